From an optimization exercise on the open Yosys and OpenROAD flow, aimed at a short achievable clock period and few clock cycles per item; shortcuts taken in it are not production practice.
In this exercise RTL edits were held to simulation tests only and were not proved equivalent to the original.
The runs stand in the order in which they began. Some may have run side by side, so a run need not build on the results above it, and the first need not be the original design.
The series may have gaps, and a smaller design here may also do less where the tests do not look.

`design/flow/run.sh`:
```
#!/bin/bash
# synth_recipe.tcl (not shown) runs the flow's synth.tcl, then flattens the netlist and writes it again
# the make line also repeats each setting of config.mk as NAME=value (left out here)
make -C /OpenROAD-flow-scripts/flow DESIGN_CONFIG=/design/flow/config.mk WORK_HOME=/design/flow/orfs CLKGATE_MAP_FILE= SYNTH_SCRIPT=/design/flow/synth_recipe.tcl finish
```
`design/flow/config.mk`:
```
export PLATFORM = sky130hd
export DESIGN_NAME = APRSC
export DESIGN_NICKNAME = APRSC
export VERILOG_FILES = /design/flow/design.v
export SDC_FILE = /design/flow/constraint.sdc
export NUM_CORES = 4
export LEC_CHECK = 0
export CAP_MARGIN = 20
export CORE_MARGIN = 2
export CORE_UTILIZATION = 40
export SLEW_MARGIN = 20
```
`design/flow/constraint.sdc`:
```
create_clock -name core_clock -period 11.5 [get_ports {clk}]
set_input_delay 2.3000 -clock core_clock [delete_from_list [all_inputs] [get_ports {clk}]]
set_output_delay 2.3000 -clock core_clock [all_outputs]
set_load 0.01 [all_outputs]
```
`design/flow/design.v`:
```
module ACCUM (
  input             reset,        
  input             clk,          
  input             clear,        
  input             scan_in0,     
  input             scan_in1,     
  input             scan_in2,     
  input             scan_in3,     
  input             scan_in4,     
  input             scan_enable,  
  input             test_mode,    
  input      [15:0] W,
  output reg [15:0] S,
  output            scan_out0,    
  output            scan_out1,    
  output            scan_out2,    
  output            scan_out3,    
  output            scan_out4     
);
  always@(posedge clk, posedge reset)begin
    if(reset)
      S <= 0;
    else if(clear)
      S <= 0;
    else
      S <= W + S;
  end
endmodule  
module FMULT (
input		reset,
input		clk,
input		scan_in0,
input		scan_in1,
input		scan_in2,
input		scan_in3,
input		scan_in4,
input		scan_enable,
input		test_mode,
output		scan_out0,
output		scan_out1,
output		scan_out2,
output		scan_out3,
output		scan_out4,
input  [15:0]	AnBn,
input  [10:0]	SRnDQn,
output [15:0]	WAnWBn
);
wire		AnBnS;
wire [12:0]	AnBnMAG;			 
wire [5:0]	AnBnMANT;			 
reg  [3:0]	AnBnEXP;			 
wire 		SRnDQnS;
wire [3:0]	SRnDQnEXP;
wire [5:0]	SRnDQnMANT;
wire 		WAnWBnS;
wire [4:0] 	WAnWBnEXP;
wire [11:0] WAnWBnMANT;
wire [14:0]	WAnWBnMAG;
assign AnBnS = AnBn[15];		 
assign SRnDQnS = SRnDQn[10];
assign WAnWBnS = AnBnS ^ SRnDQnS;	 
assign SRnDQnEXP = SRnDQn[9:6];	 
assign SRnDQnMANT = SRnDQn[5:0];	 
assign AnBnMAG = (AnBnS) ? (15'h4000 - {2'b00, AnBn[15:2]}) : (AnBn[15:2]);  
always@ (AnBnMAG) begin
	casez (AnBnMAG)
		13'b1????????????:
			begin
				AnBnEXP <= 4'hD;
			end
		13'b01???????????:
			begin
				AnBnEXP <= 4'hC;
			end
		13'b001??????????:
			begin
				AnBnEXP <= 4'hB;
			end
		13'b0001?????????:
			begin
				AnBnEXP <= 4'hA;
			end
		13'b00001????????:
			begin
				AnBnEXP <= 4'h9;
			end
		13'b000001???????:
			begin
				AnBnEXP <= 4'h8;
			end
		13'b0000001??????:
			begin
				AnBnEXP <= 4'h7;
			end
		13'b00000001?????:
			begin
				AnBnEXP <= 4'h6;
			end
		13'b000000001????:
			begin
				AnBnEXP <= 4'h5;
			end
		13'b0000000001???:
			begin
				AnBnEXP <= 4'h4;
			end
		13'b00000000001??:
			begin
				AnBnEXP <= 4'h3;
			end
		13'b000000000001?:
			begin
				AnBnEXP <= 4'h2;
			end
		13'b0000000000001:
			begin
				AnBnEXP <= 4'h1;
			end
		default:
			begin
				AnBnEXP <= 4'h0;
			end
	endcase
end
assign WAnWBnEXP = AnBnEXP + SRnDQnEXP;
assign WAnWBnMANT = (AnBnMAG)	? ((({AnBnMAG, 6'b000000} >> AnBnEXP) * SRnDQnMANT) + 12'h030) : (((6'h20) * SRnDQnMANT) + 12'h030);
assign WAnWBnMAG = (WAnWBnEXP < 27) ? ({WAnWBnMANT[11:4], 7'b0000000} >> (26 - WAnWBnEXP)) : ({WAnWBnMANT[11:4], 7'b0000000} << (WAnWBnEXP - 26));
assign WAnWBn = (WAnWBnS) ? (17'h10000 - {2'b00, WAnWBnMAG}) : (WAnWBnMAG);
endmodule  
module FMULT_ACCUM (
           reset,
           clk,
           start,
           scan_in0,
           scan_in1,
           scan_in2,
           scan_in3,
           scan_in4,
           scan_enable,
           test_mode,
           scan_out0,
           scan_out1,
           scan_out2,
           scan_out3,
           scan_out4,
           b1,b2,b3,b4,b5,b6,a1,a2,
           dq1,dq2,dq3,dq4,dq5,dq6,sr1,sr2,
           se,sez,
           done
           );
input
    reset,                       
    start,
    clk;
input[15:0] b1,b2,b3,b4,b5,b6,a1,a2;              
input[10:0] dq1,dq2,dq3,dq4,dq5,dq6,sr1,sr2;      
input
    scan_in0,                    
    scan_in1,                    
    scan_in2,                    
    scan_in3,                    
    scan_in4,                    
    scan_enable,                 
    test_mode;                   
output
    scan_out0,                   
    scan_out1,                   
    scan_out2,                   
    scan_out3,                   
    scan_out4;                   
output
    done;
reg [15:0] f1;                 
reg [10:0] f2;
reg [3:0]  in_sel;
wire[15:0] S;
wire[15:0] W;
output reg[14:0] sez,se;
reg clear,done;
FMULT FMULT_INST0(
	   .reset(reset),
           .clk(clk),
           .scan_in0(),
           .scan_in1(),
           .scan_in2(),
           .scan_in3(),
           .scan_in4(),
           .scan_out0(),
           .scan_out1(),
           .scan_out2(),
           .scan_out3(),
           .scan_out4(),
           .scan_enable(scan_enable),
           .test_mode(test_mode),
           .AnBn(f1),
           .SRnDQn(f2),
           .WAnWBn(W) 
);
ACCUM ACCUM_INST0(
	   .reset(reset),
           .clk(clk),
           .clear(clear),
           .scan_in0(),
           .scan_in1(),
           .scan_in2(),
           .scan_in3(),
           .scan_in4(),
           .scan_enable(scan_enable),
           .test_mode(test_mode),
           .W(W),
           .S(S),
           .scan_out0(),
           .scan_out1(),
           .scan_out2(),
           .scan_out3(),
           .scan_out4()
);
always @(posedge reset, posedge clk)
begin
	if(reset)
	begin
		f1<=16'h0000;
		f2<=11'h000;
		in_sel <= 4'h0;
		clear<=1'b1;
		done<=1'b0;
		sez<=15'h0000;
		se <=15'h0000;
	end
	else begin
		if (start) begin
			case (in_sel)
				4'h0: begin
					f1<=16'h0000;
					f2<=11'h000;
					in_sel<= in_sel + 1'b1;
					clear<=1'b0;
					done<=1'b0;
					sez<=15'h0000;
					se <=15'h0000;
				end
				4'h1: begin
					f1 <= b1;
					f2 <= dq1;
					in_sel<= in_sel + 1'b1;
					clear<=1'b0;
					done<=1'b0;
					sez<=15'h0000;
					se <=15'h0000;
				end 
				4'h2: begin
					f1 <= b2;
					f2 <= dq2;
					in_sel<= in_sel + 1'b1;
					clear<=1'b0;
					done<=1'b0;
					sez<=15'h0000;
					se <=15'h0000;
				end
				4'h3: begin
					f1 <= b3;
					f2 <= dq3;
					in_sel<= in_sel + 1'b1;
					clear<=1'b0;
					done<=1'b0;
					sez<=15'h0000;
					se <=15'h0000;
				end
				4'h4: begin
					f1 <= b4;
					f2 <= dq4;
					in_sel<= in_sel + 1'b1;
					clear<=1'b0;
					done<=1'b0;
					sez<=15'h0000;
					se <=15'h0000;
				end
				4'h5: begin
					f1 <= b5;
					f2 <= dq5;
					in_sel<= in_sel + 1'b1;
					clear<=1'b0;
					done<=1'b0;
					sez<=15'h0000;
					se <=15'h0000;
				end
				4'h6: begin
					f1 <= b6;
					f2 <= dq6;
					in_sel<= in_sel + 1'b1;
					clear<=1'b0;
					done<=1'b0;
					sez<=15'h0000;
					se <=15'h0000;
				end
				4'h7: begin
					f1 <= a1;
					f2 <= sr1;
					sez <= 15'h0000;
					se <=15'h0000;
					in_sel<= in_sel + 1'b1;
					clear<=1'b0;
					done<=1'b0;
				end
				4'h8: begin
					f1 <= a2;
					f2 <= sr2;
					in_sel<= in_sel + 1'b1;
					clear<=1'b0;
					done<=1'b0;
					sez[14:0]<=S[15:1];
					se <=15'h0000;
				end
				4'h9: begin
					f1 <= 16'h0000;
					f2 <= 11'h000;
					in_sel<= in_sel + 1'b1;
					clear<=1'b0;
					done<=1'b0;
					sez<=sez;
					se <=15'h0000;
				end
				default: begin
					f1<=16'h0000;
					f2<=11'h000;
					se[14:0]<=S[15:1];
					sez<=sez;
					in_sel<=1'b0;
					clear<=1'b1;
					done<=1'b1;
				end
			endcase  
		end  
	end  
end  
endmodule
module ADDB (
           reset,
           clk,
           scan_in0,
           scan_in1,
           scan_in2,
           scan_in3,
           scan_in4,
           scan_enable,
           test_mode,
           scan_out0,
           scan_out1,
           scan_out2,
           scan_out3,
           scan_out4,
	   DQ,
	   SE,
	   SR
	   );
input
    reset,                       
    clk;                         
input
    scan_in0,                    
    scan_in1,                    
    scan_in2,                    
    scan_in3,                    
    scan_in4,                    
    scan_enable,                 
    test_mode;                   
output
    scan_out0,                   
    scan_out1,                   
    scan_out2,                   
    scan_out3,                   
    scan_out4;                   
input [15:0]
	DQ;
input [14:0]	
	SE;
output wire [15:0]
	SR;
wire
	DQS,
	SES;
wire [15:0] 
	DQI,
	SEI;
assign DQS	= DQ[15];									 
assign DQI	= (DQS == 1'b0)	?	DQ	:	(65536 - ({1'b0,DQ[14:0]}))	;	 
assign SES	= SE[14];									 
assign SEI	= (SES == 1'b0)	?	SE	:	(32768 + SE)	;			 
assign SR	= (DQI + SEI);									 
endmodule  
module ADDC (
           reset,
           clk,
           scan_in0,
           scan_in1,
           scan_in2,
           scan_in3,
           scan_in4,
           scan_enable,
           test_mode,
           scan_out0,
           scan_out1,
           scan_out2,
           scan_out3,
           scan_out4,
           DQ,
           SEZ,
           PK0,
           SIGPK           
       );
input
    reset,                       
    clk;                         
input
    scan_in0,                    
    scan_in1,                    
    scan_in2,                    
    scan_in3,                    
    scan_in4,                    
    scan_enable,                 
    test_mode;                   
output
    scan_out0,                   
    scan_out1,                   
    scan_out2,                   
    scan_out3,                   
    scan_out4;                   
input [15:0]
	DQ;
input [14:0]
	SEZ;
output wire
	PK0,
	SIGPK;
wire
	DQS,
	SEZS;
wire [15:0] 
	DQI,
	DQSEZ,
	SEZI;
assign	DQS	=	DQ[15];							 
assign	DQI	=	(DQS == 0)?	DQ	:	(65536 - (DQ & 32767));	 
assign	SEZS	=	SEZ[14];						 
assign	SEZI	=	(SEZS == 0)?	SEZ	:	((32768) + SEZ);	 
assign	DQSEZ	=	(DQI + SEZI);						 
assign	PK0	=	DQSEZ[15]; 						 
assign	SIGPK	=	(DQSEZ == 0);						 
endmodule  
module FLOATA (
           reset,
           clk,
           scan_in0,
           scan_in1,
           scan_in2,
           scan_in3,
           scan_in4,
           scan_enable,
           test_mode,
           scan_out0,
           scan_out1,
           scan_out2,
           scan_out3,
           scan_out4,
	   DQ,
	   DQ0
       );
input
    reset,                       
    clk;                         
input
    scan_in0,                    
    scan_in1,                    
    scan_in2,                    
    scan_in3,                    
    scan_in4,                    
    scan_enable,                 
    test_mode;                   
output
    scan_out0,                   
    scan_out1,                   
    scan_out2,                   
    scan_out3,                   
    scan_out4;                   
input [15:0] 
	DQ;
output wire [10:0] 
	DQ0;
wire
	DQS;
wire [14:0]
	MAG;
reg [3:0]
	EXP;
wire [5:0]
	MANT;
assign	DQS = DQ[15];
assign	MAG = (DQ & 32767);
always@ (MAG) begin
	casez (MAG)	
		15'b1??????????????:
			begin
				EXP <= 15;
			end
		15'b01?????????????:
			begin
				EXP <= 14;
			end
		15'b001????????????:
			begin
				EXP <= 13;
			end
		15'b0001???????????:
			begin
				EXP <= 12;
			end
		15'b00001??????????:
			begin
				EXP <= 11;
			end
		15'b000001?????????:
			begin
				EXP <= 10;
			end
		15'b0000001????????:
			begin
				EXP <= 9;
			end
		15'b00000001???????:
			begin
				EXP <= 8;
			end
		15'b000000001??????:
			begin
				EXP <= 7;
			end
		15'b0000000001?????:
			begin
				EXP <= 6;
			end
		15'b00000000001????:
			begin
				EXP <= 5;
			end
		15'b000000000001???:
			begin
				EXP <= 4;
			end
		15'b0000000000001??:
			begin
				EXP <= 3;
			end
		15'b00000000000001?:
			begin
				EXP <= 2;
			end
		15'b000000000000001:
			begin
				EXP <= 1;
			end
		default:
			begin
				EXP <= 0;
			end
	endcase
end
assign MANT = (MAG == 0)?32:(({MAG,6'b000000})>>EXP);
assign	DQ0 = ({DQS,EXP,MANT});
endmodule  
module FLOATB (
           reset,
           clk,
           scan_in0,
           scan_in1,
           scan_in2,
           scan_in3,
           scan_in4,
           scan_enable,
           test_mode,
           scan_out0,
           scan_out1,
           scan_out2,
           scan_out3,
           scan_out4,
	   SR,
	   SR0
       );
input
    reset,                       
    clk;                         
input
    scan_in0,                    
    scan_in1,                    
    scan_in2,                    
    scan_in3,                    
    scan_in4,                    
    scan_enable,                 
    test_mode;                   
output
    scan_out0,                   
    scan_out1,                   
    scan_out2,                   
    scan_out3,                   
    scan_out4;                   
input [15:0] 
	SR;
output wire [10:0] 
	SR0;
wire 
	SRS;
wire [14:0]
	MAG;
reg [3:0]
	EXP;
wire [5:0]
	MANT;
assign SRS = SR[15];
assign MAG = (SRS == 0)?SR:((65536-SR) & 32767);
always@ (MAG) begin
	casez (MAG)	
		15'b1??????????????:
			begin
				EXP <= 15;
			end
		15'b01?????????????:
			begin
				EXP <= 14;
			end
		15'b001????????????:
			begin
				EXP <= 13;
			end
		15'b0001???????????:
			begin
				EXP <= 12;
			end
		15'b00001??????????:
			begin
				EXP <= 11;
			end
		15'b000001?????????:
			begin
				EXP <= 10;
			end
		15'b0000001????????:
			begin
				EXP <= 9;
			end
		15'b00000001???????:
			begin
				EXP <= 8;
			end
		15'b000000001??????:
			begin
				EXP <= 7;
			end
		15'b0000000001?????:
			begin
				EXP <= 6;
			end
		15'b00000000001????:
			begin
				EXP <= 5;
			end
		15'b000000000001???:
			begin
				EXP <= 4;
			end
		15'b0000000000001??:
			begin
				EXP <= 3;
			end
		15'b00000000000001?:
			begin
				EXP <= 2;
			end
		15'b000000000000001:
			begin
				EXP <= 1;
			end
		default:
			begin
				EXP <= 0;
			end
	endcase
end
assign MANT = (MAG == 0)?32:({MAG,6'b000000}>>EXP);
assign SR0 = ({SRS,EXP,MANT});
endmodule  
module UPA1 (
	input     reset,
	input     clk,
	input     scan_in0,
	input     scan_in1,
	input     scan_in2,
	input     scan_in3,
	input     scan_in4,
	input     scan_enable,
	input     test_mode,
	output    scan_out0,
	output    scan_out1,
	output    scan_out2,
	output    scan_out3,
	output    scan_out4,
	input     PK0,
	input     PK1,
	input     [15:0]A1,
	input     SIGPK,
	output    [15:0]A1T
);
   reg           [15:0] UGA1;
   wire          PKS,A1S;
   wire          [15:0] ULA1;
   wire          [15:0] UA1;
assign PKS = PK0^PK1;
always @ (SIGPK or PK0 or PK1) begin
	if ( (!PKS) && (!SIGPK))
		UGA1<= 192;
	else if ( (PKS) && (!SIGPK))
		UGA1<= 65344;
	else 
		UGA1<=0;
end
assign A1S=A1[15];
assign ULA1= A1S ? (65536-({8'h00, A1[15:8]} + 65280)) : (65536-{8'h00, A1[15:8]});
assign UA1=(UGA1+ULA1);
assign A1T=(A1+UA1);
endmodule  
module UPA2 (
input               reset,          
input               clk,            
input               test_mode,      
input               scan_enable,    
input               scan_in0,      
input               scan_in1,       
input               scan_in2,      
input               scan_in3,      
input               scan_in4,       
output              scan_out0,      
output              scan_out1,      
output              scan_out2,      
output              scan_out3,      
output              scan_out4,      
input          PK0,            
input          PK1,            
input          PK2,           
input [15:0]   A1,                
input [15:0]   A2,                
input          SIGPK,            
output [15:0]  A2T                
       );
wire        PKS1;
wire        PKS2;
wire [16:0] UGA2A;
wire        A1S;
reg  [16:0] FA1;
wire [16:0] FA;
wire [16:0] UGA2B;
wire        UGA2S;
wire [15:0] UGA2;
wire        A2S;
wire [15:0] ULA2;
wire [15:0] UA2;
wire [15:0] a;
assign PKS1 = PK0 ^ PK1;
assign PKS2 = PK0 ^ PK2; 
assign UGA2A = PKS2 ? 114688 : 16384;
assign A1S = A1[15];  
always @(A1,A1S) begin
	if (!A1S)
		FA1 <= (A1<=8191)?{A1[14:0], 2'b00}:(32764);
	else
		FA1 <= (A1>=57345)? {A1[14:0], 2'b00}: (98308);
end 
assign FA= PKS1 ? FA1 : (131072-FA1);
assign UGA2B =(UGA2A+FA);
assign UGA2S =UGA2B[16];
assign a = UGA2S ? {6'b000000, UGA2B[16:7]}+64512 : {6'b000000, UGA2B[16:7]} ;
assign UGA2 = SIGPK ? 0 : a ;         
assign A2S=A2[15]; 
assign ULA2= A2S ? (65536-({7'b0000000,A2[15:7]}+65024)) : (65536-{7'b0000000,A2[15:7]});
assign UA2 =(UGA2+ULA2);
assign A2T = (A2 + UA2);
endmodule  
module UPB (
input			reset,
input			clk,
input	[1:0]		rate_in,
input			Un,
input [15:0]	DQn,
input [15:0]	Bn,
input			scan_in0,
input			scan_in1,
input			scan_in2,
input			scan_in3,
input			scan_in4,
input			scan_enable,
input			test_mode,
output		scan_out0,
output		scan_out1,
output		scan_out2,
output		scan_out3,
output		scan_out4,
output reg [15:0] BnP
	);
wire [15:0] DQnMAG;	 
wire 		BnS;		 
wire [15:0] UBn;
reg [15:0] UGBn;		 
reg [15:0] ULBn;		 
assign DQnMAG = {1'b0, DQn[14:0]};	 
assign BnS = Bn[15];	 
always@ (DQnMAG, Un) begin
	if (DQnMAG == 16'h0000) begin
		UGBn <= 16'h0000;		 
	end else if (Un) begin
		UGBn <= 16'hFF80;		 
	end else begin
		UGBn <= 16'h0080;		 
	end
end
always@ (Bn, BnS, rate_in) begin
	if (rate_in == 2'b00) begin
		if (BnS) begin
			ULBn <= 17'h10000 - ({9'h1FF, Bn[15:9]});
		end else begin
			ULBn <= 17'h10000 - ({9'h000, Bn[15:9]});
		end
	end else begin
		if (BnS) begin
			ULBn <= 17'h10000 - ({8'hFF, Bn[15:8]});
		end else begin
			ULBn <= 17'h10000 - ({8'h00, Bn[15:8]});
		end
	end
end
assign UBn = UGBn + ULBn;
always@ (UBn, Bn) begin
	BnP <= Bn + UBn;
end
endmodule  
module LIMC (
           reset,
           clk,
           scan_in0,
           scan_in1,
           scan_in2,
           scan_in3,
           scan_in4,
           scan_enable,
           test_mode,
           scan_out0,
           scan_out1,
           scan_out2,
           scan_out3,
           scan_out4,
           A2T,
           A2P
       );
input
    reset,                       
    clk;                         
input
    scan_in0,                    
    scan_in1,                    
    scan_in2,                    
    scan_in3,                    
    scan_in4,                    
    scan_enable,                 
    test_mode;                   
output
    scan_out0,                   
    scan_out1,                   
    scan_out2,                   
    scan_out3,                   
    scan_out4;                   
input [15:0] A2T;
output reg [15:0] A2P;
 reg [15:0] A2UL;
 reg [15:0] A2LL;
always@(A2T)begin
                A2UL  = 16'h3000;                     
                A2LL  = 16'hD000;                     
		if ((16'h8000 <= A2T) && (A2T <= A2LL)) begin        
                A2P = A2LL;
                end
                else if ((A2UL <= A2T) && (A2T <= 16'h7FFF)) begin        
                A2P = A2UL;
                end 
                else begin
                A2P = A2T;
                end
end
endmodule                
module LIMD (
           reset,
           clk,
           scan_in0,
           scan_in1,
           scan_in2,
           scan_in3,
           scan_in4,
           scan_enable,
           test_mode,
           scan_out0,
           scan_out1,
           scan_out2,
           scan_out3,
           scan_out4,
           A1T,
           A2P,
           A1P
       );
input
    reset,                       
    clk;                         
input
    scan_in0,                    
    scan_in1,                    
    scan_in2,                    
    scan_in3,                    
    scan_in4,                    
    scan_enable,                 
    test_mode;                   
output
    scan_out0,                   
    scan_out1,                   
    scan_out2,                   
    scan_out3,                   
    scan_out4;                   
input [15:0]
	A1T;
input [15:0]
	A2P;
output reg [15:0]
       A1P;
 reg [15:0] A1UL;
 reg [15:0] A1LL;
 reg [15:0] OME;
always @(A1T,A2P)begin
                OME   = 16'd15360;
                A1UL  = (OME + 65536 - A2P);                     
                A1LL  = (A2P + 65536 - OME); 
                if ( 32768 <= A1T && A1T <= A1LL) begin        
                A1P = A1LL;
                end 
                else if ( A1UL <= A1T && A1T <= 32767) begin        
                A1P = A1UL;
                end 
                else begin
                A1P = A1T;
                end
end 
endmodule  
module TRIGB (
           reset,
           clk,
           scan_in0,
           scan_in1,
           scan_in2,
           scan_in3,
           scan_in4,
           scan_enable,
           test_mode,
           scan_out0,
           scan_out1,
           scan_out2,
           scan_out3,
           scan_out4,
           TR,
           AnP,
           AnR
       );
input
    reset,                       
    clk;                         
input
    scan_in0,                    
    scan_in1,                    
    scan_in2,                    
    scan_in3,                    
    scan_in4,                    
    scan_enable,                 
    test_mode,                   
    TR;
input [15:0] AnP;
output
    scan_out0,                   
    scan_out1,                   
    scan_out2,                   
    scan_out3,                   
    scan_out4;                   
output [15:0] AnR;
reg [15:0] AnR;
always @ (AnP, TR) begin
	if ( TR == 0) begin
		AnR = AnP;                    
	end else begin
		AnR = 0;                      
	end
end
endmodule  
module XOR (
           reset,
           clk,
           scan_in0,
           scan_in1,
           scan_in2,
           scan_in3,
           scan_in4,
           scan_enable,
           test_mode,
           scan_out0,
           scan_out1,
           scan_out2,
           scan_out3,
           scan_out4,
           DQn,
           DQ,
           Un
       );
input
    reset,                       
    clk;                         
input
    scan_in0,                    
    scan_in1,                    
    scan_in2,                    
    scan_in3,                    
    scan_in4,                    
    scan_enable,                 
    test_mode;                   
input [15:0] DQ;
input [10:0] DQn;
output
    scan_out0,                   
    scan_out1,                   
    scan_out2,                   
    scan_out3,                   
    scan_out4,                   
    Un;
reg DQS;
reg DQnS;
reg Un;
always @ (DQn, DQ) begin
	DQS = DQ [15];        
	DQnS = DQn [10];      
	Un = DQS ^ DQnS;      
end
endmodule  
module DELAY #(
  parameter SIZE   = 16,   
  parameter RSTVAL = 0     
)(
  input                 reset,        
  input                 clk,          
  input                 en,           
  input  [SIZE-1:0]     X,            
  output reg [SIZE-1:0] Y             
);
  localparam [SIZE-1:0] RV = RSTVAL;
  reg [31*SIZE-1:0] R;  
  always@(posedge clk, posedge reset) begin
    if(reset) begin  
      Y <= RV;
      R <= {31{RV}};
    end
    else if(en) begin  
      Y <= R[30*SIZE +: SIZE];
      R <= {R[0 +: 30*SIZE], X};
    end
  end
endmodule
module APRSC (
	input             reset,       
	input             clk,         
	input      [31:0] i_wb_adr,    
	input      [3:0]  i_wb_sel,    
	input             i_wb_we,     
	output reg [31:0] o_wb_dat,    
	input      [31:0] i_wb_dat,    
	input             i_wb_cyc,    
	input             i_wb_stb,    
	output            o_wb_ack,    
	output            o_wb_err     
);
localparam APRSC_TR   = 16'h0000;
localparam APRSC_DQ   = 16'h0004;
localparam APRSC_REQ  = 16'h0008;
localparam APRSC_RATE = 16'h000C;
localparam APRSC_A2P  = 16'h0010;
localparam APRSC_SE   = 16'h0014;
localparam APRSC_ACK  = 16'h0018;
localparam APRSC_SR   = 16'h001C;
wire sigpk, pk0, pk1, pk2;
wire u1, u2, u3, u4, u5, u6;
wire [15:0] sr_int;
wire [10:0] sr0, sr1, sr2;
wire [15:0] a1t, a2t, a1p, a1r, a2r, a1, a2;
wire [15:0] b1, b2, b3, b4, b5, b6;
wire [15:0] b1p, b2p, b3p, b4p, b5p, b6p;
wire [15:0] b1r, b2r, b3r, b4r, b5r, b6r;
wire [10:0] dq0, dq1, dq2, dq3, dq4, dq5, dq6;
wire [14:0] se_int, sez_int;
wire [15:0] a2p_int;
reg [14:0] se;         
reg        req;        
reg [15:0] dq;
reg        tr;
reg [1:0]  rate_in;
reg        ack;        
reg [1:0] state;
wire      MACdone;     
wire      MACstart;    
reg       rd_ack;      
wire wb_req   = i_wb_stb & i_wb_cyc;
wire wb_write = wb_req & i_wb_we;
wire wb_read  = wb_req & (~i_wb_we) & (~rd_ack);   
wire delayEn  = wb_read & (i_wb_adr[15:0] == APRSC_A2P);
assign o_wb_err = 1'b0;
assign o_wb_ack = i_wb_we ? wb_req : (wb_req & rd_ack);
ADDC ADDC_INST0 (           
	   .reset(reset),
           .clk(clk),
           .test_mode(1'b0),
           .DQ(dq),
           .SEZ(sez_int),
           .PK0(pk0),
           .SIGPK(sigpk)    	
	);
DELAY #(.SIZE(1), .RSTVAL(0)) DELAY_PK0(
	   .reset(reset),
           .clk(clk),
           .en(delayEn),
           .X(pk0),
           .Y(pk1)  	
	);
DELAY #(.SIZE(1), .RSTVAL(0)) DELAY_PK1(
	   .reset(reset),
           .clk(clk),
           .en(delayEn),
           .X(pk1),
           .Y(pk2)  	
	);
ADDB ADDB_INST0 (           
	   .reset(reset),
           .clk(clk),
           .test_mode(1'b0),
           .DQ(dq),
           .SE(se_int),
           .SR(sr_int)    	
	);
FLOATB FLOATB_INST0(
	   .reset(reset),
           .clk(clk),
           .test_mode(1'b0),
           .SR(sr_int),
           .SR0(sr0) 	
	);
DELAY #(.SIZE(11), .RSTVAL(32))DELAY_SR0(
	   .reset(reset),
           .clk(clk),
           .en(delayEn),
           .X(sr0),
           .Y(sr1)  	
	);
DELAY #(.SIZE(11), .RSTVAL(32)) DELAY_SR1(
	   .reset(reset),
           .clk(clk),
           .en(delayEn),
           .X(sr1),
           .Y(sr2)  	
	);
FLOATA FLOATA_INST0(
	   .reset(reset),
           .clk(clk),
           .test_mode(1'b0),
           .DQ(dq),
           .DQ0(dq0) 	
	);
DELAY #(.SIZE(11), .RSTVAL(32)) DELAY_DQ0(
	   .reset(reset),
           .clk(clk),
           .en(delayEn),
           .X(dq0),
           .Y(dq1)  	
	);
DELAY #(.SIZE(11), .RSTVAL(32)) DELAY_DQ1(
	   .reset(reset),
           .clk(clk),
           .en(delayEn),
           .X(dq1),
           .Y(dq2)  	
	);
DELAY #(.SIZE(11), .RSTVAL(32)) DELAY_DQ2(
	   .reset(reset),
           .clk(clk),
           .en(delayEn),
           .X(dq2),
           .Y(dq3)  	
	);
DELAY #(.SIZE(11), .RSTVAL(32)) DELAY_DQ3(
	   .reset(reset),
           .clk(clk),
           .en(delayEn),
           .X(dq3),
           .Y(dq4)  	
	);
DELAY #(.SIZE(11), .RSTVAL(32)) DELAY_DQ4(
	   .reset(reset),
           .clk(clk),
           .en(delayEn),
           .X(dq4),
           .Y(dq5)  	
	);
DELAY #(.SIZE(11), .RSTVAL(32)) DELAY_DQ5(
	   .reset(reset),
           .clk(clk),
           .en(delayEn),
           .X(dq5),
           .Y(dq6)  	
	);
UPA1 UPA1_INST0(
	   .reset(reset),
           .clk(clk),
           .test_mode(1'b0),
           .SIGPK(sigpk),
           .PK0(pk0),
           .PK1(pk1),
           .A1(a1),
           .A1T(a1t)
	);
LIMD LIMD_INST0(
	   .reset(reset),
           .clk(clk),
           .test_mode(1'b0),
           .A1T(a1t),
           .A2P(a2p_int),
           .A1P(a1p)
	);
TRIGB TRIGB_A1P(
	   .reset(reset),
           .clk(clk),
           .test_mode(1'b0),
           .AnP(a1p),
           .TR(tr),
           .AnR(a1r)
	);
DELAY #(.SIZE(16), .RSTVAL(0)) DELAY_A1R(
	   .reset(reset),
           .clk(clk),
           .en(delayEn),
           .X(a1r),
           .Y(a1)  	
	);
UPA2 UPA2_INST0(
	   .reset(reset),
           .clk(clk),
           .test_mode(1'b0),
           .SIGPK(sigpk),
           .PK0(pk0),
           .PK1(pk1),
           .PK2(pk2),
           .A1(a1),
           .A2(a2),
           .A2T(a2t)
	);
LIMC LIMC_INST0(
	   .reset(reset),
           .clk(clk),
           .test_mode(1'b0),
           .A2T(a2t),
           .A2P(a2p_int) 
	);
TRIGB TRIGB_A2P(
	   .reset(reset),
           .clk(clk),
           .test_mode(1'b0),
           .AnP(a2p_int), 
           .TR(tr),
           .AnR(a2r)
	);
DELAY #(.SIZE(16), .RSTVAL(0)) DELAY_A2R(
	   .reset(reset),
           .clk(clk),
           .en(delayEn),
           .X(a2r),
           .Y(a2)  	
	);
XOR XOR_INST0(
	   .reset(reset),
           .clk(clk),
           .test_mode(1'b0),
           .DQn(dq1),
           .DQ(dq),
           .Un(u1)
	);
UPB UPB_INST0(
	   .reset(reset),
           .clk(clk),
           .test_mode(1'b0),
           .DQn(dq),
           .Un(u1),
	   .rate_in(rate_in),
           .Bn(b1),
           .BnP(b1p)
	);
TRIGB TRIGB_B1P(
	   .reset(reset),
           .clk(clk),
           .test_mode(1'b0),
           .AnP(b1p),
           .TR(tr),
           .AnR(b1r)
	);
DELAY #(.SIZE(16), .RSTVAL(0)) DELAY_B1R(
	   .reset(reset),
           .clk(clk),
           .en(delayEn),
           .X(b1r),
           .Y(b1)  	
	);
XOR XOR_INST1(
	   .reset(reset),
           .clk(clk),
           .test_mode(1'b0),
           .DQn(dq2),
           .DQ(dq),
           .Un(u2)
	);
UPB UPB_INST1(
	   .reset(reset),
           .clk(clk),
           .test_mode(1'b0),
           .DQn(dq),
           .Un(u2),
	   .rate_in(rate_in),
           .Bn(b2),
           .BnP(b2p)
	);
TRIGB TRIGB_B2P(
	   .reset(reset),
           .clk(clk),
           .test_mode(1'b0),
           .AnP(b2p),
           .TR(tr),
           .AnR(b2r)
	);
DELAY #(.SIZE(16), .RSTVAL(0)) DELAY_B2R(
	   .reset(reset),
           .clk(clk),
           .en(delayEn),
           .X(b2r),
           .Y(b2)  	
	);
XOR XOR_INST2(
	   .reset(reset),
           .clk(clk),
           .test_mode(1'b0),
           .DQn(dq3),
           .DQ(dq),
           .Un(u3)
	);
UPB UPB_INST2(
	   .reset(reset),
           .clk(clk),
           .test_mode(1'b0),
           .DQn(dq),
           .Un(u3),
	   .rate_in(rate_in),
           .Bn(b3),
           .BnP(b3p)
	);
TRIGB TRIGB_B3P(
	   .reset(reset),
           .clk(clk),
           .test_mode(1'b0),
           .AnP(b3p),
           .TR(tr),
           .AnR(b3r)
	);
DELAY #(.SIZE(16), .RSTVAL(0)) DELAY_B3R(
	   .reset(reset),
           .clk(clk),
           .en(delayEn),
           .X(b3r),
           .Y(b3)  	
	);
XOR XOR_INST3(
	   .reset(reset),
           .clk(clk),
           .test_mode(1'b0),
           .DQn(dq4),
           .DQ(dq),
           .Un(u4)
	);
UPB UPB_INST3(
	   .reset(reset),
           .clk(clk),
           .test_mode(1'b0),
           .DQn(dq),
           .Un(u4),
	   .rate_in(rate_in),
           .Bn(b4),
           .BnP(b4p)
	);
TRIGB TRIGB_B4P(
	   .reset(reset),
           .clk(clk),
           .test_mode(1'b0),
           .AnP(b4p),
           .TR(tr),
           .AnR(b4r)
	);
DELAY #(.SIZE(16), .RSTVAL(0)) DELAY_B4R(
	   .reset(reset),
           .clk(clk),
           .en(delayEn),
           .X(b4r),
           .Y(b4)  	
	);
XOR XOR_INST4(
	   .reset(reset),
           .clk(clk),
           .test_mode(1'b0),
           .DQn(dq5),
           .DQ(dq),
           .Un(u5)
	);
UPB UPB_INST4(
	   .reset(reset),
           .clk(clk),
           .test_mode(1'b0),
           .DQn(dq),
           .Un(u5),
	   .rate_in(rate_in),
           .Bn(b5),
           .BnP(b5p)
	);
TRIGB TRIGB_B5P(
	   .reset(reset),
           .clk(clk),
           .test_mode(1'b0),
           .AnP(b5p),
           .TR(tr),
           .AnR(b5r)
	);
DELAY #(.SIZE(16), .RSTVAL(0)) DELAY_B5R(
	   .reset(reset),
           .clk(clk),
           .en(delayEn),
           .X(b5r),
           .Y(b5)  	
	);
XOR XOR_INST5(
	   .reset(reset),
           .clk(clk),
           .test_mode(1'b0),
           .DQn(dq6),
           .DQ(dq),
           .Un(u6)
	);
UPB UPB_INST5(
	   .reset(reset),
           .clk(clk),
           .test_mode(1'b0),
           .DQn(dq),
           .Un(u6),
	   .rate_in(rate_in),
           .Bn(b6),
           .BnP(b6p)
	);
TRIGB TRIGB_B6P(
	   .reset(reset),
           .clk(clk),
           .test_mode(1'b0),
           .AnP(b6p),
           .TR(tr),
           .AnR(b6r)
	);
DELAY #(.SIZE(16), .RSTVAL(0)) DELAY_B6R(
	   .reset(reset),
           .clk(clk),
           .en(delayEn),
           .X(b6r),
           .Y(b6)  	
	);
FMULT_ACCUM FMULT_ACCUM_INST0 (
           .reset(reset),
           .clk(clk),
           .start(MACstart),
           .test_mode(1'b0),
           .b1(b1),
           .b2(b2),
           .b3(b3),
           .b4(b4),
           .b5(b5),
           .b6(b6),
           .a1(a1),
           .a2(a2),
           .dq1(dq1),
           .dq2(dq2),
           .dq3(dq3),
           .dq4(dq4),
           .dq5(dq5),
           .dq6(dq6),
           .sr1(sr1),
           .sr2(sr2),
           .se(se_int),
           .sez(sez_int),
           .done(MACdone)
           );
assign MACstart = (state == 2'b01) | ((state == 2'b11) & ~MACdone);
always @(posedge clk or posedge reset) begin
	if(reset) begin
		se    <= 15'h0000;
		state <= 2'b00;
	end
	else begin
		case(state)
			2'b00: if(req) state <= 2'b01;
			2'b01: state <= 2'b11;
			2'b11: if(MACdone) begin
				state <= 2'b10;
				se    <= se_int;
			end
			default: if(!req) state <= 2'b00;
		endcase
	end
end
always @(posedge clk or posedge reset) begin
	if (reset) begin
		o_wb_dat <= 32'h0000_0000;
		rd_ack   <= 1'b0;
		req      <= 1'b0;
		tr       <= 1'b0;
		dq       <= 16'h0000;
		rate_in  <= 2'b00;
		ack      <= 1'b0;
	end else begin
		if ((state == 2'b11) & MACdone)
			ack <= 1'b1;
		if (wb_write) begin
			case (i_wb_adr[15:0])
				APRSC_REQ:	begin
					req <= i_wb_dat[0];
					if (i_wb_dat[0]) ack <= 1'b0;
				end
				APRSC_TR:	tr      <= i_wb_dat[0];
				APRSC_DQ:	dq      <= i_wb_dat[15:0];
				APRSC_RATE:	rate_in <= i_wb_dat[1:0];
				default:	req     <= req;
			endcase
		end
		rd_ack <= wb_read;
		if (wb_read) begin
			case (i_wb_adr[15:0])
				APRSC_ACK:	o_wb_dat <= {31'h0000_0000, ack};
				APRSC_A2P:	o_wb_dat <= {16'h0000, a2p_int};
				APRSC_SE:	o_wb_dat <= {17'h00000, se};
				APRSC_SR:	o_wb_dat <= {16'h0000, sr_int};
				default:	o_wb_dat <= 32'hdead_beef;
			endcase
		end
	end
end
endmodule  
```
==> flow_metrics.tcl, run 1 <==
set metrics [dict create \
    first_global_vias 204000 \
    dr.pass1.iters 6 \
    worstPathBufferInverterCount 11 \
    core_area_mm2 0.712 \
    finClkSkew_ns 0.128 \
    fillCellCount 69000 \
    cts_max_path_buffers 4 \
    synth_top_cell_area_share_pct 60.1 \
    fin_area_mm2 0.325 \
    finalWorstSetupSlack_ns 0.582 \
    rr_startpoint "FMULT_ACCUM_INST0.f1[3]" \
    clock-root-buffer "clkbuf_16" \
    hpwl_mm 426 \
    start_kind "flop" \
    ys_seq_area_share_pct 62.4 \
    max_stage_delay_ns 0.54 \
    critical_path.max_fanout 7 \
    die_x_um 849 \
    fin_util_pct 45.6 \
    crit_required_ns 12.47 \
    synth-edff-count 0 \
    io_pins 107 \
    period_needed_ns 10.92 \
    portBuffers 64 \
    synth_top_area_cell "dfrtp_1" \
    cp-startpoint "FMULT_ACCUM_INST0.f1[3]" \
    grt_pass1_wl_mm 1140 \
    antenna_found_initial 25 \
    ys_top_cells_by_area "dfrtp_1, nand2_1, dfstp_2, clkbuf_1, ha_1" \
    outcome "finished clean" \
    path_class "reg -> reg" \
    endpoint "FMULT_ACCUM_INST0.ACCUM_INST0.S[15]" \
    r2r_cells 54 \
    drive_gt1_share_pct 7.34 \
    vias 203000 \
    wl_per_cell_um 16.1 \
    timing.fmax_mhz 91.6 \
    die_y_um 849 \
    dieArea_mm2 0.720 \
    clock_sinks 7109 \
    grt_use_total_pct 18.9 \
    yosysMostFrequentCell "nand2_1" \
    tritoncts "done" \
    gp_congestion 0.839 \
    slew_viol_final 0 \
    grt_start_max_net_pins 238 \
    hold_viol 0 \
    synth_cell_types 119 \
    cpLargestDelayFamily "compound AO/OA/AOI/OAI gates" \
    slowest_stage "fa_1" \
    final_net_count 33000 \
    ys_async_sr_fraction_pct 100 \
    r2r-end "FMULT_ACCUM_INST0.ACCUM_INST0.S[15]" \
    holdWs_ns 0.356 \
    hold_path.class "reg -> reg" \
    finalSetupViolations 0 \
    worstSkewPairLatency_ns 1.17 \
    finalCritPeriodShare_pct 94.9 \
    synth_common_cells "nand2_1, dfrtp_1, clkbuf_1, inv_1, o21ai_0" \
    dpl_cell_area_mm2 0.298 \
    route.detailed.drc 0 \
    path_depth 54 \
    antenna_left 0 \
    critPathMostFrequentCell "buf_4" \
    crit_arrival_ns 11.89 \
    relSlewSlack_pct 15.2 \
    cts_max_level 6 \
    endpoint_kind "flop" \
    areaGrowthSynthToFinish_pct 13.8 \
    clk_pin_slew_ns 0.06 \
    worst_pin_slew_ns 1.27 \
    numCtsBuffers 743 \
    rows 310 \
    r2r_slack_ns 0.58 \
    routed_wl_mm 687 \
    synthFlopType "dfrtp_1" \
    syn-cell-area_mm2 0.285 \
    synthCells 32600 \
    drt_iter0_markers 17000 \
    synth_seq_cells 7109 \
    synth_area_per_cell_um2 8.75 \
    synth_warnings 16 \
    viasPerCell 4.75 \
    start_util_pct 40.1 \
    place_ws_ns -0.607 \
    grt-ovfl-total 0 \
    maxCapViolCount 0 \
]
worst min path at each step:
stage                          start               end  slack, ns  cells after the start
floorplan             DELAY_SR0.R[5]   DELAY_SR0.R[16]       0.43                      2
global placement    DELAY_DQ1.R[170]  DELAY_DQ1.R[181]       0.44                      2
detailed placement  DELAY_DQ1.R[335]    DELAY_DQ1.Y[5]       0.44                      2
CTS                   DELAY_B2R.R[8]   DELAY_B2R.R[24]       0.38                      2
global route        DELAY_B6R.R[467]  DELAY_B6R.R[483]       0.38                      2
finish                DELAY_B2R.R[8]   DELAY_B2R.R[24]       0.36                      2
worst min-delay path: stages, from the launching register on:
cell and delay (ns):
dfrtp_1 0.34, nand2_1 0.05, nand2_1 0.05
repair_timing:
action	CTS	global route
hold buffers	0	0
buffers inserted	7	17
endpoints found under the setup margin	22	23
pin swaps	12	69
resized for setup	41	100
per-stage QoR:
step                      std cells  setup TNS, ns
final                         42700              0
after CTS                     42600              0
after detailed placement      41300          -7.39
after floorplan               32600              -
after global routing          42700         -0.101
after global placement        41300         -14.25
logic make-up after synthesis:
kind of cell / share of synthesized area [%]
muxes: 0.439
other: 0.00263
xor gates and xnor gates: 0.813
adders and majority gates: 2.20
buffers and inverters: 2.82
AOI/OAI and AO/OA: 2.74
DFF: 62.4
and+or+nand+nor: 28.6
cell type report:
type	count	area, um^2	area share [%]
multi-input combinational	23400	100000	30.8
clock buffer	1164	22200	6.84
timing repair buffer	842	7820	2.41
inverter	375	1410	0.435
antenna	10	25.0	0.00771
sequential	7109	178000	54.9
clock inverter	218	3150	0.970
tap	9516	11900	3.67
registers in the layout, summed over array words and instances (netlist names), 496 cells and up:
register / cells
DELAY_A1R.R: 496
DELAY_B5R.R: 496
DELAY_B1R.R: 496
DELAY_B2R.R: 496
DELAY_B6R.R: 496
DELAY_A2R.R: 496
DELAY_B4R.R: 496
DELAY_B3R.R: 496
layer usage:
metal | share of wire [%] | track usage, % | routed length [um] | vias up
li1 | - | - | - | 99800
met1 | 49 | 28.7 | 339000 | 99800
met2 | 45 | 29.5 | 309000 | 2458
met3 | 3.6 | 2.37 | 25000 | 832
met4 | 2.0 | 3.69 | 13500 | 4
met5 | 0.0038 | 0 | 26 | -
placed cells by master, fill, tap and decap left out, types with 23 or more instances in the layout:
| master | Yosys | final |
|---|---|---|
| mux2i_1 | 57 | 51 |
| nand2b_1 | 32 | 30 |
| nand3_1 | 68 | 64 |
| and3_1 | 37 | 36 |
| o21a_1 | 38 | 38 |
| buf_12 | 0 | 99 |
| a21o_1 | 50 | 50 |
| nor4_1 | 27 | 24 |
| nand2_1 | 20800 | 20800 |
| clkbuf_8 | 4 | 193 |
| xnor2_1 | 186 | 182 |
| clkinv_2 | 0 | 98 |
| nor2_1 | 235 | 228 |
| clkinv_16 | 0 | 30 |
| clkbuf_16 | 0 | 748 |
| ha_1 | 318 | 310 |
| and2_1 | 29 | 25 |
| o22ai_1 | 32 | 31 |
| conb_1 | 2 | 23 |
| bufinv_16 | 0 | 38 |
| clkbuf_1 | 1661 | 223 |
| a21oi_1 | 212 | 197 |
| clkdlybuf4s50_1 | 0 | 64 |
| buf_4 | 18 | 664 |
| inv_1 | 371 | 368 |
| nor3_1 | 68 | 65 |
| a22o_1 | 69 | 69 |
| mux2_2 | 51 | 50 |
| nor2b_1 | 42 | 41 |
| xor2_1 | 79 | 77 |
| o21ai_0 | 347 | 328 |
| dfstp_2 | 257 | 257 |
| a221oi_1 | 69 | 63 |
| a31oi_1 | 47 | 45 |
| o211ai_1 | 25 | 25 |
| fa_1 | 115 | 114 |
| o31ai_1 | 51 | 47 |
| dfrtp_1 | 6852 | 6851 |
Testbench counts, summed over its fixed seeds: cycles 110,592, samples 4,096.
Power of run 1 is not shown: the default activity estimate is doubtful for this run.
==> inputs of run 2 (changes only) <==
--- a/design/flow/design.v
+++ b/design/flow/design.v
@@ -26,106 +26,62 @@
       S <= W + S;
   end
 endmodule  
-module FMULT (
-input		reset,
-input		clk,
-input		scan_in0,
-input		scan_in1,
-input		scan_in2,
-input		scan_in3,
-input		scan_in4,
-input		scan_enable,
-input		test_mode,
-output		scan_out0,
-output		scan_out1,
-output		scan_out2,
-output		scan_out3,
-output		scan_out4,
+module FMULT_PRE (
 input  [15:0]	AnBn,
 input  [10:0]	SRnDQn,
-output [15:0]	WAnWBn
+output		S,		 
+output [4:0]	EXP,		 
+output [5:0]	AMANT,		 
+output [5:0]	BMANT		 
 );
-wire		AnBnS;
-wire [12:0]	AnBnMAG;			 
-wire [5:0]	AnBnMANT;			 
-reg  [3:0]	AnBnEXP;			 
-wire 		SRnDQnS;
-wire [3:0]	SRnDQnEXP;
-wire [5:0]	SRnDQnMANT;
-wire 		WAnWBnS;
-wire [4:0] 	WAnWBnEXP;
-wire [11:0] WAnWBnMANT;
-wire [14:0]	WAnWBnMAG;
-assign AnBnS = AnBn[15];		 
-assign SRnDQnS = SRnDQn[10];
-assign WAnWBnS = AnBnS ^ SRnDQnS;	 
-assign SRnDQnEXP = SRnDQn[9:6];	 
-assign SRnDQnMANT = SRnDQn[5:0];	 
-assign AnBnMAG = (AnBnS) ? (15'h4000 - {2'b00, AnBn[15:2]}) : (AnBn[15:2]);  
-always@ (AnBnMAG) begin
+wire [12:0]	AnBnMAG;
+reg  [3:0]	AnBnEXP;
+assign S = AnBn[15] ^ SRnDQn[10];
+assign AnBnMAG = (AnBn[15]) ? (15'h4000 - {2'b00, AnBn[15:2]}) : (AnBn[15:2]);
+always @(*) begin
 	casez (AnBnMAG)
-		13'b1????????????:
-			begin
-				AnBnEXP <= 4'hD;
-			end
-		13'b01???????????:
-			begin
-				AnBnEXP <= 4'hC;
-			end
-		13'b001??????????:
-			begin
-				AnBnEXP <= 4'hB;
-			end
-		13'b0001?????????:
-			begin
-				AnBnEXP <= 4'hA;
-			end
-		13'b00001????????:
-			begin
-				AnBnEXP <= 4'h9;
-			end
-		13'b000001???????:
-			begin
-				AnBnEXP <= 4'h8;
-			end
-		13'b0000001??????:
-			begin
-				AnBnEXP <= 4'h7;
-			end
-		13'b00000001?????:
-			begin
-				AnBnEXP <= 4'h6;
-			end
-		13'b000000001????:
-			begin
-				AnBnEXP <= 4'h5;
-			end
-		13'b0000000001???:
-			begin
-				AnBnEXP <= 4'h4;
-			end
-		13'b00000000001??:
-			begin
-				AnBnEXP <= 4'h3;
-			end
-		13'b000000000001?:
-			begin
-				AnBnEXP <= 4'h2;
-			end
-		13'b0000000000001:
-			begin
-				AnBnEXP <= 4'h1;
-			end
-		default:
-			begin
-				AnBnEXP <= 4'h0;
-			end
+		13'b1????????????: AnBnEXP = 4'hD;
+		13'b01???????????: AnBnEXP = 4'hC;
+		13'b001??????????: AnBnEXP = 4'hB;
+		13'b0001?????????: AnBnEXP = 4'hA;
+		13'b00001????????: AnBnEXP = 4'h9;
+		13'b000001???????: AnBnEXP = 4'h8;
+		13'b0000001??????: AnBnEXP = 4'h7;
+		13'b00000001?????: AnBnEXP = 4'h6;
+		13'b000000001????: AnBnEXP = 4'h5;
+		13'b0000000001???: AnBnEXP = 4'h4;
+		13'b00000000001??: AnBnEXP = 4'h3;
+		13'b000000000001?: AnBnEXP = 4'h2;
+		13'b0000000000001: AnBnEXP = 4'h1;
+		default:           AnBnEXP = 4'h0;
 	endcase
 end
-assign WAnWBnEXP = AnBnEXP + SRnDQnEXP;
-assign WAnWBnMANT = (AnBnMAG)	? ((({AnBnMAG, 6'b000000} >> AnBnEXP) * SRnDQnMANT) + 12'h030) : (((6'h20) * SRnDQnMANT) + 12'h030);
-assign WAnWBnMAG = (WAnWBnEXP < 27) ? ({WAnWBnMANT[11:4], 7'b0000000} >> (26 - WAnWBnEXP)) : ({WAnWBnMANT[11:4], 7'b0000000} << (WAnWBnEXP - 26));
-assign WAnWBn = (WAnWBnS) ? (17'h10000 - {2'b00, WAnWBnMAG}) : (WAnWBnMAG);
+wire [18:0] norm = {AnBnMAG, 6'b000000} >> AnBnEXP;
+assign EXP   = AnBnEXP + SRnDQn[9:6];
+assign AMANT = (AnBnMAG != 13'd0) ? norm[5:0] : 6'h20;
+assign BMANT = SRnDQn[5:0];
+endmodule  
+module FMULT_POST (
+input		S,
+input  [4:0]	EXP,
+input  [5:0]	AMANT,
+input  [5:0]	BMANT,
+output [15:0]	WAnWBn
+);
+wire [11:0] MANT = AMANT * BMANT + 12'h030;
+wire [14:0] MAG  = (EXP < 27) ? ({MANT[11:4], 7'b0000000} >> (26 - EXP)) : ({MANT[11:4], 7'b0000000} << (EXP - 26));
+assign WAnWBn = (S) ? (17'h10000 - {2'b00, MAG}) : (MAG);
+endmodule  
+module FMULT (
+input  [15:0]	AnBn,
+input  [10:0]	SRnDQn,
+output [15:0]	WAnWBn
+);
+wire		S;
+wire [4:0]	EXP;
+wire [5:0]	AMANT, BMANT;
+FMULT_PRE  PRE  (.AnBn(AnBn), .SRnDQn(SRnDQn), .S(S), .EXP(EXP), .AMANT(AMANT), .BMANT(BMANT));
+FMULT_POST POST (.S(S), .EXP(EXP), .AMANT(AMANT), .BMANT(BMANT), .WAnWBn(WAnWBn));
 endmodule  
 module FMULT_ACCUM (
            reset,
@@ -178,23 +134,9 @@
 output reg[14:0] sez,se;
 reg clear,done;
 FMULT FMULT_INST0(
-	   .reset(reset),
-           .clk(clk),
-           .scan_in0(),
-           .scan_in1(),
-           .scan_in2(),
-           .scan_in3(),
-           .scan_in4(),
-           .scan_out0(),
-           .scan_out1(),
-           .scan_out2(),
-           .scan_out3(),
-           .scan_out4(),
-           .scan_enable(scan_enable),
-           .test_mode(test_mode),
            .AnBn(f1),
            .SRnDQn(f2),
-           .WAnWBn(W) 
+           .WAnWBn(W)
 );
 ACCUM ACCUM_INST0(
 	   .reset(reset),
@@ -713,7 +655,7 @@
    wire          [15:0] ULA1;
    wire          [15:0] UA1;
 assign PKS = PK0^PK1;
-always @ (SIGPK or PK0 or PK1) begin
+always @(*) begin
 	if ( (!PKS) && (!SIGPK))
 		UGA1<= 192;
 	else if ( (PKS) && (!SIGPK))
@@ -766,7 +708,7 @@
 assign PKS2 = PK0 ^ PK2; 
 assign UGA2A = PKS2 ? 114688 : 16384;
 assign A1S = A1[15];  
-always @(A1,A1S) begin
+always @(*) begin
 	if (!A1S)
 		FA1 <= (A1<=8191)?{A1[14:0], 2'b00}:(32764);
 	else
@@ -810,7 +752,7 @@
 reg [15:0] ULBn;		 
 assign DQnMAG = {1'b0, DQn[14:0]};	 
 assign BnS = Bn[15];	 
-always@ (DQnMAG, Un) begin
+always @(*) begin
 	if (DQnMAG == 16'h0000) begin
 		UGBn <= 16'h0000;		 
 	end else if (Un) begin
@@ -819,7 +761,7 @@
 		UGBn <= 16'h0080;		 
 	end
 end
-always@ (Bn, BnS, rate_in) begin
+always @(*) begin
 	if (rate_in == 2'b00) begin
 		if (BnS) begin
 			ULBn <= 17'h10000 - ({9'h1FF, Bn[15:9]});
@@ -835,7 +777,7 @@
 	end
 end
 assign UBn = UGBn + ULBn;
-always@ (UBn, Bn) begin
+always @(*) begin
 	BnP <= Bn + UBn;
 end
 endmodule  
@@ -1056,10 +998,12 @@
   input                 clk,          
   input                 en,           
   input  [SIZE-1:0]     X,            
-  output reg [SIZE-1:0] Y             
+  output reg [SIZE-1:0] Y,            
+  output [SIZE-1:0]     T             
 );
   localparam [SIZE-1:0] RV = RSTVAL;
   reg [31*SIZE-1:0] R;  
+  assign T = R[30*SIZE +: SIZE];
   always@(posedge clk, posedge reset) begin
     if(reset) begin  
       Y <= RV;
@@ -1092,476 +1036,257 @@
 localparam APRSC_SE   = 16'h0014;
 localparam APRSC_ACK  = 16'h0018;
 localparam APRSC_SR   = 16'h001C;
-wire sigpk, pk0, pk1, pk2;
-wire u1, u2, u3, u4, u5, u6;
-wire [15:0] sr_int;
-wire [10:0] sr0, sr1, sr2;
-wire [15:0] a1t, a2t, a1p, a1r, a2r, a1, a2;
-wire [15:0] b1, b2, b3, b4, b5, b6;
-wire [15:0] b1p, b2p, b3p, b4p, b5p, b6p;
-wire [15:0] b1r, b2r, b3r, b4r, b5r, b6r;
-wire [10:0] dq0, dq1, dq2, dq3, dq4, dq5, dq6;
-wire [14:0] se_int, sez_int;
-wire [15:0] a2p_int;
-reg [14:0] se;         
-reg        req;        
-reg [15:0] dq;
-reg        tr;
-reg [1:0]  rate_in;
-reg        ack;        
-reg [1:0] state;
-wire      MACdone;     
-wire      MACstart;    
-reg       rd_ack;      
 wire wb_req   = i_wb_stb & i_wb_cyc;
 wire wb_write = wb_req & i_wb_we;
-wire wb_read  = wb_req & (~i_wb_we) & (~rd_ack);   
-wire delayEn  = wb_read & (i_wb_adr[15:0] == APRSC_A2P);
+wire wb_read  = wb_req & ~i_wb_we;
 assign o_wb_err = 1'b0;
-assign o_wb_ack = i_wb_we ? wb_req : (wb_req & rd_ack);
-ADDC ADDC_INST0 (           
-	   .reset(reset),
-           .clk(clk),
-           .test_mode(1'b0),
-           .DQ(dq),
-           .SEZ(sez_int),
-           .PK0(pk0),
-           .SIGPK(sigpk)    	
-	);
-DELAY #(.SIZE(1), .RSTVAL(0)) DELAY_PK0(
-	   .reset(reset),
-           .clk(clk),
-           .en(delayEn),
-           .X(pk0),
-           .Y(pk1)  	
-	);
-DELAY #(.SIZE(1), .RSTVAL(0)) DELAY_PK1(
-	   .reset(reset),
-           .clk(clk),
-           .en(delayEn),
-           .X(pk1),
-           .Y(pk2)  	
-	);
-ADDB ADDB_INST0 (           
-	   .reset(reset),
-           .clk(clk),
-           .test_mode(1'b0),
-           .DQ(dq),
-           .SE(se_int),
-           .SR(sr_int)    	
-	);
-FLOATB FLOATB_INST0(
-	   .reset(reset),
-           .clk(clk),
-           .test_mode(1'b0),
-           .SR(sr_int),
-           .SR0(sr0) 	
-	);
-DELAY #(.SIZE(11), .RSTVAL(32))DELAY_SR0(
-	   .reset(reset),
-           .clk(clk),
-           .en(delayEn),
-           .X(sr0),
-           .Y(sr1)  	
-	);
-DELAY #(.SIZE(11), .RSTVAL(32)) DELAY_SR1(
-	   .reset(reset),
-           .clk(clk),
-           .en(delayEn),
-           .X(sr1),
-           .Y(sr2)  	
-	);
-FLOATA FLOATA_INST0(
-	   .reset(reset),
-           .clk(clk),
-           .test_mode(1'b0),
-           .DQ(dq),
-           .DQ0(dq0) 	
-	);
-DELAY #(.SIZE(11), .RSTVAL(32)) DELAY_DQ0(
-	   .reset(reset),
-           .clk(clk),
-           .en(delayEn),
-           .X(dq0),
-           .Y(dq1)  	
-	);
-DELAY #(.SIZE(11), .RSTVAL(32)) DELAY_DQ1(
-	   .reset(reset),
-           .clk(clk),
-           .en(delayEn),
-           .X(dq1),
-           .Y(dq2)  	
-	);
-DELAY #(.SIZE(11), .RSTVAL(32)) DELAY_DQ2(
-	   .reset(reset),
-           .clk(clk),
-           .en(delayEn),
-           .X(dq2),
-           .Y(dq3)  	
-	);
-DELAY #(.SIZE(11), .RSTVAL(32)) DELAY_DQ3(
-	   .reset(reset),
-           .clk(clk),
-           .en(delayEn),
-           .X(dq3),
-           .Y(dq4)  	
-	);
-DELAY #(.SIZE(11), .RSTVAL(32)) DELAY_DQ4(
-	   .reset(reset),
-           .clk(clk),
-           .en(delayEn),
-           .X(dq4),
-           .Y(dq5)  	
-	);
-DELAY #(.SIZE(11), .RSTVAL(32)) DELAY_DQ5(
-	   .reset(reset),
-           .clk(clk),
-           .en(delayEn),
-           .X(dq5),
-           .Y(dq6)  	
-	);
-UPA1 UPA1_INST0(
-	   .reset(reset),
-           .clk(clk),
-           .test_mode(1'b0),
-           .SIGPK(sigpk),
-           .PK0(pk0),
-           .PK1(pk1),
-           .A1(a1),
-           .A1T(a1t)
-	);
-LIMD LIMD_INST0(
-	   .reset(reset),
-           .clk(clk),
-           .test_mode(1'b0),
-           .A1T(a1t),
-           .A2P(a2p_int),
-           .A1P(a1p)
-	);
-TRIGB TRIGB_A1P(
-	   .reset(reset),
-           .clk(clk),
-           .test_mode(1'b0),
-           .AnP(a1p),
-           .TR(tr),
-           .AnR(a1r)
-	);
-DELAY #(.SIZE(16), .RSTVAL(0)) DELAY_A1R(
-	   .reset(reset),
-           .clk(clk),
-           .en(delayEn),
-           .X(a1r),
-           .Y(a1)  	
-	);
-UPA2 UPA2_INST0(
-	   .reset(reset),
-           .clk(clk),
-           .test_mode(1'b0),
-           .SIGPK(sigpk),
-           .PK0(pk0),
-           .PK1(pk1),
-           .PK2(pk2),
-           .A1(a1),
-           .A2(a2),
-           .A2T(a2t)
-	);
-LIMC LIMC_INST0(
-	   .reset(reset),
-           .clk(clk),
-           .test_mode(1'b0),
-           .A2T(a2t),
-           .A2P(a2p_int) 
-	);
-TRIGB TRIGB_A2P(
-	   .reset(reset),
-           .clk(clk),
-           .test_mode(1'b0),
-           .AnP(a2p_int), 
-           .TR(tr),
-           .AnR(a2r)
-	);
-DELAY #(.SIZE(16), .RSTVAL(0)) DELAY_A2R(
-	   .reset(reset),
-           .clk(clk),
-           .en(delayEn),
-           .X(a2r),
-           .Y(a2)  	
-	);
-XOR XOR_INST0(
-	   .reset(reset),
-           .clk(clk),
-           .test_mode(1'b0),
-           .DQn(dq1),
-           .DQ(dq),
-           .Un(u1)
-	);
-UPB UPB_INST0(
-	   .reset(reset),
-           .clk(clk),
-           .test_mode(1'b0),
-           .DQn(dq),
-           .Un(u1),
-	   .rate_in(rate_in),
-           .Bn(b1),
-           .BnP(b1p)
-	);
-TRIGB TRIGB_B1P(
-	   .reset(reset),
-           .clk(clk),
-           .test_mode(1'b0),
-           .AnP(b1p),
-           .TR(tr),
-           .AnR(b1r)
-	);
-DELAY #(.SIZE(16), .RSTVAL(0)) DELAY_B1R(
-	   .reset(reset),
-           .clk(clk),
-           .en(delayEn),
-           .X(b1r),
-           .Y(b1)  	
-	);
-XOR XOR_INST1(
-	   .reset(reset),
-           .clk(clk),
-           .test_mode(1'b0),
-           .DQn(dq2),
-           .DQ(dq),
-           .Un(u2)
-	);
-UPB UPB_INST1(
-	   .reset(reset),
-           .clk(clk),
-           .test_mode(1'b0),
-           .DQn(dq),
-           .Un(u2),
-	   .rate_in(rate_in),
-           .Bn(b2),
-           .BnP(b2p)
-	);
-TRIGB TRIGB_B2P(
-	   .reset(reset),
-           .clk(clk),
-           .test_mode(1'b0),
-           .AnP(b2p),
-           .TR(tr),
-           .AnR(b2r)
-	);
-DELAY #(.SIZE(16), .RSTVAL(0)) DELAY_B2R(
-	   .reset(reset),
-           .clk(clk),
-           .en(delayEn),
-           .X(b2r),
-           .Y(b2)  	
-	);
-XOR XOR_INST2(
-	   .reset(reset),
-           .clk(clk),
-           .test_mode(1'b0),
-           .DQn(dq3),
-           .DQ(dq),
-           .Un(u3)
-	);
-UPB UPB_INST2(
-	   .reset(reset),
-           .clk(clk),
-           .test_mode(1'b0),
-           .DQn(dq),
-           .Un(u3),
-	   .rate_in(rate_in),
-           .Bn(b3),
-           .BnP(b3p)
-	);
-TRIGB TRIGB_B3P(
-	   .reset(reset),
-           .clk(clk),
-           .test_mode(1'b0),
-           .AnP(b3p),
-           .TR(tr),
-           .AnR(b3r)
-	);
-DELAY #(.SIZE(16), .RSTVAL(0)) DELAY_B3R(
-	   .reset(reset),
-           .clk(clk),
-           .en(delayEn),
-           .X(b3r),
-           .Y(b3)  	
-	);
-XOR XOR_INST3(
-	   .reset(reset),
-           .clk(clk),
-           .test_mode(1'b0),
-           .DQn(dq4),
-           .DQ(dq),
-           .Un(u4)
-	);
-UPB UPB_INST3(
-	   .reset(reset),
-           .clk(clk),
-           .test_mode(1'b0),
-           .DQn(dq),
-           .Un(u4),
-	   .rate_in(rate_in),
-           .Bn(b4),
-           .BnP(b4p)
-	);
-TRIGB TRIGB_B4P(
-	   .reset(reset),
-           .clk(clk),
-           .test_mode(1'b0),
-           .AnP(b4p),
-           .TR(tr),
-           .AnR(b4r)
-	);
-DELAY #(.SIZE(16), .RSTVAL(0)) DELAY_B4R(
-	   .reset(reset),
-           .clk(clk),
-           .en(delayEn),
-           .X(b4r),
-           .Y(b4)  	
-	);
-XOR XOR_INST4(
-	   .reset(reset),
-           .clk(clk),
-           .test_mode(1'b0),
-           .DQn(dq5),
-           .DQ(dq),
-           .Un(u5)
-	);
-UPB UPB_INST4(
-	   .reset(reset),
-           .clk(clk),
-           .test_mode(1'b0),
-           .DQn(dq),
-           .Un(u5),
-	   .rate_in(rate_in),
-           .Bn(b5),
-           .BnP(b5p)
-	);
-TRIGB TRIGB_B5P(
-	   .reset(reset),
-           .clk(clk),
-           .test_mode(1'b0),
-           .AnP(b5p),
-           .TR(tr),
-           .AnR(b5r)
-	);
-DELAY #(.SIZE(16), .RSTVAL(0)) DELAY_B5R(
-	   .reset(reset),
-           .clk(clk),
-           .en(delayEn),
-           .X(b5r),
-           .Y(b5)  	
-	);
-XOR XOR_INST5(
-	   .reset(reset),
-           .clk(clk),
-           .test_mode(1'b0),
-           .DQn(dq6),
-           .DQ(dq),
-           .Un(u6)
-	);
-UPB UPB_INST5(
-	   .reset(reset),
-           .clk(clk),
-           .test_mode(1'b0),
-           .DQn(dq),
-           .Un(u6),
-	   .rate_in(rate_in),
-           .Bn(b6),
-           .BnP(b6p)
-	);
-TRIGB TRIGB_B6P(
-	   .reset(reset),
-           .clk(clk),
-           .test_mode(1'b0),
-           .AnP(b6p),
-           .TR(tr),
-           .AnR(b6r)
-	);
-DELAY #(.SIZE(16), .RSTVAL(0)) DELAY_B6R(
-	   .reset(reset),
-           .clk(clk),
-           .en(delayEn),
-           .X(b6r),
-           .Y(b6)  	
-	);
-FMULT_ACCUM FMULT_ACCUM_INST0 (
-           .reset(reset),
-           .clk(clk),
-           .start(MACstart),
-           .test_mode(1'b0),
-           .b1(b1),
-           .b2(b2),
-           .b3(b3),
-           .b4(b4),
-           .b5(b5),
-           .b6(b6),
-           .a1(a1),
-           .a2(a2),
-           .dq1(dq1),
-           .dq2(dq2),
-           .dq3(dq3),
-           .dq4(dq4),
-           .dq5(dq5),
-           .dq6(dq6),
-           .sr1(sr1),
-           .sr2(sr2),
-           .se(se_int),
-           .sez(sez_int),
-           .done(MACdone)
-           );
-assign MACstart = (state == 2'b01) | ((state == 2'b11) & ~MACdone);
+assign o_wb_ack = wb_req;
+reg         shift;                        
+wire        pk1, pk2, pk1n, pk2n;
+wire [10:0] sr1, sr2, sr1n, sr2n;
+wire [10:0] dq1, dq2, dq3, dq4, dq5, dq6;
+wire [10:0] dq1n, dq2n, dq3n, dq4n, dq5n, dq6n;
+wire [15:0] a1, a2, a1n, a2n;
+wire [15:0] b1, b2, b3, b4, b5, b6;
+wire [15:0] b1n, b2n, b3n, b4n, b5n, b6n;
+reg         u_pk0;
+reg  [10:0] u_sr0, u_dq0;
+reg  [15:0] u_a1r, u_a2r;
+reg  [15:0] u_b1r, u_b2r, u_b3r, u_b4r, u_b5r, u_b6r;
+DELAY #(.SIZE(1),  .RSTVAL(0))  DELAY_PK0 (.reset(reset), .clk(clk), .en(shift), .X(u_pk0), .Y(pk1), .T(pk1n));
+DELAY #(.SIZE(1),  .RSTVAL(0))  DELAY_PK1 (.reset(reset), .clk(clk), .en(shift), .X(pk1),   .Y(pk2), .T(pk2n));
+DELAY #(.SIZE(11), .RSTVAL(32)) DELAY_SR0 (.reset(reset), .clk(clk), .en(shift), .X(u_sr0), .Y(sr1), .T(sr1n));
+DELAY #(.SIZE(11), .RSTVAL(32)) DELAY_SR1 (.reset(reset), .clk(clk), .en(shift), .X(sr1),   .Y(sr2), .T(sr2n));
+DELAY #(.SIZE(11), .RSTVAL(32)) DELAY_DQ0 (.reset(reset), .clk(clk), .en(shift), .X(u_dq0), .Y(dq1), .T(dq1n));
+DELAY #(.SIZE(11), .RSTVAL(32)) DELAY_DQ1 (.reset(reset), .clk(clk), .en(shift), .X(dq1),   .Y(dq2), .T(dq2n));
+DELAY #(.SIZE(11), .RSTVAL(32)) DELAY_DQ2 (.reset(reset), .clk(clk), .en(shift), .X(dq2),   .Y(dq3), .T(dq3n));
+DELAY #(.SIZE(11), .RSTVAL(32)) DELAY_DQ3 (.reset(reset), .clk(clk), .en(shift), .X(dq3),   .Y(dq4), .T(dq4n));
+DELAY #(.SIZE(11), .RSTVAL(32)) DELAY_DQ4 (.reset(reset), .clk(clk), .en(shift), .X(dq4),   .Y(dq5), .T(dq5n));
+DELAY #(.SIZE(11), .RSTVAL(32)) DELAY_DQ5 (.reset(reset), .clk(clk), .en(shift), .X(dq5),   .Y(dq6), .T(dq6n));
+DELAY #(.SIZE(16), .RSTVAL(0))  DELAY_A1R (.reset(reset), .clk(clk), .en(shift), .X(u_a1r), .Y(a1),  .T(a1n));
+DELAY #(.SIZE(16), .RSTVAL(0))  DELAY_A2R (.reset(reset), .clk(clk), .en(shift), .X(u_a2r), .Y(a2),  .T(a2n));
+DELAY #(.SIZE(16), .RSTVAL(0))  DELAY_B1R (.reset(reset), .clk(clk), .en(shift), .X(u_b1r), .Y(b1),  .T(b1n));
+DELAY #(.SIZE(16), .RSTVAL(0))  DELAY_B2R (.reset(reset), .clk(clk), .en(shift), .X(u_b2r), .Y(b2),  .T(b2n));
+DELAY #(.SIZE(16), .RSTVAL(0))  DELAY_B3R (.reset(reset), .clk(clk), .en(shift), .X(u_b3r), .Y(b3),  .T(b3n));
+DELAY #(.SIZE(16), .RSTVAL(0))  DELAY_B4R (.reset(reset), .clk(clk), .en(shift), .X(u_b4r), .Y(b4),  .T(b4n));
+DELAY #(.SIZE(16), .RSTVAL(0))  DELAY_B5R (.reset(reset), .clk(clk), .en(shift), .X(u_b5r), .Y(b5),  .T(b5n));
+DELAY #(.SIZE(16), .RSTVAL(0))  DELAY_B6R (.reset(reset), .clk(clk), .en(shift), .X(u_b6r), .Y(b6),  .T(b6n));
+wire [7:0]  m_s;
+wire [39:0] m_exp;
+wire [47:0] m_am, m_bm;
+reg  [7:0]  p1_s;
+reg  [39:0] p1_exp;
+reg  [47:0] p1_am, p1_bm;
+FMULT_PRE PRE1 (.AnBn(b1n), .SRnDQn(dq1n), .S(m_s[0]), .EXP(m_exp[ 0 +: 5]), .AMANT(m_am[ 0 +: 6]), .BMANT(m_bm[ 0 +: 6]));
+FMULT_PRE PRE2 (.AnBn(b2n), .SRnDQn(dq2n), .S(m_s[1]), .EXP(m_exp[ 5 +: 5]), .AMANT(m_am[ 6 +: 6]), .BMANT(m_bm[ 6 +: 6]));
+FMULT_PRE PRE3 (.AnBn(b3n), .SRnDQn(dq3n), .S(m_s[2]), .EXP(m_exp[10 +: 5]), .AMANT(m_am[12 +: 6]), .BMANT(m_bm[12 +: 6]));
+FMULT_PRE PRE4 (.AnBn(b4n), .SRnDQn(dq4n), .S(m_s[3]), .EXP(m_exp[15 +: 5]), .AMANT(m_am[18 +: 6]), .BMANT(m_bm[18 +: 6]));
+FMULT_PRE PRE5 (.AnBn(b5n), .SRnDQn(dq5n), .S(m_s[4]), .EXP(m_exp[20 +: 5]), .AMANT(m_am[24 +: 6]), .BMANT(m_bm[24 +: 6]));
+FMULT_PRE PRE6 (.AnBn(b6n), .SRnDQn(dq6n), .S(m_s[5]), .EXP(m_exp[25 +: 5]), .AMANT(m_am[30 +: 6]), .BMANT(m_bm[30 +: 6]));
+FMULT_PRE PRE7 (.AnBn(a1n), .SRnDQn(sr1n), .S(m_s[6]), .EXP(m_exp[30 +: 5]), .AMANT(m_am[36 +: 6]), .BMANT(m_bm[36 +: 6]));
+FMULT_PRE PRE8 (.AnBn(a2n), .SRnDQn(sr2n), .S(m_s[7]), .EXP(m_exp[35 +: 5]), .AMANT(m_am[42 +: 6]), .BMANT(m_bm[42 +: 6]));
+wire [15:0] a2t_c0, a2t_c1, a2t_cz, a2p_c0, a2p_c1, a2p_cz;
+wire [15:0] a1t_c0, a1t_c1, a1t_cz;
+reg  [15:0] p1_a2p_c0, p1_a2p_c1, p1_a2p_cz;
+reg  [15:0] p1_a1t_c0, p1_a1t_c1, p1_a1t_cz;
+UPA2 UPA2_C0 (.reset(reset), .clk(clk), .test_mode(1'b0), .SIGPK(1'b0), .PK0(1'b0), .PK1(pk1n), .PK2(pk2n), .A1(a1n), .A2(a2n), .A2T(a2t_c0));
+UPA2 UPA2_C1 (.reset(reset), .clk(clk), .test_mode(1'b0), .SIGPK(1'b0), .PK0(1'b1), .PK1(pk1n), .PK2(pk2n), .A1(a1n), .A2(a2n), .A2T(a2t_c1));
+UPA2 UPA2_CZ (.reset(reset), .clk(clk), .test_mode(1'b0), .SIGPK(1'b1), .PK0(1'b0), .PK1(pk1n), .PK2(pk2n), .A1(a1n), .A2(a2n), .A2T(a2t_cz));
+LIMC LIMC_C0 (.reset(reset), .clk(clk), .test_mode(1'b0), .A2T(a2t_c0), .A2P(a2p_c0));
+LIMC LIMC_C1 (.reset(reset), .clk(clk), .test_mode(1'b0), .A2T(a2t_c1), .A2P(a2p_c1));
+LIMC LIMC_CZ (.reset(reset), .clk(clk), .test_mode(1'b0), .A2T(a2t_cz), .A2P(a2p_cz));
+UPA1 UPA1_C0 (.reset(reset), .clk(clk), .test_mode(1'b0), .SIGPK(1'b0), .PK0(1'b0), .PK1(pk1n), .A1(a1n), .A1T(a1t_c0));
+UPA1 UPA1_C1 (.reset(reset), .clk(clk), .test_mode(1'b0), .SIGPK(1'b0), .PK0(1'b1), .PK1(pk1n), .A1(a1n), .A1T(a1t_c1));
+UPA1 UPA1_CZ (.reset(reset), .clk(clk), .test_mode(1'b0), .SIGPK(1'b1), .PK0(1'b0), .PK1(pk1n), .A1(a1n), .A1T(a1t_cz));
 always @(posedge clk or posedge reset) begin
-	if(reset) begin
-		se    <= 15'h0000;
-		state <= 2'b00;
+	if (reset) begin
+		p1_s      <= 8'h00;
+		p1_exp    <= 40'h0;
+		p1_am     <= 48'h0;
+		p1_bm     <= 48'h0;
+		p1_a2p_c0 <= 16'h0000;
+		p1_a2p_c1 <= 16'h0000;
+		p1_a2p_cz <= 16'h0000;
+		p1_a1t_c0 <= 16'h0000;
+		p1_a1t_c1 <= 16'h0000;
+		p1_a1t_cz <= 16'h0000;
+	end else begin
+		p1_s      <= m_s;
+		p1_exp    <= m_exp;
+		p1_am     <= m_am;
+		p1_bm     <= m_bm;
+		p1_a2p_c0 <= a2p_c0;
+		p1_a2p_c1 <= a2p_c1;
+		p1_a2p_cz <= a2p_cz;
+		p1_a1t_c0 <= a1t_c0;
+		p1_a1t_c1 <= a1t_c1;
+		p1_a1t_cz <= a1t_cz;
 	end
-	else begin
-		case(state)
-			2'b00: if(req) state <= 2'b01;
-			2'b01: state <= 2'b11;
-			2'b11: if(MACdone) begin
-				state <= 2'b10;
-				se    <= se_int;
-			end
-			default: if(!req) state <= 2'b00;
-		endcase
+end
+wire [127:0] w;
+wire [15:0]  a1p_c0, a1p_c1, a1p_cz;
+reg  [127:0] p2_w;
+reg  [15:0]  p2_a2p_c0, p2_a2p_c1, p2_a2p_cz;
+reg  [15:0]  p2_a1p_c0, p2_a1p_c1, p2_a1p_cz;
+genvar gi;
+generate
+	for (gi = 0; gi < 8; gi = gi + 1) begin : g_post
+		FMULT_POST POST (.S(p1_s[gi]), .EXP(p1_exp[5*gi +: 5]), .AMANT(p1_am[6*gi +: 6]),
+		                 .BMANT(p1_bm[6*gi +: 6]), .WAnWBn(w[16*gi +: 16]));
+	end
+endgenerate
+LIMD LIMD_C0 (.reset(reset), .clk(clk), .test_mode(1'b0), .A1T(p1_a1t_c0), .A2P(p1_a2p_c0), .A1P(a1p_c0));
+LIMD LIMD_C1 (.reset(reset), .clk(clk), .test_mode(1'b0), .A1T(p1_a1t_c1), .A2P(p1_a2p_c1), .A1P(a1p_c1));
+LIMD LIMD_CZ (.reset(reset), .clk(clk), .test_mode(1'b0), .A1T(p1_a1t_cz), .A2P(p1_a2p_cz), .A1P(a1p_cz));
+always @(posedge clk or posedge reset) begin
+	if (reset) begin
+		p2_w      <= 128'h0;
+		p2_a2p_c0 <= 16'h0000;
+		p2_a2p_c1 <= 16'h0000;
+		p2_a2p_cz <= 16'h0000;
+		p2_a1p_c0 <= 16'h0000;
+		p2_a1p_c1 <= 16'h0000;
+		p2_a1p_cz <= 16'h0000;
+	end else begin
+		p2_w      <= w;
+		p2_a2p_c0 <= p1_a2p_c0;
+		p2_a2p_c1 <= p1_a2p_c1;
+		p2_a2p_cz <= p1_a2p_cz;
+		p2_a1p_c0 <= a1p_c0;
+		p2_a1p_c1 <= a1p_c1;
+		p2_a1p_cz <= a1p_cz;
 	end
 end
+wire [15:0] sum_z = p2_w[0 +: 16] + p2_w[16 +: 16] + p2_w[32 +: 16]
+                  + p2_w[48 +: 16] + p2_w[64 +: 16] + p2_w[80 +: 16];
+wire [15:0] sum_p = p2_w[96 +: 16] + p2_w[112 +: 16];
+wire [15:0] sum_a = sum_z + sum_p;
+reg [14:0] se, sez;
+reg [15:0] a2p_c0_q, a2p_c1_q, a2p_cz_q;
+reg [15:0] a1p_c0_q, a1p_c1_q, a1p_cz_q;
 always @(posedge clk or posedge reset) begin
 	if (reset) begin
-		o_wb_dat <= 32'h0000_0000;
-		rd_ack   <= 1'b0;
-		req      <= 1'b0;
-		tr       <= 1'b0;
-		dq       <= 16'h0000;
-		rate_in  <= 2'b00;
-		ack      <= 1'b0;
+		se       <= 15'h0000;
+		sez      <= 15'h0000;
+		a2p_c0_q <= 16'h0080;
+		a2p_c1_q <= 16'hFF80;
+		a2p_cz_q <= 16'h0000;
+		a1p_c0_q <= 16'h00C0;
+		a1p_c1_q <= 16'hFF40;
+		a1p_cz_q <= 16'h0000;
+	end else if (shift) begin
+		se       <= sum_a[15:1];
+		sez      <= sum_z[15:1];
+		a2p_c0_q <= p2_a2p_c0;
+		a2p_c1_q <= p2_a2p_c1;
+		a2p_cz_q <= p2_a2p_cz;
+		a1p_c0_q <= p2_a1p_c0;
+		a1p_c1_q <= p2_a1p_c1;
+		a1p_cz_q <= p2_a1p_cz;
+	end
+end
+reg [15:0] dq;
+reg        tr;
+reg [1:0]  rate_in;
+reg        ack;         
+reg [15:0] sr_q;        
+reg        pk0_q, sigpk_q;
+reg [15:0] a2p_q;       
+wire [15:0] sr_w;
+wire        pk0_w, sigpk_w;
+ADDB ADDB_INST0 (.reset(reset), .clk(clk), .test_mode(1'b0), .DQ(i_wb_dat[15:0]), .SE(se), .SR(sr_w));
+ADDC ADDC_INST0 (.reset(reset), .clk(clk), .test_mode(1'b0), .DQ(i_wb_dat[15:0]), .SEZ(sez), .PK0(pk0_w), .SIGPK(sigpk_w));
+wire [15:0] a2p_w = sigpk_w ? a2p_cz_q : (pk0_w ? a2p_c1_q : a2p_c0_q);
+wire wr_tr   = wb_write & (i_wb_adr[15:0] == APRSC_TR);
+wire wr_dq   = wb_write & (i_wb_adr[15:0] == APRSC_DQ);
+wire wr_req  = wb_write & (i_wb_adr[15:0] == APRSC_REQ);
+wire wr_rate = wb_write & (i_wb_adr[15:0] == APRSC_RATE);
+wire rd_a2p  = wb_read  & (i_wb_adr[15:0] == APRSC_A2P);
+always @(posedge clk or posedge reset) begin
+	if (reset) begin
+		dq      <= 16'h0000;
+		tr      <= 1'b0;
+		rate_in <= 2'b00;
+		ack     <= 1'b0;
+		sr_q    <= 16'h0000;
+		pk0_q   <= 1'b0;
+		sigpk_q <= 1'b1;
+		a2p_q   <= 16'h0000;
+		shift   <= 1'b0;
 	end else begin
-		if ((state == 2'b11) & MACdone)
-			ack <= 1'b1;
-		if (wb_write) begin
-			case (i_wb_adr[15:0])
-				APRSC_REQ:	begin
-					req <= i_wb_dat[0];
-					if (i_wb_dat[0]) ack <= 1'b0;
-				end
-				APRSC_TR:	tr      <= i_wb_dat[0];
-				APRSC_DQ:	dq      <= i_wb_dat[15:0];
-				APRSC_RATE:	rate_in <= i_wb_dat[1:0];
-				default:	req     <= req;
-			endcase
-		end
-		rd_ack <= wb_read;
-		if (wb_read) begin
-			case (i_wb_adr[15:0])
-				APRSC_ACK:	o_wb_dat <= {31'h0000_0000, ack};
-				APRSC_A2P:	o_wb_dat <= {16'h0000, a2p_int};
-				APRSC_SE:	o_wb_dat <= {17'h00000, se};
-				APRSC_SR:	o_wb_dat <= {16'h0000, sr_int};
-				default:	o_wb_dat <= 32'hdead_beef;
-			endcase
+		if (wr_tr)   tr      <= i_wb_dat[0];
+		if (wr_rate) rate_in <= i_wb_dat[1:0];
+		if (wr_dq) begin
+			dq      <= i_wb_dat[15:0];
+			sr_q    <= sr_w;
+			pk0_q   <= pk0_w;
+			sigpk_q <= sigpk_w;
+			a2p_q   <= a2p_w;
 		end
+		if (wr_req & i_wb_dat[0]) ack <= 1'b1;
+		else if (shift)           ack <= 1'b0;
+		shift <= rd_a2p;
+	end
+end
+wire [15:0] b1p, b2p, b3p, b4p, b5p, b6p;
+wire [15:0] b1r, b2r, b3r, b4r, b5r, b6r;
+wire        u1, u2, u3, u4, u5, u6;
+wire [10:0] dq0, sr0;
+wire [15:0] a1p = sigpk_q ? a1p_cz_q : (pk0_q ? a1p_c1_q : a1p_c0_q);
+FLOATA FLOATA_INST0 (.reset(reset), .clk(clk), .test_mode(1'b0), .DQ(dq), .DQ0(dq0));
+FLOATB FLOATB_INST0 (.reset(reset), .clk(clk), .test_mode(1'b0), .SR(sr_q), .SR0(sr0));
+XOR XOR_INST0 (.reset(reset), .clk(clk), .test_mode(1'b0), .DQn(dq1), .DQ(dq), .Un(u1));
+XOR XOR_INST1 (.reset(reset), .clk(clk), .test_mode(1'b0), .DQn(dq2), .DQ(dq), .Un(u2));
+XOR XOR_INST2 (.reset(reset), .clk(clk), .test_mode(1'b0), .DQn(dq3), .DQ(dq), .Un(u3));
+XOR XOR_INST3 (.reset(reset), .clk(clk), .test_mode(1'b0), .DQn(dq4), .DQ(dq), .Un(u4));
+XOR XOR_INST4 (.reset(reset), .clk(clk), .test_mode(1'b0), .DQn(dq5), .DQ(dq), .Un(u5));
+XOR XOR_INST5 (.reset(reset), .clk(clk), .test_mode(1'b0), .DQn(dq6), .DQ(dq), .Un(u6));
+UPB UPB_INST0 (.reset(reset), .clk(clk), .test_mode(1'b0), .DQn(dq), .Un(u1), .rate_in(rate_in), .Bn(b1), .BnP(b1p));
+UPB UPB_INST1 (.reset(reset), .clk(clk), .test_mode(1'b0), .DQn(dq), .Un(u2), .rate_in(rate_in), .Bn(b2), .BnP(b2p));
+UPB UPB_INST2 (.reset(reset), .clk(clk), .test_mode(1'b0), .DQn(dq), .Un(u3), .rate_in(rate_in), .Bn(b3), .BnP(b3p));
+UPB UPB_INST3 (.reset(reset), .clk(clk), .test_mode(1'b0), .DQn(dq), .Un(u4), .rate_in(rate_in), .Bn(b4), .BnP(b4p));
+UPB UPB_INST4 (.reset(reset), .clk(clk), .test_mode(1'b0), .DQn(dq), .Un(u5), .rate_in(rate_in), .Bn(b5), .BnP(b5p));
+UPB UPB_INST5 (.reset(reset), .clk(clk), .test_mode(1'b0), .DQn(dq), .Un(u6), .rate_in(rate_in), .Bn(b6), .BnP(b6p));
+TRIGB TRIGB_B1P (.reset(reset), .clk(clk), .test_mode(1'b0), .AnP(b1p), .TR(tr), .AnR(b1r));
+TRIGB TRIGB_B2P (.reset(reset), .clk(clk), .test_mode(1'b0), .AnP(b2p), .TR(tr), .AnR(b2r));
+TRIGB TRIGB_B3P (.reset(reset), .clk(clk), .test_mode(1'b0), .AnP(b3p), .TR(tr), .AnR(b3r));
+TRIGB TRIGB_B4P (.reset(reset), .clk(clk), .test_mode(1'b0), .AnP(b4p), .TR(tr), .AnR(b4r));
+TRIGB TRIGB_B5P (.reset(reset), .clk(clk), .test_mode(1'b0), .AnP(b5p), .TR(tr), .AnR(b5r));
+TRIGB TRIGB_B6P (.reset(reset), .clk(clk), .test_mode(1'b0), .AnP(b6p), .TR(tr), .AnR(b6r));
+always @(posedge clk or posedge reset) begin
+	if (reset) begin
+		u_pk0 <= 1'b0;
+		u_sr0 <= 11'd32;
+		u_dq0 <= 11'd32;
+		u_a1r <= 16'h0000;
+		u_a2r <= 16'h0000;
+		u_b1r <= 16'h0000;
+		u_b2r <= 16'h0000;
+		u_b3r <= 16'h0000;
+		u_b4r <= 16'h0000;
+		u_b5r <= 16'h0000;
+		u_b6r <= 16'h0000;
+	end else begin
+		u_pk0 <= pk0_q;
+		u_sr0 <= sr0;
+		u_dq0 <= dq0;
+		u_a1r <= tr ? 16'h0000 : a1p;
+		u_a2r <= tr ? 16'h0000 : a2p_q;
+		u_b1r <= b1r;
+		u_b2r <= b2r;
+		u_b3r <= b3r;
+		u_b4r <= b4r;
+		u_b5r <= b5r;
+		u_b6r <= b6r;
 	end
 end
+always @(*) begin
+	case (i_wb_adr[15:0])
+		APRSC_ACK:	o_wb_dat = {31'h0000_0000, ack};
+		APRSC_A2P:	o_wb_dat = {16'h0000, a2p_q};
+		APRSC_SE:	o_wb_dat = {17'h00000, se};
+		APRSC_SR:	o_wb_dat = {16'h0000, sr_q};
+		default:	o_wb_dat = 32'hdead_beef;
+	endcase
+end
 endmodule  
--- a/design/flow/config.mk
+++ b/design/flow/config.mk
@@ -5,7 +5,10 @@
 export SDC_FILE = /design/flow/constraint.sdc
 export NUM_CORES = 4
 export LEC_CHECK = 0
+export ABC_CLOCK_PERIOD_IN_PS = 4000
 export CAP_MARGIN = 20
 export CORE_MARGIN = 2
 export CORE_UTILIZATION = 40
+export SETUP_SLACK_MARGIN = 5
 export SLEW_MARGIN = 20
+export TNS_END_PERCENT = 100
==> flow_metrics.tcl, run 2 <==
set metrics [dict create \
    outcome "finished clean" \
    synth_common_cells "dfrtp_1, mux2_2, clkbuf_1, inv_1, nand2_1" \
    cts_max_path_buffers 4 \
    fillCellCount 73400 \
    syn-cell-area_mm2 0.331 \
    dr.pass1.iters 6 \
    vias 177000 \
    ys_seq_area_share_pct 58.4 \
    dieArea_mm2 0.834 \
    drive_gt1_share_pct 37.9 \
    die_x_um 913 \
    hold_buffers 0 \
    wl_per_cell_um 18.1 \
    dpl_cell_area_mm2 0.343 \
    die_y_um 913 \
    final_cell_mix "dfrtp_1, mux2_2, clkbuf_16" \
    crit_required_ns 9.20 \
    synth_top_area_cell "dfrtp_1" \
    grt-ovfl-total 0 \
    finClkSkew_ns 0.140 \
    tns_ns 0 \
    grtUsageMet1_pct 22.7 \
    ys_async_sr_fraction_pct 100 \
    critPathMostFrequentCell "buf_4" \
    top_usage_layer "met2" \
    io_pins 107 \
    drt_iter0_markers 10400 \
    worst_pin_slew_ns 1.25 \
    clock-root-buffer "clkbuf_16" \
    synth_warnings 14 \
    finalWorstSetupSlack_ns 5.07 \
    synthCells 23400 \
    synth_top_cell_area_share_pct 56.2 \
    cpLargestDelayFamily "buffers and inverters" \
    layout_commonest_cell "dfrtp_1" \
    synth_area_per_cell_um2 14.1 \
    portBuffers 64 \
    fin_util_pct 45.1 \
    routed_wl_mm 633 \
    hpwl_mm 422 \
    start_kind "input pin" \
    timing.fmax_mhz 155 \
    grt_pass1_wl_mm 1040 \
    synth_seq_cells 7709 \
    antenna_left 0 \
    clock_sinks 7709 \
    place_ws_ns 3.88 \
    relSlewSlack_pct 16.3 \
    rows 334 \
    antenna_found_initial 42 \
    fin_area_mm2 0.372 \
    synthFlopType "dfrtp_1" \
    areaGrowthSynthToFinish_pct 12.5 \
    numCtsBuffers 791 \
    grt_start_max_net_pins 198 \
    cts_max_level 6 \
    clk_pin_slew_ns 0.06 \
    use_met2_pct 23.0 \
    hold_viol 0 \
    path_class "in -> out" \
    viasPerCell 5.06 \
    final_net_count 24500 \
    slew_viol_final 0 \
    route.detailed.drc 0 \
    core_area_mm2 0.826 \
    multi_input_area_mm2 0.131 \
    ys_top_cells_by_area "dfrtp_1, mux2_2, ha_1, dfstp_2, fa_1" \
    yosysMostFrequentCell "dfrtp_1" \
    grt_use_met3_pct 1.80 \
    max_stage_delay_ns 0.41 \
    start_util_pct 40.1 \
    grt_setup_unrepaired "true" \
    finalSetupViolations 0 \
    synth_cell_types 106 \
    period_needed_ns 6.43 \
    regArea_mm2 0.193 \
    worstSkewPairLatency_ns 1.21 \
    synth-edff-count 0 \
    crit_arrival_ns 4.13 \
    gp_congestion 0.837 \
    worstPathBufferInverterCount 5 \
    tritoncts "done" \
    slowest_stage "clkdlybuf4s50_1" \
    first_global_vias 183000 \
    grt_use_total_pct 15.0 \
    endpoint_kind "primary output" \
    critical_path.max_fanout 11 \
    crit_chain "clkdlybuf4s50_1 -> nor4_2 -> nand4_1 -> nor2_4 -> clkinvlp_4 -> buf_4 -> buf_4 -> dlygate4sd2_1" \
    hold_path.class "reg -> reg" \
    maxCapViolCount 0 \
    finalCritPeriodShare_pct 55.9 \
]
==> run 2: cell count changes in the layout (fill, tap and decap cells not counted), moves of 363 or more <==
cell / delta
inv_1: +414
mux2_2: +6973
dfrtp_1: +575
nand2_1: -20000
nor2_1: +363
buf_4: -484
==> run 2: final timing paths <==
| kind | start | endpoint | slack (ns) | depth (start not counted) |
|---|---|---|---|---|
| setup reg to reg | p2_w[1] | se[14] | 5.25 | 26 |
| hold reg to reg | DELAY_DQ5.R[332] | p1_bm[32] | 0.37 | 0 |
| setup / recovery | i_wb_adr[11] | o_wb_dat[23] | 5.07 | 8 |
| hold / removal | DELAY_DQ5.R[332] | p1_bm[32] | 0.37 | 0 |
| max in group asynchronous | reset | DELAY_B4R.R[154] | 7.07 | 6 |
| min in group asynchronous | reset | DELAY_A2R.R[242] | 1.56 | 2 |
==> run 2: cell families after synthesis <==
family	after synthesis	synth area share [%]
AO/OA/AOI/OAI	2120	4.27
XOR/XNOR	644	1.71
adder cells (fa/ha/maj)	1007	4.58
buffers and inverters	1930	2.22
flip-flops	7709	58.4
multiplexers	7249	24.7
other	2	0.00227
AND/OR/NAND/NOR	2760	4.14
==> run 2: per-layer routing <==
layer  vias to the layer above  part of all wire (%)
met2                      2202                    44
met4                         0                   2.6
met3                       942                   3.2
met1                     91000                    50
li1                      83100                     -
met5                         -                     0
==> run 2: repair_timing <==
action,CTS,global route
setup endpoints to repair,77,153
gates resized for setup,73,100
pin swaps,9,31
buffers inserted,13,13
==> run 2: metrics by stage <==
stage               hold slack [ns]  instances
floorplan                     0.350      23400
global placement              0.360      33500
detailed placement            0.362      33500
CTS                           0.375      35000
global route                  0.390      35000
finish                        0.368      35000
==> run 2: cell type report <==
class	instances	share of cell area (%)
sequential	7709	51.9
multi-input combinational	13800	35.2
clock buffer	1153	6.28
tap	10900	3.67
clock inverter	311	1.17
timing repair buffer	319	0.919
inverter	807	0.820
antenna	27	0.0182
==> run 2: worst register-to-register path, delay by kind of cell, from the launching register on <==
family | cells | cell delay (ns)
xor gates and xnor gates | 3 | 0.48
adders and majority gates | 7 | 2.77
and+or+nand+nor | 4 | 0.78
AOI/OAI and AO/OA | 9 | 1.39
buffers and inverters | 2 | 0.12
DFF | 1 | 0.38
muxes | 1 | 0.09
Testbench counts for the RTL of run 2, summed over its fixed seeds: cycles 36,864, samples 4,096.
Power of run 2 is not shown: the default activity estimate is doubtful for this run.
==> inputs of run 3 (changes only) <==
==> design/flow/flow/run.sh (new file) <==
#!/bin/bash
# Standard layout, with plain buffers (not delay cells) on the ports and
# resizing not limited to the same cell footprint, so that the port-to-port
# read path can be sped up.
set -euo pipefail
bash standard.sh \
  MATCH_CELL_FOOTPRINT=0 \
  "BUFFER_PORTS_ARGS=-buffer_cell sky130_fd_sc_hd__buf_4" \
  SETUP_SLACK_MARGIN=6.5 \
  ABC_CLOCK_PERIOD_IN_PS=4000 \
  TNS_END_PERCENT=100 \
  finish > standard_flow.log 2>&1
==> design/flow/standard.sh (new file) <==
#!/bin/bash
# synth_recipe.tcl (not shown) runs the flow's synth.tcl, then flattens the netlist and writes it again
# the make line also repeats each setting of config.mk as NAME=value (left out here)
make -C /OpenROAD-flow-scripts/flow DESIGN_CONFIG=/design/flow/config.mk WORK_HOME=/design/flow/orfs CLKGATE_MAP_FILE= SYNTH_SCRIPT=/design/flow/synth_recipe.tcl "${@:-finish}"
==> design/flow/config.mk (replaced) <==
export PLATFORM = sky130hd
export DESIGN_NAME = APRSC
export DESIGN_NICKNAME = APRSC
export VERILOG_FILES = /design/flow/design.v
export SDC_FILE = /design/flow/constraint.sdc
export NUM_CORES = 4
export LEC_CHECK = 0
export CAP_MARGIN = 20
export CORE_MARGIN = 2
export CORE_UTILIZATION = 40
export SLEW_MARGIN = 20
removed: design/flow/run.sh
==> flow_metrics.tcl, run 3 <==
set metrics [dict create \
    min_path_cells 0 \
    gp_congestion 0.827 \
    hold_viol 0 \
    endpoint_kind "flop" \
    synth-edff-count 0 \
    viasPerCell 5.05 \
    synthCells 23400 \
    worstPathBufferInverterCount 8 \
    crit_required_ns 12.52 \
    synth_top_cell_area_share_pct 56.2 \
    fillCellCount 72400 \
    dpl_cell_area_mm2 0.343 \
    period_needed_ns 6.03 \
    whs_endpoint "p1_bm[31]" \
    holdWs_ns 0.371 \
    maxCapViolCount 0 \
    drive_gt1_share_pct 42.2 \
    ys_async_sr_fraction_pct 100 \
    place_ws_ns 3.63 \
    worstSkewPairLatency_ns 1.16 \
    io_pins 107 \
    synthFlopType "dfrtp_1" \
    clk_pin_slew_ns 0.06 \
    cts_max_path_buffers 4 \
    finalCritPeriodShare_pct 52.4 \
    critPathMostFrequentCell "buf_4" \
    dr.pass1.iters 5 \
    grt_use_total_pct 15.2 \
    final_cell_mix "dfrtp_1, mux2_2, clkbuf_16" \
    antenna_left 0 \
    hp-start "DELAY_DQ5.R[331]" \
    r2r-end "se[14]" \
    numCtsBuffers 793 \
    areaGrowthSynthToFinish_pct 15.1 \
    tritoncts "done" \
    hold_buffers 0 \
    routed_wl_mm 643 \
    core_area_mm2 0.826 \
    wl_per_cell_um 18.1 \
    clock_sinks 7709 \
    layout_commonest_cell "dfrtp_1" \
    start_util_pct 40.1 \
    rows 334 \
    timing.fmax_mhz 166 \
    yosysMostFrequentCell "dfrtp_1" \
    synth_warnings 14 \
    critical_path.max_fanout 4 \
    crit_arrival_ns 7.05 \
    relSlewSlack_pct 16.6 \
    start_kind "flop" \
    hold_path.class "reg -> reg" \
    clock-root-buffer "clkbuf_16" \
    r2r_cells 26 \
    max_stage_delay_ns 0.64 \
    outcome "finished clean" \
    ys_top_cells_by_area "dfrtp_1, mux2_2, ha_1, dfstp_2, fa_1" \
    synth_common_cells "dfrtp_1, mux2_2, clkbuf_1, inv_1, nand2_1" \
    grt_start_max_net_pins 210 \
    slew_viol_final 0 \
    hpwl_mm 421 \
    cpLargestDelayFamily "adder cells" \
    antenna_found_initial 44 \
    dieArea_mm2 0.834 \
    tns_ns 0 \
    drt_iter0_markers 10000 \
    fin_area_mm2 0.381 \
    first_global_vias 186000 \
    die_x_um 913 \
    die_y_um 913 \
    portBuffers 64 \
    grt_pass1_wl_mm 1050 \
    r2r_slack_ns 5.47 \
    finalSetupViolations 0 \
    ys_seq_area_share_pct 58.4 \
    finClkSkew_ns 0.0988 \
    synth_top_area_cell "dfrtp_1" \
    path_class "reg -> reg" \
    synth_area_per_cell_um2 14.1 \
    final_net_count 24900 \
    vias 179000 \
    grt-ovfl-total 0 \
    grt_setup_unrepaired "true" \
    cts_max_level 6 \
    slowest_stage "fa_1" \
    worst_pin_slew_ns 1.25 \
    syn-cell-area_mm2 0.331 \
    rr_startpoint "p2_w[34]" \
    synth_seq_cells 7709 \
    finalWorstSetupSlack_ns 5.47 \
    synth_cell_types 106 \
    route.detailed.drc 0 \
]
## run 3: per-stage QoR
stage                     std cells  utilization [%]
final                         35500             46.1
after global routing          35400             46.1
after CTS                     35300             45.7
after detailed placement      33500             41.6
after global placement        33500             41.6
after floorplan               23400                -
## run 3: kinds of logic after synthesis
| kind of cell | Yosys count | share of synthesized area, % |
|---|---|---|
| buffers and inverters | 1930 | 2.22 |
| adders and majority gates | 1007 | 4.58 |
| muxes | 7249 | 24.7 |
| AOI/OAI and AO/OA | 2120 | 4.27 |
| and+or+nand+nor | 2760 | 4.14 |
| xor gates and xnor gates | 644 | 1.71 |
| other | 2 | 0.00227 |
| DFF | 7709 | 58.4 |
## run 3: final cells by class
class	count	area, um^2	area share (%)
inverters	807	3090	0.810
clock inverters	326	4540	1.19
flip-flops and latches	7709	193000	50.8
diodes	32	80.1	0.0210
multi-input cells	13800	136000	35.8
clock buffers	1141	22800	6.00
repair buffers	745	7080	1.86
well taps	10900	13700	3.59
## run 3: routing by layer
metal  track usage [%]  wire length (um)
met5                 0                 0
met1              23.0            319000
met3              1.89             21000
met4              4.20             19000
met2              23.2            284000
## run 3: what timing repair did
| action | CTS | global route |
|---|---|---|
| buffers inserted | 299 | 144 |
| endpoints found under the setup margin | 292 | 307 |
| pin swaps | 428 | 311 |
| resized for setup | 941 | 444 |
| cloned | 6 | 0 |
## run 3: worst max path at each step
stage / cells after the start / startpoint / end / slack [ns]
floorplan: 1 / reset / DELAY_A1R.R[0] / -98.20
global placement: 27 / DELAY_A1R.R[482] / p1_a2p_c1[1] / 3.64
detailed placement: 27 / DELAY_A1R.R[482] / p1_a2p_c1[1] / 3.63
CTS: 26 / p2_w[34] / se[14] / 5.40
global route: 26 / p2_w[34] / se[14] / 5.28
finish: 26 / p2_w[34] / se[14] / 5.47
Power of run 3 is not shown: the default activity estimate is doubtful for this run.
==> inputs of run 4 (changes only) <==
--- a/design/flow/design.v
+++ b/design/flow/design.v
@@ -72,6 +72,23 @@
 wire [14:0] MAG  = (EXP < 27) ? ({MANT[11:4], 7'b0000000} >> (26 - EXP)) : ({MANT[11:4], 7'b0000000} << (EXP - 26));
 assign WAnWBn = (S) ? (17'h10000 - {2'b00, MAG}) : (MAG);
 endmodule  
+module FMULT_MUL (
+input  [5:0]	AMANT,
+input  [5:0]	BMANT,
+output [7:0]	MANT		 
+);
+wire [11:0] P = AMANT * BMANT + 12'h030;
+assign MANT = P[11:4];
+endmodule  
+module FMULT_SCL (
+input		S,
+input  [4:0]	EXP,
+input  [7:0]	MANT,
+output [15:0]	WAnWBn
+);
+wire [14:0] MAG = (EXP < 27) ? ({MANT, 7'b0000000} >> (26 - EXP)) : ({MANT, 7'b0000000} << (EXP - 26));
+assign WAnWBn = (S) ? (17'h10000 - {2'b00, MAG}) : (MAG);
+endmodule  
 module FMULT (
 input  [15:0]	AnBn,
 input  [10:0]	SRnDQn,
@@ -724,6 +741,38 @@
 assign UA2 =(UGA2+ULA2);
 assign A2T = (A2 + UA2);
 endmodule  
+module UPA2_UGA2 (
+input          PK0,
+input          PK1,
+input          PK2,
+input [15:0]   A1,
+input          SIGPK,
+output [15:0]  UGA2
+       );
+wire        PKS1 = PK0 ^ PK1;
+wire        PKS2 = PK0 ^ PK2;
+wire [16:0] UGA2A = PKS2 ? 114688 : 16384;
+reg  [16:0] FA1;
+wire [16:0] FA;
+wire [16:0] UGA2B;
+wire [15:0] a;
+always @(*) begin
+	if (!A1[15])
+		FA1 = (A1<=8191)?{A1[14:0], 2'b00}:(32764);
+	else
+		FA1 = (A1>=57345)? {A1[14:0], 2'b00}: (98308);
+end
+assign FA    = PKS1 ? FA1 : (131072-FA1);
+assign UGA2B = (UGA2A+FA);
+assign a     = UGA2B[16] ? {6'b000000, UGA2B[16:7]}+64512 : {6'b000000, UGA2B[16:7]} ;
+assign UGA2  = SIGPK ? 0 : a ;
+endmodule  
+module UPA2_ULA2 (
+input [15:0]   A2,
+output [15:0]  ULA2
+       );
+assign ULA2 = A2[15] ? (65536-({7'b0000000,A2[15:7]}+65024)) : (65536-{7'b0000000,A2[15:7]});
+endmodule  
 module UPB (
 input			reset,
 input			clk,
@@ -1039,8 +1088,10 @@
 wire wb_req   = i_wb_stb & i_wb_cyc;
 wire wb_write = wb_req & i_wb_we;
 wire wb_read  = wb_req & ~i_wb_we;
+wire rd_reg = (i_wb_adr[15:5] == 11'h000) & i_wb_adr[4] & (i_wb_adr[1:0] == 2'b00);
+reg  rd_other;
 assign o_wb_err = 1'b0;
-assign o_wb_ack = wb_req;
+assign o_wb_ack = wb_req & (i_wb_we | rd_reg | rd_other);
 reg         shift;                        
 wire        pk1, pk2, pk1n, pk2n;
 wire [10:0] sr1, sr2, sr1n, sr2n;
@@ -1085,82 +1136,136 @@
 FMULT_PRE PRE6 (.AnBn(b6n), .SRnDQn(dq6n), .S(m_s[5]), .EXP(m_exp[25 +: 5]), .AMANT(m_am[30 +: 6]), .BMANT(m_bm[30 +: 6]));
 FMULT_PRE PRE7 (.AnBn(a1n), .SRnDQn(sr1n), .S(m_s[6]), .EXP(m_exp[30 +: 5]), .AMANT(m_am[36 +: 6]), .BMANT(m_bm[36 +: 6]));
 FMULT_PRE PRE8 (.AnBn(a2n), .SRnDQn(sr2n), .S(m_s[7]), .EXP(m_exp[35 +: 5]), .AMANT(m_am[42 +: 6]), .BMANT(m_bm[42 +: 6]));
-wire [15:0] a2t_c0, a2t_c1, a2t_cz, a2p_c0, a2p_c1, a2p_cz;
+wire [15:0] uga2_c0, uga2_c1, ula2;
 wire [15:0] a1t_c0, a1t_c1, a1t_cz;
-reg  [15:0] p1_a2p_c0, p1_a2p_c1, p1_a2p_cz;
+reg  [15:0] p1_uga2_c0, p1_uga2_c1, p1_ula2, p1_a2;
 reg  [15:0] p1_a1t_c0, p1_a1t_c1, p1_a1t_cz;
-UPA2 UPA2_C0 (.reset(reset), .clk(clk), .test_mode(1'b0), .SIGPK(1'b0), .PK0(1'b0), .PK1(pk1n), .PK2(pk2n), .A1(a1n), .A2(a2n), .A2T(a2t_c0));
-UPA2 UPA2_C1 (.reset(reset), .clk(clk), .test_mode(1'b0), .SIGPK(1'b0), .PK0(1'b1), .PK1(pk1n), .PK2(pk2n), .A1(a1n), .A2(a2n), .A2T(a2t_c1));
-UPA2 UPA2_CZ (.reset(reset), .clk(clk), .test_mode(1'b0), .SIGPK(1'b1), .PK0(1'b0), .PK1(pk1n), .PK2(pk2n), .A1(a1n), .A2(a2n), .A2T(a2t_cz));
-LIMC LIMC_C0 (.reset(reset), .clk(clk), .test_mode(1'b0), .A2T(a2t_c0), .A2P(a2p_c0));
-LIMC LIMC_C1 (.reset(reset), .clk(clk), .test_mode(1'b0), .A2T(a2t_c1), .A2P(a2p_c1));
-LIMC LIMC_CZ (.reset(reset), .clk(clk), .test_mode(1'b0), .A2T(a2t_cz), .A2P(a2p_cz));
+UPA2_UGA2 UGA2_C0 (.SIGPK(1'b0), .PK0(1'b0), .PK1(pk1n), .PK2(pk2n), .A1(a1n), .UGA2(uga2_c0));
+UPA2_UGA2 UGA2_C1 (.SIGPK(1'b0), .PK0(1'b1), .PK1(pk1n), .PK2(pk2n), .A1(a1n), .UGA2(uga2_c1));
+UPA2_ULA2 ULA2_N  (.A2(a2n), .ULA2(ula2));
 UPA1 UPA1_C0 (.reset(reset), .clk(clk), .test_mode(1'b0), .SIGPK(1'b0), .PK0(1'b0), .PK1(pk1n), .A1(a1n), .A1T(a1t_c0));
 UPA1 UPA1_C1 (.reset(reset), .clk(clk), .test_mode(1'b0), .SIGPK(1'b0), .PK0(1'b1), .PK1(pk1n), .A1(a1n), .A1T(a1t_c1));
 UPA1 UPA1_CZ (.reset(reset), .clk(clk), .test_mode(1'b0), .SIGPK(1'b1), .PK0(1'b0), .PK1(pk1n), .A1(a1n), .A1T(a1t_cz));
 always @(posedge clk or posedge reset) begin
 	if (reset) begin
-		p1_s      <= 8'h00;
-		p1_exp    <= 40'h0;
-		p1_am     <= 48'h0;
-		p1_bm     <= 48'h0;
-		p1_a2p_c0 <= 16'h0000;
-		p1_a2p_c1 <= 16'h0000;
-		p1_a2p_cz <= 16'h0000;
-		p1_a1t_c0 <= 16'h0000;
-		p1_a1t_c1 <= 16'h0000;
-		p1_a1t_cz <= 16'h0000;
+		p1_s       <= 8'h00;
+		p1_exp     <= 40'h0;
+		p1_am      <= 48'h0;
+		p1_bm      <= 48'h0;
+		p1_uga2_c0 <= 16'h0000;
+		p1_uga2_c1 <= 16'h0000;
+		p1_ula2    <= 16'h0000;
+		p1_a2      <= 16'h0000;
+		p1_a1t_c0  <= 16'h0000;
+		p1_a1t_c1  <= 16'h0000;
+		p1_a1t_cz  <= 16'h0000;
 	end else begin
-		p1_s      <= m_s;
-		p1_exp    <= m_exp;
-		p1_am     <= m_am;
-		p1_bm     <= m_bm;
-		p1_a2p_c0 <= a2p_c0;
-		p1_a2p_c1 <= a2p_c1;
-		p1_a2p_cz <= a2p_cz;
-		p1_a1t_c0 <= a1t_c0;
-		p1_a1t_c1 <= a1t_c1;
-		p1_a1t_cz <= a1t_cz;
+		p1_s       <= m_s;
+		p1_exp     <= m_exp;
+		p1_am      <= m_am;
+		p1_bm      <= m_bm;
+		p1_uga2_c0 <= uga2_c0;
+		p1_uga2_c1 <= uga2_c1;
+		p1_ula2    <= ula2;
+		p1_a2      <= a2n;
+		p1_a1t_c0  <= a1t_c0;
+		p1_a1t_c1  <= a1t_c1;
+		p1_a1t_cz  <= a1t_cz;
 	end
 end
-wire [127:0] w;
-wire [15:0]  a1p_c0, a1p_c1, a1p_cz;
-reg  [127:0] p2_w;
-reg  [15:0]  p2_a2p_c0, p2_a2p_c1, p2_a2p_cz;
-reg  [15:0]  p2_a1p_c0, p2_a1p_c1, p2_a1p_cz;
+wire [63:0] m_mant;
+reg  [7:0]  p2_s;
+reg  [39:0] p2_exp;
+reg  [63:0] p2_mant;
 genvar gi;
 generate
-	for (gi = 0; gi < 8; gi = gi + 1) begin : g_post
-		FMULT_POST POST (.S(p1_s[gi]), .EXP(p1_exp[5*gi +: 5]), .AMANT(p1_am[6*gi +: 6]),
-		                 .BMANT(p1_bm[6*gi +: 6]), .WAnWBn(w[16*gi +: 16]));
+	for (gi = 0; gi < 8; gi = gi + 1) begin : g_mul
+		FMULT_MUL MUL (.AMANT(p1_am[6*gi +: 6]), .BMANT(p1_bm[6*gi +: 6]), .MANT(m_mant[8*gi +: 8]));
 	end
 endgenerate
-LIMD LIMD_C0 (.reset(reset), .clk(clk), .test_mode(1'b0), .A1T(p1_a1t_c0), .A2P(p1_a2p_c0), .A1P(a1p_c0));
-LIMD LIMD_C1 (.reset(reset), .clk(clk), .test_mode(1'b0), .A1T(p1_a1t_c1), .A2P(p1_a2p_c1), .A1P(a1p_c1));
-LIMD LIMD_CZ (.reset(reset), .clk(clk), .test_mode(1'b0), .A1T(p1_a1t_cz), .A2P(p1_a2p_cz), .A1P(a1p_cz));
+wire [15:0] a2t_c0 = p1_a2 + p1_uga2_c0 + p1_ula2;
+wire [15:0] a2t_c1 = p1_a2 + p1_uga2_c1 + p1_ula2;
+wire [15:0] a2t_cz = p1_a2 + p1_ula2;
+wire [15:0] a2p_c0, a2p_c1, a2p_cz;
+reg  [15:0] p2_a2p_c0, p2_a2p_c1, p2_a2p_cz;
+reg  [15:0] p2_a1t_c0, p2_a1t_c1, p2_a1t_cz;
+LIMC LIMC_C0 (.reset(reset), .clk(clk), .test_mode(1'b0), .A2T(a2t_c0), .A2P(a2p_c0));
+LIMC LIMC_C1 (.reset(reset), .clk(clk), .test_mode(1'b0), .A2T(a2t_c1), .A2P(a2p_c1));
+LIMC LIMC_CZ (.reset(reset), .clk(clk), .test_mode(1'b0), .A2T(a2t_cz), .A2P(a2p_cz));
 always @(posedge clk or posedge reset) begin
 	if (reset) begin
-		p2_w      <= 128'h0;
+		p2_s      <= 8'h00;
+		p2_exp    <= 40'h0;
+		p2_mant   <= 64'h0;
 		p2_a2p_c0 <= 16'h0000;
 		p2_a2p_c1 <= 16'h0000;
 		p2_a2p_cz <= 16'h0000;
-		p2_a1p_c0 <= 16'h0000;
-		p2_a1p_c1 <= 16'h0000;
-		p2_a1p_cz <= 16'h0000;
+		p2_a1t_c0 <= 16'h0000;
+		p2_a1t_c1 <= 16'h0000;
+		p2_a1t_cz <= 16'h0000;
+	end else begin
+		p2_s      <= p1_s;
+		p2_exp    <= p1_exp;
+		p2_mant   <= m_mant;
+		p2_a2p_c0 <= a2p_c0;
+		p2_a2p_c1 <= a2p_c1;
+		p2_a2p_cz <= a2p_cz;
+		p2_a1t_c0 <= p1_a1t_c0;
+		p2_a1t_c1 <= p1_a1t_c1;
+		p2_a1t_cz <= p1_a1t_cz;
+	end
+end
+wire [127:0] w;
+wire [15:0]  a1p_c0, a1p_c1, a1p_cz;
+reg  [127:0] p3_w;
+reg  [15:0]  p3_a2p_c0, p3_a2p_c1, p3_a2p_cz;
+reg  [15:0]  p3_a1p_c0, p3_a1p_c1, p3_a1p_cz;
+generate
+	for (gi = 0; gi < 8; gi = gi + 1) begin : g_scl
+		FMULT_SCL SCL (.S(p2_s[gi]), .EXP(p2_exp[5*gi +: 5]), .MANT(p2_mant[8*gi +: 8]), .WAnWBn(w[16*gi +: 16]));
+	end
+endgenerate
+LIMD LIMD_C0 (.reset(reset), .clk(clk), .test_mode(1'b0), .A1T(p2_a1t_c0), .A2P(p2_a2p_c0), .A1P(a1p_c0));
+LIMD LIMD_C1 (.reset(reset), .clk(clk), .test_mode(1'b0), .A1T(p2_a1t_c1), .A2P(p2_a2p_c1), .A1P(a1p_c1));
+LIMD LIMD_CZ (.reset(reset), .clk(clk), .test_mode(1'b0), .A1T(p2_a1t_cz), .A2P(p2_a2p_cz), .A1P(a1p_cz));
+always @(posedge clk or posedge reset) begin
+	if (reset) begin
+		p3_w      <= 128'h0;
+		p3_a2p_c0 <= 16'h0000;
+		p3_a2p_c1 <= 16'h0000;
+		p3_a2p_cz <= 16'h0000;
+		p3_a1p_c0 <= 16'h0000;
+		p3_a1p_c1 <= 16'h0000;
+		p3_a1p_cz <= 16'h0000;
+	end else begin
+		p3_w      <= w;
+		p3_a2p_c0 <= p2_a2p_c0;
+		p3_a2p_c1 <= p2_a2p_c1;
+		p3_a2p_cz <= p2_a2p_cz;
+		p3_a1p_c0 <= a1p_c0;
+		p3_a1p_c1 <= a1p_c1;
+		p3_a1p_cz <= a1p_cz;
+	end
+end
+reg  [15:0] p4_s12, p4_s34, p4_s56, p4_s78;
+reg  [15:0] p5_sum_z, p5_sum_a;
+always @(posedge clk or posedge reset) begin
+	if (reset) begin
+		p4_s12   <= 16'h0000;
+		p4_s34   <= 16'h0000;
+		p4_s56   <= 16'h0000;
+		p4_s78   <= 16'h0000;
+		p5_sum_z <= 16'h0000;
+		p5_sum_a <= 16'h0000;
 	end else begin
-		p2_w      <= w;
-		p2_a2p_c0 <= p1_a2p_c0;
-		p2_a2p_c1 <= p1_a2p_c1;
-		p2_a2p_cz <= p1_a2p_cz;
-		p2_a1p_c0 <= a1p_c0;
-		p2_a1p_c1 <= a1p_c1;
-		p2_a1p_cz <= a1p_cz;
+		p4_s12   <= p3_w[0 +: 16]  + p3_w[16 +: 16];
+		p4_s34   <= p3_w[32 +: 16] + p3_w[48 +: 16];
+		p4_s56   <= p3_w[64 +: 16] + p3_w[80 +: 16];
+		p4_s78   <= p3_w[96 +: 16] + p3_w[112 +: 16];
+		p5_sum_z <= p4_s12 + p4_s34 + p4_s56;
+		p5_sum_a <= (p4_s12 + p4_s34) + (p4_s56 + p4_s78);
 	end
 end
-wire [15:0] sum_z = p2_w[0 +: 16] + p2_w[16 +: 16] + p2_w[32 +: 16]
-                  + p2_w[48 +: 16] + p2_w[64 +: 16] + p2_w[80 +: 16];
-wire [15:0] sum_p = p2_w[96 +: 16] + p2_w[112 +: 16];
-wire [15:0] sum_a = sum_z + sum_p;
 reg [14:0] se, sez;
 reg [15:0] a2p_c0_q, a2p_c1_q, a2p_cz_q;
 reg [15:0] a1p_c0_q, a1p_c1_q, a1p_cz_q;
@@ -1175,14 +1280,14 @@
 		a1p_c1_q <= 16'hFF40;
 		a1p_cz_q <= 16'h0000;
 	end else if (shift) begin
-		se       <= sum_a[15:1];
-		sez      <= sum_z[15:1];
-		a2p_c0_q <= p2_a2p_c0;
-		a2p_c1_q <= p2_a2p_c1;
-		a2p_cz_q <= p2_a2p_cz;
-		a1p_c0_q <= p2_a1p_c0;
-		a1p_c1_q <= p2_a1p_c1;
-		a1p_cz_q <= p2_a1p_cz;
+		se       <= p5_sum_a[15:1];
+		sez      <= p5_sum_z[15:1];
+		a2p_c0_q <= p3_a2p_c0;
+		a2p_c1_q <= p3_a2p_c1;
+		a2p_cz_q <= p3_a2p_cz;
+		a1p_c0_q <= p3_a1p_c0;
+		a1p_c1_q <= p3_a1p_c1;
+		a1p_cz_q <= p3_a1p_cz;
 	end
 end
 reg [15:0] dq;
@@ -1213,6 +1318,7 @@
 		sigpk_q <= 1'b1;
 		a2p_q   <= 16'h0000;
 		shift   <= 1'b0;
+		rd_other <= 1'b0;
 	end else begin
 		if (wr_tr)   tr      <= i_wb_dat[0];
 		if (wr_rate) rate_in <= i_wb_dat[1:0];
@@ -1226,6 +1332,7 @@
 		if (wr_req & i_wb_dat[0]) ack <= 1'b1;
 		else if (shift)           ack <= 1'b0;
 		shift <= rd_a2p;
+		rd_other <= wb_read & ~rd_reg & ~rd_other;
 	end
 end
 wire [15:0] b1p, b2p, b3p, b4p, b5p, b6p;
@@ -1280,13 +1387,16 @@
 		u_b6r <= b6r;
 	end
 end
+wire [31:0] rd_a2p_d = rd_other ? 32'hdead_beef : {16'h0000, a2p_q};
+wire [31:0] rd_se_d  = rd_other ? 32'hdead_beef : {17'h00000, se};
+wire [31:0] rd_ack_d = rd_other ? 32'hdead_beef : {31'h0000_0000, ack};
+wire [31:0] rd_sr_d  = rd_other ? 32'hdead_beef : {16'h0000, sr_q};
 always @(*) begin
-	case (i_wb_adr[15:0])
-		APRSC_ACK:	o_wb_dat = {31'h0000_0000, ack};
-		APRSC_A2P:	o_wb_dat = {16'h0000, a2p_q};
-		APRSC_SE:	o_wb_dat = {17'h00000, se};
-		APRSC_SR:	o_wb_dat = {16'h0000, sr_q};
-		default:	o_wb_dat = 32'hdead_beef;
+	case (i_wb_adr[3:2])
+		2'b00:		o_wb_dat = rd_a2p_d;    
+		2'b01:		o_wb_dat = rd_se_d;     
+		2'b10:		o_wb_dat = rd_ack_d;    
+		default:	o_wb_dat = rd_sr_d;     
 	endcase
 end
 endmodule  
==> flow_metrics.tcl, run 4 <==
set metrics [dict create \
    synth_top_cell_area_share_pct 57.2 \
    synth_warnings 14 \
    cts_max_path_buffers 4 \
    critical_path.max_fanout 2 \
    drt_iter0_markers 10200 \
    gp_congestion 0.816 \
    die_y_um 923 \
    crit_required_ns 9.20 \
    grt_pass1_wl_mm 1010 \
    final_cell_mix "dfrtp_1, mux2_2, clkbuf_16" \
    clk_pin_slew_ns 0.06 \
    vias 178000 \
    antenna_found_initial 43 \
    ys_async_sr_fraction_pct 100 \
    grt_start_max_net_pins 206 \
    clock_sinks 8001 \
    hold_viol 0 \
    portBuffers 64 \
    synth-edff-count 0 \
    slew_viol_final 0 \
    hpwl_mm 399 \
    synth_top_area_cell "dfrtp_1" \
    clock-root-buffer "clkbuf_16" \
    synth_cell_types 121 \
    grt_setup_unrepaired "true" \
    viasPerCell 5.00 \
    synthCells 23600 \
    grt-ovfl-total 0 \
    wl_met3_mm 19.4 \
    rows 337 \
    tritoncts "done" \
    dieArea_mm2 0.851 \
    crit_chain "buf_6 -> nor4_2 -> nand4_1 -> nor2_2 -> nor3_2 -> nor2_1 -> buf_4" \
    drive_gt1_share_pct 37.7 \
    ys_seq_area_share_pct 59.4 \
    antenna_left 0 \
    slowest_stage "nor4_2" \
    wl_met1_mm 296 \
    dr.pass1.iters 6 \
    io_pins 107 \
    wl_met2_mm 281 \
    max_stage_delay_ns 0.28 \
    syn-cell-area_mm2 0.338 \
    rr_startpoint "DELAY_B5R.R[482]" \
    first_global_vias 184000 \
    relSlewSlack_pct 24.8 \
    routed_wl_mm 612 \
    synth_common_cells "dfrtp_1, mux2_2, clkbuf_1, nand2_1, inv_1" \
    cp-startpoint "i_wb_adr[8]" \
    topRoutingLayerUsed "met4" \
    maxCapViolCount 0 \
    grt_use_total_pct 14.2 \
    synth_area_per_cell_um2 14.3 \
    synthFlopType "dfrtp_1" \
    endpoint_kind "primary output" \
    areaGrowthSynthToFinish_pct 12.4 \
    timing.fmax_mhz 177 \
    tns_ns 0 \
    start_kind "input pin" \
    synth_seq_cells 8001 \
    die_x_um 923 \
    crit_arrival_ns 3.35 \
    finalCritPeriodShare_pct 49.2 \
    hold_path.class "reg -> reg" \
    finalSetupViolations 0 \
    numCtsBuffers 815 \
    yosysMostFrequentCell "dfrtp_1" \
    wl_per_cell_um 17.2 \
    ys_top_cells_by_area "dfrtp_1, mux2_2, ha_1, dfstp_2, fa_1" \
    hp-start "p1_s[6]" \
    worst_pin_slew_ns 1.13 \
    final_net_count 24800 \
    start_util_pct 40.1 \
    cts_max_level 6 \
    path_class "in -> out" \
    worstSkewPairLatency_ns 1.19 \
    route.detailed.drc 0 \
    outcome "finished clean" \
    layout_commonest_cell "dfrtp_1" \
    period_needed_ns 5.65 \
    finClkSkew_ns 0.0931 \
    core_area_mm2 0.842 \
]
==> run 4: cell count changes in the layout (fill, tap and decap cells not counted), sizes merged, moves of 27 or more <==
cell	before	now
buf	742	326
dfrtp	7431	7723
ha	665	751
clkbuf	1144	1210
and2	268	204
fa	340	287
nand2	756	803
xnor2	429	476
mux2i	211	255
clkinv	214	176
mux2	7023	7060
o211ai	89	57
a21oi	395	426
o21a	86	59
==> run 4: path summary, 6_finish.rpt <==
kind	slack, ns	cells after the start	end
worst min register to register	0.29	0	p2_s[6]
worst max-delay path	5.85	7	o_wb_ack
worst min-delay path	0.29	0	p2_s[6]
worst max register to register	6.73	13	p1_exp[24]
max in group asynchronous	7.51	5	DELAY_B2R.R[391]
min in group asynchronous	1.32	2	DELAY_B6R.R[394]
==> run 4: routing by layer <==
layer / GRT usage [%] / vias to the layer above
met5: 0 / -
met4: 3.39 / 0
met3: 1.83 / 943
met2: 22.7 / 1996
met1: 20.7 / 91600
li1: - / 83500
==> run 4: final cells by class <==
type                            instances  area (um^2)
Fill cell                           74700       462000
Sequential cell                      8001       201000
Multi-Input combinational cell      13700       131000
Clock buffer                         1205        23700
Tap cell                            11200        14000
Clock inverter                        298         4140
Timing Repair Buffer                  331         3540
Inverter                              782         2950
Antenna cell                           23         57.6
==> run 4: logic make-up after synthesis <==
logic type	share of synthesized area, %
flip-flops	59.4
multiplexers	24.5
AND/OR/NAND/NOR	3.82
AO/OA/AOI/OAI	3.78
buffers and inverters	2.12
adder cells (fa/ha/maj)	4.48
XOR/XNOR	1.85
other	0.00222
==> run 4: through the flow <==
stage                     instance area, um^2  hold WS, ns  cells  utilization, %  setup WS [ns]
after floorplan                        338000        0.331  23600               -        -102.28
after global placement                 350000        0.332  34000            41.6           4.62
after detailed placement               350000        0.335  34000            41.6           4.69
after CTS                              379000        0.293  35500            45.0           5.94
after global routing                   379000        0.308  35600            45.1           5.79
final                                  379000        0.293  35600            45.1           5.85
==> run 4: critical path, delay by kind of cell <==
family        cells  cell delay [ns]
simple gates      5             0.83
buf+inv           2             0.22
==> run 4: timing repair <==
action / 4_1_cts / 5_1_grt
pin swaps: 22 / 24
resized for setup: 94 / 88
endpoints found under the setup margin: 85 / 127
gates cloned: 4 / 2
setup buffers: 12 / 27
hold buffers: 0 / 0
Testbench counts for the RTL of run 4, summed over its fixed seeds: cycles 36,864, samples 4,096.
Power of run 4 is not shown: the default activity estimate is doubtful for this run.
==> inputs of run 5 (changes only) <==
--- a/design/flow/design.v
+++ b/design/flow/design.v
@@ -1387,16 +1387,34 @@
 		u_b6r <= b6r;
 	end
 end
-wire [31:0] rd_a2p_d = rd_other ? 32'hdead_beef : {16'h0000, a2p_q};
-wire [31:0] rd_se_d  = rd_other ? 32'hdead_beef : {17'h00000, se};
-wire [31:0] rd_ack_d = rd_other ? 32'hdead_beef : {31'h0000_0000, ack};
-wire [31:0] rd_sr_d  = rd_other ? 32'hdead_beef : {16'h0000, sr_q};
+wire        rd_other_nx = wb_read & ~rd_reg & ~rd_other;
+wire [15:0] a2p_nx = wr_dq ? a2p_w : a2p_q;
+wire [15:0] sr_nx  = wr_dq ? sr_w : sr_q;
+wire [14:0] se_nx  = shift ? p5_sum_a[15:1] : se;
+wire        ack_nx = (wr_req & i_wb_dat[0]) | (ack & ~shift);
+reg  [15:0] rdq_hi, rdq_a2p, rdq_se, rdq_ack, rdq_sr;
+always @(posedge clk or posedge reset) begin
+	if (reset) begin
+		rdq_hi  <= 16'h0000;
+		rdq_a2p <= 16'h0000;
+		rdq_se  <= 16'h0000;
+		rdq_ack <= 16'h0000;
+		rdq_sr  <= 16'h0000;
+	end else begin
+		rdq_hi  <= rd_other_nx ? 16'hdead : 16'h0000;
+		rdq_a2p <= rd_other_nx ? 16'hbeef : a2p_nx;
+		rdq_se  <= rd_other_nx ? 16'hbeef : {1'b0, se_nx};
+		rdq_ack <= rd_other_nx ? 16'hbeef : {15'h0000, ack_nx};
+		rdq_sr  <= rd_other_nx ? 16'hbeef : sr_nx;
+	end
+end
 always @(*) begin
+	o_wb_dat[31:16] = rdq_hi;
 	case (i_wb_adr[3:2])
-		2'b00:		o_wb_dat = rd_a2p_d;    
-		2'b01:		o_wb_dat = rd_se_d;     
-		2'b10:		o_wb_dat = rd_ack_d;    
-		default:	o_wb_dat = rd_sr_d;     
+		2'b00:		o_wb_dat[15:0] = rdq_a2p;    
+		2'b01:		o_wb_dat[15:0] = rdq_se;     
+		2'b10:		o_wb_dat[15:0] = rdq_ack;    
+		default:	o_wb_dat[15:0] = rdq_sr;     
 	endcase
 end
 endmodule  
==> flow_metrics.tcl, run 5 <==
set metrics [dict create \
    clock_sinks 8049 \
    gp_congestion 0.839 \
    areaGrowthSynthToFinish_pct 13.0 \
    crit_required_ns 9.20 \
    ys_seq_area_share_pct 59.1 \
    grt-ovfl-total 0 \
    vias 183000 \
    antenna_left 0 \
    die_y_um 928 \
    grt_setup_unrepaired "true" \
    synthFlopType "dfrtp_1" \
    route.detailed.drc 0 \
    place_ws_ns 3.85 \
    outcome "finished clean" \
    yosysMostFrequentCell "dfrtp_1" \
    critical_path.max_fanout 2 \
    wl_per_cell_um 18.2 \
    finalSetupViolations 0 \
    synth_area_per_cell_um2 14.2 \
    r2r_slack_ns 6.56 \
    io_pins 107 \
    synth_warnings 14 \
    finClkSkew_ns 0.129 \
    grtUsageMet1_pct 22.3 \
    core_area_mm2 0.851 \
    synth_seq_cells 8049 \
    use_met2_pct 23.5 \
    drt_iter0_markers 11000 \
    ys_async_sr_fraction_pct 100 \
    start_kind "input pin" \
    first_global_vias 189000 \
    hold_buffers 0 \
    synth_cell_types 124 \
    tritoncts "done" \
    top_usage_layer "met2" \
    hold_path.class "reg -> reg" \
    period_needed_ns 5.62 \
    fillCellCount 75400 \
    crit_chain "buf_6 -> nor4_4 -> nand4_1 -> nor2_2 -> nor3_2 -> nor2_1 -> buf_4" \
    worst_pin_slew_ns 1.20 \
    slowest_stage "nor4_4" \
    hpwl_mm 433 \
    die_x_um 928 \
    maxCapViolCount 0 \
    relSlewSlack_pct 19.6 \
    start_util_pct 40.1 \
    grt_use_total_pct 15.0 \
    rows 339 \
    hold_viol 0 \
    slew_viol_final 0 \
    clock-root-buffer "clkbuf_16" \
    antenna_found_initial 51 \
    cts_max_level 6 \
    grt_pass1_wl_mm 1070 \
    dr.pass1.iters 7 \
    synth_top_cell_area_share_pct 57.0 \
    crit_arrival_ns 3.32 \
    dieArea_mm2 0.861 \
    routed_wl_mm 655 \
    final_cell_mix "dfrtp_1, mux2_2, clkbuf_16" \
    synth_common_cells "dfrtp_1, mux2_2, clkbuf_1, nand2_1, inv_1" \
    final_net_count 25200 \
    finalCritPeriodShare_pct 48.9 \
    timing.fmax_mhz 178 \
    finalWorstSetupSlack_ns 5.88 \
    synthCells 24000 \
    worstSkewPairLatency_ns 1.17 \
    grt_use_met3_pct 1.83 \
    grt_start_max_net_pins 206 \
    cts_max_path_buffers 4 \
    endpoint_kind "primary output" \
    portBuffers 64 \
    layout_commonest_cell "dfrtp_1" \
    synth_top_area_cell "dfrtp_1" \
    syn-cell-area_mm2 0.341 \
    drive_gt1_share_pct 38.0 \
    path_class "in -> out" \
    ys_top_cells_by_area "dfrtp_1, mux2_2, ha_1, dfstp_2, fa_1" \
    tns_ns 0 \
    clk_pin_slew_ns 0.06 \
    synth-edff-count 0 \
    viasPerCell 5.06 \
    max_stage_delay_ns 0.26 \
    numCtsBuffers 833 \
]
==> run 5: routing by layer <==
metal / wire [um] / vias up
li1: - / 85300
met1: 321000 / 94000
met2: 296000 / 2386
met3: 21900 / 990
met4: 16400 / 2
met5: 12 / -
==> run 5: stage by stage <==
step | hold slack, ns | util (%) | instance area, um^2 | instances
2_1_floorplan | 0.331 | - | 341000 | 24000
3_3_place_gp | 0.332 | 41.6 | 354000 | 34400
3_5_place_dp | 0.335 | 41.6 | 354000 | 34400
4_1_cts | 0.304 | 45.2 | 384000 | 36000
5_1_grt | 0.315 | 45.3 | 386000 | 36100
6_report | 0.313 | 45.3 | 386000 | 36100
==> run 5: kinds of logic after synthesis <==
group                      after synthesis  share of synthesized area (%)
AOI/OAI and AO/OA                     2146                           4.15
xor gates and xnor gates               702                           1.80
and+or+nand+nor                       2842                           4.15
muxes                                 7302                           24.2
adders and majority gates             1038                           4.43
buffers and inverters                 1909                           2.16
other                                    2                        0.00220
DFF                                   8049                           59.1
==> run 5: path summary, 6_finish.rpt <==
path	from	to	cells after the start
min in group asynchronous	reset	DELAY_B1R.R[83]	3
worst max-delay path	i_wb_adr[1]	o_wb_ack	7
max in group asynchronous	reset	a2p_c0_q[13]	5
worst min-delay path	p1_s[2]	p2_s[2]	0
worst min register to register	p1_s[2]	p2_s[2]	0
worst max register to register	DELAY_A2R.R[482]	p1_am[42]	11
==> run 5: what timing repair did <==
action,4_1_cts,5_1_grt
setup buffers,39,30
gates resized for setup,110,209
gates cloned,9,10
setup endpoints to repair,102,150
pin swaps,33,52
==> run 5: worst max-delay path, delay by kind of cell <==
family	cells	cell delay, ns
simple gates	5	0.78
buf+inv	2	0.24
==> run 5: cell type report <==
type,instances,area [um^2],area share (%)
well taps,11300,14100,3.65
clock buffers,1211,24300,6.31
clock inverters,345,5110,1.32
inverters,789,2980,0.772
multi-input cells,14000,133000,34.5
flip-flops and latches,8049,202000,52.3
repair buffers,364,4130,1.07
diodes,22,55.1,0.0143
Testbench counts for the RTL of run 5, summed over its fixed seeds: cycles 36,864, samples 4,096.
Power of run 5 is not shown: the default activity estimate is doubtful for this run.
==> inputs of run 6 (changes only) <==
--- a/design/flow/design.v
+++ b/design/flow/design.v
@@ -1070,7 +1070,7 @@
 	input      [31:0] i_wb_adr,    
 	input      [3:0]  i_wb_sel,    
 	input             i_wb_we,     
-	output reg [31:0] o_wb_dat,    
+	output     [31:0] o_wb_dat,    
 	input      [31:0] i_wb_dat,    
 	input             i_wb_cyc,    
 	input             i_wb_stb,    
@@ -1091,7 +1091,6 @@
 wire rd_reg = (i_wb_adr[15:5] == 11'h000) & i_wb_adr[4] & (i_wb_adr[1:0] == 2'b00);
 reg  rd_other;
 assign o_wb_err = 1'b0;
-assign o_wb_ack = wb_req & (i_wb_we | rd_reg | rd_other);
 reg         shift;                        
 wire        pk1, pk2, pk1n, pk2n;
 wire [10:0] sr1, sr2, sr1n, sr2n;
@@ -1299,8 +1298,22 @@
 reg [15:0] a2p_q;       
 wire [15:0] sr_w;
 wire        pk0_w, sigpk_w;
-ADDB ADDB_INST0 (.reset(reset), .clk(clk), .test_mode(1'b0), .DQ(i_wb_dat[15:0]), .SE(se), .SR(sr_w));
-ADDC ADDC_INST0 (.reset(reset), .clk(clk), .test_mode(1'b0), .DQ(i_wb_dat[15:0]), .SEZ(sez), .PK0(pk0_w), .SIGPK(sigpk_w));
+wire        dq_neg = i_wb_dat[15];
+wire [15:0] dq_mag = {1'b0, i_wb_dat[14:0]};
+wire [15:0] sei    = {se[14], se};
+wire [15:0] sezi   = {sez[14], sez};
+wire [15:0] sr_pos = sei + dq_mag;
+wire [15:0] sr_neg = sei - dq_mag;
+wire [15:0] sz_pos = sezi + dq_mag;
+wire [15:0] sz_neg = sezi - dq_mag;
+reg  [15:0] nsezi;
+assign sr_w    = dq_neg ? sr_neg : sr_pos;
+assign pk0_w   = dq_neg ? sz_neg[15] : sz_pos[15];
+assign sigpk_w = dq_neg ? (dq_mag == sezi) : (dq_mag == nsezi);
+always @(posedge clk or posedge reset) begin
+	if (reset) nsezi <= 16'h0000;
+	else       nsezi <= 16'h0000 - sezi;
+end
 wire [15:0] a2p_w = sigpk_w ? a2p_cz_q : (pk0_w ? a2p_c1_q : a2p_c0_q);
 wire wr_tr   = wb_write & (i_wb_adr[15:0] == APRSC_TR);
 wire wr_dq   = wb_write & (i_wb_adr[15:0] == APRSC_DQ);
@@ -1408,13 +1421,35 @@
 		rdq_sr  <= rd_other_nx ? 16'hbeef : sr_nx;
 	end
 end
+APRSC_BUS BUS (
+	.adr(i_wb_adr[15:0]), .we(i_wb_we), .cyc(i_wb_cyc), .stb(i_wb_stb), .rd_other(rd_other),
+	.rdq_hi(rdq_hi), .rdq_a2p(rdq_a2p), .rdq_se(rdq_se), .rdq_ack(rdq_ack), .rdq_sr(rdq_sr),
+	.ack(o_wb_ack), .dat(o_wb_dat)
+);
+endmodule  
+module APRSC_BUS (
+	input      [15:0] adr,
+	input             we,
+	input             cyc,
+	input             stb,
+	input             rd_other,    
+	input      [15:0] rdq_hi,
+	input      [15:0] rdq_a2p,
+	input      [15:0] rdq_se,
+	input      [15:0] rdq_ack,
+	input      [15:0] rdq_sr,
+	output            ack,
+	output reg [31:0] dat
+);
+wire rd_reg = (adr[15:5] == 11'h000) & adr[4] & (adr[1:0] == 2'b00);
+assign ack = cyc & stb & (we | rd_reg | rd_other);
 always @(*) begin
-	o_wb_dat[31:16] = rdq_hi;
-	case (i_wb_adr[3:2])
-		2'b00:		o_wb_dat[15:0] = rdq_a2p;    
-		2'b01:		o_wb_dat[15:0] = rdq_se;     
-		2'b10:		o_wb_dat[15:0] = rdq_ack;    
-		default:	o_wb_dat[15:0] = rdq_sr;     
+	dat[31:16] = rdq_hi;
+	case (adr[3:2])
+		2'b00:		dat[15:0] = rdq_a2p;    
+		2'b01:		dat[15:0] = rdq_se;     
+		2'b10:		dat[15:0] = rdq_ack;    
+		default:	dat[15:0] = rdq_sr;     
 	endcase
 end
 endmodule  
==> design/flow/flow/run.sh (replaced) <==
#!/bin/bash
# Standard layout, with plain buffers (not delay cells) on the ports,
# resizing not limited to the same cell footprint, the bus interface's
# port-to-port logic mapped on its own, and the bus pins kept together on
# one edge (flow/io.tcl), so that the port-to-port read path is short.
set -euo pipefail
bash standard.sh \
  MATCH_CELL_FOOTPRINT=0 \
  "BUFFER_PORTS_ARGS=-buffer_cell sky130_fd_sc_hd__buf_4" \
  SETUP_SLACK_MARGIN=6.5 \
  SYNTH_KEEP_MODULES=APRSC_BUS \
  TNS_END_PERCENT=100 \
  IO_CONSTRAINTS=$PWD/flow/io.tcl \
  finish > standard_flow.log 2>&1
==> design/flow/flow/io.tcl (new file) <==
# Keep the bus pins that carry port-to-port and port-to-register paths
# together on the top edge, so that the logic between them is short.
set bus_pins {}
for {set i 0} {$i < 16} {incr i} { lappend bus_pins "i_wb_adr\[$i\]" }
lappend bus_pins i_wb_cyc i_wb_stb i_wb_we o_wb_ack
for {set i 0} {$i < 32} {incr i} { lappend bus_pins "o_wb_dat\[$i\]" }
for {set i 0} {$i < 16} {incr i} { lappend bus_pins "i_wb_dat\[$i\]" }
set_io_pin_constraint -pin_names $bus_pins -region top:* -group
==> flow_metrics.tcl, run 6 <==
set metrics [dict create \
    grt_pass1_wl_mm 1060 \
    timing.fmax_mhz 184 \
    clock_sinks 8065 \
    dr.pass1.iters 6 \
    grt_start_max_net_pins 200 \
    maxCapViolCount 0 \
    finClkSkew_ns 0.134 \
    outcome "finished clean" \
    core_area_mm2 0.850 \
    critical_path.max_fanout 6 \
    areaGrowthSynthToFinish_pct 12.4 \
    synth_top_cell_area_share_pct 57.2 \
    clk_pin_slew_ns 0.06 \
    viasPerCell 5.02 \
    route.detailed.drc 0 \
    portBuffers 64 \
    die_x_um 927 \
    dp_cells 34300 \
    start_util_pct 40.1 \
    ys_async_sr_fraction_pct 100 \
    cts_max_level 6 \
    die_y_um 927 \
    multi_input_area_mm2 0.132 \
    drive_gt1_share_pct 37.4 \
    hold_viol 0 \
    worstSkewPairLatency_ns 1.15 \
    clock-root-buffer "clkbuf_16" \
    synth-edff-count 0 \
    synthMuxAreaShare_pct 24.2 \
    finalCritPeriodShare_pct 47.2 \
    relSlewSlack_pct 24.0 \
    hpwl_mm 428 \
    dieArea_mm2 0.859 \
    max_stage_delay_ns 0.56 \
    synthCells 23900 \
    routed_wl_mm 648 \
    syn-cell-area_mm2 0.341 \
    worst_pin_slew_ns 1.14 \
    period_needed_ns 5.43 \
    drt_iter0_markers 9729 \
    fillCellCount 75500 \
    crit_required_ns 9.20 \
    antenna_found_initial 39 \
    antenna_left 0 \
    synthSimpleGateAreaFrac_pct 3.91 \
    grt_use_total_pct 14.9 \
    vias 180000 \
    synth_seq_cells 8065 \
    synthFlopType "dfrtp_1" \
    finalSetupViolations 0 \
    final_cell_mix "dfrtp_1, mux2_2, clkbuf_16" \
    crit_arrival_ns 3.13 \
    slowest_stage "mux4_2" \
    tritoncts "done" \
    ys_top_cells_by_area "dfrtp_1, mux2_2, ha_1, dfstp_2, fa_1" \
    path_class "in -> out" \
    layout_commonest_cell "dfrtp_1" \
    wl_per_cell_um 18.0 \
    yosysMostFrequentCell "dfrtp_1" \
    yosys.area_share.xor_xnor_pct 1.90 \
    gp_congestion 0.843 \
    regArea_mm2 0.202 \
    tns_ns 0 \
    synth_area_per_cell_um2 14.3 \
    slew_viol_final 0 \
    first_global_vias 187000 \
    crit_chain "buf_16 -> mux4_2 -> buf_6" \
    synthAdderAreaFrac_pct 4.50 \
    start_kind "input pin" \
    ys_seq_area_share_pct 59.3 \
    endpoint_kind "primary output" \
    synth_common_cells "dfrtp_1, mux2_2, clkbuf_1, inv_1, nand2_1" \
    hold_path.class "reg -> reg" \
    rows 339 \
    grt-ovfl-total 0 \
    cts_max_path_buffers 4 \
    instances_no_fill 35900 \
    io_pins 107 \
    hold_buffers 0 \
    synth_warnings 15 \
    final_net_count 25100 \
    synth_compound_area_share_pct 3.95 \
    grt_setup_unrepaired "true" \
    synth_cell_types 111 \
    synth_top_area_cell "dfrtp_1" \
    numCtsBuffers 826 \
    synth_top_family_by_area "multiplexers" \
]
-- run 6: final cells by class --
type                            instances  area share, %
Antenna cell                           38         0.0248
Clock buffer                         1207           6.33
Clock inverter                        321           1.11
Inverter                              831          0.819
Multi-Input combinational cell      13900           34.4
Sequential cell                      8065           52.8
Tap cell                            11300           3.67
Timing Repair Buffer                  321          0.915
-- run 6: what timing repair did --
item                       in CTS  in global routing
setup buffers                  11                 15
gates resized for setup        65                 55
gates cloned                    4                  0
pin swaps                       9                  9
setup endpoints to repair      74                101
-- run 6: per-stage QoR --
step	area [um^2]	hold slack [ns]	setup slack, ns	util (%)
6_report	383000	0.343	6.07	45.1
5_1_grt	383000	0.353	6.06	45.0
4_1_cts	383000	0.342	6.07	45.0
3_5_place_dp	354000	0.335	5.65	41.6
3_3_place_gp	354000	0.334	5.62	41.6
2_1_floorplan	341000	0.331	-103.18	-
-- run 6: worst max-delay path: cells and delay by family --
kind | cells | cell delay [ns]
buffers and inverters | 2 | 0.26
multiplexers | 1 | 0.56
-- run 6: modules after synthesis (local to each module, per instance) --
module / cells / flops+latches / cell area, um^2
APRSC: 23900 / 8065 / 340000
APRSC_BUS: 42 / 0 / 596
-- run 6: worst paths after layout --
path | from | depth (start not counted) | slack [ns] | endpoint
hold reg to reg | p1_a1t_c0[14] | 0 | 0.34 | p2_a1t_c0[14]
setup reg to reg | p2_a2p_c1[2] | 16 | 6.71 | p3_a1p_c1[2]
hold / removal | p1_a1t_c0[14] | 0 | 0.34 | p2_a1t_c0[14]
max in group asynchronous | reset | 7 | 7.26 | DELAY_B2R.R[182]
min in group asynchronous | reset | 2 | 1.27 | DELAY_SR0.R[13]
setup / recovery | i_wb_adr[2] | 3 | 6.07 | o_wb_dat[5]
-- run 6: kinds of logic (layout without fill, tap and decap cells) --
family          count (synthesis)  after routing
flops                        8065           8065
mux                          7312           7312
simple gates                 2724           2725
compound gates               2062           2063
buf+inv                      1941           2680
fa+ha+maj                    1054           1054
xor+xnor                      739            739
other cells                     2             49
-- run 6: per-layer routing --
layer	global-route usage, %	routed length, um
met5	0	0
met4	3.60	15800
met3	1.74	20000
met2	23.7	298000
met1	22.0	315000
Testbench counts for the RTL of run 6, summed over its fixed seeds: cycles 36,864, samples 4,096.
Power of run 6 is not shown: the default activity estimate is doubtful for this run.
==> inputs of run 7 (changes only) <==
--- a/design/flow/design.v
+++ b/design/flow/design.v
@@ -1421,8 +1421,10 @@
 		rdq_sr  <= rd_other_nx ? 16'hbeef : sr_nx;
 	end
 end
+wire [3:0] rd_sel;
+APRSC_DEC DEC (.adr(i_wb_adr[3:2]), .sel(rd_sel));
 APRSC_BUS BUS (
-	.adr(i_wb_adr[15:0]), .we(i_wb_we), .cyc(i_wb_cyc), .stb(i_wb_stb), .rd_other(rd_other),
+	.adr(i_wb_adr[15:0]), .we(i_wb_we), .cyc(i_wb_cyc), .stb(i_wb_stb), .rd_other(rd_other), .sel(rd_sel),
 	.rdq_hi(rdq_hi), .rdq_a2p(rdq_a2p), .rdq_se(rdq_se), .rdq_ack(rdq_ack), .rdq_sr(rdq_sr),
 	.ack(o_wb_ack), .dat(o_wb_dat)
 );
@@ -1433,6 +1435,7 @@
 	input             cyc,
 	input             stb,
 	input             rd_other,    
+	input      [3:0]  sel,         
 	input      [15:0] rdq_hi,
 	input      [15:0] rdq_a2p,
 	input      [15:0] rdq_se,
@@ -1445,11 +1448,15 @@
 assign ack = cyc & stb & (we | rd_reg | rd_other);
 always @(*) begin
 	dat[31:16] = rdq_hi;
-	case (adr[3:2])
-		2'b00:		dat[15:0] = rdq_a2p;    
-		2'b01:		dat[15:0] = rdq_se;     
-		2'b10:		dat[15:0] = rdq_ack;    
-		default:	dat[15:0] = rdq_sr;     
-	endcase
+	dat[15:0]  = ({16{sel[0]}} & rdq_a2p)      
+	           | ({16{sel[1]}} & rdq_se)       
+	           | ({16{sel[2]}} & rdq_ack)      
+	           | ({16{sel[3]}} & rdq_sr);      
 end
 endmodule  
+module APRSC_DEC (
+	input  [1:0] adr,
+	output [3:0] sel
+);
+assign sel = 4'b0001 << adr;
+endmodule  
--- a/design/flow/flow/run.sh
+++ b/design/flow/flow/run.sh
@@ -8,7 +8,7 @@
   MATCH_CELL_FOOTPRINT=0 \
   "BUFFER_PORTS_ARGS=-buffer_cell sky130_fd_sc_hd__buf_4" \
   SETUP_SLACK_MARGIN=6.5 \
-  SYNTH_KEEP_MODULES=APRSC_BUS \
+  "SYNTH_KEEP_MODULES=APRSC_BUS APRSC_DEC" \
   TNS_END_PERCENT=100 \
   IO_CONSTRAINTS=$PWD/flow/io.tcl \
   finish > standard_flow.log 2>&1
==> flow_metrics.tcl, run 7 <==
set metrics [dict create \
    worst_pin_slew_ns 1.15 \
    cts_max_level 6 \
    cp-startpoint "i_wb_adr[3]" \
    start_kind "input pin" \
    dr.pass1.iters 6 \
    tritoncts "done" \
    portBuffers 64 \
    fillCellCount 75600 \
    ys_seq_area_share_pct 59.3 \
    clock_sinks 8065 \
    final_cell_mix "dfrtp_1, mux2_2, clkbuf_16" \
    synth_seq_cells 8065 \
    gp_congestion 0.837 \
    routed_wl_mm 638 \
    synth_top_cell_area_share_pct 57.2 \
    wl_per_cell_um 17.7 \
    r2r_cells 19 \
    grt-ovfl-total 0 \
    drt_iter0_markers 10400 \
    outcome "finished clean" \
    ys_top_cells_by_area "dfrtp_1, mux2_2, ha_1, dfstp_2, fa_1" \
    syn-cell-area_mm2 0.341 \
    finalCritPeriodShare_pct 46.9 \
    finClkSkew_ns 0.102 \
    die_x_um 927 \
    synthFlopType "dfrtp_1" \
    hold_viol 0 \
    rr_startpoint "p2_a2p_c1[0]" \
    vias 180000 \
    drive_gt1_share_pct 37.3 \
    relSlewSlack_pct 23.1 \
    rows 339 \
    path_class "in -> out" \
    synth_common_cells "dfrtp_1, mux2_2, clkbuf_1, nand2_1, inv_1" \
    maxCapViolCount 0 \
    ys_async_sr_fraction_pct 100 \
    clock-root-buffer "clkbuf_16" \
    endpoint_kind "primary output" \
    period_needed_ns 5.40 \
    clk_pin_slew_ns 0.06 \
    synth-edff-count 0 \
    viasPerCell 5.01 \
    slowest_stage "a22oi_2" \
    io_pins 107 \
    r2r-end "p3_a1p_c1[12]" \
    endpoint "o_wb_dat[5]" \
    r2r_slack_ns 6.68 \
    antenna_found_initial 34 \
    worstSkewPairLatency_ns 1.19 \
    slew_viol_final 0 \
    synthCells 23900 \
    first_global_vias 187000 \
    min_path_cells 0 \
    critical_path.max_fanout 8 \
    synth_cell_types 129 \
    grt_setup_unrepaired "true" \
    hold_path.class "reg -> reg" \
    grt_start_max_net_pins 205 \
    crit_arrival_ns 3.10 \
    cts_max_path_buffers 4 \
    core_area_mm2 0.851 \
    crit_chain "buf_12 -> nor2b_4 -> buf_8 -> a22oi_2 -> nand2_2 -> buf_6" \
    hpwl_mm 420 \
    numCtsBuffers 818 \
    final_net_count 25100 \
    antenna_left 0 \
    synth_warnings 15 \
    yosysMostFrequentCell "dfrtp_1" \
    die_y_um 927 \
    layout_commonest_cell "dfrtp_1" \
    grt_pass1_wl_mm 1050 \
    route.detailed.drc 0 \
    crit_required_ns 9.20 \
    finalSetupViolations 0 \
    timing.fmax_mhz 185 \
    start_util_pct 40.1 \
    dieArea_mm2 0.859 \
    synth_top_area_cell "dfrtp_1" \
    areaGrowthSynthToFinish_pct 12.4 \
    tns_ns 0 \
    max_stage_delay_ns 0.17 \
    grt_use_total_pct 14.7 \
    synth_area_per_cell_um2 14.2 \
]
-- run 7: changes by cell type after synthesis, sizes merged, moves of 27 or more --
cell    before  now
a22oi       21   48
o21ai      600  548
xnor2      496  469
o211ai      73  101
nand3      172  221
nor2       607  651
-- run 7: metal layers --
metal  global-route usage (%)  wire length, um  share of wire [%]
met5                        0               23             0.0036
met4                     3.78            16700                2.6
met3                     1.77            21000                3.3
met2                     23.3           292000                 46
met1                     21.5           308000                 48
-- run 7: kinds of logic (layout without fill, tap and decap cells) --
family | count (synthesis) | count (layout) | synth area share, %
other cells | 2 | 43 | 0.00220
xor+xnor | 716 | 716 | 1.84
buf+inv | 1932 | 2642 | 2.19
compound gates | 2090 | 2090 | 4.07
mux | 7302 | 7302 | 24.1
fa+ha+maj | 1059 | 1059 | 4.52
flops | 8065 | 8065 | 59.3
simple gates | 2765 | 2766 | 3.92
-- run 7: Yosys stat by module (local to each module, per instance) --
module	flops+latches	cells
APRSC_BUS	0	78
APRSC	8065	23800
APRSC_DEC	0	4
-- run 7: worst min path at each step --
stage / start / endpoint / slack, ns
finish: DELAY_SR1.R[334] / p1_bm[46] / 0.31
global route: DELAY_SR1.R[334] / p1_bm[46] / 0.33
CTS: DELAY_SR1.R[334] / p1_bm[46] / 0.33
detailed placement: p1_exp[8] / p2_exp[8] / 0.33
global placement: p1_exp[16] / p2_exp[16] / 0.33
floorplan: p1_a1t_c0[10] / p2_a1t_c0[10] / 0.33
-- run 7: timing repair --
action,in CTS,in global routing
resized for setup,100,36
hold buffers,0,0
cloned,3,1
pin swaps,25,20
endpoints found under the setup margin,77,87
buffers inserted,8,9
-- run 7: area by class of cell --
cell class,count,area [um^2],share of cell area (%)
clock buffer,1201,24100,6.28
inverter,811,3060,0.798
tap,11300,14100,3.67
clock inverter,326,4650,1.21
antenna,32,80.1,0.0209
timing repair buffer,304,3290,0.860
sequential,8065,202000,52.8
multi-input combinational,13900,132000,34.4
-- run 7: stage by stage --
step / instances / util (%) / instance area [um^2] / setup WS [ns] / hold WS [ns]
finish: 35900 / 45.0 / 383000 / 6.10 / 0.314
global route: 35900 / 45.0 / 383000 / 6.07 / 0.334
CTS: 35900 / 45.0 / 383000 / 6.09 / 0.329
detailed placement: 34400 / 41.6 / 354000 / 5.74 / 0.335
global placement: 34400 / 41.6 / 354000 / 5.73 / 0.333
floorplan: 23900 / - / 341000 / -103.18 / 0.331
-- run 7: worst max-delay path: cells and delay by family --
| family | cells | cell delay, ns |
|---|---|---|
| compound gates | 1 | 0.17 |
| simple gates | 2 | 0.23 |
| buf+inv | 3 | 0.38 |
Testbench counts for the RTL of run 7, summed over its fixed seeds: cycles 36,864, samples 4,096.
Power of run 7 is not shown: the default activity estimate is doubtful for this run.
==> inputs of run 8 (changes only) <==
--- a/design/flow/design.v
+++ b/design/flow/design.v
@@ -1421,8 +1421,11 @@
 		rdq_sr  <= rd_other_nx ? 16'hbeef : sr_nx;
 	end
 end
-wire [3:0] rd_sel;
-APRSC_DEC DEC (.adr(i_wb_adr[3:2]), .sel(rd_sel));
+wire [15:0] rd_sel;
+APRSC_DEC DEC0 (.adr(i_wb_adr[3:2]), .sel(rd_sel[ 3: 0]));
+APRSC_DEC DEC1 (.adr(i_wb_adr[3:2]), .sel(rd_sel[ 7: 4]));
+APRSC_DEC DEC2 (.adr(i_wb_adr[3:2]), .sel(rd_sel[11: 8]));
+APRSC_DEC DEC3 (.adr(i_wb_adr[3:2]), .sel(rd_sel[15:12]));
 APRSC_BUS BUS (
 	.adr(i_wb_adr[15:0]), .we(i_wb_we), .cyc(i_wb_cyc), .stb(i_wb_stb), .rd_other(rd_other), .sel(rd_sel),
 	.rdq_hi(rdq_hi), .rdq_a2p(rdq_a2p), .rdq_se(rdq_se), .rdq_ack(rdq_ack), .rdq_sr(rdq_sr),
@@ -1435,7 +1438,7 @@
 	input             cyc,
 	input             stb,
 	input             rd_other,    
-	input      [3:0]  sel,         
+	input      [15:0] sel,         
 	input      [15:0] rdq_hi,
 	input      [15:0] rdq_a2p,
 	input      [15:0] rdq_se,
@@ -1446,12 +1449,14 @@
 );
 wire rd_reg = (adr[15:5] == 11'h000) & adr[4] & (adr[1:0] == 2'b00);
 assign ack = cyc & stb & (we | rd_reg | rd_other);
+integer k;
 always @(*) begin
 	dat[31:16] = rdq_hi;
-	dat[15:0]  = ({16{sel[0]}} & rdq_a2p)      
-	           | ({16{sel[1]}} & rdq_se)       
-	           | ({16{sel[2]}} & rdq_ack)      
-	           | ({16{sel[3]}} & rdq_sr);      
+	for (k = 0; k < 16; k = k + 1)
+		dat[k] = (sel[4*(k/4)+0] & rdq_a2p[k])      
+		       | (sel[4*(k/4)+1] & rdq_se[k])       
+		       | (sel[4*(k/4)+2] & rdq_ack[k])      
+		       | (sel[4*(k/4)+3] & rdq_sr[k]);      
 end
 endmodule  
 module APRSC_DEC (
==> flow_metrics.tcl, run 8 <==
set metrics [dict create \
    start_util_pct 40.1 \
    vias 180000 \
    first_global_vias 188000 \
    r2r_cells 16 \
    drt_iter0_markers 9622 \
    tns_ns 0 \
    outcome "finished clean" \
    hold_path.class "reg -> reg" \
    crit_required_ns 9.20 \
    min_path_cells 0 \
    cts_max_path_buffers 4 \
    clock-root-buffer "clkbuf_16" \
    clk_pin_slew_ns 0.06 \
    finalCritPeriodShare_pct 46.7 \
    fillCellCount 75400 \
    areaGrowthSynthToFinish_pct 12.6 \
    dieArea_mm2 0.859 \
    timing.fmax_mhz 186 \
    dr.pass1.iters 5 \
    synth_warnings 15 \
    synth_common_cells "dfrtp_1, mux2_2, clkbuf_1, nand2_1, ha_1" \
    maxCapViolCount 0 \
    synth_top_cell_area_share_pct 57.2 \
    numCtsBuffers 832 \
    synthCells 23900 \
    finalSetupViolations 0 \
    synth_cell_types 113 \
    portBuffers 64 \
    ys_async_sr_fraction_pct 100 \
    synth_seq_cells 8065 \
    routed_wl_mm 624 \
    hpwl_mm 409 \
    die_y_um 927 \
    ys_top_cells_by_area "dfrtp_1, mux2_2, ha_1, dfstp_2, fa_1" \
    rows 339 \
    grt_pass1_wl_mm 1030 \
    period_needed_ns 5.37 \
    critical_path.max_fanout 6 \
    grt-ovfl-total 0 \
    grt_setup_unrepaired "true" \
    antenna_left 0 \
    route.detailed.drc 0 \
    synth-edff-count 0 \
    start_kind "input pin" \
    r2r_slack_ns 6.68 \
    layout_commonest_cell "dfrtp_1" \
    ys_seq_area_share_pct 59.3 \
    viasPerCell 5.00 \
    io_pins 107 \
    path_class "in -> out" \
    cts_max_level 6 \
    synth_area_per_cell_um2 14.2 \
    hold_viol 0 \
    slew_viol_final 0 \
    yosysMostFrequentCell "dfrtp_1" \
    relSlewSlack_pct 17.6 \
    gp_congestion 0.817 \
    final_cell_mix "dfrtp_1, mux2_2, clkbuf_16" \
    clock_sinks 8065 \
    drive_gt1_share_pct 37.3 \
    synth_top_area_cell "dfrtp_1" \
    synthFlopType "dfrtp_1" \
    finClkSkew_ns 0.111 \
    syn-cell-area_mm2 0.341 \
    antenna_found_initial 24 \
    wl_per_cell_um 17.3 \
    grt_start_max_net_pins 217 \
    core_area_mm2 0.850 \
    crit_arrival_ns 3.07 \
    grt_use_total_pct 14.4 \
    tritoncts "done" \
    worst_pin_slew_ns 1.23 \
    hold_buffers 0 \
    final_net_count 25100 \
    endpoint_kind "primary output" \
    worstSkewPairLatency_ns 1.15 \
    die_x_um 927 \
]
[run 8: final cells by class]
type / count / area [um^2] / area share, %
Antenna cell: 42 / 105 / 0.0274
Clock buffer: 1222 / 24300 / 6.35
Clock inverter: 319 / 4310 / 1.12
Inverter: 768 / 2900 / 0.757
Multi-Input combinational cell: 14000 / 132000 / 34.4
Sequential cell: 8065 / 202000 / 52.7
Tap cell: 11300 / 14100 / 3.67
Timing Repair Buffer: 322 / 3550 / 0.926
[run 8: cells by family after synthesis]
logic type,Yosys count,share of synthesized area [%]
buffers and inverters,1872,2.10
multiplexers,7283,24.1
AND/OR/NAND/NOR,2903,4.16
XOR/XNOR,734,1.89
AO/OA/AOI/OAI,2029,3.88
adder cells (fa/ha/maj),1059,4.53
other,2,0.00220
flip-flops,8065,59.3
[run 8: worst paths after layout]
kind                                   from                to
max                             i_wb_adr[2]       o_wb_dat[1]
min                        DELAY_DQ5.R[334]         p1_bm[34]
max reg2reg                    p2_a2p_c1[0]      p3_a1p_c1[7]
min reg2reg                DELAY_DQ5.R[334]         p1_bm[34]
max in group asynchronous             reset  DELAY_DQ3.R[130]
min in group asynchronous             reset  DELAY_B5R.R[270]
[run 8: Yosys stat by module (local to each module, per instance)]
module	copies in the design	area, um^2	flip-flops and latches	cells inside
APRSC_BUS	1	493	0	70
APRSC	1	340000	8065	23900
APRSC_DEC	4	26.3	0	4
[run 8: critical path, cell delays in order]
cell and delay, ns:
buf_16 0.12, and2b_2 0.23, a22oi_2 0.15, nand2_2 0.12, buf_6 0.14
[run 8: layer usage]
| metal | part of all wire, % | global-route usage, % |
|---|---|---|
| met5 | 0 | 0 |
| met4 | 3.1 | 4.22 |
| met3 | 3.1 | 1.81 |
| met2 | 48 | 23.9 |
| met1 | 46 | 20.0 |
[run 8: repair_timing]
action,CTS,global route
resized for setup,96,61
hold endpoints to repair,0,0
buffers inserted,0,6
endpoints found under the setup margin,68,82
pin swaps,34,17
gates cloned,4,0
[run 8: metrics by stage]
step	area, um^2	instances	utilization (%)	hold WS, ns	setup WS, ns
global route	383000	36000	45.1	0.341	6.11
CTS	383000	36000	45.0	0.316	6.13
detailed placement	354000	34400	41.6	0.335	5.44
floorplan	341000	24000	-	0.331	-103.18
finish	383000	36000	45.1	0.331	6.13
global placement	354000	34400	41.6	0.337	5.41
Testbench counts for the RTL of run 8, summed over its fixed seeds: cycles 36,864, samples 4,096.
Power of run 8 is not shown: the default activity estimate is doubtful for this run.
==> inputs of run 9 (changes only) <==
--- a/design/flow/design.v
+++ b/design/flow/design.v
@@ -1421,11 +1421,13 @@
 		rdq_sr  <= rd_other_nx ? 16'hbeef : sr_nx;
 	end
 end
-wire [15:0] rd_sel;
-APRSC_DEC DEC0 (.adr(i_wb_adr[3:2]), .sel(rd_sel[ 3: 0]));
-APRSC_DEC DEC1 (.adr(i_wb_adr[3:2]), .sel(rd_sel[ 7: 4]));
-APRSC_DEC DEC2 (.adr(i_wb_adr[3:2]), .sel(rd_sel[11: 8]));
-APRSC_DEC DEC3 (.adr(i_wb_adr[3:2]), .sel(rd_sel[15:12]));
+wire [31:0] rd_sel;
+genvar di;
+generate
+	for (di = 0; di < 8; di = di + 1) begin : g_dec
+		APRSC_DEC DEC (.adr(i_wb_adr[3:2]), .sel(rd_sel[4*di +: 4]));
+	end
+endgenerate
 APRSC_BUS BUS (
 	.adr(i_wb_adr[15:0]), .we(i_wb_we), .cyc(i_wb_cyc), .stb(i_wb_stb), .rd_other(rd_other), .sel(rd_sel),
 	.rdq_hi(rdq_hi), .rdq_a2p(rdq_a2p), .rdq_se(rdq_se), .rdq_ack(rdq_ack), .rdq_sr(rdq_sr),
@@ -1438,7 +1440,7 @@
 	input             cyc,
 	input             stb,
 	input             rd_other,    
-	input      [15:0] sel,         
+	input      [31:0] sel,         
 	input      [15:0] rdq_hi,
 	input      [15:0] rdq_a2p,
 	input      [15:0] rdq_se,
@@ -1453,10 +1455,10 @@
 always @(*) begin
 	dat[31:16] = rdq_hi;
 	for (k = 0; k < 16; k = k + 1)
-		dat[k] = (sel[4*(k/4)+0] & rdq_a2p[k])      
-		       | (sel[4*(k/4)+1] & rdq_se[k])       
-		       | (sel[4*(k/4)+2] & rdq_ack[k])      
-		       | (sel[4*(k/4)+3] & rdq_sr[k]);      
+		dat[k] = (sel[4*(k/2)+0] & rdq_a2p[k])      
+		       | (sel[4*(k/2)+1] & rdq_se[k])       
+		       | (sel[4*(k/2)+2] & rdq_ack[k])      
+		       | (sel[4*(k/2)+3] & rdq_sr[k]);      
 end
 endmodule  
 module APRSC_DEC (
==> flow_metrics.tcl, run 9 <==
set metrics [dict create \
    outcome "finished clean" \
    finalCritPeriodShare_pct 46.6 \
    ys_async_sr_fraction_pct 100 \
    die_x_um 928 \
    path_class "in -> out" \
    crit_arrival_ns 3.06 \
    rows 339 \
    grt-ovfl-total 0 \
    numCtsBuffers 831 \
    gp_congestion 0.821 \
    dieArea_mm2 0.860 \
    syn-cell-area_mm2 0.341 \
    start_util_pct 40.1 \
    antenna_left 0 \
    io_pins 107 \
    core_area_mm2 0.851 \
    period_needed_ns 5.36 \
    finalSetupViolations 0 \
    die_y_um 928 \
    grt_start_max_net_pins 192 \
    vias 181000 \
    critical_path.max_fanout 5 \
    layout_commonest_cell "dfrtp_1" \
    synthFlopType "dfrtp_1" \
    slew_viol_final 0 \
    clock-root-buffer "clkbuf_16" \
    crit_required_ns 9.20 \
    fin_util_pct 45.1 \
    synth_top_area_cell "dfrtp_1" \
    drt_iter0_markers 10700 \
    ys_seq_area_share_pct 59.3 \
    synth_seq_cells 8065 \
    hold_viol 0 \
    clock_sinks 8065 \
    ys_top_cells_by_area "dfrtp_1, mux2_2, ha_1, dfstp_2, fa_1" \
    synth_area_per_cell_um2 14.2 \
    cts_max_level 6 \
    fin_area_mm2 0.384 \
    start_kind "input pin" \
    relSlewSlack_pct 23.1 \
    maxCapViolCount 0 \
    worst_pin_slew_ns 1.15 \
    hpwl_mm 419 \
    routed_wl_mm 640 \
    timing.fmax_mhz 187 \
    holdWs_ns 0.274 \
    antenna_found_initial 16 \
    drive_gt1_share_pct 37.3 \
    clk_pin_slew_ns 0.06 \
    viasPerCell 5.03 \
    worstSkewPairLatency_ns 1.15 \
    synth_top_cell_area_share_pct 57.1 \
    portBuffers 64 \
    final_net_count 25200 \
    final_cell_mix "dfrtp_1, mux2_2, clkbuf_16" \
    grt_use_total_pct 14.7 \
    synth_cell_types 111 \
    synth-edff-count 0 \
    grt_pass1_wl_mm 1060 \
    first_global_vias 189000 \
    tns_ns 0 \
    endpoint_kind "primary output" \
    hold_path.class "reg -> reg" \
    grt_setup_unrepaired "true" \
    cts_max_path_buffers 4 \
    dpl_cell_area_mm2 0.354 \
    dr.pass1.iters 9 \
    wl_per_cell_um 17.8 \
    route.detailed.drc 0 \
    areaGrowthSynthToFinish_pct 12.5 \
    synth_warnings 15 \
    yosysMostFrequentCell "dfrtp_1" \
    synth_common_cells "dfrtp_1, mux2_2, clkbuf_1, nand2_1, inv_1" \
    synthCells 24000 \
    tritoncts "done" \
    finClkSkew_ns 0.0984 \
]
## run 9: kinds of logic after synthesis
kind of cell,after synthesis,share of synthesized area [%]
AND/OR/NAND/NOR,2869,4.12
buffers and inverters,1918,2.15
adder cells (fa/ha/maj),1060,4.52
other,2,0.00220
AO/OA/AOI/OAI,2064,3.96
flip-flops,8065,59.3
multiplexers,7302,24.1
XOR/XNOR,717,1.84
## run 9: worst paths after layout
kind,startpoint,depth (start not counted),to,slack [ns]
worst max-delay path,i_wb_adr[2],5,o_wb_dat[5],6.14
worst min-delay path,p1_exp[39],0,p2_exp[39],0.27
worst max register to register,p2_a2p_c0[0],17,p3_a1p_c0[3],6.68
worst min register to register,p1_exp[39],0,p2_exp[39],0.27
max in group asynchronous,reset,6,DELAY_B2R.R[216],7.69
min in group asynchronous,reset,3,DELAY_DQ5.R[301],1.49
## run 9: timing repair
action / CTS / global route
setup endpoints to repair: 112 / 92
cloned: 6 / 0
resized for setup: 101 / 61
buffers inserted: 7 / 8
pin swaps: 42 / 15
hold buffers: 0 / 0
hold endpoints to repair: 0 / 0
## run 9: area by class of cell
type / instances / area, um^2
antenna: 24 / 60.1
clock buffer: 1239 / 24400
clock inverter: 301 / 4100
fill: 75500 / 467000
inverter: 805 / 3040
multi-input combinational: 14000 / 132000
sequential: 8065 / 202000
tap: 11300 / 14100
timing repair buffer: 311 / 3560
## run 9: through the flow
stage / setup WS (ns) / cells
after floorplan: -103.18 / 24000
after global placement: 5.19 / 34400
after detailed placement: 5.26 / 34400
after CTS: 6.15 / 36000
after global routing: 6.10 / 36000
final: 6.14 / 36000
## run 9: routing by layer
layer / vias up / routed length (um) / global-route usage, %
met2: 2135 / 293000 / 23.4
met5: - / 0 / 0
li1: 84900 / - / -
met1: 93200 / 308000 / 21.5
met3: 1037 / 20300 / 1.87
met4: 0 / 18400 / 3.98
## run 9: critical path, stage by stage
cell and delay [ns]:
clkbuf_16 0.14, and2b_2 0.21, a22oi_2 0.14, nand2_2 0.12
buf_6 0.14
## run 9: modules after synthesis (local to each module, per instance)
module,area (um^2),flops+latches,copies in the design,cells inside
APRSC,340000,8065,1,23900
APRSC_BUS,493,0,1,70
APRSC_DEC,26.3,0,8,4
Testbench counts for the RTL of run 9, summed over its fixed seeds: cycles 36,864, samples 4,096.
Power of run 9 is not shown: the default activity estimate is doubtful for this run.
==> inputs of run 10 (changes only) <==
--- a/design/flow/design.v
+++ b/design/flow/design.v
@@ -1421,13 +1421,13 @@
 		rdq_sr  <= rd_other_nx ? 16'hbeef : sr_nx;
 	end
 end
-wire [31:0] rd_sel;
-genvar di;
-generate
-	for (di = 0; di < 8; di = di + 1) begin : g_dec
-		APRSC_DEC DEC (.adr(i_wb_adr[3:2]), .sel(rd_sel[4*di +: 4]));
-	end
-endgenerate
+wire [15:0] rd_sel;
+wire [1:0]  rd_adr_n;
+APRSC_INV INV (.a(i_wb_adr[3:2]), .y(rd_adr_n));
+APRSC_DEC DEC0 (.adr(i_wb_adr[3:2]), .adr_n(rd_adr_n), .sel(rd_sel[ 3: 0]));
+APRSC_DEC DEC1 (.adr(i_wb_adr[3:2]), .adr_n(rd_adr_n), .sel(rd_sel[ 7: 4]));
+APRSC_DEC DEC2 (.adr(i_wb_adr[3:2]), .adr_n(rd_adr_n), .sel(rd_sel[11: 8]));
+APRSC_DEC DEC3 (.adr(i_wb_adr[3:2]), .adr_n(rd_adr_n), .sel(rd_sel[15:12]));
 APRSC_BUS BUS (
 	.adr(i_wb_adr[15:0]), .we(i_wb_we), .cyc(i_wb_cyc), .stb(i_wb_stb), .rd_other(rd_other), .sel(rd_sel),
 	.rdq_hi(rdq_hi), .rdq_a2p(rdq_a2p), .rdq_se(rdq_se), .rdq_ack(rdq_ack), .rdq_sr(rdq_sr),
@@ -1440,7 +1440,7 @@
 	input             cyc,
 	input             stb,
 	input             rd_other,    
-	input      [31:0] sel,         
+	input      [15:0] sel,         
 	input      [15:0] rdq_hi,
 	input      [15:0] rdq_a2p,
 	input      [15:0] rdq_se,
@@ -1455,15 +1455,25 @@
 always @(*) begin
 	dat[31:16] = rdq_hi;
 	for (k = 0; k < 16; k = k + 1)
-		dat[k] = (sel[4*(k/2)+0] & rdq_a2p[k])      
-		       | (sel[4*(k/2)+1] & rdq_se[k])       
-		       | (sel[4*(k/2)+2] & rdq_ack[k])      
-		       | (sel[4*(k/2)+3] & rdq_sr[k]);      
+		dat[k] = (sel[4*(k/4)+0] & rdq_a2p[k])      
+		       | (sel[4*(k/4)+1] & rdq_se[k])       
+		       | (sel[4*(k/4)+2] & rdq_ack[k])      
+		       | (sel[4*(k/4)+3] & rdq_sr[k]);      
 end
 endmodule  
 module APRSC_DEC (
 	input  [1:0] adr,
+	input  [1:0] adr_n,
 	output [3:0] sel
 );
-assign sel = 4'b0001 << adr;
+assign sel[0] = ~(adr[1]   | adr[0]);
+assign sel[1] = ~(adr[1]   | adr_n[0]);
+assign sel[2] = ~(adr_n[1] | adr[0]);
+assign sel[3] = ~(adr_n[1] | adr_n[0]);
+endmodule  
+module APRSC_INV (
+	input  [1:0] a,
+	output [1:0] y
+);
+assign y = ~a;
 endmodule  
--- a/design/flow/flow/run.sh
+++ b/design/flow/flow/run.sh
@@ -8,7 +8,7 @@
   MATCH_CELL_FOOTPRINT=0 \
   "BUFFER_PORTS_ARGS=-buffer_cell sky130_fd_sc_hd__buf_4" \
   SETUP_SLACK_MARGIN=6.5 \
-  "SYNTH_KEEP_MODULES=APRSC_BUS APRSC_DEC" \
+  "SYNTH_KEEP_MODULES=APRSC_BUS APRSC_DEC APRSC_INV" \
   TNS_END_PERCENT=100 \
   IO_CONSTRAINTS=$PWD/flow/io.tcl \
   finish > standard_flow.log 2>&1
==> flow_metrics.tcl, run 10 <==
set metrics [dict create \
    grt_start_max_net_pins 203 \
    viasPerCell 5.02 \
    path_class "in -> out" \
    ys_seq_area_share_pct 59.4 \
    drt_iter0_markers 10000 \
    dpl_cell_area_mm2 0.353 \
    hold_path.class "reg -> reg" \
    final_cell_mix "dfrtp_1, mux2_2, clkbuf_16" \
    outcome "finished clean" \
    core_area_mm2 0.848 \
    finalSetupViolations 0 \
    hold_viol 0 \
    maxCapViolCount 0 \
    ys_top_cells_by_area "dfrtp_1, mux2_2, ha_1, dfstp_2, fa_1" \
    endpoint_kind "primary output" \
    synthFlopType "dfrtp_1" \
    cts_max_level 6 \
    crit_arrival_ns 3.17 \
    layout_commonest_cell "dfrtp_1" \
    crit_required_ns 9.20 \
    place_ws_ns 5.78 \
    synth_cell_types 120 \
    antenna_found_initial 38 \
    relSlewSlack_pct 24.3 \
    die_y_um 926 \
    timing.fmax_mhz 183 \
    synthCells 23900 \
    grt_pass1_wl_mm 1050 \
    ys_async_sr_fraction_pct 100 \
    synth_seq_cells 8065 \
    areaGrowthSynthToFinish_pct 12.5 \
    fin_area_mm2 0.383 \
    start_util_pct 40.2 \
    finClkSkew_ns 0.0989 \
    grt_use_total_pct 14.7 \
    final_net_count 25000 \
    fillCellCount 75000 \
    finalCritPeriodShare_pct 47.6 \
    clock-root-buffer "clkbuf_16" \
    drive_gt1_share_pct 37.4 \
    die_x_um 926 \
    clk_pin_slew_ns 0.06 \
    synth-edff-count 0 \
    synth_area_per_cell_um2 14.3 \
    tns_ns 0 \
    grt-ovfl-total 0 \
    hpwl_mm 419 \
    worstSkewPairLatency_ns 1.18 \
    rows 338 \
    cts_max_path_buffers 4 \
    grt_setup_unrepaired "true" \
    period_needed_ns 5.47 \
    hold_buffers 0 \
    critical_path.max_fanout 8 \
    portBuffers 64 \
    synth_top_cell_area_share_pct 57.3 \
    dieArea_mm2 0.858 \
    worst_pin_slew_ns 1.13 \
    synth_common_cells "dfrtp_1, mux2_2, clkbuf_1, nand2_1, inv_1" \
    route.detailed.drc 0 \
    start_kind "input pin" \
    clock_sinks 8065 \
    synth_warnings 15 \
    syn-cell-area_mm2 0.340 \
    first_global_vias 186000 \
    gp_congestion 0.840 \
    dr.pass1.iters 6 \
    yosysMostFrequentCell "dfrtp_1" \
    slew_viol_final 0 \
    routed_wl_mm 636 \
    synth_top_area_cell "dfrtp_1" \
    numCtsBuffers 833 \
    antenna_left 0 \
    tritoncts "done" \
    holdWs_ns 0.307 \
    wl_per_cell_um 17.7 \
    finalWorstSetupSlack_ns 6.03 \
    vias 180000 \
    io_pins 107 \
]
run 10: cell types whose count changed after synthesis, sizes merged, moves of 10 or more:
cell,previous run,this run
buf,87,77
and3,56,76
nand2,819,829
a22o,16,29
or2,61,48
mux4,40,28
nand3,221,208
and2,208,220
nor3,245,228
o41ai,42,29
nor2,671,578
o21ai,546,598
o2111ai,36,19
run 10: timing repair:
item	4_1_cts	5_1_grt
endpoints found under the setup margin	62	104
gates resized for setup	58	55
setup buffers	15	2
cloned	0	0
pin swaps	22	22
run 10: final timing paths:
check	from	cells past startpoint	to	slack, ns
min	p1_a1t_cz[9]	0	p2_a1t_cz[9]	0.31
max reg2reg	p2_a2p_cz[1]	18	p3_a1p_cz[7]	6.76
max in group asynchronous	reset	5	DELAY_A1R.R[290]	7.58
min reg2reg	p1_a1t_cz[9]	0	p2_a1t_cz[9]	0.31
min in group asynchronous	reset	2	DELAY_SR0.R[8]	1.26
max	i_wb_adr[3]	7	o_wb_dat[6]	6.03
run 10: final cells by class:
type	count	area, um^2	area share (%)
clock inverters	332	4750	1.24
flip-flops and latches	8065	202000	52.8
repair buffers	303	3270	0.853
inverters	803	3030	0.790
well taps	11200	14000	3.67
multi-input cells	13900	131000	34.3
clock buffers	1205	24300	6.35
diodes	32	80.1	0.0209
run 10: stage by stage:
step,utilization (%),std cells
final,45.2,35900
after global routing,45.2,35800
after CTS,45.1,35800
after detailed placement,41.7,34300
after global placement,41.7,34300
after floorplan,-,23900
run 10: per-module statistics from Yosys, one instance, submodules excluded:
module	flip-flops and latches	times used	cells inside	cell area, um^2
APRSC_BUS	0	1	70	493
APRSC_INV	0	1	2	7.51
APRSC	8065	1	23800	340000
APRSC_DEC	0	4	4	15.0
run 10: critical path: stages:
cell and delay [ns]:
buf_12 0.11, clkinvlp_4 0.07, buf_12 0.15, nor2_4 0.05
a22oi_1 0.17, nand2_1 0.15, buf_6 0.15
run 10: logic make-up after synthesis:
logic type / count (synthesis) / share of synthesized area, %
xor+xnor: 716 / 1.84
simple gates: 2750 / 3.95
compound gates: 2074 / 3.97
mux: 7303 / 24.2
other cells: 2 / 0.00221
flops: 8065 / 59.4
fa+ha+maj: 1055 / 4.51
buf+inv: 1897 / 2.15
run 10: routing by layer:
metal  GRT usage (%)  wire length [um]  vias to the layer above
li1                -                 -                    84400
met3            1.81             20600                      986
met1            21.9            312000                    92400
met4            4.25             19100                        0
met5               0                 0                        -
met2            22.6            285000                     2216
Testbench counts for the RTL of run 10, summed over its fixed seeds: cycles 36,864, samples 4,096.
Power of run 10 is not shown: the default activity estimate is doubtful for this run.

==> separate check: timing with driven ports <==
No port has a modelled driver above. Below, the same layouts with a new extraction and two added sets of constraints.
Step 1 sets driving cells, clkbuf_16 on the clock port and buf_2 on the other inputs (assumed; they add their load-dependent delay and slew).
Step 2 also shifts input and output timing later by t, the mid clock arrival at the registers, as if the neighbouring blocks saw the same clock.
Three values: ideal, step 1, step 2; two values: the first two.
run | t, ns | setup WS [ns] | worst hold slack (ns) | worst slew at a driven data input, ns
run 1 | 1.236 | 0.582 / 0.582 / 0.582 | 0.356 / 0.356 / 0.356 | 0.11
run 2 | 1.294 | 5.067 / 5.046 / 4.312 | 0.368 / 0.368 / 0.368 | 0.04
run 3 | 1.244 | 5.472 / 5.454 / 5.440 | 0.371 / 0.371 / 0.371 | 0.14
run 4 | 1.281 | 5.846 / 5.789 / 4.961 | 0.293 / 0.293 / 0.293 | 0.51
run 5 | 1.252 | 5.878 / 5.705 / 4.997 | 0.313 / 0.313 / 0.313 | 0.59
run 6 | 1.255 | 6.067 / 5.853 / 5.688 | 0.343 / 0.343 / 0.343 | 0.21
run 7 | 1.265 | 6.101 / 6.038 / 5.757 | 0.314 / 0.314 / 0.314 | 0.10
run 8 | 1.231 | 6.132 / 5.941 / 5.713 | 0.331 / 0.331 / 0.331 | 0.20
run 9 | 1.236 | 6.141 / 5.858 / 5.728 | 0.274 / 0.274 / 0.274 | 0.28
run 10 | 1.258 | 6.027 / 5.960 / 5.792 | 0.307 / 0.307 / 0.307 | 0.08
After both steps every run listed still meets setup and hold. The setup slack of run 4, which loses most, moves by -0.057 ns with the drivers and by -0.885 ns with both steps.
